Source: an optimization exercise on an open RTL-to-GDS flow (aim: small area). Production flows keep margins and buffers that such runs may drop. RTL that was checked went through simulation tests only; none was proved equivalent to the original. The runs stand in the order in which they began. Some may have run side by side, so a run need not build on the results above it, and the first need not be the original design. Not every run is shown, and edits may drop behaviour that the tests do not exercise. For runs 10 to 16, only the layout was checked, not whether the RTL still works. The clock cells of runs 14 to 17, 19 and 20 come from the design's own scripts or RTL, not from TritonCTS. The flow treats the clock pin as an ideal source. Dropping or thinning the clock tree relies on that and would not hold on a real chip. Power is estimated from default activity; no workload was simulated.

==> flow/design.v <==
`resetall
`default_nettype none
package UART_pkg;
    typedef enum logic [2:0]    {RX_IDLE    = 3'b000,
                                RX_START    = 3'b001,
                                RX_READ     = 3'b011,
                                RX_STOP     = 3'b010,
                                RX_STOP2    = 3'b110,
                                RX_ERROR    = 3'b111,
                                RX_EOM      = 3'b101,
                                RX_XXX      = 3'bXXX } uart_rx_e;
    typedef enum logic [1:0]    {TX_IDLE    = 2'b00,
                                TX_START    = 2'b01,
                                TX_XMIT     = 2'b11,
                                TX_XXX      = 2'bXX } uart_tx_e;
endpackage  
`resetall
`default_nettype none
module SYNC 
    #(parameter int WIDTH = 1, 
                parameter int PIPE_LENGTH = 2
    )
    (   output       logic   [WIDTH-1:0] sync_sig_o,
        input  wire  logic   [WIDTH-1:0] sig_i,
        input  wire  logic               dest_clk_i
    );
    logic [PIPE_LENGTH-1:0] sync_sig;
    generate
        for ( genvar i = 0 ; i<WIDTH ; i++ ) begin
            always_ff @(posedge dest_clk_i) begin
                sync_sig <= {sync_sig,sig_i[i]};
            end
            assign sync_sig_o[i] = sync_sig[PIPE_LENGTH-1];
        end
    endgenerate
endmodule  
`resetall
`default_nettype none
module EDGE_TO_PULSE 
    #(parameter PULSE_TYPE = "redge"
    ) 
    (   output      logic pulse_o,
        input  wire logic edge_i, clk_i, rst_i
    );
    logic ff_out;
    generate if (PULSE_TYPE == "redge") begin
                always_ff @(posedge clk_i) begin
                    if (rst_i == 1) begin
                        ff_out <= '0;
                    end
                    else begin
                        ff_out <= edge_i;
                    end
                end
            assign pulse_o = edge_i && (~ff_out);
            end
            else if (PULSE_TYPE == "fedge") begin
                always_ff @(posedge clk_i) begin
                    if (rst_i == 1) begin
                        ff_out <= '0;
                    end
                    else begin
                        ff_out <= edge_i;
                    end
                end
            assign pulse_o = (~edge_i) && (ff_out);
            end    
    endgenerate
endmodule  
`resetall
`default_nettype none
module SYNC_DEBOUNCE 
    #(parameter int debounce_prd = 50
    )
    (   output        logic sync_sig_o,
        input   wire  logic raw_sig_i, dest_clk_i, dest_rst_i
    );
    logic temp_sig, sync_sig, count_en;
    int count;
    always_ff@ (posedge dest_clk_i) begin  
        if (dest_rst_i) begin
            temp_sig <= '0;
        end
        else begin
            temp_sig <= sync_sig;
        end
    end
    assign count_en = sync_sig ^ temp_sig;
    always_ff@ (posedge dest_clk_i) begin
        if (dest_rst_i) begin
            count   <= 0;
            sync_sig_o  <= '1;
        end else begin  
            if (count_en) begin
                count  <= 0;
            end
            else if (count == debounce_prd-4) begin
                sync_sig_o  <= temp_sig;
            end
            else begin
                count <= count + 1;
            end
        end
    end
    SYNC  #(
        .WIDTH(1), 
        .PIPE_LENGTH(2)
        ) 
    CDC_SYNC (
        .dest_clk_i(dest_clk_i), 
        .sig_i(raw_sig_i), 
        .sync_sig_o(sync_sig)
        );
endmodule  
`resetall
`default_nettype none
module ACC_CLK_GEN 
    #(parameter int ACC_SIZE = 12, 
                parameter int FCW = 59
    ) 
    (   output      logic clk_o, 
        input  wire logic clk_i, rst_i
    );
    logic [ACC_SIZE : 0] acc_reg; 
    always_ff @(posedge clk_i) begin 
        if (rst_i) begin
             acc_reg <= '0;
        end
        else begin      
            acc_reg <= acc_reg [ACC_SIZE-1:0] + FCW;
        end
    end
    always_ff @(posedge clk_i) begin
            if (rst_i) begin
                 clk_o <= '0;
            end
            else if (acc_reg[ACC_SIZE]) begin
                clk_o <= ~clk_o;
            end
    end
endmodule  
`resetall
`default_nettype none
module UART_RCVR
    #(parameter DATA_WIDTH = 8
    ) 
    (   output      logic                    data_rdy_o, data_err_o,
        output      logic [DATA_WIDTH-1 : 0] rcvr_data_o,
        input  wire logic                    baud_i, serial_i, data_err_clr_i, data_rdy_clr_i, clk_i, rst_i
    );
    UART_pkg::uart_rx_e                 state, next;  
    logic   [DATA_WIDTH-1 : 0]  shift_reg;
    logic                       m_data_rdy,m_data_err;  
    logic                       baud_fedg,data_rdy,data_err;
    int                         bit_count;
    always_ff @(posedge clk_i) begin
        if (rst_i) begin
            state <= UART_pkg::RX_IDLE;
        end
        else begin
            state <= next;
        end
    end
    always_comb begin
                                                                        next = UART_pkg::RX_XXX;
        case (state)
            UART_pkg::RX_IDLE:   if (!baud_i && !serial_i) begin
                                                                        next = UART_pkg::RX_START;
                        end 
                    else begin
                                                                        next = UART_pkg::RX_IDLE;  
                    end
            UART_pkg::RX_START:  if (baud_i)                                      next = UART_pkg::RX_READ;    
                    else                                                next = UART_pkg::RX_START;
            UART_pkg::RX_READ:   if (bit_count  == DATA_WIDTH && baud_i)          next = UART_pkg::RX_STOP;   
                    else                                                next = UART_pkg::RX_READ;
            UART_pkg::RX_STOP:   if (!serial_i && !baud_i)                        next = UART_pkg::RX_ERROR;  
                    else if (serial_i && !baud_i)                       next = UART_pkg::RX_STOP2;
                    else                                                next = UART_pkg::RX_STOP;
            UART_pkg::RX_STOP2:   if (!serial_i && baud_i)                        next = UART_pkg::RX_ERROR;  
                    else if (serial_i && baud_i)                        next = UART_pkg::RX_EOM;
                    else                                                next = UART_pkg::RX_STOP2;
            UART_pkg::RX_ERROR:                                                   next = UART_pkg::RX_EOM;
            UART_pkg::RX_EOM:                                                     next = UART_pkg::RX_IDLE;
            default:                                                    next = UART_pkg::RX_XXX;
        endcase
    end
    always_comb begin
                        {m_data_err,m_data_rdy} = '0;
        case (state)
            UART_pkg::RX_IDLE:    ;
            UART_pkg::RX_START:   ;
            UART_pkg::RX_READ:    ;
            UART_pkg::RX_STOP:    ;
            UART_pkg::RX_STOP2:   ;
            UART_pkg::RX_ERROR:               m_data_err  = '1;
            UART_pkg::RX_EOM:                 m_data_rdy  = '1;
            default:    {m_data_err,m_data_rdy} = 'x; 
        endcase
    end
    always_ff @(posedge clk_i) begin
        if (rst_i) begin
            data_rdy    <= '0;
            data_err    <= '0;
        end 
        else begin
            data_rdy    <= m_data_rdy;
            data_err    <= m_data_err;
        end
    end
    always_ff @(posedge clk_i) begin
       if (rst_i) begin
            shift_reg <= '0;
            bit_count <= '0;
       end 
       else begin
            if (baud_fedg && (state == UART_pkg::RX_READ)) begin
                shift_reg <= {serial_i, shift_reg[DATA_WIDTH-1:1]};
                bit_count <= bit_count+1;
            end 
            else if (state == UART_pkg::RX_IDLE) begin
                bit_count <= '0;
            end  
       end
    end
    always_ff @(posedge clk_i) begin
        if (rst_i) begin
            data_rdy_o  <= '0;
            rcvr_data_o <= '0;
        end 
        else begin
            if (data_rdy == 1) begin
                data_rdy_o  <= '1; 
                rcvr_data_o <= shift_reg;  
            end 
            else if (data_rdy_clr_i == 1) begin
                data_rdy_o  <= '0;
            end
        end
    end
    always_ff @(posedge clk_i) begin
        if (rst_i) begin
            data_err_o <= '0;
        end 
        else begin
            if (data_err == 1) begin
                data_err_o <= '1;
            end
            else if (data_err_clr_i == 1) begin
                data_err_o <= '0;
            end
        end
    end
    EDGE_TO_PULSE  #(
        .PULSE_TYPE("fedge")
        ) 
    NEGEDGE_DTCT (
        .pulse_o(baud_fedg), 
        .edge_i(baud_i), 
        .clk_i(clk_i), 
        .rst_i(rst_i)
        );
endmodule  
`resetall
`default_nettype none
module UART_XMTR #(parameter DATA_WIDTH = 8
    )
    (   output      logic                  serial_o, busy_o,
        input  wire logic [DATA_WIDTH-1:0] xmit_data_i,
        input  wire logic                  start_tx_i, baud_i, clk_i, rst_i
    );
    UART_pkg::uart_tx_e            state;
    logic [DATA_WIDTH+2:0] xmit_data;
    logic                  start_tx,baud_redg,start_tx_clr;
    int                    bit_count;
    always_ff @(posedge clk_i) begin
        if (rst_i) begin
                                                                                                    state <= UART_pkg::TX_IDLE;
            xmit_data       <= '1;
            start_tx_clr    <= '0;
            busy_o          <= '0;
        end else begin
                start_tx_clr    <= '0;
                case (state)
                    UART_pkg::TX_IDLE:   if (start_tx == 1)begin
                                                                                                    state <= UART_pkg::TX_START;
                                bit_count <= 0;
                             end else                                                               state <= UART_pkg::TX_IDLE;  
                    UART_pkg::TX_START: begin
                        start_tx_clr                            <= '1;
                        xmit_data [0]                           <= '0;                
                        xmit_data [DATA_WIDTH:1]                <= xmit_data_i;      
                        xmit_data [DATA_WIDTH+2:DATA_WIDTH+1]   <= '1;              
                        busy_o    <= '1;       
                                                                                                    state <= UART_pkg::TX_XMIT;  
                            end          
                    UART_pkg::TX_XMIT:   if (bit_count == 11) begin
                                xmit_data <= '1;
                                busy_o    <= '0; 
                                                                                                    state <= UART_pkg::TX_IDLE;
                            end else if (baud_redg) begin  
                                xmit_data <= {1'b1,xmit_data[DATA_WIDTH+2:1]};
                                bit_count <= bit_count+1;
                                                                                                    state <= UART_pkg::TX_XMIT;  
                            end
                    default: begin
                                                                                                    state <= UART_pkg::TX_XXX;
                        xmit_data       <= 'X;
                        start_tx_clr    <= 'X;
                        busy_o          <= 'X;
                    end       
                endcase
            end
    end
    EDGE_TO_PULSE  #(
        .PULSE_TYPE("redge")
        ) 
    baud_redg_detect(
        .pulse_o(baud_redg), 
        .edge_i(baud_i), 
        .clk_i(clk_i), 
        .rst_i(rst_i)
        );
    always_ff @(posedge clk_i) begin
        if (rst_i) begin
            start_tx <= '0;
        end else begin
            if (start_tx_i)         start_tx <= '1;
            else if (start_tx_clr)  start_tx <= '0;
        end
    end
    assign serial_o = xmit_data [0];
endmodule
`resetall
`default_nettype none
module UART_TOP #(parameter DATA_WIDTH = 8, ACC_SIZE = 32, FCW = 9895605
    )
    (   output      logic                       data_rdy_o, data_err_o, serial_o, busy_o,
        output      logic   [DATA_WIDTH-1:0]    rcvr_data_o,   
        input  wire logic                       serial_i, start_tx_i, clk_i, rst_i, data_rdy_clr_i, data_err_clr_i, 
        input  wire logic   [DATA_WIDTH-1:0]    xmit_data_i  
    );
    logic baud_clk, serial_sync;
    UART_RCVR   #(
        .DATA_WIDTH(DATA_WIDTH)
        )          
    RCVR (
        .data_rdy_o(data_rdy_o) , 
        .data_err_o(data_err_o), 
        .rcvr_data_o(rcvr_data_o) , 
        .baud_i(baud_clk), 
        .serial_i(serial_sync), 
        .data_err_clr_i(data_err_clr_i), 
        .data_rdy_clr_i(data_rdy_clr_i), 
        .clk_i(clk_i), 
        .rst_i(rst_i)
        );
    UART_XMTR   #(
        .DATA_WIDTH(DATA_WIDTH)
        )   
    XMTR (
        .xmit_data_i(xmit_data_i) ,
        .start_tx_i(start_tx_i), 
        .baud_i(baud_clk), 
        .clk_i(clk_i), 
        .rst_i(rst_i), 
        .busy_o(busy_o) , 
        .serial_o(serial_o)
        );
    SYNC_DEBOUNCE   #(
        .debounce_prd(50)
        )                
    SERIAL_I_DEBOUNCE (
        .sync_sig_o(serial_sync), 
        .raw_sig_i(serial_i), 
        .dest_clk_i(clk_i), 
        .dest_rst_i(rst_i)
        );
    (* use_dsp ="yes" *) ACC_CLK_GEN    #(
        .ACC_SIZE(ACC_SIZE), 
        .FCW (FCW)
        )  
        BAUD_GEN (
            .clk_o(baud_clk), 
            .clk_i(clk_i), 
            .rst_i(rst_i)
            );
endmodule
==> flow/run.sh <==
#!/bin/bash
# synth_recipe.tcl (not shown) runs the flow's synth.tcl, then flattens the netlist and writes it again
# the make line also repeats each setting of config.mk as NAME=value (left out here)
make -C /OpenROAD-flow-scripts/flow DESIGN_CONFIG=/design/flow/config.mk WORK_HOME=/design/flow/orfs CLKGATE_MAP_FILE= SYNTH_SCRIPT=/design/flow/synth_recipe.tcl finish
==> flow/config.mk <==
export PLATFORM = sky130hd
export DESIGN_NAME = UART_TOP
export DESIGN_NICKNAME = UART_TOP
export VERILOG_FILES = /design/flow/design.v
export SDC_FILE = /design/flow/constraint.sdc
export NUM_CORES = 4
export LEC_CHECK = 0
export CAP_MARGIN = 20
export CORE_MARGIN = 2
export CORE_UTILIZATION = 40
export SLEW_MARGIN = 20
==> flow/constraint.sdc <==
create_clock -name core_clock -period 10.0 [get_ports {clk_i}]
set_input_delay 2.0000 -clock core_clock [delete_from_list [all_inputs] [get_ports {clk_i}]]
set_output_delay 2.0000 -clock core_clock [all_outputs]
set_load 0.01 [all_outputs]
==> impl_metrics.yaml, run 1 <==
outcome:
  run_status: "finished clean"
worst_setup_path:
  critPathRequiredTime_ps: 8000
  critPathKind: "reg2out"
  critPathMaxFanout: 3
  cp_num_buf_inv: 1
  startpoint: "XMTR.xmit_data[0]$_SDFFE_PP1P_"
  crit_chain: "clkdlybuf4s50_1"
  worst_setup_path_start_kind: "flop"
  reg2reg_setup_slack_ps: 7240
  cp_slowest_cell: "clkdlybuf4s50_1"
  timing.rr.end: "XMTR.bit_count[19]$_SDFFCE_PN0P_"
  ff2ff_path_depth: 7
  critical-path-top-delay-family: "buffers and inverters"
  arrival_ps: 1360
  reg2reg_from: "XMTR.bit_count[0]$_SDFFCE_PN0P_"
  critPathMaxStageDelay_ps: 570
  endpoint: "serial_o"
  end_kind: "primary output"
  cp_num_cells: 1
grt:
  track_usage_pct: 15.9
  grt_pass1_vias: 5941
  grt_start_max_net_pins: 61
  grt_overflow: 0
  antenna_found_initial: 0
  grt_pass1_wl_um: 29000
yosys:
  syn_inst: 915
  syn-num-nets: 938
  synth_edf_count: 32
  netlist_top_cells_area: "dfxtp_1 (34%), edfxtp_1 (12%), nor2_1 (4.7%), xor2_1 (3.7%), xnor2_1 (3.4%)"
  yosys_warnings: 7
  synth-seq-area-share_pct: 45.1
  async_flop_share_pct: 0
  synth-seq-cells: 172
  synth_top_area_share_pct: 33.6
  yosysTopAreaCell: "dfxtp_1"
  synth_area_per_cell_um2: 9.11
  synth_cell_types: 69
  ys.flop_type: "dfxtp_1"
  synth_area_um2: 8340
final_layout:
  final_cell_mix: "dfxtp_1 (140), nor2_1 (105), nand2_1 (68)"
  nFillCells: 1969
  final_common_cell: "dfxtp_1"
  seqCellArea_um2: 3760
  finalNonFillerCells: 1205
  drive_gt1_share_pct: 8.02
  fin_nets: 946
  multi_input_area_um2: 4320
  antennaDiodeCount: 0
  largest_reg_flops: 33
  area_delta_synth_final_pct: 13.4
detailed_routing:
  drt_iter0_markers: 402
  route.detailed.drc: 0
  vias_per_cell: 5.32
  vias: 6413
  firstDrtPassIters: 4
  avgRoutedWirePerCell_um: 14.2
  routed_wirelength_um: 17100
  ant_nets: 0
clock_network:
  cts_setup_buffers: 0
  cts-resized-gates: 0
  cts_tree: "yes"
  cts.sinks: 172
  clkLatencyLatePin_ps: 430
  clkTransAtPathRegs_ps: 70
  cts_max_path_buffers: 2
  root_buffer: "clkbuf_16"
  cts-htree-levels: 4
  numCtsBuffers: 17
  cts-hold-fix-buffers: 0
sta:
  period_share_pct: 33.6
  skew_ps: 11.7
  fin_setup_tns_ps: 0
  hold_violations: 0
  rsz0062_at_grt: "no"
  slew_headroom_pct: 37.8
  drv_slew: 0
  setup_viol: 0
  fmax_mhz: 298
  fin_crit_ps: 3360
  worstMarginPinSlew_ps: 934
min_path:
  hp-class: "reg2reg"
  min_from: "SERIAL_I_DEBOUNCE.CDC_SYNC.sync_sig[0]$_DFF_P_"
  holdPathStages: 0
pwr:
  powerDensity_nw_per_um2: 188
  p_leak_nw: 3.19
  vdd_ir_drop_max_mv: 0.109
placement:
  place_inst: 1174
  dp_hpwl_um: 10900
  io_buffers: 25
  gp_congestion: 0.774
floorplan:
  initial_core_util_pct: 40.9
  rows: 52
  die_w_um: 148
  die_h_um: 148
  io_pins: 26
  core_area_um2: 20400
  die-area_um2: 22000
run:
  maxCapViolations: 0
[how the worst min path moves through the flow]
stage / endpoint / slack, ps
after floorplan: SERIAL_I_DEBOUNCE.CDC_SYNC.sync_sig[1]$_DFF_P_ / 310
after global placement: SERIAL_I_DEBOUNCE.CDC_SYNC.sync_sig[1]$_DFF_P_ / 310
after detailed placement: SERIAL_I_DEBOUNCE.CDC_SYNC.sync_sig[1]$_DFF_P_ / 330
after CTS: SERIAL_I_DEBOUNCE.CDC_SYNC.sync_sig[1]$_DFF_P_ / 340
after global routing: SERIAL_I_DEBOUNCE.CDC_SYNC.sync_sig[1]$_DFF_P_ / 350
final: SERIAL_I_DEBOUNCE.CDC_SYNC.sync_sig[1]$_DFF_P_ / 340
[Yosys cell counts (all sizes together), types with 7 or more instances]
library cell	n
ha	9
edfxtp	32
nor4	27
xor2	35
clkbuf	27
and3	16
o2111ai	8
o21ai	35
dfxtp	140
nor3	18
o211ai	13
nand4	43
nor2	105
or2	8
o2bb2ai	7
and4	9
buf	14
a21boi	12
inv	25
mux2	16
a21oi	45
or3	13
xnor2	32
nand3	41
nor2b	24
a211oi	7
mux2i	9
o41ai	7
and2	22
nand2	68
o21a	7
[per-stage QoR]
step                cell area (µm²)  hold slack, ps  utilization, %  power (mW)  setup slack [ps]
CTS                            9450             342            46.4        1.79              6620
floorplan                      8340             310               -        1.00              1750
finish                         9450             336            46.4        1.78              6640
global route                   9450             346            46.4        1.87              6590
global placement               8800             313            43.2        1.05              6480
detailed placement             8800             325            43.2        1.06              6470
[cells by family (layout without fill, tap and decap cells)]
group / after synthesis / in the layout / share of synthesized area (%)
and+or+nand+nor: 411 / 411 / 26.9
DFF: 172 / 172 / 45.1
AOI/OAI and AO/OA: 164 / 164 / 13.1
xor gates and xnor gates: 67 / 67 / 7.04
buffers and inverters: 67 / 87 / 3.29
muxes: 25 / 25 / 3.24
adders and majority gates: 9 / 9 / 1.35
[layer usage]
metal	global-route usage, %	up-vias	share of wire [%]
met1	22.8	3017	52
met2	24.3	72	44
met3	3.96	4	2.8
li1	-	3320	-
met5	0	-	0
met4	3.62	0	0.54
[worst reg2reg max path: cells and delay by family, from the launching register on]
| kind | cells | cell delay [ps] |
|---|---|---|
| flops | 1 | 430 |
| fa+ha+maj | 1 | 260 |
| compound gates | 1 | 390 |
| buf+inv | 1 | 450 |
| simple gates | 4 | 850 |
[where the power goes]
part	switching (mW)	leakage [nW]	total (mW)	internal, mW
combinational	0.121	1.43	0.221	0.100
sequential	0.0620	1.45	0.824	0.762
clock	0.293	0.311	0.732	0.438
[area by class of cell]
cell class	count	share of cell area [%]
clock buffers	18	4.76
repair buffers	31	3.10
multi-input cells	676	45.7
inverters	25	0.993
well taps	270	3.57
clock inverters	13	2.10
flip-flops and latches	172	39.8
==> run 2: changes to the inputs <==
==> flow/design.v (replaced) <==
`resetall
`default_nettype none
module UART_TOP #(parameter DATA_WIDTH = 8, ACC_SIZE = 32, FCW = 9895605
    )
    (   output      logic                       data_rdy_o, data_err_o, serial_o, busy_o,
        output      logic   [DATA_WIDTH-1:0]    rcvr_data_o,
        input  wire logic                       serial_i, start_tx_i, clk_i, rst_i, data_rdy_clr_i, data_err_clr_i,
        input  wire logic   [DATA_WIDTH-1:0]    xmit_data_i
    );
    logic [ACC_SIZE:0] acc;
    logic              baud, baud_q;
    always_ff @(posedge clk_i) begin
        if (rst_i) begin
            acc    <= '0;
            baud   <= 1'b0;
            baud_q <= 1'b0;
        end else begin
            acc    <= acc[ACC_SIZE-1:0] + FCW;
            baud   <= baud ^ acc[ACC_SIZE];
            baud_q <= baud;
        end
    end
    wire baud_fedg = baud_q & ~baud;
    wire baud_redg = ~baud_q & baud;
    logic       s0, s1, s2, ser;
    logic [5:0] dcnt;
    always_ff @(posedge clk_i) begin
        s0 <= serial_i;
        s1 <= s0;
    end
    always_ff @(posedge clk_i) begin
        if (rst_i) begin
            s2   <= 1'b0;
            dcnt <= '0;
            ser  <= 1'b1;
        end else begin
            s2 <= s1;
            if (s1 ^ s2)           dcnt <= '0;
            else if (dcnt == 6'd46) ser  <= s2;
            else                   dcnt <= dcnt + 6'd1;
        end
    end
    localparam logic [4:0] R_IDLE  = 5'b00000,
                           R_POST  = 5'b00001,    
                           R_START = 5'b00010,
                           R_STOP  = 5'b00100,
                           R_STOP2 = 5'b00101,
                           R_ERR   = 5'b00110,
                           R_EOM   = 5'b01000,
                           R_EOME  = 5'b01001,    
                           R_READ  = 5'b10000,
                           R_READ8 = 5'b11000;
    logic [4:0]            rs, rs_n;
    logic [DATA_WIDTH-1:0] rsh;
    always_comb begin
        rs_n = rs;
        case (rs)
            R_IDLE, R_POST: rs_n = (!baud && !ser) ? R_START : R_IDLE;
            R_START: if (baud) rs_n = R_READ;
            R_READ8: if (baud) rs_n = R_STOP;
            R_STOP:  if (!baud) rs_n = ser ? R_STOP2 : R_ERR;
            R_STOP2: if (baud)  rs_n = ser ? R_EOM : R_ERR;
            R_ERR:   rs_n = R_EOME;
            R_EOM, R_EOME: rs_n = R_POST;
            default: if (baud_fedg) rs_n = rs + 5'd1;    
        endcase
    end
    always_ff @(posedge clk_i) begin
        if (rst_i) rs <= R_IDLE;
        else       rs <= rs_n;
    end
    always_ff @(posedge clk_i) begin
        if (baud_fedg && rs[4]) rsh <= {ser, rsh[DATA_WIDTH-1:1]};
    end
    always_ff @(posedge clk_i) begin
        if (rst_i) begin
            data_rdy_o  <= 1'b0;
            rcvr_data_o <= '0;
            data_err_o  <= 1'b0;
        end else begin
            if (rs == R_POST) begin
                data_rdy_o  <= 1'b1;
                rcvr_data_o <= rsh;
            end else if (data_rdy_clr_i) begin
                data_rdy_o  <= 1'b0;
            end
            if (rs == R_EOME)        data_err_o <= 1'b1;
            else if (data_err_clr_i) data_err_o <= 1'b0;
        end
    end
    localparam logic [3:0] T_IDLE  = 4'b0000,
                           T_START = 4'b0001,
                           T_SB1   = 4'b0010,    
                           T_SB    = 4'b0011,    
                           T_P1    = 4'b0100,    
                           T_P2    = 4'b0101,    
                           T_END   = 4'b0110,
                           T_D0    = 4'b1000,
                           T_D7    = 4'b1111;
    logic [3:0]            ts, ts_n;
    logic [DATA_WIDTH-1:0] tdat;
    logic                  start_tx;
    always_comb begin
        ts_n = ts;
        case (ts)
            T_IDLE:      if (start_tx) ts_n = T_START;
            T_START:     ts_n = T_SB1;
            T_SB1:       ts_n = baud_redg ? T_D0 : T_SB;
            T_SB:        if (baud_redg) ts_n = T_D0;
            T_D7:        if (baud_redg) ts_n = T_P1;
            T_P1:        if (baud_redg) ts_n = T_P2;
            T_P2:        if (baud_redg) ts_n = T_END;
            T_END:       ts_n = T_IDLE;
            default:     if (baud_redg) ts_n = ts + 4'd1;    
        endcase
    end
    always_ff @(posedge clk_i) begin
        if (rst_i) begin
            ts       <= T_IDLE;
            start_tx <= 1'b0;
        end else begin
            ts <= ts_n;
            if (start_tx_i)       start_tx <= 1'b1;
            else if (ts == T_SB1) start_tx <= 1'b0;
        end
    end
    always_ff @(posedge clk_i) begin
        if (ts == T_START) tdat <= xmit_data_i;
    end
    assign busy_o   = (ts != T_IDLE) && (ts != T_START);
    assign serial_o = ts[3] ? tdat[ts[2:0]] : !((ts == T_SB1) || (ts == T_SB));
endmodule
==> run 2 against run 1 <==
Against the previous run:
- hold slack lost 5.0 ps
- cell area shrank 53%
- clock skew shrank 2.6 ps
- highest routed layer unchanged
==> impl_metrics.yaml, run 2 <==
outcome:
  run_status: "finished clean"
worst_setup_path:
  critPathKind: "reg2out"
  crit_chain: "inv_1 > ha_1 > nor3_1 > a21oi_1 > o21ai_0 > clkdlybuf4s50_1"
  ff2ff_path_depth: 7
  startpoint: "ts[0]$_SDFFE_PP0P_"
  critPathRequiredTime_ps: 8000
  critPathMaxFanout: 7
  end_kind: "primary output"
  reg2reg_setup_slack_ps: 7660
  timing.rr.end: "rs[1]$_SDFFE_PP0P_"
  arrival_ps: 2300
  cp_slowest_cell: "clkdlybuf4s50_1"
  critPathMaxStageDelay_ps: 580
  reg2reg_from: "rs[0]$_SDFFE_PP0P_"
  worst_setup_path_start_kind: "flop"
sta:
  setup_viol: 0
  period_share_pct: 43.0
  drv_slew: 0
  fmax_mhz: 233
  hold_violations: 0
  skew_ps: 9.04
  fin_setup_tns_ps: 0
  worstMarginPinSlew_ps: 944
  fin_crit_ps: 4300
  slew_headroom_pct: 37.0
  rsz0062_at_grt: "no"
pwr:
  powerDensity_nw_per_um2: 247
  p_leak_nw: 1.59
  vdd_ir_drop_max_mv: 0.0874
clock_network:
  cts.sinks: 81
  numCtsBuffers: 9
  cts_max_path_buffers: 2
  cts-hold-fix-buffers: 0
  cts-resized-gates: 0
  root_buffer: "clkbuf_8"
  clkLatencyLatePin_ps: 350
  clkTransAtPathRegs_ps: 90
  cts_tree: "yes"
  cts_setup_buffers: 0
  cts-htree-levels: 3
floorplan:
  initial_core_util_pct: 40.8
  die_w_um: 103
  core_area_um2: 9680
  io_pins: 26
  die_h_um: 103
  die-area_um2: 10700
  rows: 36
yosys:
  synth_area_per_cell_um2: 9.23
  yosysTopAreaCell: "dfxtp_1"
  syn-num-nets: 453
  netlist_top_cells_count: "dfxtp_1 (65), a21oi_1 (39), nand2_1 (39)"
  yosys_warnings: 1
  netlist_top_cells_area: "dfxtp_1 (33%), edfxtp_1 (12%), a21oi_1 (4.9%), nand2_1 (3.7%), nor2_1 (3.6%)"
  synth.most_common_cell: "dfxtp_1"
  synth_area_um2: 3950
  synth-seq-area-share_pct: 45.1
  synth_cell_types: 72
  synth_top_area_share_pct: 32.9
  async_flop_share_pct: 0
  ys.flop_type: "dfxtp_1"
  synth_edf_count: 16
  syn_inst: 428
  synth-seq-cells: 81
final_layout:
  final_cell_mix: "dfxtp_1 (65), a21oi_1 (39), nand2_1 (39)"
  area_delta_synth_final_pct: 13.2
  final_common_cell: "dfxtp_1"
  finalNonFillerCells: 582
  antennaDiodeCount: 0
  largest_reg_flops: 33
  fin_nets: 469
  nFillCells: 968
  drive_gt1_share_pct: 9.80
  post-route-util_pct: 46.2
detailed_routing:
  drt_iter0_markers: 198
  route.detailed.drc: 0
  ant_nets: 0
  routed_wirelength_um: 7670
  vias: 3137
  avgRoutedWirePerCell_um: 13.2
  firstDrtPassIters: 4
  vias_per_cell: 5.39
placement:
  gp_congestion: 0.905
  io_buffers: 25
  dp_hpwl_um: 5230
  place_inst: 566
min_path:
  min_from: "s0$_DFF_P_"
  holdPathStages: 0
  hold_end: "s1$_DFF_P_"
  hp-class: "reg2reg"
run:
  maxCapViolations: 0
grt:
  grt_pass1_vias: 2907
  antenna_found_initial: 0
  grt_start_max_net_pins: 59
  grt_overflow: 0
  track_usage_pct: 15.4
  grt_pass1_wl_um: 13200
run 2: power breakdown:
group	switching (mW)	internal (mW)	leakage [nW]	total, mW
Combinational	0.213	0.191	0.820	0.404
Clock	0.128	0.0946	0.0877	0.223
Sequential	0.0794	0.396	0.683	0.475
Total	0.420	0.682	1.59	1.10
run 2: final cells by class:
class	instances	area, µm²	share of cell area (%)
clock inverters	7	58.8	1.32
clock buffers	9	124	2.77
multi-input cells	317	2050	45.9
well taps	133	166	3.72
repair buffers	26	253	5.65
inverters	9	33.8	0.755
flip-flops and latches	81	1780	39.8
run 2: stage by stage:
step                worst slack (ps)  hold slack [ps]  cell area, µm²  power [mW]
detailed placement              6100              312            4290       0.885
CTS                             5680              332            4470        1.11
global placement                6120              312            4290       0.878
global route                    5510              341            4470        1.19
floorplan                       6730              310            3950       0.786
finish                          5700              331            4470        1.10
run 2: how the worst max path moves through the flow:
stage,to,cells after the start
5_1_grt,serial_o,6
2_1_floorplan,serial_o,5
6_report,serial_o,6
4_1_cts,serial_o,6
3_5_place_dp,serial_o,6
3_3_place_gp,serial_o,6
run 2: cells by family after synthesis:
kind of cell,Yosys count,share of synthesized area [%]
AO/OA/AOI/OAI,117,19.8
multiplexers,8,2.91
buffers and inverters,30,2.88
AND/OR/NAND/NOR,162,21.6
adder cells (fa/ha/maj),11,3.48
flip-flops,81,45.1
XOR/XNOR,19,4.21
run 2: layer usage:
metal	wire (µm)	global-route usage [%]	vias to the layer above
li1	-	-	1594
met1	3730	20.6	1461
met2	3530	24.5	73
met3	308	3.70	9
met4	106	5.47	0
met5	0	0	-
run 2: worst max-delay path, delay by kind of cell, from the launching register on:
kind	cells	cell delay (ps)
AO/OA/AOI/OAI	2	270
buffers and inverters	2	710
adder cells (fa/ha/maj)	1	300
flip-flops	1	500
AND/OR/NAND/NOR	1	170
==> run 3: changes to the inputs <==
--- a/flow/design.v
+++ b/flow/design.v
@@ -7,15 +7,25 @@
         input  wire logic                       serial_i, start_tx_i, clk_i, rst_i, data_rdy_clr_i, data_err_clr_i,
         input  wire logic   [DATA_WIDTH-1:0]    xmit_data_i
     );
-    logic [ACC_SIZE:0] acc;
-    logic              baud, baud_q;
+    localparam logic [ACC_SIZE-1:0] FCW_V = FCW;
+    logic [ACC_SIZE:0]   acc;
+    logic [ACC_SIZE:0]   acc_c;
+    logic [ACC_SIZE-1:0] acc_s;
+    logic                baud, baud_q;
+    always_comb begin
+        acc_c[0] = 1'b0;
+        for (int i = 0; i < ACC_SIZE; i++) begin
+            acc_s[i]   = acc[i] ^ FCW_V[i] ^ acc_c[i];
+            acc_c[i+1] = FCW_V[i] ? (acc[i] | acc_c[i]) : (acc[i] & acc_c[i]);
+        end
+    end
     always_ff @(posedge clk_i) begin
         if (rst_i) begin
             acc    <= '0;
             baud   <= 1'b0;
             baud_q <= 1'b0;
         end else begin
-            acc    <= acc[ACC_SIZE-1:0] + FCW;
+            acc    <= {acc_c[ACC_SIZE], acc_s};
             baud   <= baud ^ acc[ACC_SIZE];
             baud_q <= baud;
         end
==> flow/flow/run.sh (new file) <==
#!/bin/bash
# Standard ORFS layout (standard.sh) with three changes:
#  - ABC maps for area (flow/abc_area.script) instead of ORFS's delay script,
#    and Yosys does not pre-map half/full adders (ADDER_MAP_FILE empty);
#  - ports are buffered with the smallest buffer, buf_1.
# Each tool's full output is kept: make's in flow_make.log, ORFS's per-step
# logs under orfs/logs/.
set -euo pipefail
W=$PWD
rm -rf "$W/scripts_mod"
cp -r "$FLOW_HOME/scripts" "$W/scripts_mod"
cp "$W/flow/abc_area.script" "$W/scripts_mod/abc_speed.script"
export SCRIPTS_DIR="$W/scripts_mod"
export ADDER_MAP_FILE=
export BUFFER_PORTS_ARGS="-buffer_cell sky130_fd_sc_hd__buf_1"
bash "$W/standard.sh" > "$W/flow_make.log" 2>&1
==> flow/flow/abc_area.script (new file) <==
strash
&get -n
&fraig -x
&put
scorr
dc2
dch -f
amap
==> flow/standard.sh (new file) <==
#!/bin/bash
# synth_recipe.tcl (not shown) runs the flow's synth.tcl, then flattens the netlist and writes it again
# the make line also repeats each setting of config.mk as NAME=value (left out here)
make -C /OpenROAD-flow-scripts/flow DESIGN_CONFIG=/design/flow/config.mk WORK_HOME=/design/flow/orfs CLKGATE_MAP_FILE= SYNTH_SCRIPT=/design/flow/synth_recipe.tcl "${@:-finish}"
removed: flow/run.sh
==> run 3 against run 2 <==
Against the previous run:
- still clean on timing, DRC and antenna
- sequential power is 17% lower
- total power is 29% lower
- die area is 22% lower
- global-route usage is 2.6 points lower
- cell count is 18% lower
- maximum frequency is 16% lower
- routed wire length is 36% lower
- sequential share of layout area is 12 points higher
- flip-flop and latch count stayed put
- largest power group unchanged
==> impl_metrics.yaml, run 3 <==
final_layout:
  area_delta_synth_final_pct: 14.4
  fin_nets: 388
  final_cell_mix: "nor2_1 (89), dfxtp_1 (65), clkinv_1 (37)"
  nFillCells: 729
  largest_reg_flops: 33
  drive_gt1_share_pct: 3.96
  finalNonFillerCells: 478
  final_common_cell: "nor2_1"
  antennaDiodeCount: 0
sta:
  period_share_pct: 51.2
  drv_slew: 0
  rsz0062_at_grt: "no"
  setup_viol: 0
  fin_crit_ps: 5120
  fmax_mhz: 195
  worstMarginPinSlew_ps: 702
  skew_ps: 5.38
  slew_headroom_pct: 53.0
  fin_setup_tns_ps: 0
  hold_violations: 0
pwr:
  p_int_mw: 0.565
  p_switching_mw: 0.214
  pwr-share-comb_pct: 17.7
  power_frac_seq_pct: 50.5
  swShare_pct: 27.5
  p_clk_share_pct: 31.9
  p_leak_nw: 1.22
  power_mw: 0.779
  vdd_ir_drop_max_mv: 0.0875
  powerDensity_nw_per_um2: 225
min_path:
  hold_end: "s1$_DFF_P_"
  holdPathStages: 0
  hp-class: "reg2reg"
  min_from: "s0$_DFF_P_"
worst_setup_path:
  arrival_ps: 5340
  reg2reg_setup_slack_ps: 4880
  ff2ff_path_depth: 37
  critPathMaxStageDelay_ps: 320
  critPathRequiredTime_ps: 10220
  critPathKind: "reg2reg"
  critPathMaxFanout: 4
  end_kind: "flop"
  reg2reg_from: "acc[0]$_SDFF_PP0_"
  timing.rr.end: "acc[31]$_SDFF_PP0_"
  worst_setup_path_start_kind: "flop"
  cp_slowest_cell: "dfxtp_1"
  crit_path_frequent_cell: "nor2_1"
yosys:
  synth_area_per_cell_um2: 9.00
  synth_top_area_share_pct: 42.9
  ys.flop_type: "dfxtp_1"
  netlist_top_cells_count: "nor2_1 (89), dfxtp_1 (65), clkinv_1 (35)"
  synth-seq-cells: 81
  async_flop_share_pct: 0
  yosys_warnings: 1
  synth-seq-area-share_pct: 58.8
  syn-num-nets: 351
  netlist_top_cells_area: "dfxtp_1 (43%), edfxtp_1 (16%), nor2_1 (11%), nor3_1 (4.6%), clkinv_1 (4.3%)"
  synth.most_common_cell: "nor2_1"
  synth_cell_types: 31
  yosysTopAreaCell: "dfxtp_1"
  synth_area_um2: 3030
  synth_edf_count: 16
  syn_inst: 337
floorplan:
  io_pins: 26
  die-area_um2: 8290
  rows: 31
  initial_core_util_pct: 41.6
  core_area_um2: 7290
  die_h_um: 91.1
  die_w_um: 91.1
placement:
  gp_congestion: 0.864
  dp_hpwl_um: 3360
  io_buffers: 25
  place_inst: 462
detailed_routing:
  avgRoutedWirePerCell_um: 10.3
  route.detailed.drc: 0
  vias: 2330
  drt_iter0_markers: 113
  firstDrtPassIters: 4
  routed_wirelength_um: 4920
  vias_per_cell: 4.87
  ant_nets: 0
grt:
  track_usage_pct: 12.8
  antenna_found_initial: 0
  grt_pass1_vias: 2013
  grt_pass1_wl_um: 8600
  grt_overflow: 0
  grt_start_max_net_pins: 56
clock_network:
  cts-resized-gates: 0
  numCtsBuffers: 9
  cts-htree-levels: 3
  clkLatencyLatePin_ps: 330
  cts-hold-fix-buffers: 0
  cts_tree: "yes"
  clkTransAtPathRegs_ps: 70
  root_buffer: "clkbuf_8"
  cts_setup_buffers: 0
  cts_max_path_buffers: 2
  cts.sinks: 81
run:
  maxCapViolations: 0
outcome:
  run_status: "finished clean"
[run 3: final cells by class]
type,instances,area (µm²),share of cell area (%)
clock inverter,6,82.6,2.38
clock buffer,10,128,3.68
sequential,81,1780,51.4
inverter,35,131,3.79
tap,99,124,3.57
multi-input combinational,221,1120,32.3
timing repair buffer,26,103,2.96
[run 3: power by group through the flow]
stage / combinational, mW / clock [mW] / sequential (mW)
2_1_floorplan: 0.112 / 0 / 0.396
3_3_place_gp: 0.137 / 0 / 0.400
3_5_place_dp: 0.138 / 0 / 0.400
4_1_cts: 0.139 / 0.258 / 0.393
5_1_grt: 0.160 / 0.272 / 0.397
6_report: 0.138 / 0.248 / 0.393
[run 3: critical path, delay by kind of cell, from the launching register on]
kind            cells  cell delay, ps
simple gates       26            3560
buf+inv             9             920
flops               1             320
compound gates      2             220
[run 3: worst max-delay path by stage]
stage,slack (ps),cells after the start,endpoint,from
after floorplan,5370,37,acc[31]$_SDFF_PP0_,acc[1]$_SDFF_PP0_
after CTS,4850,37,acc[31]$_SDFF_PP0_,acc[0]$_SDFF_PP0_
after detailed placement,4920,37,acc[31]$_SDFF_PP0_,acc[1]$_SDFF_PP0_
final,4880,37,acc[31]$_SDFF_PP0_,acc[0]$_SDFF_PP0_
after global placement,5050,37,acc[31]$_SDFF_PP0_,acc[1]$_SDFF_PP0_
after global routing,4090,37,acc[31]$_SDFF_PP0_,acc[0]$_SDFF_PP0_
[run 3: metal layers]
| metal | up-vias | global-route usage, % | share of wire [%] |
|---|---|---|---|
| met4 | 0 | 7.95 | 1.7 |
| met3 | 6 | 3.07 | 2.8 |
| met2 | 29 | 19.0 | 44 |
| met1 | 1047 | 16.8 | 52 |
| met5 | - | 0 | 0 |
| li1 | 1248 | - | - |
[run 3: through the flow]
step	setup WS, ps	cell area, µm²	utilization, %	hold WS [ps]
after floorplan	5370	3030	-	310
after global placement	5050	3260	44.7	311
after detailed placement	4920	3260	44.7	316
after CTS	4850	3470	47.6	335
after global routing	4090	3470	47.6	339
final	4880	3470	47.6	332
[run 3: kinds of logic after synthesis]
family / share of synthesized area (%)
buffers and inverters: 4.33
AND/OR/NAND/NOR: 22.8
flip-flops: 58.8
AO/OA/AOI/OAI: 14.1
==> run 4: changes to the inputs <==
==> flow/run.sh (new file) <==
#!/bin/bash
# synth_recipe.tcl (not shown) runs the flow's synth.tcl, then flattens the netlist and writes it again
# the make line also repeats each setting of config.mk as NAME=value (left out here)
make -C /OpenROAD-flow-scripts/flow DESIGN_CONFIG=/design/flow/config.mk WORK_HOME=/design/flow/orfs CLKGATE_MAP_FILE= SYNTH_SCRIPT=/design/flow/synth_recipe.tcl finish
removed: flow/flow/run.sh
removed: flow/flow/abc_area.script
removed: flow/standard.sh
==> run 4 against run 3 <==
Against the previous run:
- worst setup slack got worse by 950 ps
- clock power is essentially flat
- routed wire length grew 19%
- utilization is 1.5 points lower
- count of clock-buffer cells in the layout is 1 higher
- critical path depth increased by 9
- non-clock buffer count is the same
- flip-flop and latch count unchanged
- via count up 6.8%
- total power grew 31%
- die area increased by 21%
- critical path type unchanged
- largest cell class unchanged
==> impl_metrics.yaml, run 4 <==
clock_network:
  cts_tree: "yes"
  clkLatencyLatePin_ps: 350
  cts-resized-gates: 0
  cts_setup_buffers: 0
  numCtsBuffers: 9
  cts-htree-levels: 3
  root_buffer: "clkbuf_8"
  cts_max_path_buffers: 2
  clkTransAtPathRegs_ps: 80
  cts.sinks: 81
  cts-hold-fix-buffers: 0
floorplan:
  die-area_um2: 10000
  core_area_um2: 9110
  die_w_um: 100
  initial_core_util_pct: 40.5
  io_pins: 26
  rows: 35
  die_h_um: 100
yosys:
  syn_inst: 367
  yosys_warnings: 1
  synth_area_per_cell_um2: 10.1
  ys.flop_type: "dfxtp_1"
  synth-seq-cells: 81
  netlist_top_cells_area: "dfxtp_1 (35%), ha_1 (14%), edfxtp_1 (13%), inv_1 (4.3%), a21oi_1 (3.9%)"
  synth.most_common_cell: "dfxtp_1"
  syn-num-nets: 422
  yosysTopAreaCell: "dfxtp_1"
  netlist_top_cells_count: "dfxtp_1 (65), inv_1 (42), ha_1 (41)"
  synth_edf_count: 16
  synth_area_um2: 3690
  synth-seq-area-share_pct: 48.3
  synth_top_area_share_pct: 35.3
  synth_cell_types: 52
  async_flop_share_pct: 0
detailed_routing:
  firstDrtPassIters: 6
  vias_per_cell: 4.92
  avgRoutedWirePerCell_um: 11.6
  ant_nets: 0
  routed_wirelength_um: 5880
  vias: 2489
  drt_iter0_markers: 101
  route.detailed.drc: 0
sta:
  period_share_pct: 60.7
  hold_violations: 0
  setup_ws_ps: 3930
  skew_ps: 13.5
  fmax_mhz: 165
  worst_hold_slack_ps: 332
  drv_slew: 0
  slew_headroom_pct: 33.3
  worstMarginPinSlew_ps: 1000
  fin_crit_ps: 6070
  rsz0062_at_grt: "no"
  setup_viol: 0
  fin_setup_tns_ps: 0
worst_setup_path:
  crit_path_frequent_cell: "ha_1"
  worst_setup_path_start_kind: "flop"
  end_kind: "flop"
  critPathMaxFanout: 2
  critPathKind: "reg2reg"
  critPathRequiredTime_ps: 10200
  critPathMaxStageDelay_ps: 320
  cp_slowest_cell: "dfxtp_1"
  arrival_ps: 6270
grt:
  grt_start_max_net_pins: 59
  grt_overflow: 0
  grt_pass1_wl_um: 10100
  grt_pass1_vias: 2313
  antenna_found_initial: 0
  track_usage_pct: 12.6
final_layout:
  finalNonFillerCells: 506
  fin_area_um2: 4200
  final_cell_mix: "dfxtp_1 (65), inv_1 (42), ha_1 (41)"
  drive_gt1_share_pct: 7.59
  largest_reg_flops: 33
  fin_nets: 446
  antennaDiodeCount: 0
  area_delta_synth_final_pct: 13.8
  final_common_cell: "dfxtp_1"
  post-route-util_pct: 46.1
placement:
  dp_hpwl_um: 3990
  gp_congestion: 0.821
  placed_area_um2: 3990
  post-place-ws_ps: 3830
  place_inst: 491
  io_buffers: 25
run:
  maxCapViolations: 0
pwr:
  powerDensity_nw_per_um2: 243
  pwr-share-comb_pct: 34.0
  power_frac_seq_pct: 42.0
  p_leak_nw: 1.70
  p_int_mw: 0.688
  vdd_ir_drop_max_mv: 0.0705
  p_clk_share_pct: 24.0
  swShare_pct: 32.6
  p_switching_mw: 0.333
  power_mw: 1.02
min_path:
  hp-class: "reg2reg"
outcome:
  run_status: "finished clean"
[run 4: critical path, delay by kind of cell, from the launching register on]
kind | cells | cell delay, ps
adder cells (fa/ha/maj) | 31 | 4850
AND/OR/NAND/NOR | 1 | 120
buffers and inverters | 14 | 640
flip-flops | 1 | 320
[run 4: per-layer routing]
metal	vias to the layer above	part of all wire [%]	GRT usage, %	routed length [µm]
li1	1291	-	-	-
met1	1148	50	16.1	2920
met2	40	45	20.0	2630
met3	10	3.7	2.92	220
met4	0	1.8	6.43	105
met5	-	0	0	0
[run 4: cells by family after synthesis]
logic type | count (synthesis) | share of synthesized area (%)
flip-flops | 81 | 48.3
AND/OR/NAND/NOR | 113 | 15.2
multiplexers | 2 | 1.22
AO/OA/AOI/OAI | 68 | 13.2
adder cells (fa/ha/maj) | 41 | 13.9
buffers and inverters | 55 | 6.58
XOR/XNOR | 7 | 1.66
[run 4: final timing paths]
check,startpoint,to,slack [ps],depth (start not counted)
hold reg to reg,s0$_DFF_P_,s1$_DFF_P_,330,0
setup reg to reg,acc[0]$_SDFF_PP0_,acc[31]$_SDFF_PP0_,3930,46
setup / recovery,acc[0]$_SDFF_PP0_,acc[31]$_SDFF_PP0_,3930,46
hold / removal,s0$_DFF_P_,s1$_DFF_P_,330,0
[run 4: final cells by class]
type,count,area (µm²)
clock buffer,11,153
timing repair buffer,26,250
multi-input combinational,231,1670
sequential,81,1780
fill,881,4910
tap,111,139
inverter,42,158
clock inverter,4,51.3
[run 4: power by group through the flow]
| stage | clock network (mW) | registers [mW] | logic [mW] |
|---|---|---|---|
| after floorplan | 0 | 0.427 | 0.273 |
| after global placement | 0 | 0.435 | 0.341 |
| after detailed placement | 0 | 0.437 | 0.347 |
| after CTS | 0.254 | 0.430 | 0.352 |
| after global routing | 0.266 | 0.438 | 0.400 |
| final | 0.245 | 0.429 | 0.348 |
==> run 5: changes to the inputs <==
==> flow/flow/run.sh (new file) <==
#!/bin/bash
# Standard ORFS layout (standard.sh) with three changes:
#  - ABC maps for area (flow/abc_area.script) instead of ORFS's delay script,
#    and Yosys does not pre-map half/full adders (ADDER_MAP_FILE empty);
#  - ports are buffered with the smallest buffer, buf_1.
# Each tool's full output is kept: make's in flow_make.log, ORFS's per-step
# logs under orfs/logs/.
set -euo pipefail
W=$PWD
rm -rf "$W/scripts_mod"
cp -r "$FLOW_HOME/scripts" "$W/scripts_mod"
cp "$W/flow/abc_area.script" "$W/scripts_mod/abc_speed.script"
export SCRIPTS_DIR="$W/scripts_mod"
export ADDER_MAP_FILE=
export CTS_ARGS="-sink_clustering_enable -repair_clock_nets -dont_use_dummy_load -buf_list {sky130_fd_sc_hd__clkbuf_4 sky130_fd_sc_hd__clkbuf_8} -sink_clustering_size 30 -sink_clustering_max_diameter 200"
export BUFFER_PORTS_ARGS="-buffer_cell sky130_fd_sc_hd__buf_1"
bash "$W/standard.sh" > "$W/flow_make.log" 2>&1
==> flow/flow/abc_area.script (new file) <==
strash
&get -n
&fraig -x
&put
scorr
dc2
dch -f
amap
==> flow/standard.sh (new file) <==
#!/bin/bash
# synth_recipe.tcl (not shown) runs the flow's synth.tcl, then flattens the netlist and writes it again
# the make line also repeats each setting of config.mk as NAME=value (left out here)
make -C /OpenROAD-flow-scripts/flow DESIGN_CONFIG=/design/flow/config.mk WORK_HOME=/design/flow/orfs CLKGATE_MAP_FILE= SYNTH_SCRIPT=/design/flow/synth_recipe.tcl "${@:-finish}"
removed: flow/run.sh
==> run 5 against run 4 <==
Against the previous run:
- still clean on timing, DRC and antenna
- global-route usage increased by 0.064 points
- critical path depth shrank 9
- synthesized cell count fell by 8.2%
==> impl_metrics.yaml, run 5 <==
outcome:
  run_status: "finished clean"
final_layout:
  multi_input_area_um2: 1120
  final_common_cell: "nor2_1"
  fin_area_um2: 3380
  seqCellArea_um2: 1780
  antennaDiodeCount: 0
  area_delta_synth_final_pct: 11.6
  fin_nets: 388
  largest_reg_flops: 33
  final_cell_mix: "nor2_1 (89), dfxtp_1 (65), clkinv_1 (35)"
  drive_gt1_share_pct: 2.96
  nFillCells: 734
placement:
  io_buffers: 25
  placed_area_um2: 3260
  gp_congestion: 0.864
  dp_hpwl_um: 3360
worst_setup_path:
  arrival_ps: 5300
  cp_slowest_cell: "dfxtp_1"
  startpoint: "acc[0]$_SDFF_PP0_"
  worst_setup_path_start_kind: "flop"
  crit_path_frequent_cell: "nor2_1"
  critPathMaxStageDelay_ps: 320
  reg2reg_from: "acc[0]$_SDFF_PP0_"
  critPathRequiredTime_ps: 10220
  end_kind: "flop"
  critPathKind: "reg2reg"
  critPathMaxFanout: 4
sta:
  fin_crit_ps: 5080
  period_share_pct: 50.8
  rsz0062_at_grt: "no"
  drv_slew: 0
  fin_setup_tns_ps: 0
  setup_viol: 0
  worstMarginPinSlew_ps: 705
  slew_headroom_pct: 52.8
  fmax_mhz: 197
  hold_violations: 0
  skew_ps: 14.2
run:
  maxCapViolations: 0
yosys:
  yosysTopAreaCell: "dfxtp_1"
  synth_cell_types: 31
  synth_area_um2: 3030
  synth-seq-cells: 81
  synth.most_common_cell: "nor2_1"
  ys.flop_type: "dfxtp_1"
  synth_edf_count: 16
  syn_inst: 337
  async_flop_share_pct: 0
  netlist_top_cells_area: "dfxtp_1 (43%), edfxtp_1 (16%), nor2_1 (11%), nor3_1 (4.6%), clkinv_1 (4.3%)"
  yosys_warnings: 1
  syn-num-nets: 351
  netlist_top_cells_count: "nor2_1 (89), dfxtp_1 (65), clkinv_1 (35)"
  synth_area_per_cell_um2: 9.00
  synth-seq-area-share_pct: 58.8
  synth_top_area_share_pct: 42.9
grt:
  antenna_found_initial: 0
  grt_pass1_vias: 1991
  grt_start_max_net_pins: 56
  grt_overflow: 0
  track_usage_pct: 12.7
  grt_pass1_wl_um: 8510
clock_network:
  cts.sinks: 81
  numCtsBuffers: 9
  clkTransAtPathRegs_ps: 70
  cts_max_path_buffers: 2
  cts_setup_buffers: 0
  cts-htree-levels: 3
  root_buffer: "clkbuf_8"
  cts-resized-gates: 0
  cts_tree: "yes"
  clkLatencyLatePin_ps: 340
  cts-hold-fix-buffers: 0
pwr:
  p_leak_nw: 1.18
  powerDensity_nw_per_um2: 209
  p_switching_mw: 0.200
  pwr-share-comb_pct: 19.4
  swShare_pct: 28.3
  vdd_ir_drop_max_mv: 0.0796
  p_clk_share_pct: 24.9
  p_int_mw: 0.507
  power_frac_seq_pct: 55.7
floorplan:
  initial_core_util_pct: 41.6
  die_w_um: 91.1
  die_h_um: 91.1
  die-area_um2: 8290
  core_area_um2: 7290
  io_pins: 26
  rows: 31
detailed_routing:
  drt_iter0_markers: 120
  vias_per_cell: 4.94
  firstDrtPassIters: 4
  route.detailed.drc: 0
  routed_wirelength_um: 4880
  ant_nets: 0
  avgRoutedWirePerCell_um: 10.4
  vias: 2327
min_path:
  hp-class: "reg2reg"
  min_from: "s0$_DFF_P_"
## run 5: cell types whose count changed after synthesis, moves of 7 or more
cell / change
ha_1: -41
nand2_1: -13
nor2b_1: -13
a22oi_1: +12
and3_1: +7
clkinv_1: +35
nor2_1: +55
nor3_1: +15
inv_1: -42
## run 5: kinds of logic (layout without fill, tap and decap cells)
logic type	count (synthesis)	count (layout)	synth area share [%]
AOI/OAI and AO/OA	65	65	14.1
DFF	81	81	58.8
and+or+nand+nor	156	156	22.8
buffers and inverters	35	70	4.33
## run 5: power groups by stage
stage	clock (mW)	combinational, mW	sequential [mW]
final	0.176	0.137	0.394
after global routing	0.199	0.160	0.397
after CTS	0.185	0.139	0.393
after detailed placement	0	0.138	0.400
after global placement	0	0.137	0.400
after floorplan	0	0.112	0.396
## run 5: worst paths after layout
path / end / slack, ps / cells after the start
worst max-delay path: acc[31]$_SDFF_PP0_ / 4920 / 37
worst min-delay path: s1$_DFF_P_ / 330 / 0
worst max register to register: acc[31]$_SDFF_PP0_ / 4920 / 37
worst min register to register: s1$_DFF_P_ / 330 / 0
## run 5: worst max-delay path, delay by kind of cell, from the launching register on
kind            cells  cell delay (ps)
flops               1              320
buf+inv             9              900
compound gates      2              210
simple gates       26             3510
## run 5: routing by layer
layer / vias up / GRT usage, % / part of all wire, %
li1: 1239 / - / -
met1: 1043 / 16.8 / 52
met2: 35 / 18.6 / 42
met3: 10 / 3.07 / 3.4
met4: 0 / 7.95 / 2.6
met5: - / 0 / 0
## run 5: final cells by class
type / count / share of cell area (%)
tap: 99 / 3.66
sequential: 81 / 52.7
multi-input combinational: 221 / 33.1
timing repair buffer: 26 / 3.03
clock buffer: 9 / 3.66
inverter: 35 / 3.88
## run 5: through the flow
step           util (%)  cells  worst slack, ps  total power [mW]  hold slack [ps]
2_1_floorplan         -    337             5370             0.507              310
3_3_place_gp       44.7    462             5050             0.537              311
3_5_place_dp       44.7    462             4920             0.539              316
4_1_cts            46.4    471             4880             0.717              333
5_1_grt            46.4    471             4120             0.756              337
6_report           46.4    471             4920             0.707              330
==> run 6: changes to the inputs <==
--- a/flow/flow/run.sh
+++ b/flow/flow/run.sh
@@ -12,6 +12,6 @@
 cp "$W/flow/abc_area.script" "$W/scripts_mod/abc_speed.script"
 export SCRIPTS_DIR="$W/scripts_mod"
 export ADDER_MAP_FILE=
-export CTS_ARGS="-sink_clustering_enable -repair_clock_nets -dont_use_dummy_load -buf_list {sky130_fd_sc_hd__clkbuf_4 sky130_fd_sc_hd__clkbuf_8} -sink_clustering_size 30 -sink_clustering_max_diameter 200"
+export CTS_ARGS="-sink_clustering_enable -repair_clock_nets -dont_use_dummy_load"
 export BUFFER_PORTS_ARGS="-buffer_cell sky130_fd_sc_hd__buf_1"
 bash "$W/standard.sh" > "$W/flow_make.log" 2>&1
==> run 6 against run 5 <==
Against the previous run:
- still clean
- sequential share of layout area stayed put
- worst setup slack unchanged
- die area did not move
- register-to-register slack hardly changed
- total power unchanged
- critical path depth unchanged
- cell area unchanged
- synthesized area stayed put
- non-clock buffer count unchanged
- global-route usage did not move
- hold slack is the same
- synthesized cell count did not move
- highest routed layer unchanged
==> impl_metrics.yaml, run 6 <==
detailed_routing:
  avgRoutedWirePerCell_um: 10.4
  vias: 2327
  dr_wl_met2_um: 2020
  vias_per_cell: 4.94
  route.detailed.drc: 0
  top_layer: "met4"
  routed_wirelength_um: 4880
  drt-met1-wl_um: 2560
  ant_nets: 0
  drt_iter0_markers: 120
  wl_met3_um: 165
  firstDrtPassIters: 4
grt:
  grt_start_max_net_pins: 56
  grt_pass1_wl_um: 8510
  antenna_found_initial: 0
  grt_overflow: 0
  track_usage_pct: 12.7
  grt_pass1_vias: 1991
worst_setup_path:
  critPathMaxFanout: 4
  startpoint: "acc[0]$_SDFF_PP0_"
  worst_setup_path_start_kind: "flop"
  critPathRequiredTime_ps: 10220
  end_kind: "flop"
  cp_slowest_cell: "dfxtp_1"
  critPathKind: "reg2reg"
  arrival_ps: 5300
  critPathMaxStageDelay_ps: 320
  critical-path-top-delay-family: "simple AND/OR/NAND/NOR gates"
  cp_num_buf_inv: 9
  crit_path_frequent_cell: "nor2_1"
  reg2reg_from: "acc[0]$_SDFF_PP0_"
yosys:
  yosys_warnings: 1
  synthXorXnorAreaFrac_pct: 0
  synth_area_per_cell_um2: 9.00
  synth_compound_gate_area_share_pct: 14.1
  yosysTopAreaCell: "dfxtp_1"
  synth-seq-area-share_pct: 58.8
  synth_area_um2: 3030
  synth.most_common_cell: "nor2_1"
  muxShareOfSynthArea_pct: 0
  synth_edf_count: 16
  async_flop_share_pct: 0
  ys.flop_type: "dfxtp_1"
  synth_top_area_share_pct: 42.9
  synthSimpleGateAreaFrac_pct: 22.8
  netlist_top_cells_area: "dfxtp_1 (43%), edfxtp_1 (16%), nor2_1 (11%), nor3_1 (4.6%), clkinv_1 (4.3%)"
  synth_cell_types: 31
  netlist_top_cells_count: "nor2_1 (89), dfxtp_1 (65), clkinv_1 (35)"
  synth_top_family_by_area: "simple AND/OR/NAND/NOR gates"
  syn-num-nets: 351
  synth-seq-cells: 81
  syn_inst: 337
  synth_fa_ha_area_share_pct: 0
final_layout:
  fin_nets: 388
  largest_reg_flops: 33
  antennaDiodeCount: 0
  area_delta_synth_final_pct: 11.6
  final_common_cell: "nor2_1"
  fin_area_um2: 3380
  final_cell_mix: "nor2_1 (89), dfxtp_1 (65), clkinv_1 (35)"
  seqCellArea_um2: 1780
  post-route-util_pct: 46.4
  drive_gt1_share_pct: 2.96
  nFillCells: 734
  multi_input_area_um2: 1120
floorplan:
  core_area_um2: 7290
  die_h_um: 91.1
  die-area_um2: 8290
  initial_core_util_pct: 41.6
  die_w_um: 91.1
  rows: 31
  io_pins: 26
min_path:
  hp-class: "reg2reg"
  min_from: "s0$_DFF_P_"
clock_network:
  clkLatencyLatePin_ps: 340
  cts-resized-gates: 0
  cts-htree-levels: 3
  numCtsBuffers: 9
  cts.sinks: 81
  clkTransAtPathRegs_ps: 70
  cts-hold-fix-buffers: 0
  cts_tree: "yes"
  root_buffer: "clkbuf_8"
  cts_setup_buffers: 0
  cts_max_path_buffers: 2
sta:
  drv_slew: 0
  slew_headroom_pct: 52.8
  skew_ps: 14.2
  worstMarginPinSlew_ps: 705
  rsz0062_at_grt: "no"
  hold_violations: 0
  fmax_mhz: 197
  setup_viol: 0
  fin_setup_tns_ps: 0
  period_share_pct: 50.8
  fin_crit_ps: 5080
run:
  maxCapViolations: 0
placement:
  gp_congestion: 0.864
  io_buffers: 25
  dp_hpwl_um: 3360
  placed_area_um2: 3260
pwr:
  p_leak_nw: 1.18
  powerDensity_nw_per_um2: 209
  vdd_ir_drop_max_mv: 0.0796
outcome:
  run_status: "finished clean"
[run 6: cell families after synthesis]
kind of cell / after synthesis
and+or+nand+nor: 156
DFF: 81
AOI/OAI and AO/OA: 65
buffers and inverters: 35
[run 6: power breakdown]
group | switching (mW) | internal [mW]
clock | 0.0958 | 0.0804
sequential | 0.0211 | 0.372
combinational | 0.0831 | 0.0540
[run 6: worst paths after layout]
check                                           to  slack, ps  depth (start not counted)
worst max-delay path            acc[31]$_SDFF_PP0_       4920                         37
worst min-delay path                    s1$_DFF_P_        330                          0
worst max register to register  acc[31]$_SDFF_PP0_       4920                         37
worst min register to register          s1$_DFF_P_        330                          0
[run 6: through the flow]
step | std cells | hold WS (ps) | power (mW) | setup WS, ps
finish | 471 | 330 | 0.707 | 4920
detailed placement | 462 | 316 | 0.539 | 4920
global placement | 462 | 311 | 0.537 | 5050
global route | 471 | 337 | 0.756 | 4120
CTS | 471 | 333 | 0.717 | 4880
floorplan | 337 | 310 | 0.507 | 5370
[run 6: layout make-up]
cell class	count	share of cell area, %
sequential	81	52.7
multi-input combinational	221	33.1
inverter	35	3.88
clock buffer	9	3.66
tap	99	3.66
timing repair buffer	26	3.03
[run 6: per-layer routing]
layer | global-route usage, % | vias to the layer above
met4 | 7.95 | 0
met5 | 0 | -
met1 | 16.8 | 1043
met2 | 18.6 | 35
li1 | - | 1239
met3 | 3.07 | 10
[run 6: worst reg2reg max path: cells and delay by family, from the launching register on]
family                 cells  cell delay [ps]
and+or+nand+nor           26             3520
buffers and inverters      9              900
DFF                        1              320
AOI/OAI and AO/OA          2              220
==> run 7: changes to the inputs <==
--- a/flow/flow/run.sh
+++ b/flow/flow/run.sh
@@ -12,6 +12,6 @@
 cp "$W/flow/abc_area.script" "$W/scripts_mod/abc_speed.script"
 export SCRIPTS_DIR="$W/scripts_mod"
 export ADDER_MAP_FILE=
-export CTS_ARGS="-sink_clustering_enable -repair_clock_nets -dont_use_dummy_load"
+export CTS_ARGS="-sink_clustering_enable -repair_clock_nets -dont_use_dummy_load -root_buf sky130_fd_sc_hd__clkbuf_8 -buf_list {sky130_fd_sc_hd__clkbuf_2 sky130_fd_sc_hd__clkbuf_4} -sink_clustering_size 20"
 export BUFFER_PORTS_ARGS="-buffer_cell sky130_fd_sc_hd__buf_1"
 bash "$W/standard.sh" > "$W/flow_make.log" 2>&1
==> run 7 against run 6 <==
Against the previous run:
- synthesized area unchanged
- routed wire length stayed put
- largest cell class unchanged
- clock skew is the same
- still clean on timing, DRC and antenna
- hold slack is the same
- critical path depth did not move
==> impl_metrics.yaml, run 7 <==
outcome:
  run_status: "finished clean"
final_layout:
  antennaDiodeCount: 0
  fin_area_um2: 3380
  final_cell_mix: "nor2_1 (89), dfxtp_1 (65), clkinv_1 (35)"
  drive_gt1_share_pct: 2.96
  fin_nets: 388
  area_delta_synth_final_pct: 11.6
  final_common_cell: "nor2_1"
  largest_reg_flops: 33
sta:
  rsz0062_at_grt: "no"
  fmax_mhz: 197
  fin_crit_ps: 5080
  setup_viol: 0
  slew_headroom_pct: 52.8
  fin_setup_tns_ps: 0
  worstMarginPinSlew_ps: 705
  period_share_pct: 50.8
  skew_ps: 14.2
  drv_slew: 0
  hold_violations: 0
grt:
  grt_pass1_vias: 1991
  track_usage_pct: 12.7
  antenna_found_initial: 0
  grt_overflow: 0
  grt_start_max_net_pins: 56
  grt_pass1_wl_um: 8510
pwr:
  p_leak_nw: 1.18
  vdd_ir_drop_max_mv: 0.0796
  powerDensity_nw_per_um2: 209
clock_network:
  cts-resized-gates: 0
  clkTransAtPathRegs_ps: 70
  cts_max_path_buffers: 2
  cts_setup_buffers: 0
  clkLatencyLatePin_ps: 340
  cts_tree: "yes"
  root_buffer: "clkbuf_8"
  cts-hold-fix-buffers: 0
  numCtsBuffers: 9
  cts.sinks: 81
  cts-htree-levels: 3
worst_setup_path:
  cp_slowest_cell: "dfxtp_1"
  startpoint: "acc[0]$_SDFF_PP0_"
  end_kind: "flop"
  arrival_ps: 5300
  critPathMaxFanout: 4
  reg2reg_from: "acc[0]$_SDFF_PP0_"
  crit_path_frequent_cell: "nor2_1"
  reg2reg_setup_slack_ps: 4920
  critPathRequiredTime_ps: 10220
  critPathKind: "reg2reg"
  critPathMaxStageDelay_ps: 320
  worst_setup_path_start_kind: "flop"
floorplan:
  initial_core_util_pct: 41.6
  die_h_um: 91.1
  die_w_um: 91.1
  die-area_um2: 8290
  rows: 31
  io_pins: 26
  core_area_um2: 7290
yosys:
  synth_edf_count: 16
  synth_top_area_share_pct: 42.9
  netlist_top_cells_area: "dfxtp_1 (43%), edfxtp_1 (16%), nor2_1 (11%), nor3_1 (4.6%), clkinv_1 (4.3%)"
  synth_area_per_cell_um2: 9.00
  yosys_warnings: 1
  syn-num-nets: 351
  synth_area_um2: 3030
  synth.most_common_cell: "nor2_1"
  async_flop_share_pct: 0
  ys.flop_type: "dfxtp_1"
  syn_inst: 337
  synth_cell_types: 31
  netlist_top_cells_count: "nor2_1 (89), dfxtp_1 (65), clkinv_1 (35)"
  synth-seq-cells: 81
  synth-seq-area-share_pct: 58.8
  yosysTopAreaCell: "dfxtp_1"
placement:
  placed_area_um2: 3260
  dp_hpwl_um: 3360
  gp_congestion: 0.864
  io_buffers: 25
detailed_routing:
  ant_nets: 0
  vias_per_cell: 4.94
  vias: 2327
  routed_wirelength_um: 4880
  avgRoutedWirePerCell_um: 10.4
  firstDrtPassIters: 4
  drt_iter0_markers: 120
  route.detailed.drc: 0
run:
  maxCapViolations: 0
min_path:
  hp-class: "reg2reg"
  min_from: "s0$_DFF_P_"
run 7: cell counts after synthesis:
No cell type changed its count.
run 7: logic make-up after synthesis:
group / Yosys count / synth area share, %
AO/OA/AOI/OAI: 65 / 14.1
buffers and inverters: 35 / 4.33
flip-flops: 81 / 58.8
AND/OR/NAND/NOR: 156 / 22.8
run 7: final timing paths:
| check | cells after the start | endpoint |
|---|---|---|
| worst max-delay path | 37 | acc[31]$_SDFF_PP0_ |
| worst min-delay path | 0 | s1$_DFF_P_ |
| worst max register to register | 37 | acc[31]$_SDFF_PP0_ |
| worst min register to register | 0 | s1$_DFF_P_ |
run 7: layout make-up:
| cell class | count | area [µm²] |
|---|---|---|
| sequential | 81 | 1780 |
| inverter | 35 | 131 |
| timing repair buffer | 26 | 103 |
| clock buffer | 9 | 124 |
| tap | 99 | 124 |
| fill | 734 | 3910 |
| multi-input combinational | 221 | 1120 |
run 7: per-layer routing:
metal / vias to the layer above / GRT usage, % / share of wire [%]
met5: - / 0 / 0
met4: 0 / 7.95 / 2.6
met3: 10 / 3.07 / 3.4
met2: 35 / 18.6 / 42
met1: 1043 / 16.8 / 52
li1: 1239 / - / -
run 7: power by group:
part | internal (mW) | switching, mW | leakage, nW
sequential | 0.372 | 0.0211 | 0.680
combinational | 0.0540 | 0.0831 | 0.438
clock | 0.0804 | 0.0958 | 0.0647
total | 0.507 | 0.200 | 1.18
run 7: per-stage QoR:
| stage | instances | total power [mW] | setup slack [ps] | hold WS (ps) | util, % |
|---|---|---|---|---|---|
| 4_1_cts | 471 | 0.717 | 4880 | 333 | 46.4 |
| 3_3_place_gp | 462 | 0.537 | 5050 | 311 | 44.7 |
| 5_1_grt | 471 | 0.756 | 4120 | 337 | 46.4 |
| 3_5_place_dp | 462 | 0.539 | 4920 | 316 | 44.7 |
| 6_report | 471 | 0.707 | 4920 | 330 | 46.4 |
| 2_1_floorplan | 337 | 0.507 | 5370 | 310 | - |
run 7: critical path, delay by kind of cell, from the launching register on:
kind / cells / cell delay, ps
buffers and inverters: 9 / 900
and+or+nand+nor: 26 / 3510
AOI/OAI and AO/OA: 2 / 210
DFF: 1 / 320
==> run 8: changes to the inputs <==
--- a/flow/flow/run.sh
+++ b/flow/flow/run.sh
@@ -12,6 +12,6 @@
 cp "$W/flow/abc_area.script" "$W/scripts_mod/abc_speed.script"
 export SCRIPTS_DIR="$W/scripts_mod"
 export ADDER_MAP_FILE=
-export CTS_ARGS="-sink_clustering_enable -repair_clock_nets -dont_use_dummy_load -root_buf sky130_fd_sc_hd__clkbuf_8 -buf_list {sky130_fd_sc_hd__clkbuf_2 sky130_fd_sc_hd__clkbuf_4} -sink_clustering_size 20"
+export CTS_ARGS="-sink_clustering_enable -repair_clock_nets -dont_use_dummy_load -buf_list {sky130_fd_sc_hd__clkbuf_4}"
 export BUFFER_PORTS_ARGS="-buffer_cell sky130_fd_sc_hd__buf_1"
 bash "$W/standard.sh" > "$W/flow_make.log" 2>&1
==> run 8 against run 7 <==
Against the previous run:
- still clean
- critical path depth unchanged
- flip-flop and latch count stayed put
- cell area shrank 1.7%
- register-to-register slack about the same
- hold slack improved by 8.7 ps
- clock power shrank 26%
- non-clock buffer count unchanged
- sequential power is essentially flat
- count of clock-buffer cells in the layout stayed put
==> impl_metrics.yaml, run 8 <==
outcome:
  run_status: "finished clean"
yosys:
  synth_top_area_share_pct: 42.9
  synth_area_per_cell_um2: 9.00
  netlist_top_cells_area: "dfxtp_1 (43%), edfxtp_1 (16%), nor2_1 (11%), nor3_1 (4.6%), clkinv_1 (4.3%)"
  ys.flop_type: "dfxtp_1"
  async_flop_share_pct: 0
  synth_cell_types: 31
  syn_inst: 337
  syn-num-nets: 351
  yosys_warnings: 1
  yosysTopAreaCell: "dfxtp_1"
  synth.most_common_cell: "nor2_1"
  synth_edf_count: 16
  netlist_top_cells_count: "nor2_1 (89), dfxtp_1 (65), clkinv_1 (35)"
  synth_area_um2: 3030
  synth-seq-cells: 81
  synth-seq-area-share_pct: 58.8
final_layout:
  fin_area_um2: 3330
  multi_input_area_um2: 1120
  drive_gt1_share_pct: 2.96
  area_delta_synth_final_pct: 9.70
  finalNonFillerCells: 471
  antennaDiodeCount: 0
  final_cell_mix: "nor2_1 (89), dfxtp_1 (65), clkinv_1 (35)"
  nFillCells: 735
  final_common_cell: "nor2_1"
  largest_reg_flops: 33
  fin_nets: 388
  seqCellArea_um2: 1780
worst_setup_path:
  critPathRequiredTime_ps: 10290
  critPathMaxFanout: 4
  reg2reg_setup_slack_ps: 4920
  arrival_ps: 5370
  critPathMaxStageDelay_ps: 330
  cp_slowest_cell: "dfxtp_1"
  cp_num_buf_inv: 9
  worst_setup_path_start_kind: "flop"
  critical-path-top-delay-family: "simple AND/OR/NAND/NOR gates"
  end_kind: "flop"
  critPathKind: "reg2reg"
  crit_path_frequent_cell: "nor2_1"
detailed_routing:
  vias: 2314
  ant_nets: 0
  vias_per_cell: 4.91
  routed_wirelength_um: 4830
  route.detailed.drc: 0
  avgRoutedWirePerCell_um: 10.3
  drt_iter0_markers: 98
  firstDrtPassIters: 4
clock_network:
  cts-resized-gates: 0
  numCtsBuffers: 9
  cts_setup_buffers: 0
  clkLatencyLatePin_ps: 400
  cts.sinks: 81
  cts_tree: "yes"
  clkTransAtPathRegs_ps: 100
  cts-hold-fix-buffers: 0
  cts-htree-levels: 3
  root_buffer: "clkbuf_4"
  cts_max_path_buffers: 2
pwr:
  p_switching_mw: 0.194
  p_clk_share_pct: 19.9
  pwr-share-comb_pct: 20.7
  vdd_ir_drop_max_mv: 0.0551
  power_frac_seq_pct: 59.4
  p_leak_nw: 1.16
  powerDensity_nw_per_um2: 199
  swShare_pct: 29.2
  p_int_mw: 0.468
placement:
  dp_hpwl_um: 3360
  io_buffers: 25
  place_inst: 462
  placed_area_um2: 3260
  gp_congestion: 0.864
sta:
  hold_violations: 0
  skew_ps: 22.8
  drv_slew: 0
  period_share_pct: 50.8
  slew_headroom_pct: 52.4
  fin_crit_ps: 5080
  worstMarginPinSlew_ps: 711
  worst_hold_slack_ps: 339
  fmax_mhz: 197
  fin_setup_tns_ps: 0
  setup_viol: 0
  rsz0062_at_grt: "no"
floorplan:
  die_w_um: 91.1
  rows: 31
  die_h_um: 91.1
  die-area_um2: 8290
  io_pins: 26
  initial_core_util_pct: 41.6
  core_area_um2: 7290
grt:
  grt_start_max_net_pins: 56
  grt_pass1_vias: 2001
  grt_pass1_wl_um: 8480
  grt_overflow: 0
  antenna_found_initial: 0
  track_usage_pct: 12.5
min_path:
  hp-class: "reg2reg"
run:
  maxCapViolations: 0
## run 8: cell counts after synthesis
No cell type changed its count.
## run 8: per-stage QoR
step / total power [mW] / util (%) / setup slack (ps)
CTS: 0.672 / 45.6 / 4880
finish: 0.662 / 45.6 / 4920
global placement: 0.537 / 44.7 / 5050
global route: 0.710 / 45.6 / 4120
floorplan: 0.507 / - / 5370
detailed placement: 0.539 / 44.7 / 4920
## run 8: final timing paths
check	from	endpoint	cells past startpoint
max reg2reg	acc[0]$_SDFF_PP0_	acc[31]$_SDFF_PP0_	37
min	s0$_DFF_P_	s1$_DFF_P_	0
min reg2reg	s0$_DFF_P_	s1$_DFF_P_	0
max	acc[0]$_SDFF_PP0_	acc[31]$_SDFF_PP0_	37
## run 8: routing by layer
layer | wire length, µm | vias to the layer above | GRT usage (%)
li1 | - | 1245 | -
met1 | 2500 | 1029 | 16.5
met2 | 2080 | 33 | 18.8
met3 | 161 | 7 | 3.07
met4 | 83 | 0 | 6.82
met5 | 0 | - | 0
## run 8: worst register-to-register path: cells and delay by family (launching register included)
family | cells | cell delay (ps)
buffers and inverters | 9 | 900
AO/OA/AOI/OAI | 2 | 220
flip-flops | 1 | 330
AND/OR/NAND/NOR | 26 | 3520
## run 8: final cells by class
| cell class | count | share of cell area (%) |
|---|---|---|
| Tap cell | 99 | 3.72 |
| Timing Repair Buffer | 26 | 3.09 |
| Multi-Input combinational cell | 221 | 33.6 |
| Inverter | 35 | 3.95 |
| Clock buffer | 9 | 2.03 |
| Sequential cell | 81 | 53.6 |
## run 8: kinds of logic after synthesis
logic type | synth area share (%)
simple gates | 22.8
flops | 58.8
compound gates | 14.1
buf+inv | 4.33
## run 8: power by group through the flow
stage | Sequential [mW] | Clock, mW | Combinational, mW
finish | 0.393 | 0.131 | 0.137
global route | 0.397 | 0.153 | 0.160
CTS | 0.393 | 0.140 | 0.139
detailed placement | 0.400 | 0 | 0.138
global placement | 0.400 | 0 | 0.137
floorplan | 0.396 | 0 | 0.112
==> run 9: changes to the inputs <==
--- a/flow/design.v
+++ b/flow/design.v
@@ -50,37 +50,49 @@
             else                   dcnt <= dcnt + 6'd1;
         end
     end
-    localparam logic [4:0] R_IDLE  = 5'b00000,
-                           R_POST  = 5'b00001,    
-                           R_START = 5'b00010,
-                           R_STOP  = 5'b00100,
-                           R_STOP2 = 5'b00101,
-                           R_ERR   = 5'b00110,
-                           R_EOM   = 5'b01000,
-                           R_EOME  = 5'b01001,    
-                           R_READ  = 5'b10000,
-                           R_READ8 = 5'b11000;
-    logic [4:0]            rs, rs_n;
+    localparam logic [3:0] R_A0   = 4'd0,
+                           R_A1   = 4'd1,
+                           R_A2   = 4'd3,
+                           R_A3   = 4'd2,
+                           R_A4   = 4'd6,
+                           R_A5   = 4'd7,
+                           R_A6   = 4'd5,
+                           R_A7   = 4'd4,
+                           R_A8   = 4'd12,
+                           R_A9   = 4'd13,
+                           R_IDLE = 4'd8,
+                           R_POST = 4'd9,
+                           R_ERR  = 4'd10,
+                           R_EOM  = 4'd11,
+                           R_EOME = 4'd14;
+    logic [3:0]            rs, rs_n;
     logic [DATA_WIDTH-1:0] rsh;
     always_comb begin
         rs_n = rs;
         case (rs)
-            R_IDLE, R_POST: rs_n = (!baud && !ser) ? R_START : R_IDLE;
-            R_START: if (baud) rs_n = R_READ;
-            R_READ8: if (baud) rs_n = R_STOP;
-            R_STOP:  if (!baud) rs_n = ser ? R_STOP2 : R_ERR;
-            R_STOP2: if (baud)  rs_n = ser ? R_EOM : R_ERR;
-            R_ERR:   rs_n = R_EOME;
-            R_EOM, R_EOME: rs_n = R_POST;
-            default: if (baud_fedg) rs_n = rs + 5'd1;    
+            R_IDLE, R_POST: rs_n = (!baud && !ser) ? R_A0 : R_IDLE;
+            R_A0: if (baud_fedg) rs_n = R_A1;
+            R_A1: if (baud_fedg) rs_n = R_A2;
+            R_A2: if (baud_fedg) rs_n = R_A3;
+            R_A3: if (baud_fedg) rs_n = R_A4;
+            R_A4: if (baud_fedg) rs_n = R_A5;
+            R_A5: if (baud_fedg) rs_n = R_A6;
+            R_A6: if (baud_fedg) rs_n = R_A7;
+            R_A7: if (baud_fedg) rs_n = R_A8;
+            R_A8: if (baud_fedg) rs_n = ser ? R_A9 : R_ERR;
+            R_A9: if (baud)      rs_n = ser ? R_EOM : R_ERR;
+            R_ERR:               rs_n = R_EOME;
+            R_EOM, R_EOME:       rs_n = R_POST;
+            default:             rs_n = R_IDLE;
         endcase
     end
     always_ff @(posedge clk_i) begin
         if (rst_i) rs <= R_IDLE;
         else       rs <= rs_n;
     end
+    wire rx_shift = baud_fedg && !rs[3];    
     always_ff @(posedge clk_i) begin
-        if (baud_fedg && rs[4]) rsh <= {ser, rsh[DATA_WIDTH-1:1]};
+        if (rx_shift) rsh <= {ser, rsh[DATA_WIDTH-1:1]};
     end
     always_ff @(posedge clk_i) begin
         if (rst_i) begin
==> flow/flow/run.sh (replaced) <==
#!/bin/bash
# Standard ORFS layout (standard.sh) with four changes:
#  - ABC maps for area (flow/abc_area.script) instead of ORFS's delay script,
#    and Yosys does not pre-map half/full adders (ADDER_MAP_FILE empty);
#  - ports are buffered with the smallest buffer, buf_1;
#  - clock tree synthesis adds no dummy loads.
# Each tool's full output is kept: make's in flow_make.log, ORFS's per-step
# logs under orfs/logs/.
set -euo pipefail
W=$PWD
rm -rf "$W/scripts_mod"
cp -r "$FLOW_HOME/scripts" "$W/scripts_mod"
cp "$W/flow/abc_area.script" "$W/scripts_mod/abc_speed.script"
export SCRIPTS_DIR="$W/scripts_mod"
export ADDER_MAP_FILE=
export CTS_ARGS="-sink_clustering_enable -repair_clock_nets -dont_use_dummy_load"
export BUFFER_PORTS_ARGS="-buffer_cell sky130_fd_sc_hd__buf_1"
bash "$W/standard.sh" > "$W/flow_make.log" 2>&1
==> run 9 against run 8 <==
Against the previous run:
- still clean on timing, DRC and antenna
- utilization rose by 0.17 points
- first-iteration DRC count fell by 20%
- die area fell by 3.9%
- cell area fell by 1.8%
- count of clock-buffer cells in the layout did not move
- critical path type unchanged
- largest power group unchanged
==> impl_metrics.yaml, run 9 <==
outcome:
  run_status: "finished clean"
final_layout:
  antennaDiodeCount: 0
  final_common_cell: "nor2_1"
  seqCellArea_um2: 1760
  fin_area_um2: 3270
  post-route-util_pct: 45.8
  drive_gt1_share_pct: 3.41
  final_cell_mix: "nor2_1 (83), dfxtp_1 (64), clkinv_1 (29)"
  nFillCells: 701
  multi_input_area_um2: 1040
  fin_nets: 368
  area_delta_synth_final_pct: 12.3
  largest_reg_flops: 33
yosys:
  netlist_top_cells_area: "dfxtp_1 (44%), edfxtp_1 (17%), nor2_1 (11%), nor3_1 (4.3%), clkinv_1 (3.7%)"
  synth_compound_gate_area_share_pct: 14.0
  synth_area_per_cell_um2: 9.21
  synth_area_um2: 2910
  synth_cell_types: 27
  synth_top_area_share_pct: 44.0
  syn_inst: 316
  yosys_warnings: 1
  muxShareOfSynthArea_pct: 0
  synth-seq-cells: 80
  synthSimpleGateAreaFrac_pct: 21.7
  yosysTopAreaCell: "dfxtp_1"
  synth_edf_count: 16
  synth_fa_ha_area_share_pct: 0
  netlist_top_cells_count: "nor2_1 (83), dfxtp_1 (64), clkinv_1 (29)"
  synthXorXnorAreaFrac_pct: 0
  synth-seq-area-share_pct: 60.6
  syn-num-nets: 330
  async_flop_share_pct: 0
  synth.most_common_cell: "nor2_1"
  synth_top_family_by_area: "simple AND/OR/NAND/NOR gates"
  ys.flop_type: "dfxtp_1"
worst_setup_path:
  worst_setup_path_start_kind: "flop"
  timing.rr.end: "acc[31]$_SDFF_PP0_"
  critPathKind: "reg2reg"
  end_kind: "flop"
  reg2reg_setup_slack_ps: 4880
  critical-path-top-delay-family: "simple AND/OR/NAND/NOR gates"
  critPathMaxStageDelay_ps: 320
  critPathRequiredTime_ps: 10220
  arrival_ps: 5350
  critPathMaxFanout: 4
  cp_slowest_cell: "dfxtp_1"
  reg2reg_from: "acc[0]$_SDFF_PP0_"
  crit_path_frequent_cell: "nor2_1"
  cp_num_buf_inv: 8
  ff2ff_path_depth: 36
clock_network:
  cts_tree: "yes"
  clkLatencyLatePin_ps: 330
  cts.sinks: 80
  clkTransAtPathRegs_ps: 70
  cts-resized-gates: 0
  cts_max_path_buffers: 2
  root_buffer: "clkbuf_8"
  cts_setup_buffers: 0
  cts-htree-levels: 3
  numCtsBuffers: 9
  cts-hold-fix-buffers: 0
min_path:
  hold_end: "s1$_DFF_P_"
  min_from: "s0$_DFF_P_"
  hp-class: "reg2reg"
  holdPathStages: 0
placement:
  post-place-ws_ps: 4870
  dp_hpwl_um: 3160
  placed_area_um2: 3140
  io_buffers: 25
  gp_congestion: 0.807
sta:
  skew_ps: 16.2
  hold_violations: 0
  fin_crit_ps: 5120
  slew_headroom_pct: 55.7
  setup_viol: 0
  setup_ws_ps: 4880
  fmax_mhz: 195
  fin_setup_tns_ps: 0
  drv_slew: 0
  worstMarginPinSlew_ps: 663
  period_share_pct: 51.2
  rsz0062_at_grt: "no"
run:
  maxCapViolations: 0
detailed_routing:
  route.detailed.drc: 0
  firstDrtPassIters: 4
  vias_per_cell: 4.83
  drt_iter0_markers: 78
  ant_nets: 0
  avgRoutedWirePerCell_um: 10.2
  vias: 2180
  routed_wirelength_um: 4620
floorplan:
  die-area_um2: 7970
  io_pins: 26
  core_area_um2: 7140
  die_h_um: 89.3
  rows: 31
  die_w_um: 89.3
  initial_core_util_pct: 40.8
pwr:
  powerDensity_nw_per_um2: 240
  vdd_ir_drop_max_mv: 0.0612
  p_leak_nw: 1.18
grt:
  antenna_found_initial: 0
  grt_start_max_net_pins: 55
  track_usage_pct: 13.1
  grt_overflow: 0
  grt_pass1_wl_um: 8070
  grt_pass1_vias: 1983
-- run 9: changes by cell type after synthesis, moves of 3 or more --
cell,delta
and2_0,+3
clkinv_1,-6
nor2_1,-6
a21oi_1,-3
nor3_1,-3
o22a_1,-4
a222oi_1,-3
-- run 9: logic make-up after synthesis --
family,after synthesis
and+or+nand+nor,144
buffers and inverters,29
DFF,80
AOI/OAI and AO/OA,63
-- run 9: how the worst max path moves through the flow --
| stage | from | endpoint | cells after the start |
|---|---|---|---|
| 6_report | acc[0]$_SDFF_PP0_ | acc[31]$_SDFF_PP0_ | 36 |
| 2_1_floorplan | acc[1]$_SDFF_PP0_ | acc[31]$_SDFF_PP0_ | 36 |
| 3_3_place_gp | acc[0]$_SDFF_PP0_ | acc[31]$_SDFF_PP0_ | 36 |
| 4_1_cts | acc[0]$_SDFF_PP0_ | acc[31]$_SDFF_PP0_ | 36 |
| 5_1_grt | acc[0]$_SDFF_PP0_ | acc[31]$_SDFF_PP0_ | 36 |
| 3_5_place_dp | acc[0]$_SDFF_PP0_ | acc[31]$_SDFF_PP0_ | 36 |
-- run 9: cell type report --
type | instances | area share, %
Sequential cell | 80 | 53.9
Multi-Input combinational cell | 207 | 31.8
Timing Repair Buffer | 27 | 3.37
Clock buffer | 9 | 3.79
Tap cell | 99 | 3.79
Inverter | 29 | 3.33
-- run 9: where the power goes --
part / leakage, nW / total [mW] / switching [mW] / internal, mW
registers: 0.671 / 0.411 / 0.0310 / 0.380
clock network: 0.0647 / 0.172 / 0.0920 / 0.0804
logic: 0.440 / 0.202 / 0.123 / 0.0788
total: 1.18 / 0.785 / 0.246 / 0.539
-- run 9: per-stage QoR --
stage / total power [mW] / hold WS [ps] / std cells
after floorplan: 0.571 / 310 / 316
after global placement: 0.615 / 311 / 442
after detailed placement: 0.621 / 316 / 442
after CTS: 0.798 / 331 / 451
after global routing: 0.850 / 332 / 451
final: 0.785 / 328 / 451
-- run 9: metal layers --
metal  vias to the layer above  part of all wire (%)  GRT usage [%]
met2                        31                    45           21.4
met5                         -                     0              0
met1                       980                    50           15.5
li1                       1159                     -              -
met3                        10                   3.2           3.14
met4                         0                   2.1           8.14
-- run 9: worst register-to-register path, delay by kind of cell, from the launching register on --
kind,cells,cell delay [ps]
flip-flops,1,320
AO/OA/AOI/OAI,2,210
buffers and inverters,8,820
AND/OR/NAND/NOR,26,3670
==> run 10: changes to the inputs <==
--- a/flow/design.v
+++ b/flow/design.v
@@ -32,6 +32,8 @@
     end
     wire baud_fedg = baud_q & ~baud;
     wire baud_redg = ~baud_q & baud;
+    localparam logic [5:0] DB_START = 6'd13,
+                           DB_DONE  = 6'd45;
     logic       s0, s1, s2, ser;
     logic [5:0] dcnt;
     always_ff @(posedge clk_i) begin
@@ -41,13 +43,13 @@
     always_ff @(posedge clk_i) begin
         if (rst_i) begin
             s2   <= 1'b0;
-            dcnt <= '0;
+            dcnt <= DB_START;
             ser  <= 1'b1;
         end else begin
             s2 <= s1;
-            if (s1 ^ s2)           dcnt <= '0;
-            else if (dcnt == 6'd46) ser  <= s2;
-            else                   dcnt <= dcnt + 6'd1;
+            if (s1 ^ s2)              dcnt <= DB_START;
+            else if (dcnt == DB_DONE) ser  <= s2;
+            else                      dcnt <= {dcnt[4:0], ~(dcnt[5] ^ dcnt[0])};
         end
     end
     localparam logic [3:0] R_A0   = 4'd0,
==> flow/flow/abc_area.script (replaced) <==
strash
&get -n
&deepsyn -T 20
&put
dch -f
amap
==> run 10 against run 9 <==
Against the previous run:
- register-to-register slack got worse by 50 ps
- sequential share of layout area grew 1.7 points
- maximum frequency shrank 1.1%
- largest power group unchanged
==> impl_metrics.yaml, run 10 <==
yosys:
  netlist_top_cells_count: "nor2_1 (68), dfxtp_1 (64), clkinv_1 (25), nor3_1 (25), a21oi_1 (23)"
  synth_top_area_share_pct: 45.5
  syn-num-nets: 306
  yosys_warnings: 1
  yosysTopAreaCell: "dfxtp_1"
  synth_edf_count: 16
  synth_cell_types: 28
  ys.flop_type: "dfxtp_1"
  async_flop_share_pct: 0
  synth_area_per_cell_um2: 9.65
  synth_area_um2: 2820
  synth-seq-cells: 80
  synth.most_common_cell: "nor2_1"
  syn_inst: 292
  synth-seq-area-share_pct: 62.5
  netlist_top_cells_area: "dfxtp_1 (45%), edfxtp_1 (17%), nor2_1 (9.1%), nor3_1 (4.4%), a21oi_1 (4.1%)"
detailed_routing:
  routed_wirelength_um: 4520
  vias_per_cell: 4.79
  avgRoutedWirePerCell_um: 10.7
  ant_nets: 0
  dr_wl_met2_um: 1920
  firstDrtPassIters: 4
  route.detailed.drc: 0
  vias: 2027
  drt_iter0_markers: 124
  wl_met3_um: 190
  drt-met1-wl_um: 2310
  top_layer: "met4"
sta:
  fin_crit_ps: 5180
  drv_slew: 0
  setup_ws_ps: 4820
  slew_headroom_pct: 36.9
  setup_viol: 0
  period_share_pct: 51.8
  skew_ps: 15.1
  hold_violations: 0
  fin_setup_tns_ps: 0
  worstMarginPinSlew_ps: 939
  rsz0062_at_grt: "no"
  fmax_mhz: 193
placement:
  io_buffers: 25
  gp_congestion: 0.780
  post-place-ws_ps: 4850
  placed_area_um2: 3040
  dp_hpwl_um: 3040
worst_setup_path:
  critPathRequiredTime_ps: 10230
  crit_path_frequent_cell: "nor2_1"
  end_kind: "flop"
  cp_num_buf_inv: 8
  critPathMaxFanout: 4
  worst_setup_path_start_kind: "flop"
  critical-path-top-delay-family: "simple AND/OR/NAND/NOR gates"
  critPathMaxStageDelay_ps: 310
  critPathKind: "reg2reg"
  cp_slowest_cell: "dfxtp_1"
  arrival_ps: 5400
clock_network:
  cts_max_path_buffers: 2
  cts-htree-levels: 3
  cts-hold-fix-buffers: 0
  root_buffer: "clkbuf_8"
  clkTransAtPathRegs_ps: 70
  cts_tree: "yes"
  cts-resized-gates: 0
  cts.sinks: 80
  clkLatencyLatePin_ps: 340
  cts_setup_buffers: 0
  numCtsBuffers: 9
floorplan:
  io_pins: 26
  rows: 30
  die_w_um: 87.9
  die-area_um2: 7730
  core_area_um2: 6790
  initial_core_util_pct: 41.5
  die_h_um: 87.9
grt:
  antenna_found_initial: 0
  grt_pass1_vias: 1696
  track_usage_pct: 12.5
  grt_start_max_net_pins: 49
  grt_overflow: 0
  grt_pass1_wl_um: 7400
final_layout:
  final_common_cell: "nor2_1"
  final_cell_mix: "nor2_1 (68), dfxtp_1 (64), clkinv_1 (25), nor3_1 (25), buf_1 (24)"
  antennaDiodeCount: 0
  fin_nets: 343
  nFillCells: 651
  largest_reg_flops: 33
  seqCellArea_um2: 1760
  fin_area_um2: 3160
  post-route-util_pct: 46.6
  area_delta_synth_final_pct: 12.3
  drive_gt1_share_pct: 3.36
  multi_input_area_um2: 962
pwr:
  p_leak_nw: 1.15
  powerDensity_nw_per_um2: 214
  vdd_ir_drop_max_mv: 0.0619
run:
  maxCapViolations: 0
min_path:
  hp-class: "reg2reg"
outcome:
  run_status: "finished clean"
==> run 10: cell count changes in the layout (fill, tap and decap cells not counted), moves of 7 or more <==
cell	before	now
a22o_1	0	8
nor2_1	83	68
a22oi_1	13	0
nand2_1	12	5
==> run 10: power breakdown <==
group          switching, mW  internal, mW
clock                 0.0946        0.0803
combinational         0.0686        0.0444
sequential            0.0217         0.369
==> run 10: logic make-up after synthesis <==
| family | after synthesis | synth area share [%] |
|---|---|---|
| simple gates | 129 | 21.0 |
| flops | 80 | 62.5 |
| compound gates | 58 | 13.2 |
| buf+inv | 25 | 3.33 |
==> run 10: cell type report <==
type,instances,share of cell area [%]
sequential,80,55.7
multi-input combinational,187,30.4
clock buffer,9,3.91
tap,96,3.80
timing repair buffer,26,3.24
inverter,25,2.97
==> run 10: stage by stage <==
stage | total power, mW | hold WS, ps | instances
after floorplan | 0.483 | 310 | 292
after CTS | 0.690 | 340 | 423
after detailed placement | 0.512 | 324 | 414
after global routing | 0.725 | 339 | 423
final | 0.679 | 333 | 423
after global placement | 0.508 | 316 | 414
==> run 10: per-layer routing <==
metal,vias up,GRT usage (%)
met3,10,3.58
li1,1089,-
met4,0,8.81
met5,-,0
met1,897,16.5
met2,31,17.4
==> run 10: final timing paths <==
check,from,endpoint,slack [ps],cells after the start
setup reg to reg,acc[1]$_SDFF_PP0_,acc[31]$_SDFF_PP0_,4820,36
setup / recovery,acc[1]$_SDFF_PP0_,acc[31]$_SDFF_PP0_,4820,36
hold / removal,s0$_DFF_P_,s1$_DFF_P_,330,0
hold reg to reg,s0$_DFF_P_,s1$_DFF_P_,330,0
==> run 11: changes to the inputs <==
--- a/flow/flow/run.sh
+++ b/flow/flow/run.sh
@@ -13,6 +13,6 @@
 cp "$W/flow/abc_area.script" "$W/scripts_mod/abc_speed.script"
 export SCRIPTS_DIR="$W/scripts_mod"
 export ADDER_MAP_FILE=
-export CTS_ARGS="-sink_clustering_enable -repair_clock_nets -dont_use_dummy_load"
+export CTS_ARGS="-sink_clustering_enable -repair_clock_nets -dont_use_dummy_load -buf_list {sky130_fd_sc_hd__clkbuf_4} -sink_clustering_max_diameter 30"
 export BUFFER_PORTS_ARGS="-buffer_cell sky130_fd_sc_hd__buf_1"
 bash "$W/standard.sh" > "$W/flow_make.log" 2>&1
==> run 11 against run 10 <==
Against the previous run:
- still clean
- utilization down 0.83 points
- synthesized cell count unchanged
- sequential power about the same
- hold slack better by 7.7 ps
- clock power down 25%
- via count up 0.49%
- worst setup slack better by 11 ps
- sequential share of layout area up 1.0 points
- routed wire length down 0.55%
- first-iteration DRC count down 15%
- maximum frequency up 0.21%
- critical endpoint unchanged
- largest cell class unchanged
- largest power group unchanged
==> impl_metrics.yaml, run 11 <==
sta:
  drv_slew: 0
  period_share_pct: 51.7
  fmax_mhz: 194
  fin_setup_tns_ps: 0
  worstMarginPinSlew_ps: 934
  skew_ps: 26.1
  setup_viol: 0
  setup_ws_ps: 4830
  slew_headroom_pct: 37.2
  rsz0062_at_grt: "no"
  hold_violations: 0
  fin_crit_ps: 5170
worst_setup_path:
  critPathMaxStageDelay_ps: 320
  cp_slowest_cell: "dfxtp_1"
  end_kind: "flop"
  crit_path_frequent_cell: "nor2_1"
  critical-path-top-delay-family: "simple AND/OR/NAND/NOR gates"
  cp_num_buf_inv: 8
  critPathMaxFanout: 4
  critPathRequiredTime_ps: 10290
  arrival_ps: 5450
  worst_setup_path_start_kind: "flop"
  critPathKind: "reg2reg"
detailed_routing:
  avgRoutedWirePerCell_um: 10.6
  firstDrtPassIters: 4
  ant_nets: 0
  drt_iter0_markers: 106
  vias: 2037
  routed_wirelength_um: 4500
  route.detailed.drc: 0
  vias_per_cell: 4.82
yosys:
  syn_inst: 292
  synth-seq-cells: 80
  synth_area_um2: 2820
  synth_cell_types: 28
  synth-seq-area-share_pct: 62.5
  yosysTopAreaCell: "dfxtp_1"
  netlist_top_cells_count: "nor2_1 (68), dfxtp_1 (64), clkinv_1 (25), nor3_1 (25), a21oi_1 (23)"
  yosys_warnings: 1
  syn-num-nets: 306
  ys.flop_type: "dfxtp_1"
  synth.most_common_cell: "nor2_1"
  netlist_top_cells_area: "dfxtp_1 (45%), edfxtp_1 (17%), nor2_1 (9.1%), nor3_1 (4.4%), a21oi_1 (4.1%)"
  synth_top_area_share_pct: 45.5
  synth_edf_count: 16
  synth_area_per_cell_um2: 9.65
  async_flop_share_pct: 0
placement:
  gp_congestion: 0.780
  io_buffers: 25
  dp_hpwl_um: 3040
  post-place-ws_ps: 4850
clock_network:
  cts_max_path_buffers: 2
  cts-htree-levels: 3
  cts-resized-gates: 0
  clkTransAtPathRegs_ps: 100
  cts_tree: "yes"
  root_buffer: "clkbuf_4"
  clkLatencyLatePin_ps: 400
  cts.sinks: 80
  numCtsBuffers: 9
  cts_setup_buffers: 0
  cts-hold-fix-buffers: 0
final_layout:
  largest_reg_flops: 33
  drive_gt1_share_pct: 3.36
  nFillCells: 661
  antennaDiodeCount: 0
  final_common_cell: "nor2_1"
  area_delta_synth_final_pct: 10.3
  fin_nets: 343
  final_cell_mix: "nor2_1 (68), dfxtp_1 (64), clkinv_1 (25), nor3_1 (25), buf_1 (24)"
pwr:
  p_leak_nw: 1.12
  vdd_ir_drop_max_mv: 0.0569
  powerDensity_nw_per_um2: 204
min_path:
  hp-class: "reg2reg"
floorplan:
  rows: 30
  core_area_um2: 6790
  die_h_um: 87.9
  die_w_um: 87.9
  io_pins: 26
  die-area_um2: 7730
  initial_core_util_pct: 41.5
grt:
  grt_start_max_net_pins: 49
  grt_overflow: 0
  grt_pass1_vias: 1697
  antenna_found_initial: 0
  grt_pass1_wl_um: 7370
  track_usage_pct: 12.4
run:
  maxCapViolations: 0
outcome:
  run_status: "finished clean"
-- run 11: cell count changes in the layout (fill, tap and decap cells not counted) --
cell      previous run  this run
clkbuf_8             9         0
clkbuf_4             0         9
-- run 11: final timing paths --
| kind | start | end | slack [ps] | cells after the start |
|---|---|---|---|---|
| setup reg to reg | acc[1]$_SDFF_PP0_ | acc[31]$_SDFF_PP0_ | 4830 | 36 |
| setup / recovery | acc[1]$_SDFF_PP0_ | acc[31]$_SDFF_PP0_ | 4830 | 36 |
| hold reg to reg | s0$_DFF_P_ | s1$_DFF_P_ | 340 | 0 |
| hold / removal | s0$_DFF_P_ | s1$_DFF_P_ | 340 | 0 |
-- run 11: metrics by stage --
step	power (mW)	cell area (µm²)	utilization (%)	cells	hold slack, ps
global placement	0.508	3040	44.8	414	316
floorplan	0.483	2820	-	292	310
detailed placement	0.512	3040	44.8	414	324
finish	0.634	3110	45.7	423	341
global route	0.680	3110	45.7	423	348
CTS	0.647	3110	45.7	423	349
-- run 11: final cells by class --
cell class              instances  area (µm²)  share of cell area (%)
clock buffers                   9        67.6                    2.17
well taps                      96         120                    3.86
inverters                      25        93.8                    3.02
multi-input cells             187         962                    31.0
flip-flops and latches         80        1760                    56.7
repair buffers                 26         103                    3.30
-- run 11: report_power, final --
group | internal [mW] | total, mW | switching (mW)
clock | 0.0420 | 0.131 | 0.0894
combinational | 0.0444 | 0.113 | 0.0685
sequential | 0.369 | 0.390 | 0.0215
total | 0.455 | 0.634 | 0.179
-- run 11: logic make-up (layout without fill, tap and decap cells) --
| kind of cell | count (synthesis) | after routing | synth area share (%) |
|---|---|---|---|
| buf+inv | 25 | 60 | 3.33 |
| compound gates | 58 | 58 | 13.2 |
| simple gates | 129 | 129 | 21.0 |
| flops | 80 | 80 | 62.5 |
-- run 11: layer usage --
| metal | vias up | routed length, µm | global-route usage (%) |
|---|---|---|---|
| met5 | - | 0 | 0 |
| met4 | 0 | 97 | 8.81 |
| met3 | 11 | 205 | 3.30 |
| met2 | 36 | 1890 | 17.1 |
| met1 | 897 | 2300 | 16.7 |
| li1 | 1093 | - | - |
==> run 12: changes to the inputs <==
--- a/flow/flow/run.sh
+++ b/flow/flow/run.sh
@@ -13,6 +13,6 @@
 cp "$W/flow/abc_area.script" "$W/scripts_mod/abc_speed.script"
 export SCRIPTS_DIR="$W/scripts_mod"
 export ADDER_MAP_FILE=
-export CTS_ARGS="-sink_clustering_enable -repair_clock_nets -dont_use_dummy_load -buf_list {sky130_fd_sc_hd__clkbuf_4} -sink_clustering_max_diameter 30"
+export CTS_ARGS="-sink_clustering_enable -repair_clock_nets -dont_use_dummy_load -buf_list {sky130_fd_sc_hd__clkbuf_4} -sink_clustering_size 10"
 export BUFFER_PORTS_ARGS="-buffer_cell sky130_fd_sc_hd__buf_1"
 bash "$W/standard.sh" > "$W/flow_make.log" 2>&1
==> run 12 against run 11 <==
Against the previous run:
- largest cell class unchanged
- combinational power about the same
- sequential power barely moved
- total power is the same
- still clean
==> impl_metrics.yaml, run 12 <==
outcome:
  run_status: "finished clean"
clock_network:
  cts-hold-fix-buffers: 0
  numCtsBuffers: 9
  cts_tree: "yes"
  cts_setup_buffers: 0
  cts.sinks: 80
  cts_max_path_buffers: 2
  cts-htree-levels: 3
  clkTransAtPathRegs_ps: 100
  root_buffer: "clkbuf_4"
  clkLatencyLatePin_ps: 400
  cts-resized-gates: 0
detailed_routing:
  vias_per_cell: 4.82
  routed_wirelength_um: 4500
  vias: 2037
  drt_iter0_markers: 106
  route.detailed.drc: 0
  avgRoutedWirePerCell_um: 10.6
  firstDrtPassIters: 4
  ant_nets: 0
sta:
  fmax_mhz: 194
  skew_ps: 26.1
  fin_setup_tns_ps: 0
  worst_hold_slack_ps: 341
  worstMarginPinSlew_ps: 934
  hold_violations: 0
  drv_slew: 0
  setup_viol: 0
  period_share_pct: 51.7
  rsz0062_at_grt: "no"
  fin_crit_ps: 5170
  slew_headroom_pct: 37.2
  setup_ws_ps: 4830
yosys:
  netlist_top_cells_count: "nor2_1 (68), dfxtp_1 (64), clkinv_1 (25), nor3_1 (25), a21oi_1 (23)"
  synth_cell_types: 28
  netlist_top_cells_area: "dfxtp_1 (45%), edfxtp_1 (17%), nor2_1 (9.1%), nor3_1 (4.4%), a21oi_1 (4.1%)"
  synth-seq-cells: 80
  ys.flop_type: "dfxtp_1"
  synth-seq-area-share_pct: 62.5
  syn-num-nets: 306
  synth_area_um2: 2820
  synth_top_area_share_pct: 45.5
  yosysTopAreaCell: "dfxtp_1"
  synth_area_per_cell_um2: 9.65
  synth.most_common_cell: "nor2_1"
  syn_inst: 292
  async_flop_share_pct: 0
  synth_edf_count: 16
  yosys_warnings: 1
floorplan:
  die-area_um2: 7730
  core_area_um2: 6790
  initial_core_util_pct: 41.5
  die_w_um: 87.9
  die_h_um: 87.9
  io_pins: 26
  rows: 30
placement:
  gp_congestion: 0.780
  dp_hpwl_um: 3040
  io_buffers: 25
  post-place-ws_ps: 4850
  placed_area_um2: 3040
  place_inst: 414
worst_setup_path:
  reg2reg_setup_slack_ps: 4830
  cp_slowest_cell: "dfxtp_1"
  critPathMaxStageDelay_ps: 320
  ff2ff_path_depth: 36
  critPathRequiredTime_ps: 10290
  critPathKind: "reg2reg"
  cp_num_buf_inv: 8
  timing.rr.end: "acc[31]$_SDFF_PP0_"
  critPathMaxFanout: 4
  arrival_ps: 5450
  crit_path_frequent_cell: "nor2_1"
  worst_setup_path_start_kind: "flop"
  reg2reg_from: "acc[1]$_SDFF_PP0_"
  end_kind: "flop"
  critical-path-top-delay-family: "simple AND/OR/NAND/NOR gates"
pwr:
  pwr-share-comb_pct: 17.8
  p_switching_mw: 0.179
  power_mw: 0.634
  p_int_mw: 0.455
  p_clk_share_pct: 20.7
  vdd_ir_drop_max_mv: 0.0569
  p_leak_nw: 1.12
  power_frac_seq_pct: 61.5
  swShare_pct: 28.3
  powerDensity_nw_per_um2: 204
min_path:
  holdPathStages: 0
  hold_end: "s1$_DFF_P_"
  hp-class: "reg2reg"
  min_from: "s0$_DFF_P_"
final_layout:
  finalNonFillerCells: 423
  drive_gt1_share_pct: 3.36
  antennaDiodeCount: 0
  largest_reg_flops: 33
  final_common_cell: "nor2_1"
  fin_nets: 343
  fin_area_um2: 3110
  post-route-util_pct: 45.7
  area_delta_synth_final_pct: 10.3
  final_cell_mix: "nor2_1 (68), dfxtp_1 (64), clkinv_1 (25), nor3_1 (25), buf_1 (24)"
grt:
  antenna_found_initial: 0
  grt_pass1_vias: 1697
  grt_overflow: 0
  grt_start_max_net_pins: 49
  track_usage_pct: 12.4
  grt_pass1_wl_um: 7370
run:
  maxCapViolations: 0
==> run 12: cell counts after synthesis <==
No cell type changed its count.
==> run 12: final cells by class <==
class                           count  area (µm²)
Clock buffer                        9        67.6
Fill cell                         661        3690
Inverter                           25        93.8
Multi-Input combinational cell    187         962
Sequential cell                    80        1760
Tap cell                           96         120
Timing Repair Buffer               26         103
==> run 12: worst reg2reg max path: cells and delay by family, from the launching register on <==
family | cells | cell delay, ps
buf+inv | 8 | 830
flops | 1 | 320
compound gates | 2 | 210
simple gates | 26 | 3720
==> run 12: power groups by stage <==
stage                     Sequential [mW]  Clock [mW]  Combinational (mW)
after floorplan                     0.392           0              0.0909
after global placement              0.397           0               0.112
after detailed placement            0.398           0               0.114
after CTS                           0.390       0.142               0.115
after global routing                0.395       0.153               0.132
final                               0.390       0.131               0.113
==> run 12: worst max path at each step <==
stage / slack (ps) / cells past startpoint / from / end
2_1_floorplan: 5360 / 36 / acc[1]$_SDFF_PP0_ / acc[31]$_SDFF_PP0_
3_3_place_gp: 4990 / 36 / acc[1]$_SDFF_PP0_ / acc[31]$_SDFF_PP0_
3_5_place_dp: 4850 / 36 / acc[1]$_SDFF_PP0_ / acc[31]$_SDFF_PP0_
4_1_cts: 4810 / 36 / acc[1]$_SDFF_PP0_ / acc[31]$_SDFF_PP0_
5_1_grt: 3990 / 36 / acc[1]$_SDFF_PP0_ / acc[31]$_SDFF_PP0_
6_report: 4830 / 36 / acc[1]$_SDFF_PP0_ / acc[31]$_SDFF_PP0_
==> run 12: kinds of logic after synthesis <==
group	after synthesis	share of synthesized area, %
buffers and inverters	25	3.33
AOI/OAI and AO/OA	58	13.2
DFF	80	62.5
and+or+nand+nor	129	21.0
==> run 12: layer usage <==
| metal | GRT usage, % | vias to the layer above | wire, µm | share of wire, % |
|---|---|---|---|---|
| met5 | 0 | - | 0 | 0 |
| met4 | 8.81 | 0 | 97 | 2.2 |
| met3 | 3.30 | 11 | 205 | 4.6 |
| met2 | 17.1 | 36 | 1890 | 42 |
| met1 | 16.7 | 897 | 2300 | 51 |
| li1 | - | 1093 | - | - |
==> run 13: changes to the inputs <==
--- a/flow/flow/run.sh
+++ b/flow/flow/run.sh
@@ -13,6 +13,6 @@
 cp "$W/flow/abc_area.script" "$W/scripts_mod/abc_speed.script"
 export SCRIPTS_DIR="$W/scripts_mod"
 export ADDER_MAP_FILE=
-export CTS_ARGS="-sink_clustering_enable -repair_clock_nets -dont_use_dummy_load -buf_list {sky130_fd_sc_hd__clkbuf_4} -sink_clustering_size 10"
+export CTS_ARGS="-sink_clustering_enable -repair_clock_nets -dont_use_dummy_load -root_buf sky130_fd_sc_hd__clkbuf_8 -tree_buf sky130_fd_sc_hd__clkbuf_4 -buf_list {sky130_fd_sc_hd__clkbuf_4 sky130_fd_sc_hd__clkbuf_8}"
 export BUFFER_PORTS_ARGS="-buffer_cell sky130_fd_sc_hd__buf_1"
 bash "$W/standard.sh" > "$W/flow_make.log" 2>&1
==> run 13 against run 12 <==
Against the previous run:
- routed wire length up 1.2%
- utilization up 0.90 points
- maximum frequency up 0.41%
- largest cell class unchanged
- critical endpoint unchanged
- largest power group unchanged
- clock skew down 6.3 ps
- still clean on timing, DRC and antenna
- synthesized cell count up 1.4%
==> impl_metrics.yaml, run 13 <==
outcome:
  run_status: "finished clean"
worst_setup_path:
  cp_slowest_cell: "dfxtp_1"
  ff2ff_path_depth: 36
  cp_num_buf_inv: 8
  critPathMaxStageDelay_ps: 310
  end_kind: "flop"
  critPathMaxFanout: 4
  arrival_ps: 5360
  worst_setup_path_start_kind: "flop"
  endpoint: "acc[31]$_SDFF_PP0_"
  critPathKind: "reg2reg"
  reg2reg_from: "acc[1]$_SDFF_PP0_"
  reg2reg_setup_slack_ps: 4850
  timing.rr.end: "acc[31]$_SDFF_PP0_"
  cp_num_cells: 36
  crit_path_frequent_cell: "nor2_1"
  startpoint: "acc[1]$_SDFF_PP0_"
  critPathRequiredTime_ps: 10220
  critical-path-top-delay-family: "simple AND/OR/NAND/NOR gates"
yosys:
  netlist_top_cells_count: "nor2_1 (68), dfxtp_1 (64), clkinv_1 (28)"
  yosys_warnings: 1
  synth_top_area_share_pct: 45.1
  netlist_top_cells_area: "dfxtp_1 (45%), edfxtp_1 (17%), nor2_1 (9.0%), nor3_1 (4.4%), a21oi_1 (3.7%)"
  ys.flop_type: "dfxtp_1"
  yosysTopAreaCell: "dfxtp_1"
  synth_area_per_cell_um2: 9.60
  synth_cell_types: 26
  syn_inst: 296
  synth.most_common_cell: "nor2_1"
  synthSimpleGateAreaFrac_pct: 21.1
  async_flop_share_pct: 0
  synth_fa_ha_area_share_pct: 0
  synth_compound_gate_area_share_pct: 13.2
  muxShareOfSynthArea_pct: 0
  synth_edf_count: 16
  synth_area_um2: 2840
  synth-seq-area-share_pct: 62.0
  syn-num-nets: 310
  synth_top_family_by_area: "simple AND/OR/NAND/NOR gates"
  synthXorXnorAreaFrac_pct: 0
  synth-seq-cells: 80
final_layout:
  area_delta_synth_final_pct: 12.2
  nFillCells: 669
  drive_gt1_share_pct: 3.32
  antennaDiodeCount: 0
  final_common_cell: "nor2_1"
  final_cell_mix: "nor2_1 (68), dfxtp_1 (64), clkinv_1 (28)"
  finalNonFillerCells: 427
  largest_reg_flops: 33
  fin_nets: 347
grt:
  grt_start_max_net_pins: 46
  grt_pass1_wl_um: 7780
  antenna_found_initial: 0
  grtUsageMet3_pct: 3.17
  grt_pass1_vias: 1880
  grt_overflow: 0
  track_usage_pct: 13.1
  grtUsageMet1_pct: 16.0
  use_met2_pct: 20.4
  busiest_layer: "met2"
clock_network:
  clkLatencyLatePin_ps: 340
  cts-htree-levels: 3
  cts_max_path_buffers: 2
  root_buffer: "clkbuf_8"
  numCtsBuffers: 9
  cts_tree: "yes"
  cts_setup_buffers: 0
  cts.sinks: 80
  cts-resized-gates: 0
  cts-hold-fix-buffers: 0
  clkTransAtPathRegs_ps: 60
floorplan:
  core_area_um2: 6830
  initial_core_util_pct: 41.6
  die_h_um: 88.3
  die-area_um2: 7790
  die_w_um: 88.3
  rows: 30
  io_pins: 26
detailed_routing:
  firstDrtPassIters: 4
  drt_iter0_markers: 117
  routed_wirelength_um: 4550
  vias: 2038
  ant_nets: 0
  vias_per_cell: 4.77
  avgRoutedWirePerCell_um: 10.7
  route.detailed.drc: 0
pwr:
  power_mw: 0.621
  p_leak_nw: 1.14
  powerDensity_nw_per_um2: 195
  vdd_ir_drop_max_mv: 0.0969
placement:
  dp_hpwl_um: 3150
  io_buffers: 25
  place_inst: 418
  post-place-ws_ps: 4850
  gp_congestion: 0.835
sta:
  fin_setup_tns_ps: 0
  period_share_pct: 51.5
  setup_viol: 0
  fmax_mhz: 194
  fin_crit_ps: 5150
  drv_slew: 0
  hold_violations: 0
  worstMarginPinSlew_ps: 734
  setup_ws_ps: 4850
  slew_headroom_pct: 50.9
  skew_ps: 19.7
  rsz0062_at_grt: "no"
run:
  maxCapViolations: 0
min_path:
  hp-class: "reg2reg"
==> run 13: metrics by stage <==
stage,instance area [µm²],utilization [%],hold WS (ps)
finish,3190,46.6,329
global route,3190,46.6,343
CTS,3190,46.6,334
detailed placement,3060,44.8,319
global placement,3060,44.8,321
floorplan,2840,-,310
==> run 13: metal layers <==
| layer | vias to the layer above | routed length [µm] |
|---|---|---|
| met5 | - | 0 |
| met4 | 0 | 91 |
| met3 | 9 | 130 |
| met2 | 24 | 2060 |
| met1 | 907 | 2270 |
| li1 | 1098 | - |
==> run 13: worst min path at each step <==
stage               cells past startpoint    endpoint        from  slack, ps
floorplan                               0  s1$_DFF_P_  s0$_DFF_P_        310
global placement                        0  s1$_DFF_P_  s0$_DFF_P_        320
detailed placement                      0  s1$_DFF_P_  s0$_DFF_P_        320
CTS                                     0  s1$_DFF_P_  s0$_DFF_P_        330
global route                            0  s1$_DFF_P_  s0$_DFF_P_        340
finish                                  0  s1$_DFF_P_  s0$_DFF_P_        330
==> run 13: area by class of cell <==
cell class                 instances  area [µm²]  area share [%]
clock buffer                       9         124            3.89
multi-input combinational        188         973            30.5
timing repair buffer              26         103            3.22
tap                               96         120            3.77
inverter                          28         105            3.30
sequential                        80        1760            55.3
==> run 13: power breakdown <==
group | internal [mW] | total (mW) | switching (mW)
clock | 0.0804 | 0.175 | 0.0943
combinational | 0.0300 | 0.0753 | 0.0454
sequential | 0.358 | 0.371 | 0.0138
==> run 13: kinds of logic (layout without fill, tap and decap cells) <==
group	count (synthesis)	after routing
flops	80	80
buf+inv	28	63
compound gates	56	56
simple gates	132	132
==> run 14: changes to the inputs <==
==> flow/flow/run.sh (replaced) <==
#!/bin/bash
# Standard ORFS layout (standard.sh) with four changes:
#  - ABC maps for area (flow/abc_area.script) instead of ORFS's delay script,
#    and Yosys does not pre-map half/full adders (ADDER_MAP_FILE empty);
#  - ports are buffered with the smallest buffer, buf_1;
#  - the clock tree is four clkbuf_8, each driving a quarter of the
#    flip-flops, built by flow/cts_tree.tcl in place of TritonCTS.
# Each tool's full output is kept: make's in flow_make.log, ORFS's per-step
# logs under orfs/logs/.
set -euo pipefail
W=$PWD
rm -rf "$W/scripts_mod"
cp -r "$FLOW_HOME/scripts" "$W/scripts_mod"
cp "$W/flow/abc_area.script" "$W/scripts_mod/abc_speed.script"
export SCRIPTS_DIR="$W/scripts_mod"
export ADDER_MAP_FILE=
export PRE_CTS_TCL="$W/flow/cts_tree.tcl"
export BUFFER_PORTS_ARGS="-buffer_cell sky130_fd_sc_hd__buf_1"
bash "$W/standard.sh" > "$W/flow_make.log" 2>&1
==> flow/flow/cts_tree.tcl (new file) <==
# Clock tree built before ORFS's CTS step (sourced as PRE_CTS_TCL).
# The flip-flops are split into four groups by position (k-means); each group
# gets one clkbuf_8 at its centre, driven straight from the clock port, so
# the port feeds four buffer inputs.  TritonCTS is then skipped; the rest of
# the CTS step (legalisation, timing repair) runs as usual.
set nclusters 4
set buf_master_name sky130_fd_sc_hd__clkbuf_8

set db [ord::get_db]
set block [ord::get_db_block]
set clknet [$block findNet clk_i]
if { $clknet == "NULL" } { error "clock net not found" }

set sinks {}
foreach it [$clknet getITerms] {
  set inst [$it getInst]
  set bb [$inst getBBox]
  set x [expr { ([$bb xMin] + [$bb xMax]) / 2.0 }]
  set y [expr { ([$bb yMin] + [$bb yMax]) / 2.0 }]
  lappend sinks [list $it $x $y]
}
set n [llength $sinks]
puts "custom clock tree: $n sinks, $nclusters buffers"

# initial centres: sinks sorted by angle around the centroid, split evenly
set cx 0.0; set cy 0.0
foreach s $sinks { set cx [expr {$cx + [lindex $s 1]}]; set cy [expr {$cy + [lindex $s 2]}] }
set cx [expr {$cx / $n}]; set cy [expr {$cy / $n}]
set ang {}
foreach s $sinks { lappend ang [list [expr {atan2([lindex $s 2] - $cy, [lindex $s 1] - $cx)}] $s] }
set ang [lsort -real -index 0 $ang]
set centres {}
for {set k 0} {$k < $nclusters} {incr k} {
  set lo [expr {$k * $n / $nclusters}]; set hi [expr {($k + 1) * $n / $nclusters}]
  set sx 0.0; set sy 0.0
  for {set i $lo} {$i < $hi} {incr i} {
    set s [lindex [lindex $ang $i] 1]
    set sx [expr {$sx + [lindex $s 1]}]; set sy [expr {$sy + [lindex $s 2]}]
  }
  lappend centres [list [expr {$sx / ($hi - $lo)}] [expr {$sy / ($hi - $lo)}]]
}
# Lloyd iterations with a cap on cluster size (balanced loads)
set cap [expr {int(ceil(double($n) / $nclusters)) + 2}]
for {set iter 0} {$iter < 30} {incr iter} {
  # assign: sinks in order of their best-distance, each to the nearest centre with room
  set cand {}
  foreach s $sinks {
    set ds {}
    for {set k 0} {$k < $nclusters} {incr k} {
      set c [lindex $centres $k]
      lappend ds [list [expr {abs([lindex $s 1] - [lindex $c 0]) + abs([lindex $s 2] - [lindex $c 1])}] $k]
    }
    set ds [lsort -real -index 0 $ds]
    lappend cand [list [lindex [lindex $ds 0] 0] $s $ds]
  }
  set cand [lsort -real -index 0 $cand]
  set count {}
  for {set k 0} {$k < $nclusters} {incr k} { lappend count 0 }
  set assign {}
  foreach c $cand {
    foreach d [lindex $c 2] {
      set k [lindex $d 1]
      if { [lindex $count $k] < $cap } {
        lset count $k [expr {[lindex $count $k] + 1}]
        lappend assign [list $k [lindex $c 1]]
        break
      }
    }
  }
  set newc {}
  for {set k 0} {$k < $nclusters} {incr k} {
    set sx 0.0; set sy 0.0; set m 0
    foreach a $assign {
      if { [lindex $a 0] == $k } {
        set s [lindex $a 1]
        set sx [expr {$sx + [lindex $s 1]}]; set sy [expr {$sy + [lindex $s 2]}]; incr m
      }
    }
    if { $m > 0 } { lappend newc [list [expr {$sx / $m}] [expr {$sy / $m}]] } else { lappend newc [lindex $centres $k] }
  }
  set centres $newc
}

set master [$db findMaster $buf_master_name]
for {set k 0} {$k < $nclusters} {incr k} {
  set c [lindex $centres $k]
  set inst [odb::dbInst_create $block $master "clkbuf_leaf_$k"]
  set w [[$inst getMaster] getWidth]; set h [[$inst getMaster] getHeight]
  $inst setLocation [expr {int([lindex $c 0] - $w / 2)}] [expr {int([lindex $c 1] - $h / 2)}]
  $inst setPlacementStatus PLACED
  set net [odb::dbNet_create $block "clknet_leaf_$k"]
  $net setSigType CLOCK
  [$inst findITerm A] connect $clknet
  [$inst findITerm X] connect $net
  set m 0
  foreach a $assign {
    if { [lindex $a 0] == $k } {
      set it [lindex [lindex $a 1] 0]
      $it disconnect
      $it connect $net
      incr m
    }
  }
  puts "clkbuf_leaf_$k at [lindex $c 0] [lindex $c 1] drives $m sinks"
}

set_propagated_clock [all_clocks]
# TritonCTS has nothing left to do
proc clock_tree_synthesis { args } { puts "clock_tree_synthesis skipped: custom tree built in PRE_CTS_TCL" }
==> run 14 against run 13 <==
Against the previous run:
- register-to-register slack got worse by 30 ps
- clock power decreased by 34%
- sequential share of layout area increased by 1.6 points
==> impl_metrics.yaml, run 14 <==
outcome:
  run_status: "finished clean"
yosys:
  synth.most_common_cell: "nor2_1"
  synth_edf_count: 16
  synth-seq-area-share_pct: 62.5
  synth_cell_types: 28
  netlist_top_cells_count: "nor2_1 (68), dfxtp_1 (64), clkinv_1 (25), nor3_1 (25), a21oi_1 (23)"
  synth_area_per_cell_um2: 9.65
  async_flop_share_pct: 0
  syn-num-nets: 306
  yosys_warnings: 1
  ys.flop_type: "dfxtp_1"
  yosysTopAreaCell: "dfxtp_1"
  syn_inst: 292
  synth_top_area_share_pct: 45.5
  synth-seq-cells: 80
  synth_area_um2: 2820
  netlist_top_cells_area: "dfxtp_1 (45%), edfxtp_1 (17%), nor2_1 (9.1%), nor3_1 (4.4%), a21oi_1 (4.1%)"
clock_network:
  clkLatencyLatePin_ps: 170
  cts-resized-gates: 0
  cts_setup_buffers: 0
  cts-hold-fix-buffers: 0
  clkTransAtPathRegs_ps: 120
final_layout:
  post-route-util_pct: 45.6
  area_delta_synth_final_pct: 9.86
  finalNonFillerCells: 418
  largest_reg_flops: 33
  final_cell_mix: "nor2_1 (68), dfxtp_1 (64), clkinv_1 (25), nor3_1 (25), buf_1 (24)"
  final_common_cell: "nor2_1"
  antennaDiodeCount: 0
  nFillCells: 653
  drive_gt1_share_pct: 1.86
  fin_nets: 338
sta:
  setup_viol: 0
  fin_setup_tns_ps: 0
  fmax_mhz: 193
  skew_ps: 17.6
  hold_violations: 0
  drv_slew: 0
  worstMarginPinSlew_ps: 967
  setup_ws_ps: 4820
  slew_headroom_pct: 35.0
  fin_crit_ps: 5180
  rsz0062_at_grt: "no"
  period_share_pct: 51.8
detailed_routing:
  vias_per_cell: 4.79
  drt_iter0_markers: 106
  routed_wirelength_um: 4480
  avgRoutedWirePerCell_um: 10.7
  firstDrtPassIters: 4
  ant_nets: 0
  vias: 2003
  route.detailed.drc: 0
pwr:
  p_switching_mw: 0.168
  p_int_mw: 0.451
  power_frac_seq_pct: 63.1
  p_leak_nw: 1.11
  pwr-share-comb_pct: 18.3
  powerDensity_nw_per_um2: 200
  vdd_ir_drop_max_mv: 0.0830
  p_clk_share_pct: 18.6
  swShare_pct: 27.2
worst_setup_path:
  worst_setup_path_start_kind: "flop"
  critPathKind: "reg2reg"
  cp_slowest_cell: "dfxtp_1"
  critPathRequiredTime_ps: 10080
  end_kind: "flop"
  critPathMaxStageDelay_ps: 330
  critical-path-top-delay-family: "simple AND/OR/NAND/NOR gates"
  critPathMaxFanout: 4
  arrival_ps: 5250
  crit_path_frequent_cell: "nor2_1"
  cp_num_buf_inv: 8
floorplan:
  die_w_um: 87.9
  io_pins: 26
  core_area_um2: 6790
  die-area_um2: 7730
  initial_core_util_pct: 41.5
  die_h_um: 87.9
  rows: 30
placement:
  post-place-ws_ps: 4850
  io_buffers: 25
  place_inst: 414
  dp_hpwl_um: 3040
  gp_congestion: 0.780
grt:
  grt_pass1_wl_um: 7190
  grt_pass1_vias: 1626
  grt_start_max_net_pins: 49
  track_usage_pct: 10.9
  antenna_found_initial: 0
  grt_overflow: 0
run:
  maxCapViolations: 0
min_path:
  hp-class: "reg2reg"
-- run 14: cell count changes in the layout (fill, tap and decap cells not counted), moves of 2 or more --
cell,previous run,this run
a22o_1,0,8
o32a_1,0,2
clkbuf_8,9,4
a32o_1,8,0
a22oi_1,2,0
clkinv_1,28,25
o21a_1,5,1
nand3_1,6,2
o22ai_1,5,2
nand4_1,0,2
a31oi_1,1,3
a21oi_1,21,23
o21ai_0,5,10
nand2_1,7,5
-- run 14: path summary, 6_finish.rpt --
| path | slack, ps | cells after the start | startpoint | to |
|---|---|---|---|---|
| setup / recovery | 4820 | 36 | acc[1]$_SDFF_PP0_ | acc[31]$_SDFF_PP0_ |
| hold / removal | 340 | 0 | s0$_DFF_P_ | s1$_DFF_P_ |
| setup reg to reg | 4820 | 36 | acc[1]$_SDFF_PP0_ | acc[31]$_SDFF_PP0_ |
| hold reg to reg | 340 | 0 | s0$_DFF_P_ | s1$_DFF_P_ |
-- run 14: area by class of cell --
class                   instances  area [µm²]  share of cell area [%]
well taps                      96         120                    3.88
inverters                      25        93.8                    3.03
flip-flops and latches         80        1760                    56.9
plain buffers                   4        55.1                    1.78
multi-input cells             187         962                    31.1
repair buffers                 26         103                    3.31
-- run 14: power groups by stage --
stage / combinational, mW / sequential [mW] / clock (mW)
4_1_cts: 0.115 / 0.391 / 0.121
5_1_grt: 0.132 / 0.395 / 0.132
6_report: 0.113 / 0.390 / 0.115
3_5_place_dp: 0.114 / 0.398 / 0
3_3_place_gp: 0.112 / 0.397 / 0
2_1_floorplan: 0.0909 / 0.392 / 0
-- run 14: metrics by stage --
step                instance area (µm²)  hold slack (ps)  total power [mW]
global placement                   3040              316             0.508
finish                             3100              342             0.619
CTS                                3100              350             0.627
floorplan                          2820              310             0.483
global route                       3100              349             0.659
detailed placement                 3040              324             0.512
-- run 14: kinds of logic after synthesis --
logic type      after synthesis  share of synthesized area [%]
simple gates                129                           21.0
flops                        80                           62.5
compound gates               58                           13.2
buf+inv                      25                           3.33
-- run 14: layer usage --
layer / routed length (µm) / GRT usage, % / vias to the layer above
li1: - / - / 1077
met1: 2300 / 15.8 / 890
met2: 1930 / 17.9 / 29
met3: 166 / 1.23 / 7
met4: 77 / 1.82 / 0
met5: 0 / 0 / -
==> run 15: changes to the inputs <==
--- a/flow/flow/cts_tree.tcl
+++ b/flow/flow/cts_tree.tcl
@@ -4,7 +4,7 @@
 # the port feeds four buffer inputs.  TritonCTS is then skipped; the rest of
 # the CTS step (legalisation, timing repair) runs as usual.
 set nclusters 4
-set buf_master_name sky130_fd_sc_hd__clkbuf_8
+set buf_master_name sky130_fd_sc_hd__clkbuf_16
 
 set db [ord::get_db]
 set block [ord::get_db_block]
==> run 15 against run 14 <==
Against the previous run:
- still clean on timing, DRC and antenna
- cell count stayed put
- routed wire length up 1.7%
- utilization increased by 0.66 points
- via count down 0.75%
- clock power is 31% higher
- critical path depth unchanged
- highest routed layer unchanged
==> impl_metrics.yaml, run 15 <==
worst_setup_path:
  critPathKind: "reg2reg"
  crit_path_frequent_cell: "nor2_1"
  end_kind: "flop"
  critPathRequiredTime_ps: 10040
  critPathMaxStageDelay_ps: 320
  ff2ff_path_depth: 36
  cp_slowest_cell: "dfxtp_1"
  critPathMaxFanout: 4
  worst_setup_path_start_kind: "flop"
  arrival_ps: 5210
clock_network:
  clkTransAtPathRegs_ps: 80
  cts_setup_buffers: 0
  clkLatencyLatePin_ps: 150
  cts-resized-gates: 0
  cts-hold-fix-buffers: 0
pwr:
  vdd_ir_drop_max_mv: 0.0775
  p_leak_nw: 1.13
  powerDensity_nw_per_um2: 209
  power_mw: 0.655
sta:
  rsz0062_at_grt: "no"
  period_share_pct: 51.7
  skew_ps: 12.6
  fmax_mhz: 193
  slew_headroom_pct: 34.1
  worstMarginPinSlew_ps: 980
  fin_crit_ps: 5170
  fin_setup_tns_ps: 0
  setup_viol: 0
  setup_ws_ps: 4830
  hold_violations: 0
  drv_slew: 0
placement:
  post-place-ws_ps: 4850
  gp_congestion: 0.780
  io_buffers: 25
  dp_hpwl_um: 3040
yosys:
  muxShareOfSynthArea_pct: 0
  async_flop_share_pct: 0
  synth_compound_gate_area_share_pct: 13.2
  synth_edf_count: 16
  synth-seq-area-share_pct: 62.5
  synth_top_family_by_area: "simple AND/OR/NAND/NOR gates"
  netlist_top_cells_area: "dfxtp_1 (45%), edfxtp_1 (17%), nor2_1 (9.1%), nor3_1 (4.4%), a21oi_1 (4.1%)"
  yosysTopAreaCell: "dfxtp_1"
  synth_fa_ha_area_share_pct: 0
  synth-seq-cells: 80
  synth_top_area_share_pct: 45.5
  synth_area_um2: 2820
  synth.most_common_cell: "nor2_1"
  ys.flop_type: "dfxtp_1"
  syn-num-nets: 306
  syn_inst: 292
  synth_cell_types: 28
  synth_area_per_cell_um2: 9.65
  synthSimpleGateAreaFrac_pct: 21.0
  yosys_warnings: 1
  netlist_top_cells_count: "nor2_1 (68), dfxtp_1 (64), clkinv_1 (25), nor3_1 (25), a21oi_1 (23)"
  synthXorXnorAreaFrac_pct: 0
final_layout:
  seqCellArea_um2: 1760
  drive_gt1_share_pct: 1.86
  multi_input_area_um2: 962
  antennaDiodeCount: 0
  final_common_cell: "nor2_1"
  fin_nets: 338
  largest_reg_flops: 33
  final_cell_mix: "nor2_1 (68), dfxtp_1 (64), clkinv_1 (25), nor3_1 (25), buf_1 (24)"
  post-route-util_pct: 46.2
  area_delta_synth_final_pct: 11.5
  nFillCells: 644
floorplan:
  die_w_um: 87.9
  rows: 30
  io_pins: 26
  initial_core_util_pct: 41.5
  die_h_um: 87.9
  core_area_um2: 6790
  die-area_um2: 7730
detailed_routing:
  route.detailed.drc: 0
  vias_per_cell: 4.76
  firstDrtPassIters: 4
  ant_nets: 0
  drt_iter0_markers: 114
  avgRoutedWirePerCell_um: 10.9
  vias: 1988
  routed_wirelength_um: 4550
run:
  maxCapViolations: 0
grt:
  grt_start_max_net_pins: 49
  grt_overflow: 0
  grt_pass1_wl_um: 7310
  grt_pass1_vias: 1627
  track_usage_pct: 11.1
  antenna_found_initial: 0
min_path:
  hp-class: "reg2reg"
  holdPathStages: 0
outcome:
  run_status: "finished clean"
## run 15: cell count changes in the layout (fill, tap and decap cells not counted)
cell / previous run / this run
clkbuf_16: 0 / 4
clkbuf_8: 4 / 0
## run 15: kinds of logic (layout without fill, tap and decap cells)
family | count (synthesis) | in the layout
buffers and inverters | 25 | 55
AO/OA/AOI/OAI | 58 | 58
AND/OR/NAND/NOR | 129 | 129
flip-flops | 80 | 80
## run 15: final cells by class
cell class / count / area share (%)
plain buffers: 4 / 3.19
well taps: 96 / 3.82
repair buffers: 26 / 3.27
inverters: 25 / 2.99
multi-input cells: 187 / 30.6
flip-flops and latches: 80 / 56.1
## run 15: path summary, 6_finish.rpt
check / start / slack [ps] / end
min reg2reg: s0$_DFF_P_ / 340 / s1$_DFF_P_
max: acc[1]$_SDFF_PP0_ / 4830 / acc[31]$_SDFF_PP0_
min: s0$_DFF_P_ / 340 / s1$_DFF_P_
max reg2reg: acc[1]$_SDFF_PP0_ / 4830 / acc[31]$_SDFF_PP0_
## run 15: through the flow
| stage | cell area, µm² | cells | hold slack (ps) |
|---|---|---|---|
| final | 3140 | 418 | 335 |
| after global placement | 3040 | 414 | 316 |
| after detailed placement | 3040 | 414 | 324 |
| after global routing | 3140 | 418 | 341 |
| after floorplan | 2820 | 292 | 310 |
| after CTS | 3140 | 418 | 342 |
## run 15: per-layer routing
metal / global-route usage (%) / wire length [µm] / vias to the layer above
li1: - / - / 1080
met1: 16.2 / 2340 / 876
met2: 18.1 / 1960 / 29
met3: 1.70 / 202 / 3
met4: 1.40 / 56 / 0
met5: 0 / 0 / -
## run 15: where the power goes
| part | switching [mW] | total [mW] | internal [mW] |
|---|---|---|---|
| clock network | 0.0785 | 0.151 | 0.0726 |
| registers | 0.0223 | 0.391 | 0.369 |
| logic | 0.0687 | 0.113 | 0.0443 |
## run 15: critical path: cells and delay by family (launching register included)
family / cells / cell delay [ps]
AO/OA/AOI/OAI: 2 / 210
buffers and inverters: 8 / 830
flip-flops: 1 / 320
AND/OR/NAND/NOR: 26 / 3700
==> run 16: changes to the inputs <==
--- a/flow/flow/cts_tree.tcl
+++ b/flow/flow/cts_tree.tcl
@@ -4,7 +4,7 @@
 # the port feeds four buffer inputs.  TritonCTS is then skipped; the rest of
 # the CTS step (legalisation, timing repair) runs as usual.
 set nclusters 4
-set buf_master_name sky130_fd_sc_hd__clkbuf_16
+set buf_master_name sky130_fd_sc_hd__clkbuf_8
 
 set db [ord::get_db]
 set block [ord::get_db_block]
--- a/flow/config.mk
+++ b/flow/config.mk
@@ -7,5 +7,5 @@
 export LEC_CHECK = 0
 export CAP_MARGIN = 20
 export CORE_MARGIN = 2
-export CORE_UTILIZATION = 40
+export CORE_UTILIZATION = 70
 export SLEW_MARGIN = 20
==> run 16 against run 15 <==
Against the previous run:
- still clean
- total power fell by 6.0%
- clock skew is 5.5 ps lower
- maximum frequency shrank 3.0%
- critical endpoint unchanged
==> impl_metrics.yaml, run 16 <==
final_layout:
  multi_input_area_um2: 962
  final_cell_mix: "nor2_1 (68), dfxtp_1 (64), clkinv_1 (25), nor3_1 (25), buf_1 (24)"
  drive_gt1_share_pct: 1.86
  seqCellArea_um2: 1760
  area_delta_synth_final_pct: 7.82
  final_common_cell: "nor2_1"
  antennaDiodeCount: 0
  nFillCells: 280
  fin_nets: 338
  largest_reg_flops: 33
grt:
  grt_start_max_net_pins: 49
  track_usage_pct: 19.5
  antenna_found_initial: 0
  grt_overflow: 0
  grt_pass1_vias: 1724
  grt_pass1_wl_um: 7180
worst_setup_path:
  worst_setup_path_start_kind: "flop"
  ff2ff_path_depth: 36
  critPathMaxFanout: 4
  cp_slowest_cell: "dfxtp_1"
  reg2reg_setup_slack_ps: 4670
  arrival_ps: 5390
  timing.rr.end: "acc[31]$_SDFF_PP0_"
  reg2reg_from: "acc[1]$_SDFF_PP0_"
  crit_path_frequent_cell: "nor2_1"
  endpoint: "acc[31]$_SDFF_PP0_"
  critPathMaxStageDelay_ps: 330
  critPathKind: "reg2reg"
  end_kind: "flop"
  critPathRequiredTime_ps: 10070
  startpoint: "acc[1]$_SDFF_PP0_"
yosys:
  synth_area_per_cell_um2: 9.65
  syn_inst: 292
  synth_edf_count: 16
  async_flop_share_pct: 0
  yosys_warnings: 1
  synth-seq-cells: 80
  synth_top_area_share_pct: 45.5
  syn-num-nets: 306
  synth_area_um2: 2820
  synth-seq-area-share_pct: 62.5
  yosysTopAreaCell: "dfxtp_1"
  synth_cell_types: 28
  synth.most_common_cell: "nor2_1"
  netlist_top_cells_area: "dfxtp_1 (45%), edfxtp_1 (17%), nor2_1 (9.1%), nor3_1 (4.4%), a21oi_1 (4.1%)"
  netlist_top_cells_count: "nor2_1 (68), dfxtp_1 (64), clkinv_1 (25), nor3_1 (25), a21oi_1 (23)"
  ys.flop_type: "dfxtp_1"
clock_network:
  clkLatencyLatePin_ps: 170
  cts-hold-fix-buffers: 0
  cts-resized-gates: 0
  clkTransAtPathRegs_ps: 110
  cts_setup_buffers: 0
sta:
  setup_ws_ps: 4670
  fin_setup_tns_ps: 0
  skew_ps: 7.06
  fmax_mhz: 188
  fin_crit_ps: 5330
  worstMarginPinSlew_ps: 898
  rsz0062_at_grt: "no"
  slew_headroom_pct: 39.7
  period_share_pct: 53.3
  drv_slew: 0
  hold_violations: 0
  setup_viol: 0
floorplan:
  die_h_um: 67.4
  die-area_um2: 4550
  io_pins: 26
  initial_core_util_pct: 71.5
  die_w_um: 67.4
  core_area_um2: 3940
  rows: 23
run:
  maxCapViolations: 0
detailed_routing:
  ant_nets: 0
  routed_wirelength_um: 4360
  drt_iter0_markers: 115
  vias_per_cell: 5.48
  route.detailed.drc: 0
  avgRoutedWirePerCell_um: 11.7
  vias: 2038
  firstDrtPassIters: 4
placement:
  post-place-ws_ps: 4740
  io_buffers: 25
  dp_hpwl_um: 3090
  gp_congestion: 0.801
outcome:
  run_status: "finished clean"
pwr:
  powerDensity_nw_per_um2: 203
  p_leak_nw: 1.11
  vdd_ir_drop_max_mv: 0.165
min_path:
  hp-class: "reg2reg"
==> run 16: critical path, delay by kind of cell, from the launching register on <==
family,cells,cell delay (ps)
buffers and inverters,8,820
flip-flops,1,330
AO/OA/AOI/OAI,2,200
AND/OR/NAND/NOR,26,3870
==> run 16: per-layer routing <==
| metal | part of all wire (%) | wire [µm] | GRT usage (%) | up-vias |
|---|---|---|---|---|
| li1 | - | - | - | 1079 |
| met1 | 49 | 2130 | 27.4 | 914 |
| met2 | 46 | 1980 | 34.0 | 40 |
| met3 | 4.4 | 192 | 1.83 | 5 |
| met4 | 1.3 | 55 | 2.30 | 0 |
| met5 | 0 | 0 | 0 | - |
==> run 16: layout make-up <==
type	instances	share of cell area [%]
Timing Repair Buffer	26	3.38
Multi-Input combinational cell	187	31.7
Inverter	25	3.09
Tap cell	50	2.06
Sequential cell	80	58.0
Buffer	4	1.81
==> run 16: cells by family (layout without fill, tap and decap cells) <==
family	after synthesis	after routing	synth area share, %
buffers and inverters	25	55	3.33
AOI/OAI and AO/OA	58	58	13.2
and+or+nand+nor	129	129	21.0
DFF	80	80	62.5
==> run 16: power by group <==
group	total, mW	internal [mW]	leakage [nW]	switching (mW)
clock network	0.111	0.0374	0.0288	0.0736
logic	0.115	0.0444	0.409	0.0702
registers	0.390	0.369	0.672	0.0216
total	0.616	0.451	1.11	0.165
==> run 16: worst min path at each step <==
stage | start | to | slack, ps | cells after the start
after CTS | s0$_DFF_P_ | s1$_DFF_P_ | 340 | 0
after floorplan | s0$_DFF_P_ | s1$_DFF_P_ | 310 | 0
final | s0$_DFF_P_ | s1$_DFF_P_ | 340 | 0
after global routing | s0$_DFF_P_ | s1$_DFF_P_ | 350 | 0
after global placement | s0$_DFF_P_ | s1$_DFF_P_ | 310 | 0
after detailed placement | s0$_DFF_P_ | s1$_DFF_P_ | 310 | 0
==> run 16: metrics by stage <==
stage / cells / total power [mW] / area (µm²) / utilization, % / hold slack (ps)
2_1_floorplan: 292 / 0.483 / 2820 / - / 310
3_3_place_gp: 368 / 0.506 / 2980 / 75.7 / 310
3_5_place_dp: 368 / 0.511 / 2980 / 75.7 / 315
4_1_cts: 372 / 0.619 / 3040 / 77.1 / 342
5_1_grt: 372 / 0.651 / 3040 / 77.1 / 353
6_report: 372 / 0.616 / 3040 / 77.1 / 339
==> run 17: changes to the inputs <==
--- a/flow/design.v
+++ b/flow/design.v
@@ -85,7 +85,7 @@
             R_A9: if (baud)      rs_n = ser ? R_EOM : R_ERR;
             R_ERR:               rs_n = R_EOME;
             R_EOM, R_EOME:       rs_n = R_POST;
-            default:             rs_n = R_IDLE;
+            default:             rs_n = R_EOM;
         endcase
     end
     always_ff @(posedge clk_i) begin
==> flow/flow/abc_area.script (replaced) <==
strash
&get -n
&deepsyn -I 1 -J 1000
&put
dch -f
amap
==> run 17 against run 16 <==
Against the previous run:
- still clean
- register-to-register slack improved by 190 ps
- flip-flop and latch count unchanged
- maximum frequency up 3.8%
- combinational power decreased by 35%
- hold slack about the same
- largest cell class unchanged
- largest power group unchanged
- highest routed layer unchanged
==> impl_metrics.yaml, run 17 <==
outcome:
  run_status: "finished clean"
detailed_routing:
  avgRoutedWirePerCell_um: 11.5
  ant_nets: 0
  route.detailed.drc: 0
  vias: 2059
  drt_iter0_markers: 96
  vias_per_cell: 5.49
  routed_wirelength_um: 4320
  firstDrtPassIters: 4
yosys:
  netlist_top_cells_count: "nor2_1 (68), dfxtp_1 (64), nor3_1 (30)"
  synth-seq-area-share_pct: 62.5
  synth-seq-cells: 80
  syn_inst: 295
  synth_top_area_share_pct: 45.5
  async_flop_share_pct: 0
  yosysTopAreaCell: "dfxtp_1"
  synth.most_common_cell: "nor2_1"
  ys.flop_type: "dfxtp_1"
  netlist_top_cells_area: "dfxtp_1 (45%), edfxtp_1 (17%), nor2_1 (9.1%), nor3_1 (5.3%), a21oi_1 (4.4%)"
  synth_area_per_cell_um2: 9.55
  synth_cell_types: 28
  yosys_warnings: 1
  synth_area_um2: 2820
  syn-num-nets: 309
  synth_edf_count: 16
placement:
  io_buffers: 25
  gp_congestion: 0.730
  place_inst: 371
  dp_hpwl_um: 3090
worst_setup_path:
  critPathMaxFanout: 4
  critPathRequiredTime_ps: 10060
  end_kind: "flop"
  crit_path_frequent_cell: "nor2_1"
  critPathMaxStageDelay_ps: 320
  cp_slowest_cell: "dfxtp_1"
  arrival_ps: 5190
  worst_setup_path_start_kind: "flop"
  critPathKind: "reg2reg"
final_layout:
  area_delta_synth_final_pct: 7.82
  final_cell_mix: "nor2_1 (68), dfxtp_1 (64), nor3_1 (30)"
  antennaDiodeCount: 0
  largest_reg_flops: 33
  final_common_cell: "nor2_1"
  finalNonFillerCells: 375
  fin_nets: 341
  drive_gt1_share_pct: 1.85
sta:
  rsz0062_at_grt: "no"
  skew_ps: 14.4
  period_share_pct: 51.3
  fin_setup_tns_ps: 0
  slew_headroom_pct: 57.2
  hold_violations: 0
  setup_viol: 0
  drv_slew: 0
  worstMarginPinSlew_ps: 640
  fin_crit_ps: 5130
  fmax_mhz: 195
grt:
  grt_pass1_vias: 1706
  grt_start_max_net_pins: 45
  grt_overflow: 0
  grt_pass1_wl_um: 7000
  antenna_found_initial: 0
  track_usage_pct: 19.1
clock_network:
  clkLatencyLatePin_ps: 170
  cts-resized-gates: 0
  clkTransAtPathRegs_ps: 100
  cts-hold-fix-buffers: 0
  cts_setup_buffers: 0
floorplan:
  initial_core_util_pct: 71.4
  die_w_um: 67.4
  io_pins: 26
  die_h_um: 67.4
  core_area_um2: 3940
  die-area_um2: 4550
  rows: 23
run:
  maxCapViolations: 0
pwr:
  p_leak_nw: 1.10
  powerDensity_nw_per_um2: 183
  vdd_ir_drop_max_mv: 0.171
min_path:
  hp-class: "reg2reg"
==> run 17: cell type report <==
class                           count  area [µm²]
Multi-Input combinational cell    189         957
Sequential cell                    80        1760
Timing Repair Buffer               26         103
Inverter                           26        97.6
Buffer                              4        55.1
Fill cell                         287         906
Tap cell                           50        62.6
==> run 17: cells by family (layout without fill, tap and decap cells) <==
family	Yosys count	count (layout)	synth area share [%]
simple gates	134	134	21.3
buf+inv	26	56	3.46
flops	80	80	62.5
compound gates	55	55	12.7
==> run 17: metrics by stage <==
stage	utilization, %	setup WS, ps	total power, mW	cell area, µm²	hold WS, ps
after floorplan	-	5360	0.437	2820	310
after CTS	77.0	4810	0.560	3040	343
final	77.0	4870	0.556	3040	338
after global routing	77.0	4130	0.586	3040	346
after global placement	75.6	5070	0.451	2980	313
after detailed placement	75.6	4860	0.454	2980	318
==> run 17: report_power, final <==
part	internal [mW]	switching (mW)
Sequential	0.357	0.0143
Combinational	0.0298	0.0448
Clock	0.0374	0.0722
Total	0.424	0.131
==> run 17: routing by layer <==
layer  wire, µm  vias up  GRT usage (%)  part of all wire (%)
li1           -     1088              -                     -
met4         47        0           3.32                   1.1
met1       2050      937           24.8                    47
met5          0        -              0                     0
met3        178        5           2.83                   4.1
met2       2050       29           34.3                    47
==> run 17: worst paths after layout <==
check / from / to / slack [ps] / cells after the start
worst max-delay path: acc[1]$_SDFF_PP0_ / acc[31]$_SDFF_PP0_ / 4870 / 36
worst min-delay path: s0$_DFF_P_ / s1$_DFF_P_ / 340 / 0
worst max register to register: acc[1]$_SDFF_PP0_ / acc[31]$_SDFF_PP0_ / 4870 / 36
worst min register to register: s0$_DFF_P_ / s1$_DFF_P_ / 340 / 0
==> run 17: critical path: cells and delay by family (launching register included) <==
kind	cells	cell delay (ps)
and+or+nand+nor	26	3680
buffers and inverters	8	790
DFF	1	320
AOI/OAI and AO/OA	2	200
==> run 18: changes to the inputs <==
--- a/flow/config.mk
+++ b/flow/config.mk
@@ -7,5 +7,5 @@
 export LEC_CHECK = 0
 export CAP_MARGIN = 20
 export CORE_MARGIN = 2
-export CORE_UTILIZATION = 70
+export CORE_UTILIZATION = 85
 export SLEW_MARGIN = 20
==> run 18 against run 17 <==
Against the previous run:
- the flow now stops in 3_1_place_gp_skip_io
- synthesized cell count stayed put
- synthesized area stayed put
==> impl_metrics.yaml, run 18 <==
outcome:
  run_status: "stopped before the end"
  failed_stage: "3_1_place_gp_skip_io"
  error: "[ERROR GPL-0301] Utilization 100.322 % exceeds 100%."
floorplan:
  initial_core_util_pct: 90.8
  die_h_um: 61.6
  rows: 20
  die_w_um: 61.6
yosys:
  ys.flop_type: "dfxtp_1"
  synth-seq-cells: 80
  syn-num-nets: 309
  synth-seq-area-share_pct: 62.5
  yosys_warnings: 1
  synth.most_common_cell: "nor2_1"
  synth_edf_count: 16
  synth_area_um2: 2820
  syn_inst: 295
  netlist_top_cells_count: "nor2_1 (68), dfxtp_1 (64), nor3_1 (30)"
  netlist_top_cells_area: "dfxtp_1 (45%), edfxtp_1 (17%), nor2_1 (9.1%), nor3_1 (5.3%), a21oi_1 (4.4%)"
  synth_area_per_cell_um2: 9.55
  async_flop_share_pct: 0
  synth_top_area_share_pct: 45.5
  synth_cell_types: 28
  yosysTopAreaCell: "dfxtp_1"
[run 18: cell counts after synthesis]
No cell type changed its count.
[run 18: cell families after synthesis]
kind of cell / synth area share [%]
buffers and inverters: 3.46
AOI/OAI and AO/OA: 12.7
DFF: 62.5
and+or+nand+nor: 21.3
==> run 19: changes to the inputs <==
--- a/flow/flow/run.sh
+++ b/flow/flow/run.sh
@@ -3,7 +3,7 @@
 #  - ABC maps for area (flow/abc_area.script) instead of ORFS's delay script,
 #    and Yosys does not pre-map half/full adders (ADDER_MAP_FILE empty);
 #  - ports are buffered with the smallest buffer, buf_1;
-#  - the clock tree is four clkbuf_8, each driving a quarter of the
+#  - the clock tree is four clkbuf_16, each driving a quarter of the
 #    flip-flops, built by flow/cts_tree.tcl in place of TritonCTS.
 # Each tool's full output is kept: make's in flow_make.log, ORFS's per-step
 # logs under orfs/logs/.
--- a/flow/flow/cts_tree.tcl
+++ b/flow/flow/cts_tree.tcl
@@ -1,10 +1,10 @@
 # Clock tree built before ORFS's CTS step (sourced as PRE_CTS_TCL).
 # The flip-flops are split into four groups by position (k-means); each group
-# gets one clkbuf_8 at its centre, driven straight from the clock port, so
+# gets one clkbuf_16 at its centre, driven straight from the clock port, so
 # the port feeds four buffer inputs.  TritonCTS is then skipped; the rest of
 # the CTS step (legalisation, timing repair) runs as usual.
 set nclusters 4
-set buf_master_name sky130_fd_sc_hd__clkbuf_8
+set buf_master_name sky130_fd_sc_hd__clkbuf_16
 
 set db [ord::get_db]
 set block [ord::get_db_block]
--- a/flow/config.mk
+++ b/flow/config.mk
@@ -7,5 +7,5 @@
 export LEC_CHECK = 0
 export CAP_MARGIN = 20
 export CORE_MARGIN = 2
-export CORE_UTILIZATION = 85
+export CORE_UTILIZATION = 70
 export SLEW_MARGIN = 20
==> run 19 against run 18 <==
Against the previous run:
- now clean on timing, DRC and antenna
- synthesized cell count is the same
- synthesized area unchanged
==> impl_metrics.yaml, run 19 <==
outcome:
  run_status: "finished clean"
yosys:
  yosys_warnings: 1
  synth_fa_ha_area_share_pct: 0
  ys.flop_type: "dfxtp_1"
  synth-seq-cells: 80
  synth-seq-area-share_pct: 62.5
  synthSimpleGateAreaFrac_pct: 21.3
  yosysTopAreaCell: "dfxtp_1"
  muxShareOfSynthArea_pct: 0
  synth_top_area_share_pct: 45.5
  async_flop_share_pct: 0
  synth_compound_gate_area_share_pct: 12.7
  netlist_top_cells_area: "dfxtp_1 (45%), edfxtp_1 (17%), nor2_1 (9.1%), nor3_1 (5.3%), a21oi_1 (4.4%)"
  synth_cell_types: 28
  syn-num-nets: 309
  synth_area_um2: 2820
  netlist_top_cells_count: "nor2_1 (68), dfxtp_1 (64), nor3_1 (30)"
  synth.most_common_cell: "nor2_1"
  synth_area_per_cell_um2: 9.55
  syn_inst: 295
  synth_top_family_by_area: "simple AND/OR/NAND/NOR gates"
  synth_edf_count: 16
  synthXorXnorAreaFrac_pct: 0
run:
  maxCapViolations: 0
pwr:
  powerDensity_nw_per_um2: 192
  p_leak_nw: 1.12
  power_mw: 0.591
  vdd_ir_drop_max_mv: 0.168
worst_setup_path:
  critPathMaxStageDelay_ps: 310
  reg2reg_setup_slack_ps: 4840
  worst_setup_path_start_kind: "flop"
  critPathKind: "reg2reg"
  ff2ff_path_depth: 36
  critPathMaxFanout: 4
  end_kind: "flop"
  arrival_ps: 5200
  cp_slowest_cell: "dfxtp_1"
  crit_path_frequent_cell: "nor2_1"
  critPathRequiredTime_ps: 10030
floorplan:
  die_h_um: 67.4
  io_pins: 26
  rows: 23
  die-area_um2: 4550
  core_area_um2: 3940
  initial_core_util_pct: 71.4
  die_w_um: 67.4
final_layout:
  seqCellArea_um2: 1760
  final_cell_mix: "nor2_1 (68), dfxtp_1 (64), nor3_1 (30)"
  antennaDiodeCount: 0
  fin_area_um2: 3080
  largest_reg_flops: 33
  drive_gt1_share_pct: 1.85
  fin_nets: 341
  multi_input_area_um2: 957
  finalNonFillerCells: 375
  final_common_cell: "nor2_1"
  nFillCells: 277
  post-route-util_pct: 78.2
  area_delta_synth_final_pct: 9.42
sta:
  fin_setup_tns_ps: 0
  setup_viol: 0
  rsz0062_at_grt: "no"
  fin_crit_ps: 5160
  worstMarginPinSlew_ps: 649
  period_share_pct: 51.6
  worst_hold_slack_ps: 331
  drv_slew: 0
  fmax_mhz: 194
  hold_violations: 0
  setup_ws_ps: 4840
  slew_headroom_pct: 56.6
  skew_ps: 10.9
clock_network:
  cts-hold-fix-buffers: 0
  cts_setup_buffers: 0
  cts-resized-gates: 0
  clkTransAtPathRegs_ps: 70
  clkLatencyLatePin_ps: 150
grt:
  grt_overflow: 0
  antenna_found_initial: 0
  use_met2_pct: 35.3
  grt_pass1_vias: 1737
  grt_pass1_wl_um: 7120
  grtUsageMet3_pct: 2.83
  grt_start_max_net_pins: 45
  busiest_layer: "met2"
  grtUsageMet1_pct: 25.1
  track_usage_pct: 19.5
detailed_routing:
  vias: 2082
  ant_nets: 0
  drt_iter0_markers: 127
  avgRoutedWirePerCell_um: 11.6
  vias_per_cell: 5.55
  routed_wirelength_um: 4360
  firstDrtPassIters: 4
  route.detailed.drc: 0
placement:
  placed_area_um2: 2980
  io_buffers: 25
  place_inst: 371
  dp_hpwl_um: 3090
  gp_congestion: 0.730
  post-place-ws_ps: 4860
min_path:
  hp-class: "reg2reg"
  holdPathStages: 0
## run 19: cell counts after synthesis
Identical to the previous run, type by type.
## run 19: where the power goes
part           total, mW  switching, mW  internal, mW
combinational     0.0749         0.0451        0.0298
sequential         0.372         0.0143         0.357
clock              0.145         0.0722        0.0723
## run 19: cell families after synthesis
group	Yosys count
and+or+nand+nor	134
buffers and inverters	26
AOI/OAI and AO/OA	55
DFF	80
## run 19: final cells by class
class / count / share of cell area (%)
buffer: 4 / 3.25
inverter: 26 / 3.17
tap: 50 / 2.03
multi-input combinational: 189 / 31.1
sequential: 80 / 57.2
timing repair buffer: 26 / 3.33
## run 19: worst paths after layout
check                     from                  to
max          acc[1]$_SDFF_PP0_  acc[31]$_SDFF_PP0_
min                 s0$_DFF_P_          s1$_DFF_P_
max reg2reg  acc[1]$_SDFF_PP0_  acc[31]$_SDFF_PP0_
min reg2reg         s0$_DFF_P_          s1$_DFF_P_
## run 19: critical path: cells and delay by family, from the launching register on
kind,cells,cell delay (ps)
compound gates,2,200
flops,1,310
simple gates,26,3690
buf+inv,8,810
## run 19: routing by layer
layer / share of wire (%) / routed length (µm) / vias up
met4: 1.2 / 51 / 0
met2: 49 / 2130 / 40
met5: 0 / 0 / -
met3: 4.2 / 184 / 4
met1: 46 / 2000 / 950
li1: - / - / 1088
==> run 20: changes to the inputs <==
--- a/flow/flow/run.sh
+++ b/flow/flow/run.sh
@@ -3,7 +3,7 @@
 #  - ABC maps for area (flow/abc_area.script) instead of ORFS's delay script,
 #    and Yosys does not pre-map half/full adders (ADDER_MAP_FILE empty);
 #  - ports are buffered with the smallest buffer, buf_1;
-#  - the clock tree is four clkbuf_16, each driving a quarter of the
+#  - the clock tree is four clkbuf_8, each driving a quarter of the
 #    flip-flops, built by flow/cts_tree.tcl in place of TritonCTS.
 # Each tool's full output is kept: make's in flow_make.log, ORFS's per-step
 # logs under orfs/logs/.
--- a/flow/flow/cts_tree.tcl
+++ b/flow/flow/cts_tree.tcl
@@ -1,10 +1,10 @@
 # Clock tree built before ORFS's CTS step (sourced as PRE_CTS_TCL).
 # The flip-flops are split into four groups by position (k-means); each group
-# gets one clkbuf_16 at its centre, driven straight from the clock port, so
+# gets one clkbuf_8 at its centre, driven straight from the clock port, so
 # the port feeds four buffer inputs.  TritonCTS is then skipped; the rest of
 # the CTS step (legalisation, timing repair) runs as usual.
 set nclusters 4
-set buf_master_name sky130_fd_sc_hd__clkbuf_16
+set buf_master_name sky130_fd_sc_hd__clkbuf_8
 
 set db [ord::get_db]
 set block [ord::get_db_block]
@@ -39,8 +39,8 @@
   }
   lappend centres [list [expr {$sx / ($hi - $lo)}] [expr {$sy / ($hi - $lo)}]]
 }
-# Lloyd iterations with a cap on cluster size (balanced loads)
-set cap [expr {int(ceil(double($n) / $nclusters)) + 2}]
+# Lloyd iterations with equal cluster sizes (balanced loads)
+set cap [expr {int(ceil(double($n) / $nclusters))}]
 for {set iter 0} {$iter < 30} {incr iter} {
   # assign: sinks in order of their best-distance, each to the nearest centre with room
   set cand {}
==> run 20 against run 19 <==
Against the previous run:
- sequential power about the same
- maximum frequency increased by 0.73%
- utilization decreased by 1.1 points
- largest cell class unchanged
==> impl_metrics.yaml, run 20 <==
outcome:
  run_status: "finished clean"
grt:
  grt_overflow: 0
  grt_pass1_vias: 1713
  track_usage_pct: 19.2
  antenna_found_initial: 0
  grt_start_max_net_pins: 45
  grt_pass1_wl_um: 7020
final_layout:
  largest_reg_flops: 33
  final_common_cell: "nor2_1"
  antennaDiodeCount: 0
  fin_nets: 341
  area_delta_synth_final_pct: 7.82
  drive_gt1_share_pct: 1.85
  final_cell_mix: "nor2_1 (68), dfxtp_1 (64), nor3_1 (30)"
  post-route-util_pct: 77.0
floorplan:
  rows: 23
  die_h_um: 67.4
  io_pins: 26
  initial_core_util_pct: 71.4
  core_area_um2: 3940
  die-area_um2: 4550
  die_w_um: 67.4
yosys:
  synth_edf_count: 16
  async_flop_share_pct: 0
  ys.flop_type: "dfxtp_1"
  synth.most_common_cell: "nor2_1"
  yosysTopAreaCell: "dfxtp_1"
  netlist_top_cells_count: "nor2_1 (68), dfxtp_1 (64), nor3_1 (30)"
  synth_cell_types: 28
  syn-num-nets: 309
  netlist_top_cells_area: "dfxtp_1 (45%), edfxtp_1 (17%), nor2_1 (9.1%), nor3_1 (5.3%), a21oi_1 (4.4%)"
  synth_area_um2: 2820
  synth_top_area_share_pct: 45.5
  synth_area_per_cell_um2: 9.55
  synth-seq-area-share_pct: 62.5
  synth-seq-cells: 80
  yosys_warnings: 1
  syn_inst: 295
run:
  maxCapViolations: 0
worst_setup_path:
  critPathRequiredTime_ps: 10060
  timing.rr.end: "acc[31]$_SDFF_PP0_"
  reg2reg_setup_slack_ps: 4880
  end_kind: "flop"
  worst_setup_path_start_kind: "flop"
  critPathKind: "reg2reg"
  reg2reg_from: "acc[1]$_SDFF_PP0_"
  arrival_ps: 5190
  cp_slowest_cell: "dfxtp_1"
  crit_path_frequent_cell: "nor2_1"
  critPathMaxFanout: 4
  critPathMaxStageDelay_ps: 330
  ff2ff_path_depth: 36
pwr:
  pwr-share-comb_pct: 13.4
  swShare_pct: 23.6
  vdd_ir_drop_max_mv: 0.174
  p_int_mw: 0.424
  p_clk_share_pct: 19.8
  power_frac_seq_pct: 66.8
  p_leak_nw: 1.10
  p_switching_mw: 0.131
  powerDensity_nw_per_um2: 183
detailed_routing:
  avgRoutedWirePerCell_um: 11.7
  vias_per_cell: 5.50
  ant_nets: 0
  firstDrtPassIters: 4
  drt_iter0_markers: 94
  vias: 2063
  route.detailed.drc: 0
  routed_wirelength_um: 4380
clock_network:
  cts_setup_buffers: 0
  clkLatencyLatePin_ps: 170
  cts-resized-gates: 0
  cts-hold-fix-buffers: 0
  clkTransAtPathRegs_ps: 110
sta:
  setup_ws_ps: 4880
  hold_violations: 0
  skew_ps: 9.88
  drv_slew: 0
  fmax_mhz: 195
  setup_viol: 0
  fin_crit_ps: 5120
  slew_headroom_pct: 54.9
  period_share_pct: 51.2
  worstMarginPinSlew_ps: 674
  fin_setup_tns_ps: 0
  rsz0062_at_grt: "no"
placement:
  gp_congestion: 0.730
  dp_hpwl_um: 3090
  post-place-ws_ps: 4860
  io_buffers: 25
min_path:
  min_from: "s0$_DFF_P_"
  hp-class: "reg2reg"
  holdPathStages: 0
  hold_end: "s1$_DFF_P_"
[run 20: cell counts after synthesis]
No cell type changed its count.
[run 20: how the worst max path moves through the flow]
stage | startpoint | to | slack [ps] | depth (start not counted)
2_1_floorplan | acc[1]$_SDFF_PP0_ | acc[31]$_SDFF_PP0_ | 5360 | 36
3_3_place_gp | acc[1]$_SDFF_PP0_ | acc[31]$_SDFF_PP0_ | 5070 | 36
3_5_place_dp | acc[1]$_SDFF_PP0_ | acc[31]$_SDFF_PP0_ | 4860 | 36
4_1_cts | acc[1]$_SDFF_PP0_ | acc[31]$_SDFF_PP0_ | 4810 | 36
5_1_grt | acc[1]$_SDFF_PP0_ | acc[31]$_SDFF_PP0_ | 4120 | 36
6_report | acc[1]$_SDFF_PP0_ | acc[31]$_SDFF_PP0_ | 4880 | 36
[run 20: stage by stage]
step	hold slack (ps)	instances	area [µm²]	power, mW
final	339	375	3040	0.556
after global routing	349	375	3040	0.587
after floorplan	310	295	2820	0.437
after global placement	313	371	2980	0.451
after CTS	344	375	3040	0.561
after detailed placement	318	371	2980	0.454
[run 20: area by class of cell]
cell class / instances / area, µm²
sequential: 80 / 1760
multi-input combinational: 189 / 957
fill: 285 / 906
timing repair buffer: 26 / 103
inverter: 26 / 97.6
tap: 50 / 62.6
buffer: 4 / 55.1
[run 20: cell families (layout without fill, tap and decap cells)]
kind of cell / Yosys count / after routing / synth area share (%)
AOI/OAI and AO/OA: 55 / 55 / 12.7
buffers and inverters: 26 / 56 / 3.46
DFF: 80 / 80 / 62.5
and+or+nand+nor: 134 / 134 / 21.3
[run 20: worst max-delay path, delay by kind of cell (launching register included)]
kind,cells,cell delay (ps)
and+or+nand+nor,26,3680
DFF,1,330
AOI/OAI and AO/OA,2,200
buffers and inverters,8,800
[run 20: power groups by stage]
| stage | Combinational (mW) | Sequential, mW | Clock, mW |
|---|---|---|---|
| after global routing | 0.0870 | 0.375 | 0.124 |
| after floorplan | 0.0613 | 0.375 | 0 |
| final | 0.0745 | 0.372 | 0.110 |
| after CTS | 0.0756 | 0.372 | 0.114 |
| after global placement | 0.0726 | 0.378 | 0 |
| after detailed placement | 0.0753 | 0.379 | 0 |
[run 20: routing by layer]
| metal | up-vias | global-route usage [%] | wire length, µm |
|---|---|---|---|
| met5 | - | 0 | 0 |
| met4 | 0 | 3.32 | 47 |
| met3 | 5 | 2.83 | 178 |
| met2 | 31 | 35.1 | 2090 |
| met1 | 940 | 24.4 | 2060 |
| li1 | 1087 | - | - |

## port drivers added, routing unchanged
The results above use ideal ports. As a check the final layouts listed here were re-extracted and re-timed, cells and wires unchanged. Step 1, drivers: a clkbuf_16 drives clk_i and a buf_2 each remaining input, both assumed. Step 2 times the ports against the registers' clock, not the clock port: input delays grow and output delays shrink by t, the midpoint of the rising clock arrivals with the driver on. Three values: no drivers, after step 1, after step 2; two values: the first two.
run	shift t [ns]	setup WS [ns]	worst register clock-pin slew, ns
run 1	0.467	6.639 / 6.596 / 6.461	0.07 / 0.07
run 2	0.371	5.700 / 5.670 / 6.041	0.09 / 0.09
run 3	0.362	4.881 / 4.881 / 4.881	0.08 / 0.08
run 4	0.371	3.930 / 3.930 / 3.930	0.08 / 0.08
run 5	0.361	4.921 / 4.921 / 4.921	0.08 / 0.08
run 6	0.361	4.921 / 4.921 / 4.921	0.08 / 0.08
run 7	0.361	4.921 / 4.921 / 4.921	0.08 / 0.08
run 8	0.410	4.918 / 4.918 / 4.918	0.12 / 0.12
run 9	0.354	4.877 / 4.877 / 4.877	0.08 / 0.08
run 10	0.360	4.823 / 4.823 / 4.823	0.07 / 0.07
run 11	0.410	4.834 / 4.834 / 4.834	0.11 / 0.11
run 12	0.410	4.834 / 4.834 / 4.834	0.11 / 0.11
run 13	0.360	4.854 / 4.854 / 4.854	0.08 / 0.08
run 14	0.223	4.823 / 4.823 / 4.823	0.12 / 0.12
run 15	0.218	4.830 / 4.830 / 4.830	0.08 / 0.08
run 16	0.218	4.672 / 4.672 / 4.672	0.11 / 0.11
run 17	0.220	4.866 / 4.866 / 4.866	0.12 / 0.12
run 19	0.212	4.838 / 4.838 / 4.838	0.08 / 0.08
run 20	0.221	4.875 / 4.875 / 4.875	0.11 / 0.11
After both steps setup and hold are still met in every run listed. For run 1, which loses most, drivers alone change the setup slack by -0.043 ns; drivers and shift together by -0.178 ns.
